What follows belongs to an exercise in optimizing a design on an open flow for small area; a production flow would make more cautious choices.
RTL that was checked went through simulation tests only; none was proved equivalent to the original.
The runs stand in the order in which they began. Some may have run side by side, so a run need not build on the results above it, and the first need not be the original design.
The series may have gaps, and a smaller design here may also do less where the tests do not look.
Function not checked in runs 1 to 3, 5, 7 to 9 and 20: the RTL went through the layout flow alone.
Power and IR drop assume default switching activity.

[design/flow/config.mk]
export PLATFORM = sky130hd
export DESIGN_NAME = top
export DESIGN_NICKNAME = top
export VERILOG_FILES = /design/flow/design.v
export SDC_FILE = /design/flow/constraint.sdc
export NUM_CORES = 4
export LEC_CHECK = 0
export CAP_MARGIN = 20
export CORE_MARGIN = 2
export CORE_UTILIZATION = 40
export SLEW_MARGIN = 20
[design/flow/constraint.sdc]
create_clock -name core_clock -period 8.5 [get_ports {clk}]
set_input_delay 1.7000 -clock core_clock [delete_from_list [all_inputs] [get_ports {clk}]]
set_output_delay 1.7000 -clock core_clock [all_outputs]
set_load 0.01 [all_outputs]
[design/flow/design.v]
`timescale 1ns / 1ps
module alu (
    input wire [3:0] a,
    input wire [3:0] b,
    input wire [2:0] op,
    output reg [3:0] result,
    output wire zero,
    output wire negative,
    output reg carry,
    output reg overflow
);
    reg [4:0] extended_result;
    always @(*) begin
        result = 4'b0000;
        carry = 1'b0;
        overflow = 1'b0;
        extended_result = 5'b00000;
        case (op)
            3'b000: begin  
                extended_result = {1'b0, a} + {1'b0, b};
                result = extended_result[3:0];
                carry = extended_result[4];
                overflow = (a[3] == b[3]) && (result[3] != a[3]);
            end
            3'b001: begin  
                extended_result = {1'b0, a} - {1'b0, b};
                result = extended_result[3:0];
                carry = (a < b);
                overflow = (a[3] != b[3]) && (result[3] != a[3]);
            end
            3'b010: result = a & b;  
            3'b011: result = a | b;  
            3'b100: result = a ^ b;  
            3'b101: begin  
                result = a << b[1:0];
                case (b[1:0])
                    2'b01: carry = a[3];
                    2'b10: carry = a[2];
                    2'b11: carry = a[1];
                    default: carry = 1'b0;
                endcase
            end
            3'b110: begin  
                result = a >> b[1:0];
                case (b[1:0])
                    2'b01: carry = a[0];
                    2'b10: carry = a[1];
                    2'b11: carry = a[2];
                    default: carry = 1'b0;
                endcase
            end
            3'b111: result = (a < b) ? 4'b0001 : 4'b0000;  
            default: result = 4'b0000;
        endcase
    end
    assign zero = (result == 4'b0000);
    assign negative = result[3];
endmodule
`timescale 1ns / 1ps
module control_unit (
    input wire [15:0] instruction,
    output wire [2:0] alu_op,
    output wire [1:0] dest_addr,
    output wire [1:0] src_a_addr,
    output wire [1:0] src_b_addr,
    output wire use_immediate,
    output wire [3:0] immediate
);
    assign alu_op = instruction[15:13];
    assign dest_addr = instruction[12:11];
    assign src_a_addr = instruction[10:9];
    assign src_b_addr = instruction[8:7];
    assign use_immediate = instruction[6];
    assign immediate = instruction[3:0];
endmodule
`timescale 1ns / 1ps
module instruction_memory (
    input wire clk,
    input wire reset,
    input wire write_enable,
    input wire [3:0] write_addr,
    input wire [15:0] write_data,
    input wire [3:0] read_addr,
    output wire [15:0] instruction
);
    reg [15:0] memory [0:15];
    integer i;
    always @(posedge clk or posedge reset) begin
        if (reset) begin
            for (i = 0; i < 16; i = i + 1) begin
                memory[i] <= 16'b0000_0000_0000_0000;
            end
        end else if (write_enable) begin
            memory[write_addr] <= write_data;
        end
    end
    assign instruction = memory[read_addr];
endmodule
`timescale 1ns / 1ps
module register_file (
    input wire clk,
    input wire reset,
    input wire write_enable,
    input wire [1:0] write_addr,
    input wire [3:0] write_data,
    input wire [1:0] read_addr_a,
    input wire [1:0] read_addr_b,
    output wire [3:0] reg_a,
    output wire [3:0] reg_b
);
    reg [3:0] registers [0:3];
    integer i;
    always @(posedge clk or posedge reset) begin
        if (reset) begin
            for (i = 0; i < 4; i = i + 1) begin
                registers[i] <= 4'b0000;
            end
        end else if (write_enable) begin
            registers[write_addr] <= write_data;
        end
    end
    assign reg_a = registers[read_addr_a];
    assign reg_b = registers[read_addr_b];
endmodule
`timescale 1ns / 1ps
module top (
    input wire clk,
    input wire reset,
    input wire run_enable,
    input wire reg_write_enable,
    input wire [1:0] reg_write_addr,
    input wire [3:0] reg_write_data,
    input wire instr_write_enable,
    input wire [3:0] instr_write_addr,
    input wire [15:0] instr_write_data,
    output reg [3:0] pc,
    output wire [15:0] instruction,
    output wire [3:0] result,
    output wire zero,
    output wire negative,
    output wire carry,
    output wire overflow
);
    wire [1:0] dest_addr, src_a_addr, src_b_addr;
    wire [2:0] alu_op;
    wire use_immediate;
    wire [3:0] immediate;
    wire [3:0] a, b, alu_b;
    wire cpu_step;
    wire rf_write_enable;
    wire [1:0] rf_write_addr;
    wire [3:0] rf_write_data;
    instruction_memory imem (
        .clk(clk),
        .reset(reset),
        .write_enable(instr_write_enable),
        .write_addr(instr_write_addr),
        .write_data(instr_write_data),
        .read_addr(pc),
        .instruction(instruction)
    );
    control_unit cu (
        .instruction(instruction),
        .alu_op(alu_op),
        .dest_addr(dest_addr),
        .src_a_addr(src_a_addr),
        .src_b_addr(src_b_addr),
        .use_immediate(use_immediate),
        .immediate(immediate)
    );
    assign cpu_step = run_enable & ~reg_write_enable & ~instr_write_enable;
    assign rf_write_enable = reg_write_enable | cpu_step;
    assign rf_write_addr = reg_write_enable ? reg_write_addr : dest_addr;
    assign rf_write_data = reg_write_enable ? reg_write_data : result;
    register_file rf (
        .clk(clk),
        .reset(reset),
        .write_enable(rf_write_enable),
        .write_addr(rf_write_addr),
        .write_data(rf_write_data),
        .read_addr_a(src_a_addr),
        .read_addr_b(src_b_addr),
        .reg_a(a),
        .reg_b(b)
    );
    assign alu_b = use_immediate ? immediate : b;
    alu alu_inst (
        .a(a),
        .b(alu_b),
        .op(alu_op),
        .result(result),
        .zero(zero),
        .negative(negative),
        .carry(carry),
        .overflow(overflow)
    );
    always @(posedge clk or posedge reset) begin
        if (reset) begin
            pc <= 4'b0000;
        end else if (cpu_step) begin
            pc <= pc + 4'b0001;
        end
    end
endmodule
[design/flow/run.sh]
#!/bin/bash
# synth_recipe.tcl (not shown) runs the flow's synth.tcl, then flattens the netlist and writes it again
# the make line also repeats each setting of config.mk as NAME=value (left out here)
make -C /OpenROAD-flow-scripts/flow DESIGN_CONFIG=/design/flow/config.mk WORK_HOME=/design/flow/orfs CLKGATE_MAP_FILE= SYNTH_SCRIPT=/design/flow/synth_recipe.tcl finish
==> key figures, run 1 <==
Clocking
  – Clk slew on worst S/H paths: 60 ps
  – Later-pin clock latency in the skew report: 590 ps
  – Post-CTS sizing: 0
  – Root Driver: clkbuf_16
  – Htree depth: 1
  – Post-CTS Hold Fix Bufs: 0
  – Postcts setup bufs: 0
  – Clk buf depth: 3
  – Num CTS Buffers: 30
  – Clk sinks: 276
  – CTS tree: yes

Layout
  – ANT cells: 0
  – Synth-to-layout area growth: 14.6%
  – Filler cells: 3204
  – Layout cell share with drive strength beyond 1: 0.338
  – Multi-input gate area: 0.00660 mm²
  – Fin area: 0.0161 mm²
  – Register area: 0.00691 mm²
  – Nets: 1231
  – Non-Filler Instances: 1662

Timing
  – FMAX: 126 MHz
  – Period utilisation layout: 0.932
  – Clock period minus worst slack: 7920 ps
  – Setup TNS: 0 ps
  – Unrepaired setup endpoints after global routing: false
  – Fin. Hold Viols: 0
  – Fin worst setup slack: 579 ps
  – Rel. slew slack: 0.240
  – # setup viols final: 0
  – Final Slew Violations: 0
  – Worst Skew: 49.6 ps
  – Worst Tran Pin Value: 1140 ps

Placement
  – HPWL after DPL: 24500 µm
  – IO buf count: 58
  – Placed Cells incl. Taps: 1606
  – Post-Place Cell Area: 0.0150 mm²
  – Placement Setup Slack: 1240 ps
  – GPL Wtd Cong: 0.897

Setup path
  – R2R Path End: rf.registers[2][2]$_DFFE_PP0P_
  – CP peak stage delay: 810 ps
  – WP data required: 6800 ps
  – CP Max Fanout: 38
  – Critical Path End: zero
  – Critical Path Source Type: register
  – Critical path class: register to primary output
  – R2R depth: 19
  – Slowest CP cell: ha_2
  – Most frequent CP cell: nand3_1
  – Worst setup EP type: primary output
  – R2R Setup Slk: 3040 ps
  – Reg2reg start: pc[0]$_DFFE_PP0P_
  – Crit-path cells: inv_1 > ha_2 > buf_4 > a222oi_1 > nand3_1 > nand3_1 > o211ai_2 > nand2b_1 > o221a_1 > inv_4 > ha_1 > fa_1 > o21bai_1 > nand2_1 > a2bb2oi_1 > o21a_1 > o21ai_2 > a2111oi_4 > clkdlybuf4s50_1
  – Crit path arrival time: 6220 ps
  – CP startpoint: pc[0]$_DFFE_PP0P_

Die
  – Core Region: 0.0345 mm²
  – DIE AREA: 0.0367 mm²
  – Initial Utilization: 0.407
  – Die width: 191 µm
  – IO Pins: 59
  – Die Y: 191 µm
  – Num rows: 68

GRT
  – First-pass GRT wire length: 60400 µm
  – Grt total ovfl: 0
  – Pin count of the biggest net entering global routing: 89
  – GRT Total Usage: 0.216
  – Initial antenna violation count: 0
  – Number of global-route vias before repair: 9719

Synthesis
  – Synthesized flop and latch total: 276
  – Syn nets: 1201
  – Synth top cells by count: dfrtp_1 (276), mux2_2 (270), nand2_1 (52)
  – Post-synth top area cell: dfrtp_1
  – YS warnings: 6
  – Synth Flop Type: dfrtp_1
  – Async SR Flop Fraction: 1.00
  – Top post-synthesis cells by area: dfrtp_1 (49%), mux2_2 (22%), mux2i_1 (2.3%), a22oi_1 (1.8%), nand2_1 (1.4%)
  – Cell Area, Synth: 0.0141 mm²
  – Seq/Total Area, Yosys: 0.491
  – Number of synthesized flops with an enable pin: 0
  – Syn_area_per_cell: 12.2 µm²
  – Top-area cell type share of the netlist area: 0.491
  – Syn Inst Count: 1153
  – Cell with the most instances after synthesis: dfrtp_1
  – Post-synth cell types: 86

Route
  – DR DRC count: 0
  – DR WL/cell: 23.6 µm
  – Post-route ant nets: 0
  – First DRT Iteration DRCs: 626
  – Pre-antenna DRT Iters: 5
  – Vias/cell: 5.88
  – Via Count: 9780
  – Final wirelength: 39200 µm

Hold path
  – Worst hold start: imem.memory[5][13]$_DFFE_PP0P_
  – Hold Path Class: register to register

Status
  – Status: timing/DRC/antenna clean

Run
  – Max-Cap Viols: 0
==> layer usage <==
layer | vias up | wire (µm) | GRT usage
li1 | 4349 | - | -
met3 | 54 | 2110 | 0.0299
met1 | 5091 | 17600 | 0.303
met5 | - | 0 | 0
met4 | 0 | 782 | 0.0462
met2 | 286 | 18700 | 0.356
==> layout by cell type, fill, tap and decap left out, drive strengths merged, types with 7 or more instances in the layout <==
cell type and n:
mux2 277, nor3 10, o211ai 11, a22oi 34
nand3 29, nand2 52, inv 24, clkinv 11
mux2i 36, nor2 40, a211oi 12, a221oi 22
dfrtp 276, ha 15, o21ai 30, nand3b 7
clkbuf 42, clkdlybuf4s50 58, a21oi 36, a222oi 13
a31oi 17, buf 34, nand2b 12
==> worst min path at each step <==
stage / end / slack (ps) / cells after the start
global placement: imem.memory[4][7]$_DFFE_PP0P_ / 480 / 1
finish: imem.memory[5][13]$_DFFE_PP0P_ / 500 / 1
global route: imem.memory[12][14]$_DFFE_PP0P_ / 510 / 1
detailed placement: imem.memory[8][1]$_DFFE_PP0P_ / 490 / 1
CTS: imem.memory[8][1]$_DFFE_PP0P_ / 500 / 1
floorplan: rf.registers[1][2]$_DFFE_PP0P_ / 460 / 1
==> cells by family after synthesis <==
| kind of cell | Yosys count | synth area share |
|---|---|---|
| multiplexers | 314 | 0.252 |
| buffers and inverters | 121 | 0.0424 |
| AO/OA/AOI/OAI | 234 | 0.128 |
| adder cells (fa/ha/maj) | 17 | 0.0162 |
| AND/OR/NAND/NOR | 184 | 0.0660 |
| flip-flops | 276 | 0.491 |
| XOR/XNOR | 7 | 0.00436 |
==> final cells by class <==
class                      instances  share of cell area
clock buffer                      42              0.0544
clock inverter                    14              0.0123
tap                              455              0.0353
timing repair buffer              92              0.0527
multi-input combinational        756               0.410
inverter                          27             0.00668
sequential                       276               0.429
==> critical path: cells and delay by family (launching register included) <==
| kind | cells | cell delay (ps) |
|---|---|---|
| flip-flops | 1 | 430 |
| AO/OA/AOI/OAI | 8 | 1830 |
| adder cells (fa/ha/maj) | 3 | 1540 |
| buffers and inverters | 4 | 1280 |
| AND/OR/NAND/NOR | 4 | 540 |
==> sequential cells by signal, summed over array words and instances, names as in the netlist <==
name          count
imem.memory     256
pc                4
rf.registers     16
==> metrics by stage <==
stage | hold slack (ps) | utilization
finish | 500 | 0.466
global route | 510 | 0.466
detailed placement | 486 | 0.435
CTS | 499 | 0.466
floorplan | 464 | -
global placement | 479 | 0.435
Power of run 1 is not shown: the default activity estimate is doubtful for this run.
==> inputs of run 2 (changes only) <==
--- a/design/flow/design.v
+++ b/design/flow/design.v
@@ -11,3 +11,6 @@
 );
-    reg [4:0] extended_result;
+    wire sub = op[0];
+    wire [3:0] bx = b ^ {4{sub}};
+    wire [4:0] sum = {1'b0, a} + {1'b0, bx} + {4'b0, sub};
+    wire lt = ~sum[4];
     always @(*) begin
@@ -16,20 +19,12 @@
         overflow = 1'b0;
-        extended_result = 5'b00000;
         case (op)
-            3'b000: begin  
-                extended_result = {1'b0, a} + {1'b0, b};
-                result = extended_result[3:0];
-                carry = extended_result[4];
-                overflow = (a[3] == b[3]) && (result[3] != a[3]);
-            end
-            3'b001: begin  
-                extended_result = {1'b0, a} - {1'b0, b};
-                result = extended_result[3:0];
-                carry = (a < b);
-                overflow = (a[3] != b[3]) && (result[3] != a[3]);
-            end
-            3'b010: result = a & b;  
-            3'b011: result = a | b;  
-            3'b100: result = a ^ b;  
-            3'b101: begin  
+            3'b000, 3'b001: begin
+                result = sum[3:0];
+                carry = sum[4] ^ sub;
+                overflow = (a[3] == bx[3]) && (sum[3] != a[3]);
+            end
+            3'b010: result = a & b;
+            3'b011: result = a | b;
+            3'b100: result = a ^ b;
+            3'b101: begin
                 result = a << b[1:0];
@@ -42,3 +37,3 @@
             end
-            3'b110: begin  
+            3'b110: begin
                 result = a >> b[1:0];
@@ -51,4 +46,3 @@
             end
-            3'b111: result = (a < b) ? 4'b0001 : 4'b0000;  
-            default: result = 4'b0000;
+            default: result = {3'b000, lt};
         endcase
@@ -85,14 +79,31 @@
 );
-    reg [15:0] memory [0:15];
+    reg [255:0] words;
+    reg [15:0] valid;
+    wire [15:0] we;
+    wire [15:0] sel;
+    genvar w;
+    generate
+        for (w = 0; w < 16; w = w + 1) begin : g_word
+            assign we[w] = write_enable & (write_addr == w);
+            assign sel[w] = valid[w] & (read_addr == w);
+            always @(posedge clk) begin
+                words[16*w +: 16] <= words[16*w +: 16] ^
+                    ({16{we[w]}} & (write_data ^ words[16*w +: 16]));
+            end
+            always @(posedge clk or posedge reset) begin
+                if (reset)
+                    valid[w] <= 1'b0;
+                else if (we[w])
+                    valid[w] <= 1'b1;
+            end
+        end
+    endgenerate
+    reg [15:0] rd;
     integer i;
-    always @(posedge clk or posedge reset) begin
-        if (reset) begin
-            for (i = 0; i < 16; i = i + 1) begin
-                memory[i] <= 16'b0000_0000_0000_0000;
-            end
-        end else if (write_enable) begin
-            memory[write_addr] <= write_data;
-        end
-    end
-    assign instruction = memory[read_addr];
+    always @(*) begin
+        rd = 16'b0;
+        for (i = 0; i < 16; i = i + 1)
+            rd = rd | ({16{sel[i]}} & words[16*i +: 16]);
+    end
+    assign instruction = rd;
 endmodule
--- a/design/flow/config.mk
+++ b/design/flow/config.mk
@@ -7,2 +7,3 @@
 export LEC_CHECK = 0
+export ABC_AREA = 1
 export CAP_MARGIN = 20
==> run 2 against run 1 <==
Compared with the run above:
- still clean on timing, DRC and antenna
- via count down 14%
- final cell count down 3.4%
- first-iteration DRC count up 37%
- critical path type unchanged
- critical endpoint is now carry
==> key figures, run 2 <==
Setup path
  – Crit path arrival time: 5490 ps
  – Reg2reg start: pc[3]$_DFFE_PP0P_
  – Critical Path Source Type: register
  – R2R Path End: rf.registers[3][0]$_DFFE_PP0P_
  – Critical path class: register to primary output
  – CP Max Fanout: 15
  – R2R Setup Slk: 3940 ps
  – Slowest CP cell: clkdlybuf4s50_1
  – Worst setup EP type: primary output
  – Crit-path cells: nor2_2 > buf_4 > nand2_4 > inv_2 > nand2_1 > nand2_1 > nor2_1 > nand3_1 > inv_1 > o21ai_0 > nand3_1 > nand2_1 > inv_2 > nand2_2 > o21ai_0 > fa_1 > a21oi_1 > nor2_1 > nor2_1 > xnor2_1 > o22ai_1 > a31oi_1 > o21ai_0 > clkdlybuf4s50_1
  – CP peak stage delay: 580 ps
  – WP data required: 6800 ps
  – R2R depth: 24

Clocking
  – Clk sinks: 292
  – Clk buf depth: 3
  – Post-CTS Hold Fix Bufs: 0
  – Num CTS Buffers: 29
  – Post-CTS sizing: 0
  – Root Driver: clkbuf_16
  – Htree depth: 1
  – CTS tree: yes
  – Postcts setup bufs: 0
  – Clk slew on worst S/H paths: 60 ps
  – Later-pin clock latency in the skew report: 560 ps

Placement
  – Placement Setup Slack: 1940 ps
  – GPL Wtd Cong: 0.918
  – IO buf count: 58
  – HPWL after DPL: 22200 µm
  – Placed Cells incl. Taps: 1553

Die
  – Core Region: 0.0314 mm²
  – Die width: 182 µm
  – IO Pins: 59
  – Die Y: 182 µm
  – Num rows: 65
  – DIE AREA: 0.0332 mm²
  – Initial Utilization: 0.405

Timing
  – Fin worst setup slack: 1310 ps
  – Final Slew Violations: 0
  – Setup TNS: 0 ps
  – Unrepaired setup endpoints after global routing: false
  – # setup viols final: 0
  – Clock period minus worst slack: 7190 ps
  – FMAX: 139 MHz
  – Worst Skew: 14.8 ps
  – Period utilisation layout: 0.846
  – Fin. Hold Viols: 0
  – Rel. slew slack: 0.274
  – Hold WS: 473 ps
  – Worst Tran Pin Value: 1090 ps

Synthesis
  – Syn nets: 1144
  – Post-synth cell types: 49
  – Synth Flop Type: edfxtp_1
  – Synth top cells by count: nand2_1 (326), edfxtp_1 (256), nand3_1 (93)
  – Seq/Total Area, Yosys: 0.676
  – Cell Area, Synth: 0.0127 mm²
  – Syn_area_per_cell: 11.6 µm²
  – Async SR Flop Fraction: 0.123
  – Number of synthesized flops with an enable pin: 256
  – Post-synth top area cell: edfxtp_1
  – Top post-synthesis cells by area: edfxtp_1 (61%), nand2_1 (9.6%), dfrtp_1 (7.1%), nand3_1 (3.7%), nor2_1 (2.0%)
  – Syn Inst Count: 1096
  – Cell with the most instances after synthesis: nand2_1
  – Top-area cell type share of the netlist area: 0.605
  – Synthesized flop and latch total: 292
  – YS warnings: 5

Route
  – DR DRC count: 0
  – Final wirelength: 34200 µm
  – First DRT Iteration DRCs: 860
  – Post-route ant nets: 0
  – Met2 Wirelength: 16300 µm
  – DR WL/cell: 21.3 µm
  – Top Metal Used: met4
  – Via Count: 8382
  – Pre-antenna DRT Iters: 5
  – Vias/cell: 5.22
  – Routed wl met3: 2100 µm
  – M1 wire length: 15000 µm

Run
  – Max-Cap Viols: 0

Layout
  – Most frequent cells in the layout: nand2_1 (326), edfxtp_1 (256), nand3_1 (93), inv_1 (63), nor2_1 (59)
  – Synth-to-layout area growth: 16.0%
  – Layout cell share with drive strength beyond 1: 0.152
  – Filler cells: 2829
  – Most common cell after layout, fill and taps aside: nand2_1
  – Non-Filler Instances: 1605
  – Nets: 1230
  – ANT cells: 0

Hold path
  – Hold-critical path depth: 1
  – Worst hold start: imem.valid[13]$_DFFE_PP0P_
  – Hold Path Class: register to register
  – Hold Path Sink: imem.valid[13]$_DFFE_PP0P_

GRT
  – Initial antenna violation count: 0
  – Pin count of the biggest net entering global routing: 37
  – Number of global-route vias before repair: 8103
  – Grt total ovfl: 0
  – GRT Total Usage: 0.207
  – First-pass GRT wire length: 50900 µm

Status
  – Status: timing/DRC/antenna clean
[run 2: worst max path at each step]
stage                           start     to  cells after the start
global placement    pc[2]$_DFFE_PP0P_   zero                     24
floorplan           pc[0]$_DFFE_PP0P_   zero                     20
detailed placement  pc[3]$_DFFE_PP0P_   zero                     24
global route        pc[2]$_DFFE_PP0P_   zero                     24
CTS                 pc[3]$_DFFE_PP0P_   zero                     24
finish              pc[3]$_DFFE_PP0P_  carry                     24
[run 2: logic make-up after synthesis]
| group | Yosys count | synth area share |
|---|---|---|
| compound gates | 73 | 0.0446 |
| xor+xnor | 8 | 0.00552 |
| fa+ha+maj | 17 | 0.0173 |
| flops | 292 | 0.676 |
| simple gates | 602 | 0.221 |
| buf+inv | 104 | 0.0352 |
[run 2: critical path, delay by kind of cell, from the launching register on]
family	cells	cell delay (ps)
and+or+nand+nor	11	1780
buffers and inverters	5	1350
AOI/OAI and AO/OA	6	720
DFF	1	510
adders and majority gates	1	480
xor gates and xnor gates	1	100
[run 2: final cells by class]
| type | count | area (µm²) | share of cell area |
|---|---|---|---|
| sequential | 292 | 8590 | 0.583 |
| multi-input combinational | 700 | 3740 | 0.254 |
| clock buffer | 33 | 741 | 0.0503 |
| timing repair buffer | 78 | 731 | 0.0496 |
| tap | 402 | 503 | 0.0341 |
| inverter | 81 | 304 | 0.0206 |
| clock inverter | 19 | 125 | 0.00849 |
[run 2: metal layers]
metal | GRT usage | up-vias
met5 | 0 | -
met4 | 0.0461 | 0
met3 | 0.0295 | 45
met2 | 0.344 | 266
met1 | 0.290 | 4119
li1 | - | 3952
[run 2: through the flow]
step                       util  cell area, µm²
after floorplan               -           12700
after global placement    0.441           13900
after detailed placement  0.442           13900
after CTS                 0.469           14700
after global routing      0.469           14700
final                     0.469           14700
Power of run 2 is not shown: the default activity estimate is doubtful for this run.
==> inputs of run 3 (changes only) <==
--- a/design/flow/config.mk
+++ b/design/flow/config.mk
@@ -11,2 +11,3 @@
 export CORE_UTILIZATION = 40
+export CTS_BUF_LIST = sky130_fd_sc_hd__clkbuf_2 sky130_fd_sc_hd__clkbuf_4 sky130_fd_sc_hd__clkbuf_8
 export SLEW_MARGIN = 20
==> run 3 against run 2 <==
Compared with the run above:
- utilization up 0.072 points
- worst setup slack better by 21 ps
- via count up 1.5%
- final area up 0.15%
- sequential share of layout area down 0.089 points
- critical path type unchanged
- still clean on timing, DRC and antenna
- critical endpoint unchanged
==> key figures, run 3 <==
Status
  – Status: timing/DRC/antenna clean

Timing
  – Final Slew Violations: 0
  – Rel. slew slack: 0.256
  – Unrepaired setup endpoints after global routing: false
  – Fin. Hold Viols: 0
  – Period utilisation layout: 0.844
  – FMAX: 139 MHz
  – Clock period minus worst slack: 7170 ps
  – Worst Skew: 18.9 ps
  – Hold WS: 472 ps
  – Setup TNS: 0 ps
  – Worst Tran Pin Value: 1110 ps
  – # setup viols final: 0

Clocking
  – Clk buf depth: 3
  – Clk sinks: 292
  – Clk slew on worst S/H paths: 60 ps
  – Post-CTS sizing: 0
  – Later-pin clock latency in the skew report: 560 ps
  – Root Driver: clkbuf_8
  – Htree depth: 2
  – CTS tree: yes
  – Post-CTS Hold Fix Bufs: 0
  – Postcts setup bufs: 0
  – Num CTS Buffers: 48

Synthesis
  – Synth top cells by count: nand2_1 (326), edfxtp_1 (256), nand3_1 (93)
  – Syn_area_per_cell: 11.6 µm²
  – Seq/Total Area, Yosys: 0.676
  – Syn nets: 1144
  – Post-synth top area cell: edfxtp_1
  – Syn Inst Count: 1096
  – Number of synthesized flops with an enable pin: 256
  – Synthesized flop and latch total: 292
  – Cell with the most instances after synthesis: nand2_1
  – Cell Area, Synth: 0.0127 mm²
  – Top post-synthesis cells by area: edfxtp_1 (61%), nand2_1 (9.6%), dfrtp_1 (7.1%), nand3_1 (3.7%), nor2_1 (2.0%)
  – Async SR Flop Fraction: 0.123
  – Post-synth cell types: 49
  – YS warnings: 5
  – Synth Flop Type: edfxtp_1
  – Top-area cell type share of the netlist area: 0.605

Route
  – Top Metal Used: met4
  – Met2 Wirelength: 16100 µm
  – Vias/cell: 5.19
  – Via Count: 8511
  – Post-route ant nets: 0
  – DR DRC count: 0
  – DR WL/cell: 21.0 µm
  – M1 wire length: 15100 µm
  – Final wirelength: 34500 µm
  – Routed wl met3: 2440 µm
  – First DRT Iteration DRCs: 836
  – Pre-antenna DRT Iters: 5

Hold path
  – Worst hold start: imem.valid[0]$_DFFE_PP0P_
  – Hold Path Sink: imem.valid[0]$_DFFE_PP0P_
  – Hold Path Class: register to register
  – Hold-critical path depth: 1

GRT
  – First-pass GRT wire length: 51500 µm
  – Number of global-route vias before repair: 8325
  – Pin count of the biggest net entering global routing: 37
  – Grt total ovfl: 0
  – Initial antenna violation count: 0
  – GRT Total Usage: 0.210

Layout
  – ANT cells: 0
  – Most common cell after layout, fill and taps aside: nand2_1
  – Synth-to-layout area growth: 16.2%
  – Fin area: 0.0148 mm²
  – Most frequent cells in the layout: nand2_1 (326), edfxtp_1 (256), nand3_1 (93), inv_1 (63), nor2_1 (59)
  – Non-Filler Instances: 1639
  – Layout cell share with drive strength beyond 1: 0.172
  – Nets: 1249

Placement
  – HPWL after DPL: 22200 µm
  – GPL Wtd Cong: 0.918
  – Post-Place Cell Area: 0.0139 mm²
  – Placed Cells incl. Taps: 1553
  – IO buf count: 58

Setup path
  – R2R Setup Slk: 3970 ps
  – CP Max Fanout: 15
  – Crit path arrival time: 5470 ps
  – R2R depth: 24
  – WP data required: 6800 ps
  – Reg2reg start: pc[3]$_DFFE_PP0P_
  – Critical Path Source Type: register
  – Worst setup EP type: primary output
  – Critical path class: register to primary output
  – R2R Path End: rf.registers[3][0]$_DFFE_PP0P_

Die
  – DIE AREA: 0.0332 mm²
  – Num rows: 65
  – Initial Utilization: 0.405
  – Die Y: 182 µm
  – Core Region: 0.0314 mm²
  – IO Pins: 59
  – Die width: 182 µm

Run
  – Max-Cap Viols: 0
[run 3: cell types whose count changed in the layout (fill, tap and decap cells not counted), moves of 4 or more]
cell,delta
clkbuf_4,+15
clkinv_1,+8
clkbuf_16,-29
clkbuf_8,+49
clkinvlp_4,-4
clkbuf_1,-4
[run 3: how the worst max path moves through the flow]
stage	from	end	slack, ps	cells after the start
2_1_floorplan	pc[0]$_DFFE_PP0P_	zero	3440	20
4_1_cts	pc[2]$_DFFE_PP0P_	zero	1310	24
6_report	pc[3]$_DFFE_PP0P_	carry	1330	24
3_5_place_dp	pc[3]$_DFFE_PP0P_	zero	1940	24
5_1_grt	pc[2]$_DFFE_PP0P_	zero	820	24
3_3_place_gp	pc[2]$_DFFE_PP0P_	zero	2050	24
[run 3: routing by layer]
metal / track usage / vias to the layer above
li1: - / 3999
met1: 0.292 / 4116
met2: 0.341 / 334
met3: 0.0349 / 62
met4: 0.0623 / 0
met5: 0 / -
[run 3: area by class of cell]
| cell class | instances | area [µm²] |
|---|---|---|
| Clock buffer | 64 | 787 |
| Clock inverter | 22 | 101 |
| Fill cell | 2833 | 16600 |
| Inverter | 81 | 304 |
| Multi-Input combinational cell | 700 | 3740 |
| Sequential cell | 292 | 8590 |
| Tap cell | 402 | 503 |
| Timing Repair Buffer | 78 | 731 |
[run 3: critical path: stages, from the launching register on]
cell and delay, ps:
dfrtp_1 510, nor2_2 550, buf_4 260, nand2_4 60
inv_2 280, nand2_1 90, nand2_1 80, nor2_1 50
nand3_1 350, inv_1 150, o21ai_0 110, nand3_1 90
nand2_1 180, inv_2 80, nand2_2 110, o21ai_0 130
fa_1 480, a21oi_1 160, nor2_1 50, nor2_1 150
xnor2_1 90, o22ai_1 170, a31oi_1 60, o21ai_0 100
clkdlybuf4s50_1 580
[run 3: kinds of logic after synthesis]
group,after synthesis,share of synthesized area
AO/OA/AOI/OAI,73,0.0446
buffers and inverters,104,0.0352
adder cells (fa/ha/maj),17,0.0173
XOR/XNOR,8,0.00552
flip-flops,292,0.676
AND/OR/NAND/NOR,602,0.221
[run 3: stage by stage]
step	setup slack, ps	utilization
after global placement	2050	0.441
after floorplan	3440	-
after CTS	1310	0.470
after global routing	822	0.470
after detailed placement	1940	0.442
final	1330	0.470
Power of run 3 is not shown: the default activity estimate is doubtful for this run.
==> inputs of run 4 (changes only) <==
--- a/design/flow/design.v
+++ b/design/flow/design.v
@@ -81,5 +81,7 @@
     reg [15:0] valid;
+    wire [255:0] next_words;
     wire [15:0] we;
+    wire [15:0] hold;
     wire [15:0] sel;
-    genvar w;
+    genvar w, b;
     generate
@@ -87,6 +89,12 @@
             assign we[w] = write_enable & (write_addr == w);
+            assign hold[w] = ~we[w];
             assign sel[w] = valid[w] & (read_addr == w);
-            always @(posedge clk) begin
-                words[16*w +: 16] <= words[16*w +: 16] ^
-                    ({16{we[w]}} & (write_data ^ words[16*w +: 16]));
+            for (b = 0; b < 16; b = b + 1) begin : g_bit
+                imem_bit_next u_next (
+                    .load(we[w]),
+                    .hold(hold[w]),
+                    .new_bit(write_data[b]),
+                    .old_bit(words[16*w + b]),
+                    .next_bit(next_words[16*w + b])
+                );
             end
@@ -100,10 +108,40 @@
     endgenerate
-    reg [15:0] rd;
-    integer i;
-    always @(*) begin
-        rd = 16'b0;
-        for (i = 0; i < 16; i = i + 1)
-            rd = rd | ({16{sel[i]}} & words[16*i +: 16]);
-    end
-    assign instruction = rd;
+    always @(posedge clk) begin
+        words <= next_words;
+    end
+    generate
+        for (b = 0; b < 16; b = b + 1) begin : g_read
+            wire [5:0] part_n;
+            for (w = 0; w < 5; w = w + 1) begin : g_grp
+                imem_read3 u_read (
+                    .sel0(sel[3*w]),     .bit0(words[16*(3*w) + b]),
+                    .sel1(sel[3*w + 1]), .bit1(words[16*(3*w + 1) + b]),
+                    .sel2(sel[3*w + 2]), .bit2(words[16*(3*w + 2) + b]),
+                    .out_n(part_n[w])
+                );
+            end
+            assign part_n[5] = ~(sel[15] & words[16*15 + b]);
+            assign instruction[b] = ~&part_n;
+        end
+    endgenerate
+endmodule
+module imem_bit_next (
+    input wire load,
+    input wire hold,
+    input wire new_bit,
+    input wire old_bit,
+    output wire next_bit
+);
+    assign next_bit = (load & new_bit) | (hold & old_bit);
+endmodule
+module imem_read3 (
+    input wire sel0,
+    input wire bit0,
+    input wire sel1,
+    input wire bit1,
+    input wire sel2,
+    input wire bit2,
+    output wire out_n
+);
+    assign out_n = ~((sel0 & bit0) | (sel1 & bit1) | (sel2 & bit2));
 endmodule
==> design/flow/config.mk (replaced) <==
export PLATFORM = sky130hd
export DESIGN_NAME = top
export DESIGN_NICKNAME = top
export VERILOG_FILES = /design/flow/design.v
export SDC_FILE = /design/flow/constraint.sdc
export NUM_CORES = 4
export LEC_CHECK = 0
export CAP_MARGIN = 20
export CORE_MARGIN = 2
export CORE_UTILIZATION = 40
export SLEW_MARGIN = 20
export SYNTH_HIERARCHICAL = 1
==> run 4 against run 3 <==
Compared with the run above:
- worst hold slack worse by 2.2 ps
- highest routed layer unchanged
- final area decreased by 9.1%
- non-clock buffer count down 7
- worst setup slack got worse by 490 ps
- utilization grew 1.1 points
- die area down 11%
- still clean
- final cell count shrank 14%
- flip-flop and latch count unchanged
- register-to-register slack got worse by 770 ps
- critical endpoint is now zero
==> key figures, run 4 <==
Status
  – Status: timing/DRC/antenna clean

Synthesis
  – Cell Area, Synth: 0.0113 mm²
  – Number of synthesized flops with an enable pin: 0
  – Top-area cell type share of the netlist area: 0.453
  – Synthesized flop and latch total: 292
  – YS warnings: 11
  – Seq/Total Area, Yosys: 0.532
  – Mux share of post-synthesis cell area: 0.0473
  – Post-synthesis compound-gate area fraction: 0.301
  – Post-synth top area cell: dfxtp_1
  – Top post-synthesis cells by area: dfxtp_1 (45%), a22o_1 (20%), dfrtp_1 (8.0%), a222oi_1 (7.1%), mux2_2 (2.8%)
  – Syn Inst Count: 931
  – Synth top cells by count: a22o_1 (256), dfxtp_1 (256), a222oi_1 (80)
  – Synth Flop Type: dfxtp_1
  – Async SR Flop Fraction: 0.123
  – Post-synth cell types: 56
  – Syn nets: 976
  – Largest family of logic cells by synthesized area: compound AO/OA/AOI/OAI gates
  – Synth Area in Adders: 0.0161
  – Syn_area_per_cell: 12.2 µm²
  – Synth Area in Simple Gates: 0.0679
  – XOR/XNOR Fraction of Synth Area: 0.00774

Clocking
  – Post-CTS Hold Fix Bufs: 0
  – Htree depth: 1
  – Postcts setup bufs: 0
  – CTS tree: yes
  – Clk sinks: 292
  – Num CTS Buffers: 30
  – Root Driver: clkbuf_16
  – Clk buf depth: 3
  – Clk slew on worst S/H paths: 60 ps
  – Later-pin clock latency in the skew report: 560 ps
  – Post-CTS sizing: 0

Die
  – Core Region: 0.0279 mm²
  – Initial Utilization: 0.406
  – Num rows: 61
  – Die Y: 172 µm
  – Die width: 172 µm
  – DIE AREA: 0.0297 mm²
  – IO Pins: 59

Route
  – Final wirelength: 34800 µm
  – Via Count: 8723
  – DR WL/cell: 24.6 µm
  – DR DRC count: 0
  – Post-route ant nets: 0
  – Vias/cell: 6.19
  – First DRT Iteration DRCs: 1075
  – Pre-antenna DRT Iters: 7

Run
  – Max-Cap Viols: 0

Timing
  – Fin. Hold Viols: 0
  – Clock period minus worst slack: 7660 ps
  – Final Slew Violations: 0
  – Worst Tran Pin Value: 983 ps
  – Setup TNS: 0 ps
  – # setup viols final: 0
  – Unrepaired setup endpoints after global routing: false
  – Worst Skew: 12.6 ps
  – FMAX: 130 MHz
  – Period utilisation layout: 0.902
  – Rel. slew slack: 0.343

Layout
  – Nets: 1053
  – Most frequent cells in the layout: a22o_1 (256), dfxtp_1 (256), a222oi_1 (80), clkdlybuf4s50_1 (58), dfrtp_1 (36)
  – Max FFs per register: 256
  – Top Registers: imem.words x256, imem.valid x16, rf.registers x16
  – Fin area: 0.0134 mm²
  – ANT cells: 0
  – Filler cells: 2470
  – Layout cell share with drive strength beyond 1: 0.111
  – Biggest register: imem.words
  – Synth-to-layout area growth: 18.5%

Hold path
  – Worst hold start: imem.words[161]$_DFF_P_
  – Hold Path Class: register to register
  – Hold-critical path depth: 1
  – Hold Path Sink: imem.words[161]$_DFF_P_

Placement
  – GPL Wtd Cong: 0.895
  – IO buf count: 58
  – HPWL after DPL: 22300 µm
  – Post-Place Cell Area: 0.0123 mm²

Power
  – Power consumption: 0.00616 W
  – PwrDens: 459 mW/mm²
  – Leakage: 5.86 nW
  – Share of total power in the clock network: 0.238
  – Max IR drop VDD: 0.740 mV
  – Comb power frac: 0.452
  – Cell-internal power: 0.00395 W
  – Sequential cell fraction of total power: 0.310
  – Switch Pwr: 0.00221 W
  – Net Sw Frac: 0.358

GRT
  – Initial antenna violation count: 0
  – First-pass GRT wire length: 52500 µm
  – Grt total ovfl: 0
  – Pin count of the biggest net entering global routing: 21
  – Number of global-route vias before repair: 8413
  – GRT Total Usage: 0.233

Setup path
  – Reg2reg start: pc[1]$_DFFE_PP0P_
  – R2R Setup Slk: 3200 ps
  – CP startpoint: pc[1]$_DFFE_PP0P_
  – WP data required: 6800 ps
  – Worst setup EP type: primary output
  – R2R Path End: rf.registers[1][0]$_DFFE_PP0P_
  – CP Max Fanout: 16
  – R2R depth: 16
  – Critical path class: register to primary output
  – Critical Path Source Type: register
  – Crit path arrival time: 5960 ps
## run 4: final cells by class
cell class                 instances  area, µm²  share of cell area
multi-input combinational        582       4990               0.372
sequential                       292       6030               0.449
inverter                          31        116             0.00868
tap                              378        473              0.0353
clock buffer                      44        937              0.0699
clock inverter                    12        191              0.0143
timing repair buffer              71        678              0.0506
## run 4: per-stage QoR
stage,util,cells,setup slack [ps],hold WS (ps)
floorplan,-,931,1610,425
global placement,0.441,1354,1570,451
detailed placement,0.441,1354,1460,447
CTS,0.481,1410,837,468
global route,0.481,1410,406,479
finish,0.481,1410,836,470
## run 4: worst max-delay path by stage
stage	slack [ps]	cells past startpoint	endpoint
3_5_place_dp	1460	16	zero
2_1_floorplan	1610	17	carry
3_3_place_gp	1570	16	carry
4_1_cts	840	16	zero
5_1_grt	410	16	carry
6_report	840	16	zero
## run 4: cells by family (layout without fill, tap and decap cells)
group / count (synthesis) / count (layout)
fa+ha+maj: 14 / 14
mux: 40 / 40
compound gates: 383 / 383
xor+xnor: 10 / 10
flops: 292 / 292
simple gates: 135 / 135
buf+inv: 57 / 158
## run 4: routing by layer
| layer | wire (µm) | global-route usage |
|---|---|---|
| met2 | 14300 | 0.329 |
| met5 | 0 | 0 |
| met4 | 1200 | 0.0848 |
| met3 | 2950 | 0.0446 |
| met1 | 16300 | 0.350 |
## run 4: power groups by stage
stage	logic [W]	registers [W]	clock network, W
floorplan	0.00193	0.00186	0
global placement	0.00274	0.00193	0
detailed placement	0.00277	0.00192	0
CTS	0.00279	0.00190	0.00148
global route	0.00305	0.00194	0.00153
finish	0.00278	0.00191	0.00147
## run 4: Yosys stat by module (local to each module, per instance)
module,times used,cell area [µm²],flip-flops and latches
register_file,1,803,16
instruction_memory,1,6290,272
top,1,319,4
alu,1,758,0
control_unit,1,105,0
imem_read3,80,10.0,0
imem_bit_next,256,8.76,0
## run 4: critical path, cell delays in order, from the launching register on
cell and delay (ps):
dfrtp_1 510, nor2b_1 380, and3_1 640, a222oi_1 250, nand3_1 160, a211o_1 300, mux4_2 540, mux2_2 390
xor2_1 220, inv_1 90, fa_1 420, nor2b_1 160, o21ai_0 120, and2_1 180, o32a_1 230, nor4_2 250
clkdlybuf4s50_1 570
==> inputs of run 5 (changes only) <==
--- a/design/flow/design.v
+++ b/design/flow/design.v
@@ -81,7 +81,5 @@
     reg [15:0] valid;
-    wire [255:0] next_words;
     wire [15:0] we;
-    wire [15:0] hold;
     wire [15:0] sel;
-    genvar w, b;
+    genvar w;
     generate
@@ -89,12 +87,6 @@
             assign we[w] = write_enable & (write_addr == w);
-            assign hold[w] = ~we[w];
             assign sel[w] = valid[w] & (read_addr == w);
-            for (b = 0; b < 16; b = b + 1) begin : g_bit
-                imem_bit_next u_next (
-                    .load(we[w]),
-                    .hold(hold[w]),
-                    .new_bit(write_data[b]),
-                    .old_bit(words[16*w + b]),
-                    .next_bit(next_words[16*w + b])
-                );
+            always @(posedge clk) begin
+                words[16*w +: 16] <= words[16*w +: 16] ^
+                    ({16{we[w]}} & (write_data ^ words[16*w +: 16]));
             end
@@ -108,40 +100,10 @@
     endgenerate
-    always @(posedge clk) begin
-        words <= next_words;
-    end
-    generate
-        for (b = 0; b < 16; b = b + 1) begin : g_read
-            wire [5:0] part_n;
-            for (w = 0; w < 5; w = w + 1) begin : g_grp
-                imem_read3 u_read (
-                    .sel0(sel[3*w]),     .bit0(words[16*(3*w) + b]),
-                    .sel1(sel[3*w + 1]), .bit1(words[16*(3*w + 1) + b]),
-                    .sel2(sel[3*w + 2]), .bit2(words[16*(3*w + 2) + b]),
-                    .out_n(part_n[w])
-                );
-            end
-            assign part_n[5] = ~(sel[15] & words[16*15 + b]);
-            assign instruction[b] = ~&part_n;
-        end
-    endgenerate
-endmodule
-module imem_bit_next (
-    input wire load,
-    input wire hold,
-    input wire new_bit,
-    input wire old_bit,
-    output wire next_bit
-);
-    assign next_bit = (load & new_bit) | (hold & old_bit);
-endmodule
-module imem_read3 (
-    input wire sel0,
-    input wire bit0,
-    input wire sel1,
-    input wire bit1,
-    input wire sel2,
-    input wire bit2,
-    output wire out_n
-);
-    assign out_n = ~((sel0 & bit0) | (sel1 & bit1) | (sel2 & bit2));
+    reg [15:0] rd;
+    integer i;
+    always @(*) begin
+        rd = 16'b0;
+        for (i = 0; i < 16; i = i + 1)
+            rd = rd | ({16{sel[i]}} & words[16*i +: 16]);
+    end
+    assign instruction = rd;
 endmodule
--- a/design/flow/config.mk
+++ b/design/flow/config.mk
@@ -7,2 +7,3 @@
 export LEC_CHECK = 0
+export ABC_AREA = 1
 export CAP_MARGIN = 20
@@ -10,3 +11,5 @@
 export CORE_UTILIZATION = 40
+export CTS_BUF_LIST = sky130_fd_sc_hd__clkbuf_16
+export CTS_CLUSTER_DIAMETER = 80
+export CTS_CLUSTER_SIZE = 30
 export SLEW_MARGIN = 20
-export SYNTH_HIERARCHICAL = 1
==> run 5 against run 4 <==
Compared with the run above:
- worst hold slack improved by 12 ps
- utilization shrank 2.6 points
- final cell count increased by 12%
- flip-flop and latch count is the same
- synthesized cell count is 18% higher
- sequential share of layout area increased by 15 points
==> key figures, run 5 <==
Layout
  – Nets: 1216
  – Most common cell after layout, fill and taps aside: nand2_1
  – Layout cell share with drive strength beyond 1: 0.141
  – Multi-input gate area: 0.00374 mm²
  – Most frequent cells in the layout: nand2_1 (326), edfxtp_1 (256), nand3_1 (93), inv_1 (63), nor2_1 (59)
  – Non-Filler Instances: 1576
  – ANT cells: 0
  – Filler cells: 2855
  – Register area: 0.00859 mm²
  – Synth-to-layout area growth: 12.6%

Timing
  – Period utilisation layout: 0.840
  – Fin. Hold Viols: 0
  – Rel. slew slack: 0.254
  – Setup TNS: 0 ps
  – Clock period minus worst slack: 7140 ps
  – Final Slew Violations: 0
  – FMAX: 140 MHz
  – Worst Skew: 17.2 ps
  – Worst Tran Pin Value: 1120 ps
  – Unrepaired setup endpoints after global routing: false
  – # setup viols final: 0

Placement
  – IO buf count: 58
  – HPWL after DPL: 22200 µm
  – GPL Wtd Cong: 0.918
  – Placed Cells incl. Taps: 1553

Synthesis
  – Cell with the most instances after synthesis: nand2_1
  – Number of synthesized flops with an enable pin: 256
  – Synth top cells by count: nand2_1 (326), edfxtp_1 (256), nand3_1 (93)
  – Synth Area in Adders: 0.0173
  – Cell Area, Synth: 0.0127 mm²
  – Top post-synthesis cells by area: edfxtp_1 (61%), nand2_1 (9.6%), dfrtp_1 (7.1%), nand3_1 (3.7%), nor2_1 (2.0%)
  – Synthesized flop and latch total: 292
  – Seq/Total Area, Yosys: 0.676
  – Synth Flop Type: edfxtp_1
  – Mux share of post-synthesis cell area: 0
  – YS warnings: 5
  – Post-synthesis compound-gate area fraction: 0.0446
  – Top-area cell type share of the netlist area: 0.605
  – Syn nets: 1144
  – Synth Area in Simple Gates: 0.221
  – Post-synth top area cell: edfxtp_1
  – Syn Inst Count: 1096
  – Post-synth cell types: 49
  – Async SR Flop Fraction: 0.123
  – XOR/XNOR Fraction of Synth Area: 0.00552
  – Syn_area_per_cell: 11.6 µm²
  – Largest family of logic cells by synthesized area: simple AND/OR/NAND/NOR gates

Setup path
  – Worst setup EP type: primary output
  – Critical path class: register to primary output
  – CP Max Fanout: 15
  – R2R Setup Slk: 3930 ps
  – Crit path arrival time: 5440 ps
  – WP data required: 6800 ps
  – Critical Path Source Type: register

Die
  – Initial Utilization: 0.405
  – Core Region: 0.0314 mm²
  – Die Y: 182 µm
  – Num rows: 65
  – IO Pins: 59
  – Die width: 182 µm
  – DIE AREA: 0.0332 mm²

GRT
  – Grt total ovfl: 0
  – Pin count of the biggest net entering global routing: 37
  – First-pass GRT wire length: 50400 µm
  – Initial antenna violation count: 0
  – GRT Total Usage: 0.205
  – Number of global-route vias before repair: 7956

Clocking
  – Clk slew on worst S/H paths: 100 ps
  – Htree depth: 1
  – Num CTS Buffers: 15
  – Postcts setup bufs: 0
  – Root Driver: clkbuf_16
  – Post-CTS sizing: 0
  – Clk sinks: 292
  – CTS tree: yes
  – Post-CTS Hold Fix Bufs: 0
  – Clk buf depth: 3
  – Later-pin clock latency in the skew report: 500 ps

Route
  – Vias/cell: 5.28
  – Post-route ant nets: 0
  – Via Count: 8326
  – Pre-antenna DRT Iters: 5
  – Final wirelength: 33800 µm
  – DR DRC count: 0
  – DR WL/cell: 21.5 µm
  – First DRT Iteration DRCs: 839

Run
  – Max-Cap Viols: 0

Status
  – Status: timing/DRC/antenna clean

Hold path
  – Hold Path Class: register to register
run 5: changes by cell type after synthesis, moves of 71 or more:
cell,change
a222oi_1,-80
nand3_1,+71
a22o_1,-240
edfxtp_1,+256
nand2_1,+293
dfxtp_1,-256
run 5: layout make-up:
class,instances,area share
clock buffer,15,0.0262
sequential,292,0.600
inverter,81,0.0213
timing repair buffer,78,0.0511
tap,402,0.0352
multi-input combinational,700,0.262
clock inverter,8,0.00429
run 5: worst paths after layout:
check,start,end,cells after the start
worst max-delay path,pc[3]$_DFFE_PP0P_,carry,24
worst min-delay path,imem.valid[0]$_DFFE_PP0P_,imem.valid[0]$_DFFE_PP0P_,1
worst max register to register,pc[3]$_DFFE_PP0P_,rf.registers[3][0]$_DFFE_PP0P_,24
worst min register to register,imem.valid[0]$_DFFE_PP0P_,imem.valid[0]$_DFFE_PP0P_,1
max in group asynchronous,reset,rf.registers[3][0]$_DFFE_PP0P_,3
min in group asynchronous,reset,imem.valid[3]$_DFFE_PP0P_,3
run 5: metal layers:
metal,up-vias,wire length [µm],global-route usage
met5,-,0,0
met3,40,2400,0.0269
li1,3903,-,-
met4,0,786,0.0468
met2,315,15900,0.339
met1,4068,14700,0.288
run 5: logic make-up after synthesis:
family | count (synthesis)
AO/OA/AOI/OAI | 73
XOR/XNOR | 8
adder cells (fa/ha/maj) | 17
buffers and inverters | 104
flip-flops | 292
AND/OR/NAND/NOR | 602
run 5: critical path, cell delays in order (launching register included):
cell and delay, ps:
dfrtp_1 520, nor2_2 540, buf_4 260, nand2_4 60, inv_2 270, nand2_1 90, nand2_1 80, nor2_1 50
nand3_1 360, inv_1 160, o21ai_0 110, nand3_1 90, nand2_1 180, inv_2 80, nand2_2 110, o21ai_0 140
fa_1 480, a21oi_1 160, nor2_1 50, nor2_1 160, xnor2_1 100, o22ai_1 170, a31oi_1 60, o21ai_0 100
clkdlybuf4s50_1 580
run 5: metrics by stage:
stage	instance area (µm²)	hold slack (ps)	setup slack, ps	utilization
after CTS	14300	478	1380	0.455
final	14300	482	1360	0.456
after detailed placement	13900	456	1940	0.442
after floorplan	12700	439	3440	-
after global placement	13900	452	2050	0.441
after global routing	14300	491	886	0.456
Power of run 5 is not shown: the default activity estimate is doubtful for this run.
==> inputs of run 6 (changes only) <==
--- a/design/flow/design.v
+++ b/design/flow/design.v
@@ -81,5 +81,7 @@
     reg [15:0] valid;
+    wire [255:0] next_words;
     wire [15:0] we;
+    wire [15:0] hold;
     wire [15:0] sel;
-    genvar w;
+    genvar w, b;
     generate
@@ -87,6 +89,12 @@
             assign we[w] = write_enable & (write_addr == w);
+            assign hold[w] = ~we[w];
             assign sel[w] = valid[w] & (read_addr == w);
-            always @(posedge clk) begin
-                words[16*w +: 16] <= words[16*w +: 16] ^
-                    ({16{we[w]}} & (write_data ^ words[16*w +: 16]));
+            for (b = 0; b < 16; b = b + 1) begin : g_bit
+                imem_bit_next u_next (
+                    .load(we[w]),
+                    .hold(hold[w]),
+                    .new_bit(write_data[b]),
+                    .old_bit(words[16*w + b]),
+                    .next_bit(next_words[16*w + b])
+                );
             end
@@ -100,10 +108,40 @@
     endgenerate
-    reg [15:0] rd;
-    integer i;
-    always @(*) begin
-        rd = 16'b0;
-        for (i = 0; i < 16; i = i + 1)
-            rd = rd | ({16{sel[i]}} & words[16*i +: 16]);
-    end
-    assign instruction = rd;
+    always @(posedge clk) begin
+        words <= next_words;
+    end
+    generate
+        for (b = 0; b < 16; b = b + 1) begin : g_read
+            wire [5:0] part_n;
+            for (w = 0; w < 5; w = w + 1) begin : g_grp
+                imem_read3 u_read (
+                    .sel0(sel[3*w]),     .bit0(words[16*(3*w) + b]),
+                    .sel1(sel[3*w + 1]), .bit1(words[16*(3*w + 1) + b]),
+                    .sel2(sel[3*w + 2]), .bit2(words[16*(3*w + 2) + b]),
+                    .out_n(part_n[w])
+                );
+            end
+            assign part_n[5] = ~(sel[15] & words[16*15 + b]);
+            assign instruction[b] = ~&part_n;
+        end
+    endgenerate
+endmodule
+module imem_bit_next (
+    input wire load,
+    input wire hold,
+    input wire new_bit,
+    input wire old_bit,
+    output wire next_bit
+);
+    assign next_bit = (load & new_bit) | (hold & old_bit);
+endmodule
+module imem_read3 (
+    input wire sel0,
+    input wire bit0,
+    input wire sel1,
+    input wire bit1,
+    input wire sel2,
+    input wire bit2,
+    output wire out_n
+);
+    assign out_n = ~((sel0 & bit0) | (sel1 & bit1) | (sel2 & bit2));
 endmodule
==> design/flow/flow/run.sh (new file) <==
#!/bin/bash
# The standard layout (standard.sh: the standard flow's synthesis and ORFS flow) with three
# changes that only affect sizing and buffering:
#  - every port gets the smallest buffer (buf_1) rather than the default pick;
#  - after floorplan, logic cells are set to their smallest drive strength
#    (flow/downsize.tcl); the resizer upsizes where needed later on;
#  - the clock tree uses larger sink clusters of clkbuf_16 leaf buffers.
set -euo pipefail
here=$(pwd)
bash standard.sh \
  "BUFFER_PORTS_ARGS=-buffer_cell sky130_fd_sc_hd__buf_1" \
  "POST_FLOORPLAN_TCL=$here/flow/downsize.tcl" \
  "CTS_ARGS=-sink_clustering_enable -repair_clock_nets -sink_clustering_size 30 -sink_clustering_max_diameter 80 -buf_list sky130_fd_sc_hd__clkbuf_16" \
  finish > "$here/standard_sh.log" 2>&1
==> design/flow/flow/downsize.tcl (new file) <==
# Run after floorplan (POST_FLOORPLAN_TCL): give every logic cell the smallest
# drive strength of its family. Synthesis sizes cells for loads it can only
# guess; the resizer's repair_design and repair_timing steps that follow in
# placement, CTS and routing upsize or buffer wherever slew, capacitance or
# timing need it.
set n_down 0
foreach inst [get_cells *] {
  set lc [get_lib_cells -of_objects $inst]
  set name [get_name $lc]
  if {![regexp {^(sky130_fd_sc_hd__[a-z0-9]+)_([0-9]+)$} $name -> base size]} { continue }
  set best $name
  set best_area [get_property $lc area]
  foreach cand [get_lib_cells ${base}_*] {
    set cname [get_name $cand]
    if {![regexp "^${base}_\[0-9\]+\$" $cname]} { continue }
    if {[get_property $cand dont_use]} { continue }
    set a [get_property $cand area]
    if {$a < $best_area} { set best $cname; set best_area $a }
  }
  if {$best ne $name} {
    replace_cell $inst $best
    incr n_down
  }
}
puts "downsize.tcl: downsized $n_down cells"
==> design/flow/standard.sh (new file) <==
#!/bin/bash
# synth_recipe.tcl (not shown) runs the flow's synth.tcl, then flattens the netlist and writes it again
# the make line also repeats each setting of config.mk as NAME=value (left out here)
make -C /OpenROAD-flow-scripts/flow DESIGN_CONFIG=/design/flow/config.mk WORK_HOME=/design/flow/orfs CLKGATE_MAP_FILE= SYNTH_SCRIPT=/design/flow/synth_recipe.tcl "${@:-finish}"
==> design/flow/config.mk (replaced) <==
export PLATFORM = sky130hd
export DESIGN_NAME = top
export DESIGN_NICKNAME = top
export VERILOG_FILES = /design/flow/design.v
export SDC_FILE = /design/flow/constraint.sdc
export NUM_CORES = 4
export LEC_CHECK = 0
export CAP_MARGIN = 20
export CORE_MARGIN = 2
export CORE_UTILIZATION = 40
export SLEW_MARGIN = 20
export SYNTH_HIERARCHICAL = 1
removed: design/flow/run.sh
==> run 6 against run 5 <==
Compared with the run above:
- still clean on timing, DRC and antenna
- area after synthesis down 11%
- count of clock-buffer cells in the layout unchanged
- worst hold slack worse by 6.6 ps
- synthesized cell count is 15% lower
- flip-flop and latch count is the same
- via count is 4.2% higher
- critical endpoint is now zero
==> key figures, run 6 <==
Setup path
  – Reg2reg start: pc[1]$_DFFE_PP0P_
  – Critical Path End: zero
  – R2R depth: 15
  – Critical Path Source Type: register
  – WP data required: 6800 ps
  – Crit path arrival time: 5580 ps
  – CP Max Fanout: 16
  – R2R Setup Slk: 3070 ps
  – Critical path class: register to primary output
  – Worst setup EP type: primary output
  – CP startpoint: pc[1]$_DFFE_PP0P_
  – R2R Path End: rf.registers[2][3]$_DFFE_PP0P_

GRT
  – Pin count of the biggest net entering global routing: 32
  – GRT Total Usage: 0.227
  – Initial antenna violation count: 0
  – Number of global-route vias before repair: 8233
  – First-pass GRT wire length: 51400 µm
  – Grt total ovfl: 0

Die
  – Core Region: 0.0279 mm²
  – Initial Utilization: 0.406
  – IO Pins: 59
  – DIE AREA: 0.0297 mm²
  – Num rows: 61
  – Die width: 172 µm
  – Die Y: 172 µm

Placement
  – Placement Setup Slack: 1820 ps
  – GPL Wtd Cong: 0.904
  – HPWL after DPL: 22300 µm
  – IO buf count: 58
  – Post-Place Cell Area: 0.0119 mm²

Layout
  – Top Registers: imem.words x256, imem.valid x16, rf.registers x16
  – Most frequent cells in the layout: a22o_1 (256), dfxtp_1 (256), a222oi_1 (80), buf_1 (56), dfrtp_1 (36)
  – Layout cell share with drive strength beyond 1: 0.0769
  – Nets: 1039
  – ANT cells: 0
  – Biggest register: imem.words
  – Synth-to-layout area growth: 9.22%
  – Fin area: 0.0124 mm²
  – Post-layout util: 0.444
  – Max FFs per register: 256

Power
  – Cell-internal power: 0.00308 W
  – Switch Pwr: 0.00204 W
  – Share of total power in the clock network: 0.159
  – Comb power frac: 0.468
  – Sequential cell fraction of total power: 0.373
  – Net Sw Frac: 0.398
  – Max IR drop VDD: 0.677 mV
  – PwrDens: 414 mW/mm²
  – Leakage: 5.39 nW

Synthesis
  – Seq/Total Area, Yosys: 0.532
  – Number of synthesized flops with an enable pin: 0
  – Top post-synthesis cells by area: dfxtp_1 (45%), a22o_1 (20%), dfrtp_1 (8.0%), a222oi_1 (7.1%), mux2_2 (2.8%)
  – Post-synth cell types: 56
  – Synth Flop Type: dfxtp_1
  – Synth top cells by count: a22o_1 (256), dfxtp_1 (256), a222oi_1 (80)
  – Syn Inst Count: 931
  – Synthesized flop and latch total: 292
  – YS warnings: 11
  – Post-synth top area cell: dfxtp_1
  – Top-area cell type share of the netlist area: 0.453
  – Async SR Flop Fraction: 0.123
  – Cell Area, Synth: 0.0113 mm²
  – Syn_area_per_cell: 12.2 µm²
  – Syn nets: 976

Route
  – Via Count: 8674
  – Pre-antenna DRT Iters: 7
  – DR WL/cell: 24.6 µm
  – Post-route ant nets: 0
  – DR DRC count: 0
  – First DRT Iteration DRCs: 1002
  – Final wirelength: 33900 µm
  – Vias/cell: 6.29

Clocking
  – Num CTS Buffers: 14
  – Post-CTS Hold Fix Bufs: 0
  – Post-CTS sizing: 0
  – Clk buf depth: 3
  – Root Driver: clkbuf_16
  – CTS tree: yes
  – Clk slew on worst S/H paths: 120 ps
  – Postcts setup bufs: 0
  – Clk sinks: 292
  – Later-pin clock latency in the skew report: 500 ps
  – Htree depth: 1

Timing
  – Worst Tran Pin Value: 1270 ps
  – Fin worst setup slack: 1220 ps
  – Final Slew Violations: 0
  – Worst Skew: 28.4 ps
  – Unrepaired setup endpoints after global routing: false
  – # setup viols final: 0
  – Fin. Hold Viols: 0
  – FMAX: 137 MHz
  – Period utilisation layout: 0.856
  – Rel. slew slack: 0.156
  – Clock period minus worst slack: 7280 ps
  – Setup TNS: 0 ps

Run
  – Max-Cap Viols: 0

Hold path
  – Hold-critical path depth: 1
  – Hold Path Class: register to register

Status
  – Status: timing/DRC/antenna clean
==> run 6: stage by stage <==
step                hold WS (ps)  total power [W]  std cells
global route                 492          0.00543       1379
detailed placement           446          0.00430       1356
CTS                          477          0.00512       1379
floorplan                    425          0.00379        931
finish                       475          0.00511       1379
global placement             447          0.00427       1355
==> run 6: cells by family after synthesis <==
logic type               Yosys count  synth area share
buffers and inverters             57            0.0276
adder cells (fa/ha/maj)           14            0.0161
flip-flops                       292             0.532
AO/OA/AOI/OAI                    383             0.301
multiplexers                      40            0.0473
AND/OR/NAND/NOR                  135            0.0679
XOR/XNOR                          10           0.00774
==> run 6: layout make-up <==
type                       instances  area, µm²
clock buffer                      15        375
clock inverter                     8       90.1
sequential                       292       6030
inverter                          31        116
timing repair buffer              73        337
multi-input combinational        582       4940
fill                            2618      15500
tap                              378        473
==> run 6: worst max-delay path: stages (launching register included) <==
cell and delay (ps):
dfrtp_1 540, nor2b_1 320, and3_1 640, a222oi_1 260, nand3_1 160, a211o_1 320
mux4_2 540, mux2_2 400, xor2_1 200, ha_1 320, nand2_1 50, o21ai_0 310
xnor2_1 100, o311ai_0 660, nor4_1 90, buf_1 160
==> run 6: worst min-delay path by stage <==
stage	start	end	slack (ps)
after floorplan	imem.valid[0]$_DFFE_PP0P_	imem.valid[0]$_DFFE_PP0P_	430
after global placement	imem.valid[8]$_DFFE_PP0P_	imem.valid[8]$_DFFE_PP0P_	450
after detailed placement	imem.valid[10]$_DFFE_PP0P_	imem.valid[10]$_DFFE_PP0P_	450
after CTS	imem.valid[10]$_DFFE_PP0P_	imem.valid[10]$_DFFE_PP0P_	480
after global routing	imem.words[192]$_DFF_P_	imem.words[192]$_DFF_P_	490
final	imem.valid[10]$_DFFE_PP0P_	imem.valid[10]$_DFFE_PP0P_	470
==> run 6: modules after synthesis, one instance, submodules excluded <==
| module | flip-flops and latches | cells inside | area (µm²) |
|---|---|---|---|
| imem_read3 | 0 | 1 | 10.0 |
| instruction_memory | 272 | 408 | 6290 |
| control_unit | 0 | 14 | 105 |
| alu | 0 | 102 | 758 |
| register_file | 16 | 45 | 803 |
| imem_bit_next | 0 | 1 | 8.76 |
| top | 4 | 26 | 319 |
==> run 6: power by group through the flow <==
stage | logic (W) | registers (W) | clock network, W
floorplan | 0.00193 | 0.00186 | 0
global placement | 0.00234 | 0.00193 | 0
detailed placement | 0.00237 | 0.00192 | 0
CTS | 0.00239 | 0.00190 | 0.000829
global route | 0.00261 | 0.00194 | 0.000877
finish | 0.00239 | 0.00190 | 0.000813
==> run 6: metal layers <==
metal | vias to the layer above | share of wire | GRT usage
met5 | - | 0 | 0
met4 | 0 | 0.034 | 0.0826
met3 | 52 | 0.076 | 0.0346
met2 | 335 | 0.43 | 0.334
met1 | 4347 | 0.46 | 0.337
li1 | 3940 | - | -
==> inputs of run 7 (changes only) <==
--- a/design/flow/design.v
+++ b/design/flow/design.v
@@ -13,4 +13,11 @@
     wire [3:0] bx = b ^ {4{sub}};
-    wire [4:0] sum = {1'b0, a} + {1'b0, bx} + {4'b0, sub};
-    wire lt = ~sum[4];
+    wire [4:0] c;
+    wire [3:0] sum;
+    assign c[0] = sub;
+    genvar i;
+    generate for (i = 0; i < 4; i = i + 1) begin : g_add
+        assign sum[i] = a[i] ^ bx[i] ^ c[i];
+        assign c[i+1] = (a[i] & bx[i]) | (c[i] & (a[i] ^ bx[i]));
+    end endgenerate
+    wire lt = ~c[4];
     always @(*) begin
@@ -21,4 +28,4 @@
             3'b000, 3'b001: begin
-                result = sum[3:0];
-                carry = sum[4] ^ sub;
+                result = sum;
+                carry = c[4] ^ sub;
                 overflow = (a[3] == bx[3]) && (sum[3] != a[3]);
@@ -159,15 +166,27 @@
 );
-    reg [3:0] registers [0:3];
-    integer i;
+    reg [15:0] registers;
+    wire [15:0] next_registers;
+    genvar r, b;
+    generate
+        for (r = 0; r < 4; r = r + 1) begin : g_reg
+            wire load = write_enable & (write_addr == r);
+            for (b = 0; b < 4; b = b + 1) begin : g_bit
+                imem_bit_next u_next (
+                    .load(load),
+                    .hold(~load),
+                    .new_bit(write_data[b]),
+                    .old_bit(registers[4*r + b]),
+                    .next_bit(next_registers[4*r + b])
+                );
+            end
+        end
+    endgenerate
     always @(posedge clk or posedge reset) begin
-        if (reset) begin
-            for (i = 0; i < 4; i = i + 1) begin
-                registers[i] <= 4'b0000;
-            end
-        end else if (write_enable) begin
-            registers[write_addr] <= write_data;
-        end
-    end
-    assign reg_a = registers[read_addr_a];
-    assign reg_b = registers[read_addr_b];
+        if (reset)
+            registers <= 16'b0;
+        else
+            registers <= next_registers;
+    end
+    assign reg_a = registers[4*read_addr_a +: 4];
+    assign reg_b = registers[4*read_addr_b +: 4];
 endmodule
==> design/flow/flow/run.sh (replaced) <==
#!/bin/bash
# The standard layout (standard.sh: the standard flow's synthesis and ORFS flow) with
# changes that only affect sizing and buffering:
#  - every port gets the smallest buffer (buf_1) rather than the default pick;
#  - after floorplan, synthesis buffers are removed and logic cells are set to
#    their smallest drive strength (flow/downsize.tcl); the resizer buffers and
#    upsizes where needed later on;
#  - the clock tree uses larger sink clusters of clkbuf_16 leaf buffers and no
#    dummy loads.
set -euo pipefail
here=$(pwd)
bash standard.sh \
  "BUFFER_PORTS_ARGS=-buffer_cell sky130_fd_sc_hd__buf_1" \
  "POST_FLOORPLAN_TCL=$here/flow/downsize.tcl" \
  "CTS_ARGS=-sink_clustering_enable -repair_clock_nets -sink_clustering_size 28 -sink_clustering_max_diameter 60 -buf_list sky130_fd_sc_hd__clkbuf_16 -dont_use_dummy_load" \
  finish > "$here/standard_sh.log" 2>&1
--- a/design/flow/flow/downsize.tcl
+++ b/design/flow/flow/downsize.tcl
@@ -1 +1,3 @@
+# Remove the buffers synthesis inserted; repair_design re-buffers where needed.
+remove_buffers
 # Run after floorplan (POST_FLOORPLAN_TCL): give every logic cell the smallest
==> run 7 against run 6 <==
Compared with the run above:
- fmax down 6.0%
- via count rose by 0.56%
- combinational power fell by 4%
- clock skew barely moved
- area after synthesis barely moved
- worst hold slack lost 14 ps
- largest cell class unchanged
- still clean
- non-clock buffer count is 3 higher
- clock power increased by 9.0%
- worst setup slack worse by 460 ps
==> key figures, run 7 <==
Status
  – Status: timing/DRC/antenna clean

Hold path
  – Hold Path Class: register to register
  – Worst hold start: imem.valid[2]$_DFFE_PP0P_

Synthesis
  – Post-synth cell types: 56
  – Synth top cells by count: a22o_1 (272), dfxtp_1 (256), a222oi_1 (80)
  – Syn nets: 979
  – Syn_area_per_cell: 12.1 µm²
  – Cell with the most instances after synthesis: a22o_1
  – Cell Area, Synth: 0.0113 mm²
  – Seq/Total Area, Yosys: 0.532
  – Number of synthesized flops with an enable pin: 0
  – Post-synth top area cell: dfxtp_1
  – Top post-synthesis cells by area: dfxtp_1 (45%), a22o_1 (21%), dfrtp_1 (8.0%), a222oi_1 (7.1%), mux4_1 (1.9%)
  – YS warnings: 10
  – Synth Flop Type: dfxtp_1
  – Async SR Flop Fraction: 0.123
  – Synthesized flop and latch total: 292
  – Syn Inst Count: 934
  – Top-area cell type share of the netlist area: 0.453

Power
  – Switch Pwr: 0.00201 W
  – Net Sw Frac: 0.394
  – Comb power frac: 0.452
  – Max IR drop VDD: 0.585 mV
  – Sequential cell fraction of total power: 0.374
  – Cell-internal power: 0.00309 W
  – PwrDens: 410 mW/mm²
  – Leakage: 5.48 nW
  – Share of total power in the clock network: 0.174

GRT
  – Number of global-route vias before repair: 8237
  – Initial antenna violation count: 0
  – First-pass GRT wire length: 52400 µm
  – GRT Total Usage: 0.233
  – Pin count of the biggest net entering global routing: 24
  – Grt total ovfl: 0

Setup path
  – CP peak stage delay: 630 ps
  – WP data required: 6800 ps
  – Most frequent CP cell: fa_1
  – Crit path arrival time: 6040 ps
  – CP Max Fanout: 17
  – Slowest CP cell: and3_1
  – CP startpoint: pc[1]$_DFFE_PP0P_
  – Crit-path cells: nor2b_1 > and3_1 > a222oi_1 > nand3_1 > a211o_1 > mux4_2 > mux2_2 > mux2_2 > fa_1 > fa_1 > inv_1 > fa_1 > nor2_1 > a21oi_1 > nor2_1 > a2111o_1 > nor4_1 > buf_1
  – Buf/Inv on CP: 2
  – Critical Path Source Type: register
  – Worst setup EP type: primary output
  – Critical path class: register to primary output
  – Family with the most delay on the worst path: simple AND/OR/NAND/NOR gates
  – Reg2reg start: pc[1]$_DFFE_PP0P_

Clocking
  – Later-pin clock latency in the skew report: 510 ps
  – Post-CTS Hold Fix Bufs: 0
  – Postcts setup bufs: 0
  – Clk sinks: 292
  – Clk slew on worst S/H paths: 90 ps
  – CTS tree: yes
  – Root Driver: clkbuf_16
  – Post-CTS sizing: 0
  – Num CTS Buffers: 21
  – Htree depth: 1
  – Clk buf depth: 3

Route
  – Final wirelength: 34500 µm
  – Via Count: 8723
  – Post-route ant nets: 0
  – First DRT Iteration DRCs: 1144
  – DR DRC count: 0
  – Vias/cell: 6.31
  – Pre-antenna DRT Iters: 8
  – DR WL/cell: 24.9 µm

Layout
  – Non-Filler Instances: 1383
  – ANT cells: 0
  – Most frequent cells in the layout: a22o_1 (272), dfxtp_1 (256), a222oi_1 (80), buf_1 (57), dfrtp_1 (36)
  – Most common cell after layout, fill and taps aside: a22o_1
  – Synth-to-layout area growth: 9.82%
  – Top Registers: imem.words x256, imem.valid x16, rf.registers x16
  – Nets: 1052
  – Max FFs per register: 256
  – Biggest register: imem.words
  – Post-layout util: 0.446
  – Layout cell share with drive strength beyond 1: 0.0677

Run
  – Max-Cap Viols: 0

Timing
  – # setup viols final: 0
  – Final Slew Violations: 0
  – Setup TNS: 0 ps
  – Hold WS: 461 ps
  – Period utilisation layout: 0.911
  – Fin. Hold Viols: 0
  – Rel. slew slack: 0.228
  – Clock period minus worst slack: 7740 ps
  – Unrepaired setup endpoints after global routing: false
  – Worst Tran Pin Value: 1160 ps
  – Worst Skew: 28.3 ps
  – FMAX: 129 MHz

Die
  – Die width: 172 µm
  – IO Pins: 59
  – DIE AREA: 0.0297 mm²
  – Core Region: 0.0279 mm²
  – Die Y: 172 µm
  – Num rows: 61
  – Initial Utilization: 0.406

Placement
  – Placed Cells incl. Taps: 1362
  – GPL Wtd Cong: 0.916
  – IO buf count: 58
  – HPWL after DPL: 23000 µm
run 7: cell count changes in the layout (fill, tap and decap cells not counted), moves of 3 or more:
| cell | before | now |
|---|---|---|
| a221oi_1 | 4 | 1 |
| inv_1 | 34 | 31 |
| o21ai_0 | 5 | 1 |
| nor3_1 | 3 | 0 |
| nor2_1 | 8 | 14 |
| clkbuf_16 | 15 | 21 |
| o22ai_1 | 0 | 3 |
| a21oi_1 | 8 | 12 |
| a22o_1 | 256 | 272 |
| nand2b_1 | 23 | 17 |
| mux2_2 | 28 | 12 |
| and3b_1 | 1 | 4 |
run 7: per-layer routing:
| layer | global-route usage | vias up | part of all wire |
|---|---|---|---|
| li1 | - | 3975 | - |
| met1 | 0.347 | 4322 | 0.47 |
| met2 | 0.341 | 385 | 0.42 |
| met3 | 0.0435 | 41 | 0.084 |
| met4 | 0.0665 | 0 | 0.025 |
| met5 | 0 | - | 0 |
run 7: worst paths after layout:
path	end	slack, ps	depth (start not counted)
worst max-delay path	zero	760	18
worst min-delay path	imem.valid[2]$_DFFE_PP0P_	460	1
worst max register to register	rf.registers[6]$_DFF_PP0_	2680	15
worst min register to register	imem.valid[2]$_DFFE_PP0P_	460	1
max in group asynchronous	imem.valid[2]$_DFFE_PP0P_	6730	2
min in group asynchronous	pc[0]$_DFFE_PP0P_	1120	2
run 7: layout make-up:
type / instances / area, µm²
inverter: 33 / 124
tap: 378 / 473
multi-input combinational: 583 / 4920
fill: 2580 / 15400
timing repair buffer: 76 / 369
clock buffer: 21 / 526
sequential: 292 / 6030
run 7: modules after synthesis (local to each module, per instance):
module | cells | flops+latches
imem_read3 | 1 | 0
register_file | 33 | 16
instruction_memory | 408 | 272
top | 26 | 4
control_unit | 14 | 0
imem_bit_next | 1 | 0
alu | 101 | 0
run 7: cells by family (layout without fill, tap and decap cells):
logic type      Yosys count  after routing  share of synthesized area
compound gates          397            397                      0.311
xor+xnor                 10             10                    0.00774
fa+ha+maj                14             14                     0.0175
buf+inv                  59            130                     0.0281
flops                   292            292                      0.532
mux                      23             23                     0.0333
simple gates            139            139                     0.0704
run 7: power by group through the flow:
stage	logic, W	registers, W	clock network, W
floorplan	0.00181	0.00186	0
global placement	0.00228	0.00193	0
detailed placement	0.00229	0.00192	0
CTS	0.00230	0.00190	0.000902
global route	0.00256	0.00194	0.000957
finish	0.00230	0.00191	0.000886
run 7: stage by stage:
stage / instance area (µm²) / setup slack [ps] / total power [W]
floorplan: 11300 / 988 / 0.00367
global placement: 11900 / 1390 / 0.00421
detailed placement: 11900 / 1310 / 0.00422
CTS: 12400 / 742 / 0.00511
global route: 12400 / 347 / 0.00546
finish: 12400 / 755 / 0.00509
==> inputs of run 8 (changes only) <==
--- a/design/flow/flow/run.sh
+++ b/design/flow/flow/run.sh
@@ -14,3 +14,3 @@
   "POST_FLOORPLAN_TCL=$here/flow/downsize.tcl" \
-  "CTS_ARGS=-sink_clustering_enable -repair_clock_nets -sink_clustering_size 28 -sink_clustering_max_diameter 60 -buf_list sky130_fd_sc_hd__clkbuf_16 -dont_use_dummy_load" \
+  "CTS_ARGS=-sink_clustering_enable -repair_clock_nets -sink_clustering_size 30 -sink_clustering_max_diameter 80 -buf_list sky130_fd_sc_hd__clkbuf_16 -dont_use_dummy_load" \
   finish > "$here/standard_sh.log" 2>&1
--- a/design/flow/config.mk
+++ b/design/flow/config.mk
@@ -9,3 +9,3 @@
 export CORE_MARGIN = 2
-export CORE_UTILIZATION = 40
+export CORE_UTILIZATION = 65
 export SLEW_MARGIN = 20
==> run 8 against run 7 <==
Compared with the run above:
- final cell count fell by 12%
- fmax fell by 1.9%
- still clean
- critical path type unchanged
- register-to-register slack got worse by 160 ps
- largest power group unchanged
- utilization rose by 25 points
- die area fell by 38%
- sequential power barely moved
- worst hold slack improved by 15 ps
==> key figures, run 8 <==
Die
  – Initial Utilization: 0.659
  – Die width: 136 µm
  – Core Region: 0.0172 mm²
  – IO Pins: 59
  – Num rows: 48
  – DIE AREA: 0.0185 mm²
  – Die Y: 136 µm

Run
  – Max-Cap Viols: 0

Synthesis
  – Syn Inst Count: 934
  – Seq/Total Area, Yosys: 0.532
  – Mux share of post-synthesis cell area: 0.0333
  – Synth Area in Simple Gates: 0.0704
  – Cell with the most instances after synthesis: a22o_1
  – Largest family of logic cells by synthesized area: compound AO/OA/AOI/OAI gates
  – Top post-synthesis cells by area: dfxtp_1 (45%), a22o_1 (21%), dfrtp_1 (8.0%), a222oi_1 (7.1%), mux4_1 (1.9%)
  – Synth Area in Adders: 0.0175
  – Post-synth cell types: 56
  – Post-synth top area cell: dfxtp_1
  – Async SR Flop Fraction: 0.123
  – Syn nets: 979
  – Synth Flop Type: dfxtp_1
  – Top-area cell type share of the netlist area: 0.453
  – YS warnings: 10
  – Number of synthesized flops with an enable pin: 0
  – Synth top cells by count: a22o_1 (272), dfxtp_1 (256), a222oi_1 (80)
  – Syn_area_per_cell: 12.1 µm²
  – Synthesized flop and latch total: 292
  – Cell Area, Synth: 0.0113 mm²
  – XOR/XNOR Fraction of Synth Area: 0.00774
  – Post-synthesis compound-gate area fraction: 0.311

Timing
  – Fin worst setup slack: 608 ps
  – FMAX: 127 MHz
  – Unrepaired setup endpoints after global routing: false
  – Hold WS: 476 ps
  – Worst Skew: 52.4 ps
  – # setup viols final: 0
  – Final Slew Violations: 0
  – Fin. Hold Viols: 0
  – Worst Tran Pin Value: 1230 ps
  – Period utilisation layout: 0.928
  – Rel. slew slack: 0.178
  – Clock period minus worst slack: 7890 ps
  – Setup TNS: 0 ps

Layout
  – Max FFs per register: 256
  – Synth-to-layout area growth: 5.79%
  – Post-layout util: 0.697
  – ANT cells: 0
  – Biggest register: imem.words
  – Top Registers: imem.words x256, imem.valid x16, rf.registers x16
  – Most frequent cells in the layout: a22o_1 (272), dfxtp_1 (256), a222oi_1 (80), buf_1 (57), dfrtp_1 (36)
  – Most common cell after layout, fill and taps aside: a22o_1
  – Nets: 1034
  – Layout cell share with drive strength beyond 1: 0.0507

Power
  – Cell-internal power: 0.00295 W
  – PwrDens: 413 mW/mm²
  – Share of total power in the clock network: 0.143
  – Power consumption: 0.00495 W
  – Leakage: 5.34 nW
  – Sequential cell fraction of total power: 0.386
  – Net Sw Frac: 0.404
  – Max IR drop VDD: 0.587 mV
  – Comb power frac: 0.471
  – Switch Pwr: 0.00200 W

GRT
  – Grt total ovfl: 0
  – Number of global-route vias before repair: 8584
  – Pin count of the biggest net entering global routing: 31
  – GRT Total Usage: 0.355
  – Initial antenna violation count: 0
  – First-pass GRT wire length: 50700 µm

Status
  – Status: timing/DRC/antenna clean

Clocking
  – Clk sinks: 292
  – Htree depth: 1
  – Postcts setup bufs: 0
  – Post-CTS Hold Fix Bufs: 0
  – Later-pin clock latency in the skew report: 500 ps
  – Root Driver: clkbuf_16
  – Clk slew on worst S/H paths: 110 ps
  – Post-CTS sizing: 0
  – CTS tree: yes
  – Num CTS Buffers: 14
  – Clk buf depth: 3

Placement
  – GPL Wtd Cong: 0.953
  – IO buf count: 58
  – HPWL after DPL: 21900 µm
  – Placement Setup Slack: 1260 ps

Route
  – Final wirelength: 33200 µm
  – First DRT Iteration DRCs: 1211
  – DR DRC count: 0
  – Post-route ant nets: 0
  – DR WL/cell: 27.4 µm
  – Pre-antenna DRT Iters: 6
  – Via Count: 9162
  – Vias/cell: 7.56

Setup path
  – Critical path class: register to primary output
  – R2R Setup Slk: 2520 ps
  – WP data required: 6800 ps
  – Critical Path Source Type: register
  – CP Max Fanout: 17
  – Crit path arrival time: 6190 ps
  – Worst setup EP type: primary output

Hold path
  – Hold Path Class: register to register
-- run 8: worst paths after layout --
check | from | end | depth (start not counted)
min in group asynchronous | reset | pc[3]$_DFFE_PP0P_ | 2
worst min-delay path | imem.words[124]$_DFF_P_ | imem.words[124]$_DFF_P_ | 1
worst min register to register | imem.words[124]$_DFF_P_ | imem.words[124]$_DFF_P_ | 1
worst max register to register | pc[1]$_DFFE_PP0P_ | rf.registers[10]$_DFF_PP0_ | 15
max in group asynchronous | reset | imem.valid[3]$_DFFE_PP0P_ | 2
worst max-delay path | pc[1]$_DFFE_PP0P_ | zero | 18
-- run 8: power by group through the flow --
stage	Combinational, W	Clock [W]	Sequential, W
5_1_grt	0.00254	0.000757	0.00194
2_1_floorplan	0.00181	0	0.00186
3_3_place_gp	0.00224	0	0.00191
6_report	0.00233	0.000708	0.00191
3_5_place_dp	0.00229	0	0.00192
4_1_cts	0.00230	0.000713	0.00190
-- run 8: stage by stage --
step	std cells	instance area, µm²
6_report	1212	12000
3_5_place_dp	1197	11600
4_1_cts	1211	12000
2_1_floorplan	934	11300
5_1_grt	1212	12000
3_3_place_gp	1197	11600
-- run 8: area by class of cell --
type                    count  area [µm²]
flip-flops and latches    292        6030
repair buffers             65         279
fillers                  1301        5200
inverters                  33         124
multi-input cells         583        4920
clock buffers              14         350
well taps                 225         282
-- run 8: metal layers --
| metal | global-route usage | vias to the layer above | part of all wire | routed length [µm] |
|---|---|---|---|---|
| li1 | - | 3936 | - | - |
| met1 | 0.548 | 4586 | 0.44 | 14500 |
| met2 | 0.510 | 592 | 0.43 | 14200 |
| met3 | 0.0656 | 48 | 0.11 | 3680 |
| met4 | 0.0990 | 0 | 0.027 | 882 |
| met5 | 0 | - | 0 | 0 |
-- run 8: worst max-delay path, cell delays in order (launching register included) --
cell	delay, ps
dfrtp_1	510
nor2b_1	240
and3_1	430
a222oi_1	610
nand3_1	190
a211o_1	380
mux4_2	450
mux2_2	420
mux2_2	320
fa_1	380
fa_1	360
inv_1	80
fa_1	200
nor2_1	50
a21oi_1	140
nor2_1	50
a2111o_1	430
nor4_1	260
buf_1	180
-- run 8: logic make-up after synthesis --
family	count (synthesis)
multiplexers	23
AND/OR/NAND/NOR	139
XOR/XNOR	10
buffers and inverters	59
adder cells (fa/ha/maj)	14
flip-flops	292
AO/OA/AOI/OAI	397
-- run 8: modules after synthesis, one instance, submodules excluded --
| module | copies in the design | flops+latches | cells | cell area, µm² |
|---|---|---|---|---|
| control_unit | 1 | 0 | 14 | 105 |
| imem_bit_next | 272 | 0 | 1 | 8.76 |
| imem_read3 | 80 | 0 | 1 | 10.0 |
| top | 1 | 4 | 26 | 319 |
| alu | 1 | 0 | 101 | 752 |
| instruction_memory | 1 | 272 | 408 | 6290 |
| register_file | 1 | 16 | 33 | 674 |
==> inputs of run 9 (changes only) <==
--- a/design/flow/flow/run.sh
+++ b/design/flow/flow/run.sh
@@ -14,3 +14,3 @@
   "POST_FLOORPLAN_TCL=$here/flow/downsize.tcl" \
-  "CTS_ARGS=-sink_clustering_enable -repair_clock_nets -sink_clustering_size 30 -sink_clustering_max_diameter 80 -buf_list sky130_fd_sc_hd__clkbuf_16 -dont_use_dummy_load" \
+  "CTS_ARGS=-sink_clustering_enable -repair_clock_nets -sink_clustering_size 30 -sink_clustering_max_diameter 60 -buf_list sky130_fd_sc_hd__clkbuf_16 -dont_use_dummy_load" \
   finish > "$here/standard_sh.log" 2>&1
--- a/design/flow/config.mk
+++ b/design/flow/config.mk
@@ -10,2 +10,3 @@
 export CORE_UTILIZATION = 65
+export PLACE_DENSITY = 0.75
 export SLEW_MARGIN = 20
==> run 9 against run 8 <==
Compared with the run above:
- flip-flop and latch count did not move
- combinational power barely moved
- non-clock buffer count fell by 1
- sequential power barely moved
- clock skew rose by 7.6 ps
- fmax rose by 1.4%
- critical path type unchanged
- critical endpoint unchanged
- largest cell class unchanged
==> key figures, run 9 <==
Setup path
  – Reg2reg start: pc[0]$_DFFE_PP0P_
  – CP startpoint: pc[0]$_DFFE_PP0P_
  – Critical path class: register to primary output
  – CP peak stage delay: 650 ps
  – CP Max Fanout: 17
  – WP data required: 6800 ps
  – Crit path arrival time: 6090 ps
  – Crit-path cells: nor2_1 > and3_1 > a222oi_1 > nand3_1 > a211o_1 > mux4_2 > mux2_2 > mux2_2 > fa_1 > fa_1 > inv_1 > fa_1 > nor2_1 > a21oi_1 > nor2_1 > a2111o_1 > nor4_1 > buf_1
  – Worst setup EP type: primary output
  – Critical Path Source Type: register
  – Slowest CP cell: a222oi_1

Timing
  – Fin worst setup slack: 713 ps
  – FMAX: 128 MHz
  – Hold WS: 458 ps
  – # setup viols final: 0
  – Rel. slew slack: 0.235
  – Fin. Hold Viols: 0
  – Worst Tran Pin Value: 1150 ps
  – Setup TNS: 0 ps
  – Clock period minus worst slack: 7790 ps
  – Unrepaired setup endpoints after global routing: false
  – Worst Skew: 60.0 ps
  – Period utilisation layout: 0.916
  – Final Slew Violations: 0

Route
  – Final wirelength: 33000 µm
  – First DRT Iteration DRCs: 1336
  – Vias/cell: 7.46
  – Pre-antenna DRT Iters: 6
  – DR WL/cell: 27.1 µm
  – DR DRC count: 0
  – Post-route ant nets: 0
  – Via Count: 9064

Clocking
  – Num CTS Buffers: 18
  – Postcts setup bufs: 0
  – Htree depth: 1
  – Clk slew on worst S/H paths: 80 ps
  – Post-CTS Hold Fix Bufs: 0
  – Root Driver: clkbuf_16
  – CTS tree: yes
  – Post-CTS sizing: 0
  – Later-pin clock latency in the skew report: 520 ps
  – Clk buf depth: 3
  – Clk sinks: 292

Layout
  – Biggest register: imem.words
  – Most common cell after layout, fill and taps aside: a22o_1
  – Most frequent cells in the layout: a22o_1 (272), dfxtp_1 (256), a222oi_1 (80), buf_1 (57), dfrtp_1 (36)
  – Synth-to-layout area growth: 6.54%
  – Layout cell share with drive strength beyond 1: 0.0535
  – ANT cells: 0
  – Filler cells: 1239
  – Max FFs per register: 256
  – Nets: 1037
  – Register area: 0.00603 mm²
  – Multi-input gate area: 0.00492 mm²
  – Top Registers: imem.words x256, imem.valid x16, rf.registers x16

Power
  – PwrDens: 415 mW/mm²
  – Leakage: 5.39 nW
  – Power consumption: 0.00501 W
  – Max IR drop VDD: 1.07 mV

GRT
  – Grt total ovfl: 0
  – First-pass GRT wire length: 49500 µm
  – Pin count of the biggest net entering global routing: 30
  – Initial antenna violation count: 0
  – GRT Total Usage: 0.349
  – Number of global-route vias before repair: 8473

Synthesis
  – Number of synthesized flops with an enable pin: 0
  – YS warnings: 10
  – Seq/Total Area, Yosys: 0.532
  – Async SR Flop Fraction: 0.123
  – Post-synth cell types: 56
  – Syn Inst Count: 934
  – Syn_area_per_cell: 12.1 µm²
  – Synth Flop Type: dfxtp_1
  – Cell with the most instances after synthesis: a22o_1
  – Top-area cell type share of the netlist area: 0.453
  – Post-synth top area cell: dfxtp_1
  – Top post-synthesis cells by area: dfxtp_1 (45%), a22o_1 (21%), dfrtp_1 (8.0%), a222oi_1 (7.1%), mux4_1 (1.9%)
  – Syn nets: 979
  – Synth top cells by count: a22o_1 (272), dfxtp_1 (256), a222oi_1 (80)
  – Synthesized flop and latch total: 292
  – Cell Area, Synth: 0.0113 mm²

Placement
  – HPWL after DPL: 21800 µm
  – Placement Setup Slack: 1300 ps
  – IO buf count: 58
  – GPL Wtd Cong: 0.943

Die
  – DIE AREA: 0.0185 mm²
  – Initial Utilization: 0.659
  – Die width: 136 µm
  – Core Region: 0.0172 mm²
  – Num rows: 48
  – IO Pins: 59
  – Die Y: 136 µm

Status
  – Status: timing/DRC/antenna clean

Run
  – Max-Cap Viols: 0

Hold path
  – Worst hold start: imem.valid[2]$_DFFE_PP0P_
  – Hold Path Class: register to register
[run 9: per-module statistics from Yosys, one instance, submodules excluded]
module              times used  flip-flops and latches  cells  cell area, µm²
control_unit                 1                       0     14             105
instruction_memory           1                     272    408            6290
imem_read3                  80                       0      1            10.0
alu                          1                       0    101             752
top                          1                       4     26             319
imem_bit_next              272                       0      1            8.76
register_file                1                      16     33             674
[run 9: cell type report]
cell class                      count  area share
Multi-Input combinational cell    583       0.408
Inverter                           33      0.0103
Timing Repair Buffer               64      0.0219
Tap cell                          225      0.0233
Clock buffer                       18      0.0373
Sequential cell                   292       0.500
[run 9: per-stage QoR]
stage                     std cells  utilization  instance area (µm²)
after global routing           1215        0.702                12100
final                          1215        0.702                12100
after global placement         1197        0.676                11600
after detailed placement       1197        0.676                11600
after CTS                      1215        0.702                12100
after floorplan                 934            -                11300
[run 9: logic make-up (layout without fill, tap and decap cells)]
group | after synthesis | in the layout | share of synthesized area
and+or+nand+nor | 139 | 139 | 0.0704
DFF | 292 | 292 | 0.532
muxes | 23 | 23 | 0.0333
xor gates and xnor gates | 10 | 10 | 0.00774
buffers and inverters | 59 | 115 | 0.0281
AOI/OAI and AO/OA | 397 | 397 | 0.311
adders and majority gates | 14 | 14 | 0.0175
[run 9: final timing paths]
kind	cells past startpoint	slack, ps	end
min	1	460	imem.valid[2]$_DFFE_PP0P_
max reg2reg	18	2620	rf.registers[11]$_DFF_PP0_
min in group asynchronous	2	1140	pc[0]$_DFFE_PP0P_
min reg2reg	1	460	imem.valid[2]$_DFFE_PP0P_
max in group asynchronous	2	6700	imem.valid[2]$_DFFE_PP0P_
max	18	710	zero
[run 9: power by group]
group / switching (W) / internal [W]
logic: 0.00134 / 0.000958
registers: 0.000213 / 0.00169
clock network: 0.000427 / 0.000378
total: 0.00198 / 0.00303
[run 9: per-layer routing]
metal	vias up	track usage	share of wire
li1	3949	-	-
met1	4459	0.522	0.42
met2	593	0.500	0.42
met3	63	0.0839	0.13
met4	0	0.109	0.030
met5	-	0	0
[run 9: worst max-delay path, delay by kind of cell, from the launching register on]
kind                       cells  cell delay [ps]
AOI/OAI and AO/OA              4             1580
adders and majority gates      3              950
buffers and inverters          2              260
DFF                            1              540
muxes                          3             1180
and+or+nand+nor                6             1090
==> inputs of run 10 (changes only) <==
--- a/design/flow/design.v
+++ b/design/flow/design.v
@@ -5,7 +5,7 @@
     input wire [2:0] op,
-    output reg [3:0] result,
+    output wire [3:0] result,
     output wire zero,
     output wire negative,
-    output reg carry,
-    output reg overflow
+    output wire carry,
+    output wire overflow
 );
@@ -17,41 +17,29 @@
     genvar i;
-    generate for (i = 0; i < 4; i = i + 1) begin : g_add
-        assign sum[i] = a[i] ^ bx[i] ^ c[i];
-        assign c[i+1] = (a[i] & bx[i]) | (c[i] & (a[i] ^ bx[i]));
-    end endgenerate
-    wire lt = ~c[4];
-    always @(*) begin
-        result = 4'b0000;
-        carry = 1'b0;
-        overflow = 1'b0;
-        case (op)
-            3'b000, 3'b001: begin
-                result = sum;
-                carry = c[4] ^ sub;
-                overflow = (a[3] == bx[3]) && (sum[3] != a[3]);
-            end
-            3'b010: result = a & b;
-            3'b011: result = a | b;
-            3'b100: result = a ^ b;
-            3'b101: begin
-                result = a << b[1:0];
-                case (b[1:0])
-                    2'b01: carry = a[3];
-                    2'b10: carry = a[2];
-                    2'b11: carry = a[1];
-                    default: carry = 1'b0;
-                endcase
-            end
-            3'b110: begin
-                result = a >> b[1:0];
-                case (b[1:0])
-                    2'b01: carry = a[0];
-                    2'b10: carry = a[1];
-                    2'b11: carry = a[2];
-                    default: carry = 1'b0;
-                endcase
-            end
-            default: result = {3'b000, lt};
-        endcase
-    end
+    generate
+        for (i = 0; i < 4; i = i + 1) begin : g_add
+            assign sum[i] = a[i] ^ bx[i] ^ c[i];
+            assign c[i+1] = (a[i] & bx[i]) | (c[i] & (a[i] ^ bx[i]));
+        end
+    endgenerate
+    wire [1:0] s = b[1:0];
+    wire s0 = (s == 2'd0), s1 = (s == 2'd1), s2 = (s == 2'd2), s3 = (s == 2'd3);
+    wire [3:0] shl = {(s0 & a[3]) | (s1 & a[2]) | (s2 & a[1]) | (s3 & a[0]),
+                      (s0 & a[2]) | (s1 & a[1]) | (s2 & a[0]),
+                      (s0 & a[1]) | (s1 & a[0]),
+                      (s0 & a[0])};
+    wire [3:0] shr = {(s0 & a[3]),
+                      (s0 & a[2]) | (s1 & a[3]),
+                      (s0 & a[1]) | (s1 & a[2]) | (s2 & a[3]),
+                      (s0 & a[0]) | (s1 & a[1]) | (s2 & a[2]) | (s3 & a[3])};
+    wire shl_out = (s1 & a[3]) | (s2 & a[2]) | (s3 & a[1]);
+    wire shr_out = (s1 & a[0]) | (s2 & a[1]) | (s3 & a[2]);
+    wire o_arith = ~op[2] & ~op[1];
+    wire o_and = (op == 3'b010), o_or = (op == 3'b011), o_xor = (op == 3'b100);
+    wire o_sll = (op == 3'b101), o_srl = (op == 3'b110), o_slt = (op == 3'b111);
+    assign result = ({4{o_arith}} & sum) | ({4{o_and}} & (a & b)) |
+                    ({4{o_or}} & (a | b)) | ({4{o_xor}} & (a ^ b)) |
+                    ({4{o_sll}} & shl) | ({4{o_srl}} & shr) |
+                    {3'b000, o_slt & ~c[4]};
+    assign carry = (o_arith & (c[4] ^ sub)) | (o_sll & shl_out) | (o_srl & shr_out);
+    assign overflow = o_arith & (c[3] ^ c[4]);
     assign zero = (result == 4'b0000);
--- a/design/flow/flow/run.sh
+++ b/design/flow/flow/run.sh
@@ -14,3 +14,3 @@
   "POST_FLOORPLAN_TCL=$here/flow/downsize.tcl" \
-  "CTS_ARGS=-sink_clustering_enable -repair_clock_nets -sink_clustering_size 30 -sink_clustering_max_diameter 60 -buf_list sky130_fd_sc_hd__clkbuf_16 -dont_use_dummy_load" \
+  "CTS_ARGS=-sink_clustering_enable -repair_clock_nets -sink_clustering_size 30 -sink_clustering_max_diameter 80 -buf_list sky130_fd_sc_hd__clkbuf_16 -dont_use_dummy_load" \
   finish > "$here/standard_sh.log" 2>&1
--- a/design/flow/config.mk
+++ b/design/flow/config.mk
@@ -7,7 +7,6 @@
 export LEC_CHECK = 0
-export CAP_MARGIN = 20
+export CAP_MARGIN = 5
 export CORE_MARGIN = 2
 export CORE_UTILIZATION = 65
-export PLACE_DENSITY = 0.75
-export SLEW_MARGIN = 20
+export SLEW_MARGIN = 5
 export SYNTH_HIERARCHICAL = 1
==> run 10 against run 9 <==
Compared with the run above:
- final area fell by 1.5%
- non-clock buffer count unchanged
- worst setup slack got worse by 140 ps
- total power decreased by 3.9%
- critical path depth stayed put
- critical path type unchanged
- via count increased by 0.44%
- clock skew fell by 19 ps
- synthesized cell count fell by 0.75%
- first-iteration DRC count up 4.3%
- die area fell by 0.62%
- highest routed layer unchanged
==> key figures, run 10 <==
Clocking
  – Postcts setup bufs: 0
  – Clk slew on worst S/H paths: 110 ps
  – Post-CTS sizing: 0
  – CTS tree: yes
  – Clk buf depth: 3
  – Later-pin clock latency in the skew report: 500 ps
  – Root Driver: clkbuf_16
  – Num CTS Buffers: 14
  – Post-CTS Hold Fix Bufs: 0
  – Clk sinks: 292
  – Htree depth: 1

Layout
  – Max FFs per register: 256
  – Top Registers: imem.words x256, imem.valid x16, rf.registers x16
  – Biggest register: imem.words
  – Most common cell after layout, fill and taps aside: a22o_1
  – Layout cell share with drive strength beyond 1: 0.0470
  – Nets: 1023
  – Most frequent cells in the layout: a22o_1 (272), dfxtp_1 (256), a222oi_1 (80), buf_1 (58)
  – Fin area: 0.0119 mm²
  – ANT cells: 0
  – Synth-to-layout area growth: 5.66%

Power
  – Sequential cell fraction of total power: 0.396
  – PwrDens: 405 mW/mm²
  – Switch Pwr: 0.00194 W
  – Comb power frac: 0.457
  – Max IR drop VDD: 0.573 mV
  – Leakage: 5.28 nW
  – Share of total power in the clock network: 0.147
  – Cell-internal power: 0.00288 W
  – Net Sw Frac: 0.403

Setup path
  – R2R depth: 18
  – Crit path arrival time: 6230 ps
  – CP Max Fanout: 16
  – Critical Path Source Type: register
  – WP data required: 6800 ps
  – Critical path class: register to primary output
  – Worst setup EP type: primary output

Synthesis
  – XOR/XNOR Fraction of Synth Area: 0.00545
  – Synthesized flop and latch total: 292
  – Syn_area_per_cell: 12.1 µm²
  – Seq/Total Area, Yosys: 0.536
  – Cell with the most instances after synthesis: a22o_1
  – Syn Inst Count: 927
  – Cell Area, Synth: 0.0112 mm²
  – Synth Area in Adders: 0.0153
  – Mux share of post-synthesis cell area: 0.0338
  – Async SR Flop Fraction: 0.123
  – Synth top cells by count: a22o_1 (272), dfxtp_1 (256), a222oi_1 (80)
  – Synth Area in Simple Gates: 0.0722
  – Top post-synthesis cells by area: dfxtp_1 (46%), a22o_1 (21%), dfrtp_1 (8.0%), a222oi_1 (7.1%), mux4_1 (1.9%)
  – Number of synthesized flops with an enable pin: 0
  – Largest family of logic cells by synthesized area: compound AO/OA/AOI/OAI gates
  – YS warnings: 9
  – Post-synth cell types: 54
  – Synth Flop Type: dfxtp_1
  – Post-synthesis compound-gate area fraction: 0.310
  – Syn nets: 970
  – Post-synth top area cell: dfxtp_1
  – Top-area cell type share of the netlist area: 0.456

Run
  – Max-Cap Viols: 0

Route
  – Post-route ant nets: 0
  – DR WL/cell: 28.0 µm
  – Via Count: 9104
  – DR DRC count: 0
  – Pre-antenna DRT Iters: 6
  – Final wirelength: 33700 µm
  – First DRT Iteration DRCs: 1394
  – Vias/cell: 7.57

GRT
  – Grt total ovfl: 0
  – Initial antenna violation count: 0
  – GRT Total Usage: 0.361
  – First-pass GRT wire length: 51000 µm
  – Pin count of the biggest net entering global routing: 31
  – Number of global-route vias before repair: 8498

Die
  – IO Pins: 59
  – Core Region: 0.0171 mm²
  – Die Y: 136 µm
  – Initial Utilization: 0.657
  – DIE AREA: 0.0184 mm²
  – Num rows: 48
  – Die width: 136 µm

Placement
  – IO buf count: 58
  – GPL Wtd Cong: 0.966
  – Post-Place Cell Area: 0.0115 mm²
  – HPWL after DPL: 22200 µm

Hold path
  – Hold Path Class: register to register
  – Hold-critical path depth: 1

Timing
  – # setup viols final: 0
  – Period utilisation layout: 0.933
  – Setup TNS: 0 ps
  – Fin. Hold Viols: 0
  – Worst Tran Pin Value: 1250 ps
  – Final Slew Violations: 0
  – Clock period minus worst slack: 7930 ps
  – FMAX: 126 MHz
  – Rel. slew slack: 0.166
  – Worst Skew: 41.1 ps
  – Unrepaired setup endpoints after global routing: false

Status
  – Status: timing/DRC/antenna clean
## run 10: cell count changes after synthesis, moves of 3 or more
cell	delta
buf_4	-4
xor2_1	-3
a31oi_1	+3
nor3_1	+3
nand3_1	+3
o22ai_1	-3
a21oi_1	-6
## run 10: final cells by class
cell class / instances / area, µm²
sequential: 292 / 6030
fill: 1263 / 5230
multi-input combinational: 578 / 4850
clock buffer: 14 / 350
tap: 225 / 282
timing repair buffer: 64 / 263
inverter: 30 / 113
## run 10: Yosys stat by module, one instance, submodules excluded
module	copies in the design	flops+latches	cells inside	area [µm²]
control_unit	1	0	14	105
register_file	1	16	33	674
top	1	4	26	319
alu	1	0	94	679
imem_bit_next	272	0	1	8.76
instruction_memory	1	272	408	6290
imem_read3	80	0	1	10.0
## run 10: cell families (layout without fill, tap and decap cells)
group | Yosys count | in the layout
muxes | 23 | 23
buffers and inverters | 57 | 108
AOI/OAI and AO/OA | 391 | 391
DFF | 292 | 292
and+or+nand+nor | 145 | 145
xor gates and xnor gates | 7 | 7
adders and majority gates | 12 | 12
## run 10: layer usage
layer / wire, µm / GRT usage / share of wire
met3: 4520 / 0.112 / 0.13
met1: 13900 / 0.529 / 0.41
met4: 955 / 0.0995 / 0.028
met2: 14300 / 0.518 / 0.42
met5: 0 / 0 / 0
## run 10: final timing paths
path | from | end | slack, ps
min in group asynchronous | reset | pc[0]$_DFFE_PP0P_ | 1130
min | imem.words[241]$_DFF_P_ | imem.words[241]$_DFF_P_ | 470
max in group asynchronous | reset | imem.valid[0]$_DFFE_PP0P_ | 6670
max | pc[1]$_DFFE_PP0P_ | zero | 570
max reg2reg | pc[1]$_DFFE_PP0P_ | rf.registers[7]$_DFF_PP0_ | 2530
min reg2reg | imem.words[241]$_DFF_P_ | imem.words[241]$_DFF_P_ | 470
## run 10: power groups by stage
stage,Sequential (W),Clock (W),Combinational (W)
2_1_floorplan,0.00186,0,0.00168
3_3_place_gp,0.00191,0,0.00209
3_5_place_dp,0.00192,0,0.00215
4_1_cts,0.00190,0.000714,0.00216
5_1_grt,0.00194,0.000759,0.00238
6_report,0.00191,0.000708,0.00220
## run 10: through the flow
step	cells	hold WS [ps]	utilization	worst slack, ps	total power (W)
global placement	1189	445	0.674	1390	0.00400
finish	1203	473	0.694	572	0.00481
global route	1203	488	0.694	163	0.00508
floorplan	927	425	-	1080	0.00354
detailed placement	1189	444	0.674	1240	0.00407
CTS	1203	473	0.694	668	0.00477
## run 10: worst max-delay path, cell delays in order (launching register included)
cell,delay [ps]
dfrtp_1,550
nor2b_1,360
and3_1,650
a222oi_1,250
nand3_1,170
a211o_1,290
mux4_2,550
mux2_2,380
nand2_1,170
a21boi_0,250
fa_1,210
inv_1,50
fa_1,410
fa_1,420
nor2b_1,140
a21oi_1,120
o221ai_1,220
nor4_1,350
buf_1,180
==> inputs of run 11 (changes only) <==
--- a/design/flow/config.mk
+++ b/design/flow/config.mk
@@ -9,3 +9,4 @@
 export CORE_MARGIN = 2
-export CORE_UTILIZATION = 65
+export CORE_UTILIZATION = 80
+export PLACE_DENSITY = 0.85
 export SLEW_MARGIN = 5
==> run 11 against run 10 <==
Compared with the run above:
- still clean on timing, DRC and antenna
- register-to-register slack about the same
- count of clock-buffer cells in the layout is 1 lower
- synthesized cell count stayed put
- utilization rose by 16 points
- worst setup slack worse by 46 ps
- area after synthesis did not move
- die area is 18% lower
- combinational power decreased by 2%
- fmax decreased by 0.57%
- first-iteration DRC count is 34% higher
- sequential share of layout area grew 0.35 points
==> key figures, run 11 <==
Status
  – Status: timing/DRC/antenna clean

Synthesis
  – Top-area cell type share of the netlist area: 0.456
  – Cell with the most instances after synthesis: a22o_1
  – Synthesized flop and latch total: 292
  – Seq/Total Area, Yosys: 0.536
  – Number of synthesized flops with an enable pin: 0
  – YS warnings: 9
  – Syn Inst Count: 927
  – Post-synth top area cell: dfxtp_1
  – Synth top cells by count: a22o_1 (272), dfxtp_1 (256), a222oi_1 (80)
  – Post-synth cell types: 54
  – Top post-synthesis cells by area: dfxtp_1 (46%), a22o_1 (21%), dfrtp_1 (8.0%), a222oi_1 (7.1%), mux4_1 (1.9%)
  – Syn nets: 970
  – Syn_area_per_cell: 12.1 µm²
  – Synth Flop Type: dfxtp_1
  – Async SR Flop Fraction: 0.123
  – Cell Area, Synth: 0.0112 mm²

Layout
  – Multi-input gate area: 0.00485 mm²
  – Most frequent cells in the layout: a22o_1 (272), dfxtp_1 (256), a222oi_1 (80), buf_1 (58)
  – Biggest register: imem.words
  – Register area: 0.00603 mm²
  – Filler cells: 723
  – ANT cells: 0
  – Max FFs per register: 256
  – Layout cell share with drive strength beyond 1: 0.0461
  – Most common cell after layout, fill and taps aside: a22o_1
  – Synth-to-layout area growth: 4.94%
  – Top Registers: imem.words x256, imem.valid x16, rf.registers x16
  – Nets: 1022

Hold path
  – Hold-critical path depth: 1
  – Hold Path Sink: imem.valid[12]$_DFFE_PP0P_
  – Worst hold start: imem.valid[12]$_DFFE_PP0P_
  – Hold Path Class: register to register

Setup path
  – Crit-path cells: nor2b_1 > and3_1 > a222oi_1 > nand3_1 > a211o_1 > mux4_2 > mux2_2 > nand2_1 > a21boi_0 > fa_1 > inv_1 > fa_1 > fa_1 > nor2b_1 > a21oi_1 > o221ai_1 > nor4_1 > buf_1
  – Critical Path Source Type: register
  – CP peak stage delay: 680 ps
  – Reg2reg start: pc[1]$_DFFE_PP0P_
  – R2R Path End: rf.registers[3]$_DFF_PP0_
  – WP data required: 6800 ps
  – Worst setup EP type: primary output
  – CP startpoint: pc[1]$_DFFE_PP0P_
  – Buf/Inv on CP: 2
  – CP Max Fanout: 16
  – Family with the most delay on the worst path: simple AND/OR/NAND/NOR gates
  – Slowest CP cell: and3_1
  – R2R depth: 18
  – Crit path arrival time: 6270 ps
  – R2R Setup Slk: 2520 ps
  – Most frequent CP cell: fa_1
  – Critical path class: register to primary output

Clocking
  – Htree depth: 1
  – Later-pin clock latency in the skew report: 480 ps
  – Clk buf depth: 3
  – Clk slew on worst S/H paths: 110 ps
  – Post-CTS Hold Fix Bufs: 0
  – Clk sinks: 292
  – CTS tree: yes
  – Post-CTS sizing: 0
  – Root Driver: clkbuf_16
  – Num CTS Buffers: 13
  – Postcts setup bufs: 0

Route
  – Final wirelength: 32300 µm
  – Via Count: 9171
  – DR WL/cell: 27.9 µm
  – First DRT Iteration DRCs: 1863
  – Pre-antenna DRT Iters: 12
  – Vias/cell: 7.93
  – Post-route ant nets: 0
  – DR DRC count: 0

Timing
  – Final Slew Violations: 0
  – Setup TNS: 0 ps
  – Clock period minus worst slack: 7970 ps
  – Fin worst setup slack: 526 ps
  – FMAX: 125 MHz
  – Fin. Hold Viols: 0
  – # setup viols final: 0
  – Unrepaired setup endpoints after global routing: false
  – Rel. slew slack: 0.192
  – Worst Tran Pin Value: 1210 ps
  – Worst Skew: 21.7 ps
  – Hold WS: 479 ps
  – Period utilisation layout: 0.938

GRT
  – Pin count of the biggest net entering global routing: 31
  – GRT Total Usage: 0.426
  – Initial antenna violation count: 0
  – Number of global-route vias before repair: 8502
  – First-pass GRT wire length: 48800 µm
  – Grt total ovfl: 0

Die
  – Die width: 123 µm
  – Die Y: 123 µm
  – Initial Utilization: 0.814
  – Num rows: 43
  – IO Pins: 59
  – Core Region: 0.0138 mm²
  – DIE AREA: 0.0150 mm²

Placement
  – GPL Wtd Cong: 0.999
  – IO buf count: 58
  – HPWL after DPL: 21200 µm
  – Placement Setup Slack: 1190 ps

Run
  – Max-Cap Viols: 0

Power
  – Power consumption: 0.00476 W
  – Max IR drop VDD: 0.643 mV
  – Leakage: 5.26 nW
  – PwrDens: 403 mW/mm²
==> run 11: changes by cell type in the layout (fill, tap and decap cells not counted), sizes merged <==
| cell | change |
|---|---|
| clkbuf | -1 |
==> run 11: worst register-to-register path, delay by kind of cell, from the launching register on <==
family                   cells  cell delay (ps)
AND/OR/NAND/NOR              5             1570
flip-flops                   1              560
multiplexers                 3             1290
AO/OA/AOI/OAI                6             1370
adder cells (fa/ha/maj)      3             1050
buffers and inverters        1               50
==> run 11: worst max-delay path by stage <==
stage | end | slack [ps] | depth (start not counted)
2_1_floorplan | zero | 1080 | 19
6_report | zero | 530 | 18
3_3_place_gp | zero | 1520 | 18
3_5_place_dp | zero | 1190 | 18
5_1_grt | zero | 290 | 18
4_1_cts | zero | 640 | 18
==> run 11: layout make-up <==
| cell class | instances | share of cell area |
|---|---|---|
| Timing Repair Buffer | 64 | 0.0223 |
| Tap cell | 180 | 0.0191 |
| Clock buffer | 13 | 0.0276 |
| Inverter | 30 | 0.00954 |
| Multi-Input combinational cell | 578 | 0.411 |
| Sequential cell | 292 | 0.510 |
==> run 11: report_power, final <==
part           switching, W  internal (W)
logic               0.00127      0.000884
registers          0.000232       0.00169
clock network      0.000401      0.000278
==> run 11: per-layer routing <==
metal	part of all wire	up-vias	track usage
met5	0	-	0
met4	0.048	0	0.178
met3	0.15	109	0.102
met2	0.42	748	0.592
met1	0.39	4410	0.637
li1	-	3904	-
==> run 11: cell families (layout without fill, tap and decap cells) <==
logic type,Yosys count,after routing,synth area share
muxes,23,23,0.0338
AOI/OAI and AO/OA,391,391,0.310
DFF,292,292,0.536
and+or+nand+nor,145,145,0.0722
xor gates and xnor gates,7,7,0.00545
adders and majority gates,12,12,0.0153
buffers and inverters,57,107,0.0272
==> run 11: through the flow <==
| stage | area, µm² | cells | utilization |
|---|---|---|---|
| after detailed placement | 11500 | 1144 | 0.830 |
| after global placement | 11500 | 1144 | 0.830 |
| final | 11800 | 1157 | 0.854 |
| after floorplan | 11200 | 927 | - |
| after CTS | 11800 | 1157 | 0.854 |
| after global routing | 11800 | 1157 | 0.854 |
==> run 11: Yosys stat by module (local to each module, per instance) <==
module	cells inside	times used	area [µm²]	flip-flops and latches
alu	94	1	679	0
top	26	1	319	4
imem_bit_next	1	272	8.76	0
imem_read3	1	80	10.0	0
instruction_memory	408	1	6290	272
control_unit	14	1	105	0
register_file	33	1	674	16
==> inputs of run 12 (changes only) <==
--- a/design/flow/design.v
+++ b/design/flow/design.v
@@ -23,22 +23,31 @@
     endgenerate
-    wire [1:0] s = b[1:0];
-    wire s0 = (s == 2'd0), s1 = (s == 2'd1), s2 = (s == 2'd2), s3 = (s == 2'd3);
-    wire [3:0] shl = {(s0 & a[3]) | (s1 & a[2]) | (s2 & a[1]) | (s3 & a[0]),
-                      (s0 & a[2]) | (s1 & a[1]) | (s2 & a[0]),
-                      (s0 & a[1]) | (s1 & a[0]),
-                      (s0 & a[0])};
-    wire [3:0] shr = {(s0 & a[3]),
-                      (s0 & a[2]) | (s1 & a[3]),
-                      (s0 & a[1]) | (s1 & a[2]) | (s2 & a[3]),
-                      (s0 & a[0]) | (s1 & a[1]) | (s2 & a[2]) | (s3 & a[3])};
-    wire shl_out = (s1 & a[3]) | (s2 & a[2]) | (s3 & a[1]);
-    wire shr_out = (s1 & a[0]) | (s2 & a[1]) | (s3 & a[2]);
     wire o_arith = ~op[2] & ~op[1];
-    wire o_and = (op == 3'b010), o_or = (op == 3'b011), o_xor = (op == 3'b100);
-    wire o_sll = (op == 3'b101), o_srl = (op == 3'b110), o_slt = (op == 3'b111);
-    assign result = ({4{o_arith}} & sum) | ({4{o_and}} & (a & b)) |
-                    ({4{o_or}} & (a | b)) | ({4{o_xor}} & (a ^ b)) |
-                    ({4{o_sll}} & shl) | ({4{o_srl}} & shr) |
-                    {3'b000, o_slt & ~c[4]};
-    assign carry = (o_arith & (c[4] ^ sub)) | (o_sll & shl_out) | (o_srl & shr_out);
+    wire o_and = ~op[2] & op[1] & ~op[0];
+    wire o_or = ~op[2] & op[1] & op[0];
+    wire o_xor = op[2] & ~op[1] & ~op[0];
+    wire o_sll = op[2] & ~op[1] & op[0];
+    wire o_srl = op[2] & op[1] & ~op[0];
+    wire o_slt = op[2] & op[1] & op[0];
+    wire [3:0] x = a ^ b;
+    wire [3:0] n = a & b;
+    wire sel_n = o_and | o_or;
+    wire sel_x = o_or | o_xor;
+    wire [3:0] s;
+    assign s[0] = ~b[1] & ~b[0];
+    assign s[1] = ~b[1] & b[0];
+    assign s[2] = b[1] & ~b[0];
+    assign s[3] = b[1] & b[0];
+    wire [3:0] l = {4{o_sll}} & s;
+    wire [3:0] r = {4{o_srl}} & s;
+    wire z = (o_sll | o_srl) & s[0];
+    wire [3:0] shift;
+    assign shift[0] = (z & a[0]) | (r[1] & a[1]) | (r[2] & a[2]) | (r[3] & a[3]);
+    assign shift[1] = (z & a[1]) | (l[1] & a[0]) | (r[1] & a[2]) | (r[2] & a[3]);
+    assign shift[2] = (z & a[2]) | (l[1] & a[1]) | (l[2] & a[0]) | (r[1] & a[3]);
+    assign shift[3] = (z & a[3]) | (l[1] & a[2]) | (l[2] & a[1]) | (l[3] & a[0]);
+    assign result = ({4{o_arith}} & sum) | ({4{sel_n}} & n) | ({4{sel_x}} & x) |
+                    shift | {3'b000, o_slt & ~c[4]};
+    assign carry = (o_arith & (c[4] ^ sub)) |
+                   (l[1] & a[3]) | (l[2] & a[2]) | (l[3] & a[1]) |
+                   (r[1] & a[0]) | (r[2] & a[1]) | (r[3] & a[2]);
     assign overflow = o_arith & (c[3] ^ c[4]);
--- a/design/flow/config.mk
+++ b/design/flow/config.mk
@@ -9,4 +9,3 @@
 export CORE_MARGIN = 2
-export CORE_UTILIZATION = 80
-export PLACE_DENSITY = 0.85
+export CORE_UTILIZATION = 65
 export SLEW_MARGIN = 5
==> run 12 against run 11 <==
Compared with the run above:
- area after synthesis decreased by 0.60%
- utilization decreased by 15 points
- worst setup slack improved by 460 ps
- fmax increased by 6.1%
- routed wire length increased by 3.1%
- via count decreased by 2.0%
- flip-flop and latch count unchanged
- first-iteration DRC count decreased by 20%
- worst hold slack got worse by 2.9 ps
- final area about the same
==> key figures, run 12 <==
Status
  – Status: timing/DRC/antenna clean

Hold path
  – Hold Path Class: register to register
  – Hold-critical path depth: 1

Route
  – First DRT Iteration DRCs: 1483
  – DR WL/cell: 28.2 µm
  – DR DRC count: 0
  – Pre-antenna DRT Iters: 9
  – Final wirelength: 33300 µm
  – Post-route ant nets: 0
  – Via Count: 8991
  – Vias/cell: 7.61

Synthesis
  – Post-synth top area cell: dfxtp_1
  – Async SR Flop Fraction: 0.123
  – Synthesized flop and latch total: 292
  – YS warnings: 9
  – Syn nets: 946
  – Post-synth cell types: 50
  – Number of synthesized flops with an enable pin: 0
  – Top post-synthesis cells by area: dfxtp_1 (46%), a22o_1 (21%), dfrtp_1 (8.1%), a222oi_1 (7.2%), mux4_1 (1.9%)
  – Seq/Total Area, Yosys: 0.539
  – Syn Inst Count: 907
  – Top-area cell type share of the netlist area: 0.458
  – Synth top cells by count: a22o_1 (273), dfxtp_1 (256), a222oi_1 (80)
  – Cell Area, Synth: 0.0112 mm²
  – Syn_area_per_cell: 12.3 µm²
  – Synth Flop Type: dfxtp_1
  – Cell with the most instances after synthesis: a22o_1

Timing
  – FMAX: 133 MHz
  – Clock period minus worst slack: 7510 ps
  – Fin. Hold Viols: 0
  – Setup TNS: 0 ps
  – Worst Skew: 18.7 ps
  – # setup viols final: 0
  – Unrepaired setup endpoints after global routing: false
  – Rel. slew slack: 0.129
  – Period utilisation layout: 0.884
  – Worst Tran Pin Value: 1310 ps
  – Final Slew Violations: 0

Layout
  – Max FFs per register: 256
  – ANT cells: 0
  – Filler cells: 1251
  – Synth-to-layout area growth: 5.54%
  – Post-layout util: 0.707
  – Biggest register: imem.words
  – Layout cell share with drive strength beyond 1: 0.0499
  – Nets: 1002
  – Most common cell after layout, fill and taps aside: a22o_1
  – Most frequent cells in the layout: a22o_1 (273), dfxtp_1 (256), a222oi_1 (80), buf_1 (58), dfrtp_1 (36)
  – Top Registers: imem.words x256, imem.valid x16, rf.registers x16

Clocking
  – Root Driver: clkbuf_16
  – Post-CTS sizing: 0
  – Later-pin clock latency in the skew report: 490 ps
  – Htree depth: 1
  – Clk slew on worst S/H paths: 110 ps
  – Postcts setup bufs: 0
  – Clk buf depth: 3
  – Post-CTS Hold Fix Bufs: 0
  – Clk sinks: 292
  – CTS tree: yes
  – Num CTS Buffers: 13

GRT
  – Number of global-route vias before repair: 8399
  – GRT Total Usage: 0.355
  – First-pass GRT wire length: 50000 µm
  – Grt total ovfl: 0
  – Pin count of the biggest net entering global routing: 31
  – Initial antenna violation count: 0

Setup path
  – CP Max Fanout: 16
  – R2R depth: 18
  – Crit path arrival time: 5810 ps
  – Critical Path Source Type: register
  – WP data required: 6800 ps
  – Worst setup EP type: primary output
  – Critical path class: register to primary output

Power
  – PwrDens: 400 mW/mm²
  – Max IR drop VDD: 0.599 mV
  – Leakage: 5.25 nW

Die
  – Core Region: 0.0167 mm²
  – Die Y: 135 µm
  – Num rows: 47
  – Die width: 135 µm
  – DIE AREA: 0.0183 mm²
  – Initial Utilization: 0.670
  – IO Pins: 59

Placement
  – IO buf count: 58
  – HPWL after DPL: 21700 µm
  – GPL Wtd Cong: 0.935

Run
  – Max-Cap Viols: 0
-- run 12: cell types whose count changed after synthesis, sizes merged, moves of 6 or more --
cell / before / now
o21ai: 2 / 8
and3b: 3 / 11
nand2: 36 / 29
nor2: 13 / 6
-- run 12: cell type report --
| cell class | count | area (µm²) | share of cell area |
|---|---|---|---|
| multi-input combinational | 564 | 4800 | 0.407 |
| inverter | 27 | 101 | 0.00859 |
| timing repair buffer | 65 | 270 | 0.0229 |
| clock buffer | 13 | 325 | 0.0276 |
| sequential | 292 | 6030 | 0.511 |
| tap | 220 | 275 | 0.0233 |
-- run 12: cells by family (layout without fill, tap and decap cells) --
family	Yosys count	after routing	share of synthesized area
buf+inv	51	105	0.0257
flops	292	292	0.539
fa+ha+maj	8	8	0.0110
simple gates	133	133	0.0704
compound gates	392	392	0.314
xor+xnor	7	7	0.00548
mux	24	24	0.0347
-- run 12: modules after synthesis, one instance, submodules excluded --
module              cell area, µm²  flops+latches  copies in the design  cells
top                            319              4                     1     26
imem_read3                    10.0              0                    80      1
register_file                  674             16                     1     33
imem_bit_next                 8.76              0                   272      1
instruction_memory            6290            272                     1    408
alu                            612              0                     1     74
control_unit                   105              0                     1     14
-- run 12: path summary, 6_finish.rpt --
kind	startpoint	endpoint	slack (ps)
worst min register to register	imem.valid[8]$_DFFE_PP0P_	imem.valid[8]$_DFFE_PP0P_	480
worst max-delay path	pc[1]$_DFFE_PP0P_	zero	990
max in group asynchronous	reset	rf.registers[2]$_DFF_PP0_	6760
worst max register to register	pc[1]$_DFFE_PP0P_	rf.registers[15]$_DFF_PP0_	2860
worst min-delay path	imem.valid[8]$_DFFE_PP0P_	imem.valid[8]$_DFFE_PP0P_	480
min in group asynchronous	reset	pc[2]$_DFFE_PP0P_	1120
-- run 12: stage by stage --
stage,setup slack [ps],cells,hold slack (ps),cell area [µm²],total power [W]
2_1_floorplan,1220,907,425,11200,0.00346
3_3_place_gp,1720,1168,445,11500,0.00394
3_5_place_dp,1600,1168,445,11500,0.00399
4_1_cts,1080,1181,473,11800,0.00467
5_1_grt,566,1181,493,11800,0.00494
6_report,987,1181,476,11800,0.00472
-- run 12: routing by layer --
metal | track usage | share of wire
met3 | 0.106 | 0.13
met5 | 0 | 0
met2 | 0.509 | 0.42
met4 | 0.0828 | 0.023
met1 | 0.532 | 0.42
-- run 12: critical path: stages, from the launching register on --
cell       delay (ps)
dfrtp_1           510
nor2b_1           230
and3_1            430
a222oi_1          590
nand3_1           190
a211o_1           380
mux4_2            460
mux2_2            350
o21ai_0           220
fa_1              230
fa_1              200
inv_1              60
fa_1              430
and3_1            200
o21ai_0           150
o2111ai_1         190
nor4_1            310
buf_1             180
-- run 12: report_power, final --
part	internal (W)	leakage (nW)	switching (W)	total [W]
logic	0.000890	2.54	0.00123	0.00212
clock network	0.000278	0.160	0.000409	0.000687
registers	0.00169	2.55	0.000219	0.00191
==> inputs of run 13 (changes only) <==
--- a/design/flow/flow/run.sh
+++ b/design/flow/flow/run.sh
@@ -14,3 +14,3 @@
   "POST_FLOORPLAN_TCL=$here/flow/downsize.tcl" \
-  "CTS_ARGS=-sink_clustering_enable -repair_clock_nets -sink_clustering_size 30 -sink_clustering_max_diameter 80 -buf_list sky130_fd_sc_hd__clkbuf_16 -dont_use_dummy_load" \
+  "CTS_ARGS=-sink_clustering_enable -repair_clock_nets -sink_clustering_size 28 -sink_clustering_max_diameter 80 -buf_list sky130_fd_sc_hd__clkbuf_16 -dont_use_dummy_load" \
   finish > "$here/standard_sh.log" 2>&1
--- a/design/flow/config.mk
+++ b/design/flow/config.mk
@@ -9,3 +9,5 @@
 export CORE_MARGIN = 2
-export CORE_UTILIZATION = 65
+export CORE_UTILIZATION = 70
+export GPL_ROUTABILITY_DRIVEN = 0
+export GPL_TIMING_DRIVEN = 0
 export SLEW_MARGIN = 5
==> run 13 against run 12 <==
Compared with the run above:
- critical endpoint unchanged
- non-clock buffer count shrank 4
- via count grew 2.5%
- area after synthesis is the same
- routed wire length is 2.6% lower
- sequential power hardly changed
- combinational power is essentially flat
- die area decreased by 6.9%
- clock skew grew 15 ps
- worst setup slack worse by 330 ps
- clock power grew 3%
- largest power group unchanged
- total power down 0.52%
- fmax shrank 4.2%
==> key figures, run 13 <==
Setup path
  – WP data required: 6800 ps
  – CP Max Fanout: 16
  – CP startpoint: pc[1]$_DFFE_PP0P_
  – Worst setup EP type: primary output
  – Reg2reg start: pc[1]$_DFFE_PP0P_
  – Crit path arrival time: 6140 ps
  – Critical Path Source Type: register
  – Critical path class: register to primary output

Power
  – Power consumption: 0.00469 W
  – Leakage: 5.25 nW
  – PwrDens: 398 mW/mm²
  – Max IR drop VDD: 0.564 mV

Layout
  – Synth-to-layout area growth: 5.58%
  – Non-Filler Instances: 1174
  – Most common cell after layout, fill and taps aside: a22o_1
  – Biggest register: imem.words
  – ANT cells: 0
  – Post-layout util: 0.749
  – Nets: 999
  – Fin area: 0.0118 mm²
  – Top Registers: imem.words x256, imem.valid x16, rf.registers x16
  – Most frequent cells in the layout: a22o_1 (273), dfxtp_1 (256), a222oi_1 (80), buf_1 (58), dfrtp_1 (36)
  – Layout cell share with drive strength beyond 1: 0.0501
  – Max FFs per register: 256

Timing
  – Hold WS: 468 ps
  – Clock period minus worst slack: 7840 ps
  – # setup viols final: 0
  – Unrepaired setup endpoints after global routing: false
  – Final Slew Violations: 0
  – FMAX: 128 MHz
  – Worst Skew: 34.1 ps
  – Fin. Hold Viols: 0
  – Period utilisation layout: 0.922
  – Worst Tran Pin Value: 1080 ps
  – Rel. slew slack: 0.283

Synthesis
  – Number of synthesized flops with an enable pin: 0
  – Syn nets: 946
  – Top-area cell type share of the netlist area: 0.458
  – Syn Inst Count: 907
  – Async SR Flop Fraction: 0.123
  – Cell Area, Synth: 0.0112 mm²
  – Synthesized flop and latch total: 292
  – Syn_area_per_cell: 12.3 µm²
  – Post-synth cell types: 50
  – Post-synth top area cell: dfxtp_1
  – Seq/Total Area, Yosys: 0.539
  – YS warnings: 9
  – Top post-synthesis cells by area: dfxtp_1 (46%), a22o_1 (21%), dfrtp_1 (8.1%), a222oi_1 (7.2%), mux4_1 (1.9%)
  – Synth Flop Type: dfxtp_1
  – Cell with the most instances after synthesis: a22o_1
  – Synth top cells by count: a22o_1 (273), dfxtp_1 (256), a222oi_1 (80)

Placement
  – Placed Cells incl. Taps: 1160
  – HPWL after DPL: 20200 µm
  – Post-Place Cell Area: 0.0115 mm²
  – IO buf count: 58

Route
  – Final wirelength: 32400 µm
  – Post-route ant nets: 0
  – Pre-antenna DRT Iters: 6
  – DR DRC count: 0
  – Vias/cell: 7.85
  – First DRT Iteration DRCs: 1552
  – Via Count: 9214
  – DR WL/cell: 27.6 µm

Clocking
  – CTS tree: yes
  – Num CTS Buffers: 14
  – Htree depth: 1
  – Clk slew on worst S/H paths: 100 ps
  – Later-pin clock latency in the skew report: 490 ps
  – Post-CTS sizing: 0
  – Clk buf depth: 3
  – Postcts setup bufs: 0
  – Clk sinks: 292
  – Post-CTS Hold Fix Bufs: 0
  – Root Driver: clkbuf_16

Die
  – IO Pins: 59
  – Die width: 130 µm
  – DIE AREA: 0.0170 mm²
  – Num rows: 46
  – Core Region: 0.0158 mm²
  – Initial Utilization: 0.709
  – Die Y: 130 µm

GRT
  – Initial antenna violation count: 0
  – Number of global-route vias before repair: 8662
  – GRT Total Usage: 0.372
  – Grt total ovfl: 0
  – First-pass GRT wire length: 48900 µm
  – Pin count of the biggest net entering global routing: 29

Hold path
  – Worst hold start: imem.valid[15]$_DFFE_PP0P_
  – Hold Path Class: register to register

Status
  – Status: timing/DRC/antenna clean

Run
  – Max-Cap Viols: 0
==> run 13: cell counts after synthesis <==
Identical to the previous run, type by type.
==> run 13: area by class of cell <==
class,count,area [µm²]
clock buffers,14,350
flip-flops and latches,292,6030
fillers,1056,3960
inverters,27,101
well taps,216,270
multi-input cells,564,4810
repair buffers,61,248
==> run 13: kinds of logic after synthesis <==
| logic type | synth area share |
|---|---|
| flip-flops | 0.539 |
| multiplexers | 0.0347 |
| AND/OR/NAND/NOR | 0.0704 |
| XOR/XNOR | 0.00548 |
| adder cells (fa/ha/maj) | 0.0110 |
| buffers and inverters | 0.0257 |
| AO/OA/AOI/OAI | 0.314 |
==> run 13: per-stage QoR <==
step	setup slack, ps	setup TNS, ps
6_report	661	0
5_1_grt	397	0
4_1_cts	746	0
3_5_place_dp	1290	0
3_3_place_gp	-262	-689
2_1_floorplan	1220	0
==> run 13: metal layers <==
layer  global-route usage  routed length [µm]
met1                0.531               13200
met2                0.571               14600
met3               0.0806                3720
met4                0.121                 908
met5                    0                   0
==> run 13: worst paths after layout <==
check	endpoint	slack [ps]	cells past startpoint
worst max-delay path	zero	660	17
worst min-delay path	imem.valid[15]$_DFFE_PP0P_	470	1
worst max register to register	rf.registers[7]$_DFF_PP0_	2540	18
worst min register to register	imem.valid[15]$_DFFE_PP0P_	470	1
max in group asynchronous	imem.valid[15]$_DFFE_PP0P_	6800	2
min in group asynchronous	pc[1]$_DFFE_PP0P_	1090	2
==> run 13: power breakdown <==
group          switching [W]  internal (W)
combinational        0.00120      0.000888
sequential          0.000210       0.00169
clock               0.000409      0.000298
total                0.00182       0.00288
==> run 13: per-module statistics from Yosys, one instance, submodules excluded <==
module | flip-flops and latches | cells
register_file | 16 | 33
imem_bit_next | 0 | 1
control_unit | 0 | 14
imem_read3 | 0 | 1
top | 4 | 26
alu | 0 | 74
instruction_memory | 272 | 408
==> run 13: worst max-delay path: stages (launching register included) <==
cell       delay (ps)
dfrtp_1           580
nor2b_1           330
and3_1            750
a222oi_1          270
nand3_1           230
a211o_1           300
mux4_2            570
mux2_2            370
o21ai_0           220
fa_1              250
fa_1              220
inv_1              70
fa_1              450
and3_1            220
o21ai_0           140
o2111ai_1         190
nor4_1            330
buf_1             180
==> inputs of run 14 (changes only) <==
--- a/design/flow/config.mk
+++ b/design/flow/config.mk
@@ -10,4 +10,2 @@
 export CORE_UTILIZATION = 70
-export GPL_ROUTABILITY_DRIVEN = 0
-export GPL_TIMING_DRIVEN = 0
 export SLEW_MARGIN = 5
==> run 14 against run 13 <==
Compared with the run above:
- largest power group unchanged
- non-clock buffer count up 2
- global-route usage up 0.18 points
- highest routed layer unchanged
- clock skew decreased by 1.3 ps
- worst hold slack gained 7.2 ps
- critical path type unchanged
- first-iteration DRC count shrank 2.1%
- die area did not move
- final area stayed put
==> key figures, run 14 <==
Die
  – Core Region: 0.0158 mm²
  – IO Pins: 59
  – Num rows: 46
  – DIE AREA: 0.0170 mm²
  – Die Y: 130 µm
  – Initial Utilization: 0.709
  – Die width: 130 µm

Route
  – Via Count: 8988
  – Final wirelength: 32200 µm
  – Pre-antenna DRT Iters: 8
  – DR WL/cell: 27.4 µm
  – Post-route ant nets: 0
  – First DRT Iteration DRCs: 1519
  – Vias/cell: 7.64
  – DR DRC count: 0

Power
  – Comb power frac: 0.446
  – Share of total power in the clock network: 0.148
  – Max IR drop VDD: 0.622 mV
  – Power consumption: 0.00471 W
  – Cell-internal power: 0.00288 W
  – Leakage: 5.26 nW
  – Sequential cell fraction of total power: 0.406
  – PwrDens: 399 mW/mm²
  – Switch Pwr: 0.00183 W
  – Net Sw Frac: 0.389

Clocking
  – Post-CTS Hold Fix Bufs: 0
  – Clk slew on worst S/H paths: 100 ps
  – Clk sinks: 292
  – Root Driver: clkbuf_16
  – Postcts setup bufs: 0
  – Clk buf depth: 3
  – CTS tree: yes
  – Htree depth: 1
  – Later-pin clock latency in the skew report: 490 ps
  – Post-CTS sizing: 0
  – Num CTS Buffers: 14

Setup path
  – CP peak stage delay: 610 ps
  – Slowest CP cell: a222oi_1
  – Buf/Inv on CP: 2
  – Crit-path cells: nor2_1 > and3_1 > a222oi_1 > nand3_1 > a211o_1 > mux4_2 > mux2_2 > xor2_1 > fa_1 > fa_1 > inv_1 > fa_1 > nand2b_1 > a32oi_1 > o2111ai_1 > nor4_1 > buf_1
  – Most frequent CP cell: fa_1
  – Critical path class: register to primary output
  – Crit path arrival time: 5820 ps
  – Family with the most delay on the worst path: compound AO/OA/AOI/OAI gates
  – WP data required: 6800 ps
  – CP Max Fanout: 16
  – Critical Path Source Type: register
  – Worst setup EP type: primary output

Synthesis
  – Post-synth cell types: 50
  – Syn Inst Count: 907
  – Synthesized flop and latch total: 292
  – Synth top cells by count: a22o_1 (273), dfxtp_1 (256), a222oi_1 (80)
  – Number of synthesized flops with an enable pin: 0
  – Synth Flop Type: dfxtp_1
  – Post-synth top area cell: dfxtp_1
  – Cell with the most instances after synthesis: a22o_1
  – Async SR Flop Fraction: 0.123
  – Syn_area_per_cell: 12.3 µm²
  – Seq/Total Area, Yosys: 0.539
  – Syn nets: 946
  – Top post-synthesis cells by area: dfxtp_1 (46%), a22o_1 (21%), dfrtp_1 (8.1%), a222oi_1 (7.2%), mux4_1 (1.9%)
  – Cell Area, Synth: 0.0112 mm²
  – YS warnings: 9
  – Top-area cell type share of the netlist area: 0.458

GRT
  – First-pass GRT wire length: 48700 µm
  – Initial antenna violation count: 0
  – Number of global-route vias before repair: 8461
  – GRT Total Usage: 0.374
  – Pin count of the biggest net entering global routing: 29
  – Grt total ovfl: 0

Timing
  – FMAX: 133 MHz
  – Worst Skew: 32.8 ps
  – Hold WS: 476 ps
  – Period utilisation layout: 0.884
  – Rel. slew slack: 0.192
  – Setup TNS: 0 ps
  – # setup viols final: 0
  – Fin. Hold Viols: 0
  – Clock period minus worst slack: 7520 ps
  – Fin worst setup slack: 982 ps
  – Final Slew Violations: 0
  – Worst Tran Pin Value: 1210 ps
  – Unrepaired setup endpoints after global routing: false

Layout
  – Layout cell share with drive strength beyond 1: 0.0490
  – Max FFs per register: 256
  – Biggest register: imem.words
  – Filler cells: 1116
  – Most frequent cells in the layout: a22o_1 (273), dfxtp_1 (256), a222oi_1 (80), buf_1 (58), dfrtp_1 (36)
  – Nets: 1001
  – ANT cells: 0
  – Synth-to-layout area growth: 5.58%
  – Most common cell after layout, fill and taps aside: a22o_1
  – Top Registers: imem.words x256, imem.valid x16, rf.registers x16

Status
  – Status: timing/DRC/antenna clean

Placement
  – HPWL after DPL: 21000 µm
  – GPL Wtd Cong: 0.930
  – IO buf count: 58
  – Placement Setup Slack: 1590 ps

Run
  – Max-Cap Viols: 0

Hold path
  – Hold Path Class: register to register
## run 14: cell counts after synthesis
Identical to the previous run, type by type.
## run 14: cell families (layout without fill, tap and decap cells)
group	after synthesis	after routing	synth area share
xor+xnor	7	7	0.00548
compound gates	392	392	0.314
fa+ha+maj	8	8	0.0110
simple gates	133	133	0.0704
buf+inv	51	104	0.0257
flops	292	292	0.539
mux	24	24	0.0347
## run 14: routing by layer
metal,GRT usage,share of wire,routed length [µm],up-vias
met2,0.528,0.42,13500,615
met1,0.573,0.42,13400,4448
met4,0.107,0.028,913,0
met3,0.0928,0.14,4390,62
met5,0,0,0,-
li1,-,-,-,3863
## run 14: stage by stage
step                      instances  instance area [µm²]   util
after detailed placement       1162                11500  0.726
after CTS                      1176                11800  0.749
final                          1176                11800  0.749
after floorplan                 907                11200      -
after global routing           1176                11800  0.749
after global placement         1162                11500  0.726
## run 14: final timing paths
| check | start | to | slack (ps) | depth (start not counted) |
|---|---|---|---|---|
| worst max-delay path | pc[0]$_DFFE_PP0P_ | zero | 980 | 17 |
| worst min-delay path | imem.words[52]$_DFF_P_ | imem.words[52]$_DFF_P_ | 480 | 1 |
| worst max register to register | pc[0]$_DFFE_PP0P_ | rf.registers[3]$_DFF_PP0_ | 2830 | 17 |
| worst min register to register | imem.words[52]$_DFF_P_ | imem.words[52]$_DFF_P_ | 480 | 1 |
| max in group asynchronous | reset | imem.valid[14]$_DFFE_PP0P_ | 6690 | 2 |
| min in group asynchronous | reset | pc[2]$_DFFE_PP0P_ | 1150 | 2 |
## run 14: area by class of cell
cell class                      count  area [µm²]  share of cell area
Multi-Input combinational cell    564        4800               0.407
Inverter                           27         101             0.00858
Sequential cell                   292        6030               0.510
Clock buffer                       14         350              0.0297
Timing Repair Buffer               63         255              0.0216
Tap cell                          216         270              0.0229
## run 14: worst reg2reg max path: cells and delay by family (launching register included)
kind	cells	cell delay, ps
compound gates	5	1670
xor+xnor	1	180
fa+ha+maj	3	1010
buf+inv	1	90
flops	1	580
mux	3	1180
simple gates	4	820
## run 14: power groups by stage
stage	Clock [W]	Sequential [W]	Combinational, W
after global placement	0	0.00191	0.00199
after global routing	0.000746	0.00194	0.00226
after detailed placement	0	0.00192	0.00206
after floorplan	0	0.00186	0.00160
final	0.000698	0.00191	0.00210
after CTS	0.000700	0.00190	0.00207
## run 14: per-module statistics from Yosys, one instance, submodules excluded
module / copies in the design / cells inside / cell area (µm²) / flops+latches
top: 1 / 26 / 319 / 4
alu: 1 / 74 / 612 / 0
instruction_memory: 1 / 408 / 6290 / 272
control_unit: 1 / 14 / 105 / 0
imem_read3: 80 / 1 / 10.0 / 0
register_file: 1 / 33 / 674 / 16
imem_bit_next: 272 / 1 / 8.76 / 0
==> inputs of run 15 (changes only) <==
--- a/design/flow/flow/run.sh
+++ b/design/flow/flow/run.sh
@@ -14,3 +14,3 @@
   "POST_FLOORPLAN_TCL=$here/flow/downsize.tcl" \
-  "CTS_ARGS=-sink_clustering_enable -repair_clock_nets -sink_clustering_size 28 -sink_clustering_max_diameter 80 -buf_list sky130_fd_sc_hd__clkbuf_16 -dont_use_dummy_load" \
+  "CTS_ARGS=-sink_clustering_enable -repair_clock_nets -sink_clustering_size 32 -sink_clustering_max_diameter 100 -buf_list sky130_fd_sc_hd__clkbuf_16 -dont_use_dummy_load" \
   finish > "$here/standard_sh.log" 2>&1
==> run 15 against run 14 <==
Compared with the run above:
- still clean on timing, DRC and antenna
- count of clock-buffer cells in the layout shrank 1
- total power shrank 0.50%
- flip-flop and latch count is the same
- final area shrank 0.21%
- worst setup slack gained 14 ps
- critical path depth is the same
- highest routed layer unchanged
==> key figures, run 15 <==
Status
  – Status: timing/DRC/antenna clean

Timing
  – # setup viols final: 0
  – Final Slew Violations: 0
  – Setup TNS: 0 ps
  – Rel. slew slack: 0.229
  – FMAX: 133 MHz
  – Hold WS: 475 ps
  – Fin. Hold Viols: 0
  – Unrepaired setup endpoints after global routing: false
  – Period utilisation layout: 0.883
  – Clock period minus worst slack: 7500 ps
  – Worst Tran Pin Value: 1160 ps
  – Worst Skew: 70.0 ps

Layout
  – ANT cells: 0
  – Filler cells: 1107
  – Biggest register: imem.words
  – Nets: 1000
  – Most frequent cells in the layout: a22o_1 (273), dfxtp_1 (256), a222oi_1 (80), buf_1 (58), dfrtp_1 (36)
  – Top Registers: imem.words x256, imem.valid x16, rf.registers x16
  – Layout cell share with drive strength beyond 1: 0.0480
  – Max FFs per register: 256
  – Post-layout util: 0.747
  – Synth-to-layout area growth: 5.36%
  – Most common cell after layout, fill and taps aside: a22o_1

Synthesis
  – Synth top cells by count: a22o_1 (273), dfxtp_1 (256), a222oi_1 (80)
  – Post-synth top area cell: dfxtp_1
  – Post-synth cell types: 50
  – Syn_area_per_cell: 12.3 µm²
  – Top post-synthesis cells by area: dfxtp_1 (46%), a22o_1 (21%), dfrtp_1 (8.1%), a222oi_1 (7.2%), mux4_1 (1.9%)
  – Seq/Total Area, Yosys: 0.539
  – YS warnings: 9
  – Top-area cell type share of the netlist area: 0.458
  – Number of synthesized flops with an enable pin: 0
  – Syn nets: 946
  – Synth Flop Type: dfxtp_1
  – Async SR Flop Fraction: 0.123
  – Syn Inst Count: 907
  – Synthesized flop and latch total: 292
  – Cell Area, Synth: 0.0112 mm²
  – Cell with the most instances after synthesis: a22o_1

Route
  – Pre-antenna DRT Iters: 7
  – Vias/cell: 7.62
  – Post-route ant nets: 0
  – Final wirelength: 31900 µm
  – Via Count: 8953
  – DR DRC count: 0
  – DR WL/cell: 27.1 µm
  – First DRT Iteration DRCs: 1486

Power
  – Leakage: 5.24 nW
  – PwrDens: 398 mW/mm²
  – Max IR drop VDD: 0.621 mV

Die
  – Initial Utilization: 0.709
  – Die Y: 130 µm
  – Die width: 130 µm
  – DIE AREA: 0.0170 mm²
  – Core Region: 0.0158 mm²
  – IO Pins: 59
  – Num rows: 46

Placement
  – IO buf count: 58
  – GPL Wtd Cong: 0.930
  – HPWL after DPL: 21000 µm

Clocking
  – Clk buf depth: 3
  – Htree depth: 1
  – Num CTS Buffers: 13
  – Root Driver: clkbuf_16
  – Post-CTS sizing: 0
  – Clk sinks: 292
  – Postcts setup bufs: 0
  – Post-CTS Hold Fix Bufs: 0
  – Later-pin clock latency in the skew report: 490 ps
  – CTS tree: yes
  – Clk slew on worst S/H paths: 110 ps

Setup path
  – CP peak stage delay: 670 ps
  – Critical Path Source Type: register
  – Crit-path cells: nor2b_1 > and3_1 > a222oi_1 > nand3_1 > a211o_1 > mux4_2 > mux2_2 > xor2_1 > fa_1 > fa_1 > inv_1 > fa_1 > nand2b_1 > a32oi_1 > o2111ai_1 > nor4_1 > buf_1
  – Family with the most delay on the worst path: simple AND/OR/NAND/NOR gates
  – Most frequent CP cell: fa_1
  – WP data required: 6800 ps
  – CP Max Fanout: 16
  – Buf/Inv on CP: 2
  – Critical path class: register to primary output
  – Crit path arrival time: 5800 ps
  – Worst setup EP type: primary output
  – Slowest CP cell: and3_1

GRT
  – Number of global-route vias before repair: 8349
  – Initial antenna violation count: 0
  – GRT Total Usage: 0.371
  – Pin count of the biggest net entering global routing: 33
  – First-pass GRT wire length: 48400 µm
  – Grt total ovfl: 0

Hold path
  – Hold Path Class: register to register

Run
  – Max-Cap Viols: 0
-- run 15: cell types whose count changed in the layout (fill, tap and decap cells not counted) --
cell       delta
clkbuf_16     -1
-- run 15: final timing paths --
kind                            cells after the start  slack (ps)                    start                   endpoint
max in group asynchronous                           2        6730                    reset  imem.valid[5]$_DFFE_PP0P_
min in group asynchronous                           2        1160                    reset          pc[2]$_DFFE_PP0P_
worst max register to register                     17        2880        pc[1]$_DFFE_PP0P_  rf.registers[7]$_DFF_PP0_
worst max-delay path                               17        1000        pc[1]$_DFFE_PP0P_                       zero
worst min-delay path                                1         470  imem.words[128]$_DFF_P_    imem.words[128]$_DFF_P_
worst min register to register                      1         470  imem.words[128]$_DFF_P_    imem.words[128]$_DFF_P_
-- run 15: Yosys stat by module (local to each module, per instance), a selection --
module | cells | flip-flops and latches
top | 26 | 4
instruction_memory | 408 | 272
imem_read3 | 1 | 0
control_unit | 14 | 0
alu | 74 | 0
imem_bit_next | 1 | 0
-- run 15: power breakdown --
group | internal [W] | switching, W
combinational | 0.000885 | 0.00121
clock | 0.000278 | 0.000402
sequential | 0.00169 | 0.000218
total | 0.00285 | 0.00183
-- run 15: area by class of cell --
| cell class | instances | area, µm² | area share |
|---|---|---|---|
| multi-input cells | 564 | 4800 | 0.408 |
| well taps | 216 | 270 | 0.0229 |
| repair buffers | 63 | 255 | 0.0217 |
| flip-flops and latches | 292 | 6030 | 0.511 |
| clock buffers | 13 | 325 | 0.0276 |
| inverters | 27 | 101 | 0.00860 |
-- run 15: cells by family (layout without fill, tap and decap cells) --
family                   count (synthesis)  after routing  share of synthesized area
buffers and inverters                   51            103                     0.0257
multiplexers                            24             24                     0.0347
AND/OR/NAND/NOR                        133            133                     0.0704
adder cells (fa/ha/maj)                  8              8                     0.0110
XOR/XNOR                                 7              7                    0.00548
flip-flops                             292            292                      0.539
AO/OA/AOI/OAI                          392            392                      0.314
-- run 15: per-stage QoR --
stage	worst slack (ps)	instance area, µm²	std cells	power, W
floorplan	1220	11200	907	0.00346
global placement	1760	11500	1162	0.00389
detailed placement	1590	11500	1162	0.00398
CTS	1040	11800	1175	0.00465
global route	694	11800	1175	0.00492
finish	996	11800	1175	0.00469
-- run 15: per-layer routing --
layer	GRT usage	up-vias	part of all wire
met1	0.571	4408	0.42
met3	0.0912	58	0.13
met4	0.114	0	0.033
met2	0.518	622	0.42
li1	-	3865	-
met5	0	-	0
==> inputs of run 16 (changes only) <==
--- a/design/flow/flow/run.sh
+++ b/design/flow/flow/run.sh
@@ -14,3 +14,3 @@
   "POST_FLOORPLAN_TCL=$here/flow/downsize.tcl" \
-  "CTS_ARGS=-sink_clustering_enable -repair_clock_nets -sink_clustering_size 32 -sink_clustering_max_diameter 100 -buf_list sky130_fd_sc_hd__clkbuf_16 -dont_use_dummy_load" \
+  "CTS_ARGS=-sink_clustering_enable -repair_clock_nets -sink_clustering_size 30 -sink_clustering_max_diameter 90 -buf_list sky130_fd_sc_hd__clkbuf_16 -dont_use_dummy_load" \
   finish > "$here/standard_sh.log" 2>&1
==> run 16 against run 15 <==
Compared with the run above:
- sequential power barely moved
- critical path depth stayed put
- area after synthesis unchanged
- count of clock-buffer cells in the layout stayed put
- global-route usage up 0.075 points
- via count shrank 0.23%
- register-to-register slack hardly changed
- clock skew shrank 46 ps
- fmax grew 0.26%
- flip-flop and latch count unchanged
- critical path type unchanged
- critical endpoint unchanged
- highest routed layer unchanged
==> key figures, run 16 <==
Status
  – Status: timing/DRC/antenna clean

Layout
  – Fin area: 0.0118 mm²
  – Most common cell after layout, fill and taps aside: a22o_1
  – Nets: 1000
  – Layout cell share with drive strength beyond 1: 0.0480
  – Max FFs per register: 256
  – Synth-to-layout area growth: 5.36%
  – Top Registers: imem.words x256, imem.valid x16, rf.registers x16
  – ANT cells: 0
  – Most frequent cells in the layout: a22o_1 (273), dfxtp_1 (256), a222oi_1 (80), buf_1 (58), dfrtp_1 (36)
  – Biggest register: imem.words

GRT
  – First-pass GRT wire length: 48200 µm
  – Pin count of the biggest net entering global routing: 31
  – GRT Total Usage: 0.372
  – Initial antenna violation count: 0
  – Grt total ovfl: 0
  – Number of global-route vias before repair: 8291

Clocking
  – Htree depth: 1
  – CTS tree: yes
  – Num CTS Buffers: 13
  – Root Driver: clkbuf_16
  – Post-CTS Hold Fix Bufs: 0
  – Clk slew on worst S/H paths: 110 ps
  – Clk buf depth: 3
  – Postcts setup bufs: 0
  – Clk sinks: 292
  – Later-pin clock latency in the skew report: 490 ps
  – Post-CTS sizing: 0

Placement
  – IO buf count: 58
  – HPWL after DPL: 21000 µm
  – GPL Wtd Cong: 0.930
  – Post-Place Cell Area: 0.0115 mm²

Setup path
  – Critical Path Source Type: register
  – Critical path class: register to primary output
  – Crit path arrival time: 5780 ps
  – Slowest CP cell: and3_1
  – WP data required: 6800 ps
  – Crit-path cells: nor2b_1 > and3_1 > a222oi_1 > nand3_1 > a211o_1 > mux4_2 > mux2_2 > xor2_1 > fa_1 > fa_1 > inv_1 > fa_1 > nand2b_1 > a32oi_1 > o2111ai_1 > nor4_1 > buf_1
  – Worst setup EP type: primary output
  – Buf/Inv on CP: 2
  – Most frequent CP cell: fa_1
  – CP Max Fanout: 16
  – CP peak stage delay: 670 ps
  – Family with the most delay on the worst path: simple AND/OR/NAND/NOR gates

Synthesis
  – Number of synthesized flops with an enable pin: 0
  – Post-synth top area cell: dfxtp_1
  – Seq/Total Area, Yosys: 0.539
  – Cell Area, Synth: 0.0112 mm²
  – Synth Flop Type: dfxtp_1
  – Top post-synthesis cells by area: dfxtp_1 (46%), a22o_1 (21%), dfrtp_1 (8.1%), a222oi_1 (7.2%), mux4_1 (1.9%)
  – Syn Inst Count: 907
  – Cell with the most instances after synthesis: a22o_1
  – Syn nets: 946
  – Post-synth cell types: 50
  – Syn_area_per_cell: 12.3 µm²
  – Top-area cell type share of the netlist area: 0.458
  – Synthesized flop and latch total: 292
  – YS warnings: 9
  – Synth top cells by count: a22o_1 (273), dfxtp_1 (256), a222oi_1 (80)
  – Async SR Flop Fraction: 0.123

Timing
  – Clock period minus worst slack: 7480 ps
  – FMAX: 134 MHz
  – Hold WS: 481 ps
  – Final Slew Violations: 0
  – # setup viols final: 0
  – Worst Tran Pin Value: 1190 ps
  – Setup TNS: 0 ps
  – Unrepaired setup endpoints after global routing: false
  – Rel. slew slack: 0.206
  – Worst Skew: 23.8 ps
  – Period utilisation layout: 0.881
  – Fin. Hold Viols: 0

Die
  – Core Region: 0.0158 mm²
  – Die Y: 130 µm
  – IO Pins: 59
  – Initial Utilization: 0.709
  – Die width: 130 µm
  – Num rows: 46
  – DIE AREA: 0.0170 mm²

Route
  – Pre-antenna DRT Iters: 9
  – Vias/cell: 7.60
  – DR DRC count: 0
  – First DRT Iteration DRCs: 1476
  – Met2 Wirelength: 13600 µm
  – Top Metal Used: met4
  – DR WL/cell: 27.2 µm
  – Final wirelength: 32000 µm
  – M1 wire length: 13100 µm
  – Post-route ant nets: 0
  – Via Count: 8932
  – Routed wl met3: 4450 µm

Power
  – Leakage: 5.24 nW
  – PwrDens: 397 mW/mm²
  – Max IR drop VDD: 0.610 mV

Run
  – Max-Cap Viols: 0

Hold path
  – Hold Path Class: register to register
==> run 16: worst paths after layout <==
check | from | end | depth (start not counted) | slack, ps
max | pc[1]$_DFFE_PP0P_ | zero | 17 | 1020
min | imem.words[124]$_DFF_P_ | imem.words[124]$_DFF_P_ | 1 | 480
max reg2reg | pc[1]$_DFFE_PP0P_ | rf.registers[7]$_DFF_PP0_ | 17 | 2890
min reg2reg | imem.words[124]$_DFF_P_ | imem.words[124]$_DFF_P_ | 1 | 480
max in group asynchronous | reset | imem.valid[5]$_DFFE_PP0P_ | 2 | 6710
min in group asynchronous | reset | pc[2]$_DFFE_PP0P_ | 2 | 1170
==> run 16: Yosys stat by module, one instance, submodules excluded <==
| module | area [µm²] | cells | flops+latches | times used |
|---|---|---|---|---|
| alu | 612 | 74 | 0 | 1 |
| control_unit | 105 | 14 | 0 | 1 |
| imem_bit_next | 8.76 | 1 | 0 | 272 |
| imem_read3 | 10.0 | 1 | 0 | 80 |
| instruction_memory | 6290 | 408 | 272 | 1 |
| register_file | 674 | 33 | 16 | 1 |
| top | 319 | 26 | 4 | 1 |
==> run 16: per-stage QoR <==
step	util	setup slack, ps	instances	total power [W]
after global placement	0.726	1760	1162	0.00389
after CTS	0.747	1060	1175	0.00465
final	0.747	1020	1175	0.00468
after detailed placement	0.726	1590	1162	0.00398
after floorplan	-	1220	907	0.00346
after global routing	0.747	706	1175	0.00492
==> run 16: cell type report <==
cell class	count	area (µm²)
Tap cell	216	270
Fill cell	1108	3990
Sequential cell	292	6030
Clock buffer	13	325
Timing Repair Buffer	63	255
Multi-Input combinational cell	564	4800
Inverter	27	101
==> run 16: layer usage <==
metal  vias up  track usage
li1       3863            -
met1      4381        0.571
met2       637        0.526
met3        51       0.0957
met4         0       0.0970
met5         -            0
==> run 16: cell families after synthesis <==
kind of cell | share of synthesized area
buffers and inverters | 0.0257
adders and majority gates | 0.0110
DFF | 0.539
and+or+nand+nor | 0.0704
xor gates and xnor gates | 0.00548
muxes | 0.0347
AOI/OAI and AO/OA | 0.314
==> run 16: power by group <==
group,internal [W],total (W),switching (W)
clock,0.000278,0.000675,0.000397
sequential,0.00169,0.00191,0.000218
combinational,0.000885,0.00210,0.00121
==> run 16: worst register-to-register path, delay by kind of cell, from the launching register on <==
kind / cells / cell delay (ps)
and+or+nand+nor: 4 / 1210
AOI/OAI and AO/OA: 5 / 1210
buffers and inverters: 1 / 90
xor gates and xnor gates: 1 / 180
muxes: 3 / 1260
adders and majority gates: 3 / 1010
DFF: 1 / 540
==> inputs of run 17 (changes only) <==
--- a/design/flow/design.v
+++ b/design/flow/design.v
@@ -264,4 +264,4 @@
             pc <= 4'b0000;
-        end else if (cpu_step) begin
-            pc <= pc + 4'b0001;
+        end else begin
+            pc <= pc + {3'b000, cpu_step};
         end
==> run 17 against run 16 <==
Compared with the run above:
- utilization shrank 0.079 points
- synthesized cell count shrank 0.22%
- critical path type unchanged
- worst setup slack lost 190 ps
- count of clock-buffer cells in the layout is the same
- global-route usage is essentially flat
- worst hold slack lost 5.2 ps
- final area shrank 0.11%
- sequential share of layout area grew 0.054 points
- area after synthesis is essentially flat
- via count grew 0.88%
- final cell count shrank 0.17%
- largest cell class unchanged
==> key figures, run 17 <==
Placement
  – IO buf count: 58
  – GPL Wtd Cong: 0.945
  – HPWL after DPL: 21100 µm

Setup path
  – Slowest CP cell: a222oi_1
  – Reg2reg start: pc[1]$_DFF_PP0_
  – Crit path arrival time: 5970 ps
  – R2R Setup Slk: 2650 ps
  – Crit-path cells: nor2b_1 > and3_1 > a222oi_1 > nand3_1 > a211o_1 > mux4_2 > mux2_1 > o21ai_0 > fa_1 > fa_1 > inv_1 > fa_1 > and3_1 > o21ai_0 > o2111ai_1 > nor4_1 > buf_1
  – Critical Path Source Type: register
  – R2R Path End: rf.registers[3]$_DFF_PP0_
  – R2R depth: 18
  – Family with the most delay on the worst path: compound AO/OA/AOI/OAI gates
  – WP data required: 6800 ps
  – CP peak stage delay: 610 ps
  – Most frequent CP cell: fa_1
  – CP Max Fanout: 16
  – Buf/Inv on CP: 2
  – Worst setup EP type: primary output
  – Critical path class: register to primary output

GRT
  – First-pass GRT wire length: 48600 µm
  – GRT Total Usage: 0.371
  – Grt total ovfl: 0
  – Number of global-route vias before repair: 8450
  – Initial antenna violation count: 0
  – Pin count of the biggest net entering global routing: 31

Clocking
  – CTS tree: yes
  – Num CTS Buffers: 13
  – Post-CTS sizing: 0
  – Later-pin clock latency in the skew report: 480 ps
  – Clk slew on worst S/H paths: 110 ps
  – Clk sinks: 292
  – Post-CTS Hold Fix Bufs: 0
  – Postcts setup bufs: 0
  – Clk buf depth: 3
  – Htree depth: 1
  – Root Driver: clkbuf_16

Synthesis
  – Top post-synthesis cells by area: dfxtp_1 (46%), a22o_1 (21%), dfrtp_1 (8.1%), a222oi_1 (7.2%), mux4_1 (1.9%)
  – Async SR Flop Fraction: 0.123
  – Syn nets: 945
  – Synth Flop Type: dfxtp_1
  – YS warnings: 9
  – Synth top cells by count: a22o_1 (273), dfxtp_1 (256), a222oi_1 (80)
  – Synthesized flop and latch total: 292
  – Syn Inst Count: 905
  – Post-synth top area cell: dfxtp_1
  – Number of synthesized flops with an enable pin: 0
  – Syn_area_per_cell: 12.4 µm²
  – Seq/Total Area, Yosys: 0.539
  – Top-area cell type share of the netlist area: 0.459
  – Post-synth cell types: 49
  – Cell Area, Synth: 0.0112 mm²
  – Cell with the most instances after synthesis: a22o_1

Die
  – DIE AREA: 0.0170 mm²
  – Num rows: 46
  – Core Region: 0.0158 mm²
  – Die width: 130 µm
  – IO Pins: 59
  – Initial Utilization: 0.709
  – Die Y: 130 µm

Timing
  – Clock period minus worst slack: 7670 ps
  – Fin. Hold Viols: 0
  – Worst Tran Pin Value: 1310 ps
  – Rel. slew slack: 0.128
  – Unrepaired setup endpoints after global routing: false
  – # setup viols final: 0
  – Period utilisation layout: 0.902
  – FMAX: 130 MHz
  – Worst Skew: 23.8 ps
  – Setup TNS: 0 ps
  – Final Slew Violations: 0

Hold path
  – Hold Path Class: register to register
  – Worst hold start: imem.valid[14]$_DFFE_PP0P_
  – Hold Path Sink: imem.valid[14]$_DFFE_PP0P_
  – Hold-critical path depth: 1

Route
  – Pre-antenna DRT Iters: 9
  – Vias/cell: 7.68
  – Via Count: 9011
  – DR DRC count: 0
  – First DRT Iteration DRCs: 1432
  – DR WL/cell: 27.3 µm
  – Final wirelength: 32100 µm
  – Post-route ant nets: 0

Layout
  – Layout cell share with drive strength beyond 1: 0.0376
  – Top Registers: imem.words x256, imem.valid x16, rf.registers x16
  – Filler cells: 1093
  – Most common cell after layout, fill and taps aside: a22o_1
  – Post-layout util: 0.746
  – Max FFs per register: 256
  – Synth-to-layout area growth: 5.30%
  – Biggest register: imem.words
  – Most frequent cells in the layout: a22o_1 (273), dfxtp_1 (256), a222oi_1 (80), buf_1 (58), dfrtp_1 (36)
  – ANT cells: 0
  – Nets: 999

Power
  – Leakage: 5.25 nW
  – PwrDens: 395 mW/mm²
  – Max IR drop VDD: 0.488 mV

Run
  – Max-Cap Viols: 0

Status
  – Status: timing/DRC/antenna clean
## run 17: routing by layer
metal | global-route usage | vias up | wire length, µm
met2 | 0.532 | 620 | 13700
met5 | 0 | - | 0
li1 | - | 3851 | -
met4 | 0.0876 | 0 | 763
met3 | 0.0955 | 59 | 4330
met1 | 0.566 | 4481 | 13200
## run 17: power by group
group	internal [W]	switching, W	leakage, nW	total (W)
Combinational	0.000860	0.00121	2.53	0.00207
Clock	0.000278	0.000392	0.160	0.000670
Sequential	0.00169	0.000215	2.55	0.00191
Total	0.00283	0.00182	5.25	0.00465
## run 17: layout make-up
cell class | instances | area, µm² | area share
flip-flops and latches | 292 | 6030 | 0.512
multi-input cells | 563 | 4790 | 0.407
clock buffers | 13 | 325 | 0.0276
well taps | 216 | 270 | 0.0230
repair buffers | 63 | 255 | 0.0217
inverters | 26 | 97.6 | 0.00829
## run 17: worst reg2reg max path: cells and delay by family, from the launching register on
family | cells | cell delay [ps]
mux | 3 | 1360
compound gates | 6 | 1800
buf+inv | 1 | 90
simple gates | 5 | 1040
fa+ha+maj | 3 | 970
flops | 1 | 500
## run 17: cell families after synthesis
group	share of synthesized area
buffers and inverters	0.0254
adders and majority gates	0.0121
DFF	0.539
and+or+nand+nor	0.0697
AOI/OAI and AO/OA	0.313
muxes	0.0357
xor gates and xnor gates	0.00470
## run 17: per-module statistics from Yosys, one instance, submodules excluded
module,cells,cell area (µm²),copies in the design,flip-flops and latches
alu,74,612,1,0
register_file,33,674,1,16
top,24,314,1,4
instruction_memory,408,6290,1,272
control_unit,14,105,1,0
imem_bit_next,1,8.76,272,0
imem_read3,1,10.0,80,0
## run 17: worst max path at each step
stage	cells past startpoint	slack [ps]	from	end
after floorplan	18	1190	pc[2]$_DFF_PP0_	zero
after global placement	17	1670	pc[1]$_DFF_PP0_	zero
after detailed placement	17	1400	pc[1]$_DFF_PP0_	zero
after CTS	17	880	pc[1]$_DFF_PP0_	zero
after global routing	17	440	pc[1]$_DFF_PP0_	zero
final	17	830	pc[1]$_DFF_PP0_	zero
## run 17: metrics by stage
stage | setup WS (ps) | std cells | instance area [µm²] | hold slack [ps] | power, W
global route | 437 | 1173 | 11800 | 493 | 0.00488
global placement | 1670 | 1160 | 11400 | 443 | 0.00387
CTS | 876 | 1173 | 11800 | 475 | 0.00460
detailed placement | 1400 | 1160 | 11400 | 445 | 0.00394
finish | 830 | 1173 | 11800 | 476 | 0.00465
floorplan | 1190 | 905 | 11200 | 425 | 0.00348
==> inputs of run 18 (changes only) <==
--- a/design/flow/design.v
+++ b/design/flow/design.v
@@ -24,5 +24,2 @@
     wire o_arith = ~op[2] & ~op[1];
-    wire o_and = ~op[2] & op[1] & ~op[0];
-    wire o_or = ~op[2] & op[1] & op[0];
-    wire o_xor = op[2] & ~op[1] & ~op[0];
     wire o_sll = op[2] & ~op[1] & op[0];
@@ -30,6 +27,6 @@
     wire o_slt = op[2] & op[1] & op[0];
+    wire sel_n = ~op[2] & op[1];
+    wire sel_x = (~op[2] & op[1] & op[0]) | (op[2] & ~op[1] & ~op[0]);
     wire [3:0] x = a ^ b;
     wire [3:0] n = a & b;
-    wire sel_n = o_and | o_or;
-    wire sel_x = o_or | o_xor;
     wire [3:0] s;
@@ -39,17 +36,43 @@
     assign s[3] = b[1] & b[0];
-    wire [3:0] l = {4{o_sll}} & s;
-    wire [3:0] r = {4{o_srl}} & s;
+    wire [3:1] l = {3{o_sll}} & s[3:1];
+    wire [3:1] r = {3{o_srl}} & s[3:1];
     wire z = (o_sll | o_srl) & s[0];
-    wire [3:0] shift;
-    assign shift[0] = (z & a[0]) | (r[1] & a[1]) | (r[2] & a[2]) | (r[3] & a[3]);
-    assign shift[1] = (z & a[1]) | (l[1] & a[0]) | (r[1] & a[2]) | (r[2] & a[3]);
-    assign shift[2] = (z & a[2]) | (l[1] & a[1]) | (l[2] & a[0]) | (r[1] & a[3]);
-    assign shift[3] = (z & a[3]) | (l[1] & a[2]) | (l[2] & a[1]) | (l[3] & a[0]);
-    assign result = ({4{o_arith}} & sum) | ({4{sel_n}} & n) | ({4{sel_x}} & x) |
-                    shift | {3'b000, o_slt & ~c[4]};
-    assign carry = (o_arith & (c[4] ^ sub)) |
-                   (l[1] & a[3]) | (l[2] & a[2]) | (l[3] & a[1]) |
-                   (r[1] & a[0]) | (r[2] & a[1]) | (r[3] & a[2]);
+    wire arith_carry = c[4] ^ sub;
+    wire [2:0] r0_n;
+    imem_read3 u_r0_0 (.sel0(o_arith), .bit0(sum[0]), .sel1(sel_n), .bit1(n[0]),
+                          .sel2(sel_x), .bit2(x[0]), .out_n(r0_n[0]));
+    imem_read3 u_r0_1 (.sel0(z), .bit0(a[0]), .sel1(r[1]), .bit1(a[1]),
+                          .sel2(r[2]), .bit2(a[2]), .out_n(r0_n[1]));
+    assign r0_n[2] = ~((r[3] & a[3]) | (o_slt & ~c[4]));
+    assign result[0] = ~&r0_n;
+    wire [2:0] r1_n;
+    imem_read3 u_r1_0 (.sel0(o_arith), .bit0(sum[1]), .sel1(sel_n), .bit1(n[1]),
+                          .sel2(sel_x), .bit2(x[1]), .out_n(r1_n[0]));
+    imem_read3 u_r1_1 (.sel0(z), .bit0(a[1]), .sel1(l[1]), .bit1(a[0]),
+                          .sel2(r[1]), .bit2(a[2]), .out_n(r1_n[1]));
+    assign r1_n[2] = ~((r[2] & a[3]));
+    assign result[1] = ~&r1_n;
+    wire [2:0] r2_n;
+    imem_read3 u_r2_0 (.sel0(o_arith), .bit0(sum[2]), .sel1(sel_n), .bit1(n[2]),
+                          .sel2(sel_x), .bit2(x[2]), .out_n(r2_n[0]));
+    imem_read3 u_r2_1 (.sel0(z), .bit0(a[2]), .sel1(l[1]), .bit1(a[1]),
+                          .sel2(l[2]), .bit2(a[0]), .out_n(r2_n[1]));
+    assign r2_n[2] = ~((r[1] & a[3]));
+    assign result[2] = ~&r2_n;
+    wire [2:0] r3_n;
+    imem_read3 u_r3_0 (.sel0(o_arith), .bit0(sum[3]), .sel1(sel_n), .bit1(n[3]),
+                          .sel2(sel_x), .bit2(x[3]), .out_n(r3_n[0]));
+    imem_read3 u_r3_1 (.sel0(z), .bit0(a[3]), .sel1(l[1]), .bit1(a[2]),
+                          .sel2(l[2]), .bit2(a[1]), .out_n(r3_n[1]));
+    assign r3_n[2] = ~((l[3] & a[0]));
+    assign result[3] = ~&r3_n;
+    wire [2:0] cy_n;
+    imem_read3 u_cy_0 (.sel0(o_arith), .bit0(arith_carry), .sel1(l[1]), .bit1(a[3]),
+                          .sel2(l[2]), .bit2(a[2]), .out_n(cy_n[0]));
+    imem_read3 u_cy_1 (.sel0(l[3]), .bit0(a[1]), .sel1(r[1]), .bit1(a[0]),
+                          .sel2(r[2]), .bit2(a[1]), .out_n(cy_n[1]));
+    assign cy_n[2] = ~((r[3] & a[2]));
+    assign carry = ~&cy_n;
     assign overflow = o_arith & (c[3] ^ c[4]);
-    assign zero = (result == 4'b0000);
+    assign zero = ~|result;
     assign negative = result[3];
==> run 18 against run 17 <==
Compared with the run above:
- final area shrank 0.88%
- total power fell by 0.31%
- largest cell class unchanged
- flip-flop and latch count did not move
- synthesized cell count down 1.8%
- fmax shrank 5.2%
- routed wire length decreased by 0.86%
- critical path depth decreased by 1
- via count fell by 1.1%
- critical path type unchanged
- sequential share of layout area is 0.46 points higher
- utilization is 1.5 points higher
- combinational power about the same
- largest power group unchanged
- count of clock-buffer cells in the layout unchanged
==> key figures, run 18 <==
Hold path
  – Hold Path Class: register to register
  – Hold Path Sink: imem.valid[11]$_DFFE_PP0P_
  – Worst hold start: imem.valid[11]$_DFFE_PP0P_
  – Hold-critical path depth: 1

Synthesis
  – Syn nets: 929
  – Number of synthesized flops with an enable pin: 0
  – Post-synth cell types: 46
  – Top-area cell type share of the netlist area: 0.464
  – Top post-synthesis cells by area: dfxtp_1 (46%), a22o_1 (22%), a222oi_1 (8.2%), dfrtp_1 (8.2%), mux4_1 (1.9%)
  – Synthesized flop and latch total: 292
  – Post-synth top area cell: dfxtp_1
  – Cell Area, Synth: 0.0111 mm²
  – Async SR Flop Fraction: 0.123
  – Syn_area_per_cell: 12.4 µm²
  – Synth top cells by count: a22o_1 (273), dfxtp_1 (256), a222oi_1 (90)
  – Cell with the most instances after synthesis: a22o_1
  – Seq/Total Area, Yosys: 0.545
  – Syn Inst Count: 889
  – Synth Flop Type: dfxtp_1
  – YS warnings: 9

Setup path
  – Worst setup EP type: primary output
  – Most frequent CP cell: fa_1
  – Critical path class: register to primary output
  – Family with the most delay on the worst path: compound AO/OA/AOI/OAI gates
  – Crit-path cells: and2b_1 > and3_1 > a222oi_1 > nand3_1 > a211o_1 > mux4_2 > mux2_1 > xnor2_1 > fa_1 > fa_1 > inv_1 > fa_1 > a222oi_1 > o211ai_1 > nor4_1 > buf_1
  – CP Max Fanout: 16
  – Crit path arrival time: 6390 ps
  – R2R Setup Slk: 2320 ps
  – R2R depth: 16
  – R2R Path End: rf.registers[11]$_DFF_PP0_
  – Critical Path Source Type: register
  – CP peak stage delay: 530 ps
  – Reg2reg start: pc[1]$_DFF_PP0_
  – Slowest CP cell: dfrtp_1
  – WP data required: 6800 ps
  – Buf/Inv on CP: 2

GRT
  – Grt total ovfl: 0
  – Number of global-route vias before repair: 8027
  – Pin count of the biggest net entering global routing: 31
  – First-pass GRT wire length: 47700 µm
  – GRT Total Usage: 0.372
  – Initial antenna violation count: 0

Die
  – Die width: 130 µm
  – Core Region: 0.0153 mm²
  – Num rows: 45
  – Die Y: 130 µm
  – IO Pins: 59
  – Initial Utilization: 0.722
  – DIE AREA: 0.0168 mm²

Run
  – Max-Cap Viols: 0

Clocking
  – Clk sinks: 292
  – Clk buf depth: 3
  – Post-CTS Hold Fix Bufs: 0
  – Htree depth: 1
  – Later-pin clock latency in the skew report: 480 ps
  – Postcts setup bufs: 0
  – Num CTS Buffers: 13
  – Clk slew on worst S/H paths: 110 ps
  – Root Driver: clkbuf_16
  – Post-CTS sizing: 0
  – CTS tree: yes

Placement
  – Placed Cells incl. Taps: 1141
  – HPWL after DPL: 20800 µm
  – IO buf count: 58
  – GPL Wtd Cong: 0.995
  – Post-Place Cell Area: 0.0113 mm²

Timing
  – Worst Tran Pin Value: 1230 ps
  – Fin. Hold Viols: 0
  – Final Slew Violations: 0
  – # setup viols final: 0
  – Unrepaired setup endpoints after global routing: false
  – Clock period minus worst slack: 8090 ps
  – Setup TNS: 0 ps
  – Rel. slew slack: 0.183
  – Worst Skew: 24.4 ps
  – FMAX: 124 MHz
  – Period utilisation layout: 0.952

Power
  – Max IR drop VDD: 0.827 mV
  – Leakage: 5.16 nW
  – PwrDens: 397 mW/mm²

Route
  – DR DRC count: 0
  – DR WL/cell: 27.6 µm
  – Vias/cell: 7.72
  – First DRT Iteration DRCs: 1569
  – Final wirelength: 31800 µm
  – Pre-antenna DRT Iters: 7
  – Post-route ant nets: 0
  – Via Count: 8911

Layout
  – Fin area: 0.0117 mm²
  – ANT cells: 0
  – Layout cell share with drive strength beyond 1: 0.0339
  – Most common cell after layout, fill and taps aside: a22o_1
  – Max FFs per register: 256
  – Nets: 985
  – Non-Filler Instances: 1154
  – Most frequent cells in the layout: a22o_1 (273), dfxtp_1 (256), a222oi_1 (90), buf_1 (58), dfrtp_1 (36)
  – Top Registers: imem.words x256, imem.valid x16, rf.registers x16
  – Synth-to-layout area growth: 5.55%
  – Biggest register: imem.words

Status
  – Status: timing/DRC/antenna clean
run 18: changes by cell type in the layout (fill, tap and decap cells not counted), moves of 3 or more:
cell / change
a222oi_1: +10
and3b_1: -8
nor2_1: +8
o21ai_0: -8
a22oi_1: -4
mux2_2: -3
o2111ai_1: -3
o211ai_1: +3
run 18: layout make-up:
| class | count | area (µm²) |
|---|---|---|
| multi-input cells | 551 | 4700 |
| inverters | 24 | 90.1 |
| repair buffers | 63 | 255 |
| flip-flops and latches | 292 | 6030 |
| well taps | 211 | 264 |
| fillers | 1041 | 3650 |
| clock buffers | 13 | 325 |
run 18: power breakdown:
group	switching (W)	total, W	internal [W]	leakage, nW
Sequential	0.000216	0.00191	0.00169	2.55
Clock	0.000394	0.000671	0.000278	0.160
Combinational	0.00121	0.00205	0.000845	2.45
run 18: metrics by stage:
stage | hold WS [ps] | power [W] | utilization | setup WS (ps)
floorplan | 425 | 0.00344 | - | 923
global placement | 445 | 0.00380 | 0.740 | 1380
detailed placement | 444 | 0.00390 | 0.740 | 1120
CTS | 473 | 0.00457 | 0.762 | 585
global route | 488 | 0.00486 | 0.762 | 103
finish | 474 | 0.00463 | 0.762 | 408
run 18: how the worst max path moves through the flow:
stage,start,endpoint,slack [ps],cells after the start
2_1_floorplan,pc[2]$_DFF_PP0_,zero,920,16
3_3_place_gp,pc[1]$_DFF_PP0_,zero,1380,16
3_5_place_dp,pc[1]$_DFF_PP0_,zero,1120,16
4_1_cts,pc[1]$_DFF_PP0_,zero,580,16
5_1_grt,pc[2]$_DFF_PP0_,zero,100,16
6_report,pc[1]$_DFF_PP0_,zero,410,16
run 18: cells by family after synthesis:
group | Yosys count | synth area share
compound gates | 386 | 0.316
xor+xnor | 7 | 0.00555
fa+ha+maj | 9 | 0.0122
buf+inv | 46 | 0.0230
flops | 292 | 0.545
mux | 19 | 0.0322
simple gates | 130 | 0.0657
run 18: per-module statistics from Yosys, one instance, submodules excluded:
module | flip-flops and latches | area, µm² | cells | copies in the design
alu | 0 | 387 | 48 | 1
register_file | 16 | 674 | 33 | 1
control_unit | 0 | 105 | 14 | 1
imem_bit_next | 0 | 8.76 | 1 | 272
instruction_memory | 272 | 6290 | 408 | 1
top | 4 | 314 | 24 | 1
imem_read3 | 0 | 10.0 | 1 | 90
run 18: worst reg2reg max path: stages (launching register included):
cell and delay, ps:
dfrtp_1 530, and2b_1 270, and3_1 390, a222oi_1 490
nand3_1 210, a211o_1 390, mux4_2 470, mux2_1 420
xnor2_1 210, fa_1 450, fa_1 420, inv_1 90
fa_1 410, a222oi_1 400, o211ai_1 250, mux2_1 430
a22o_1 240
run 18: routing by layer:
metal  wire (µm)  global-route usage  up-vias
li1            -                   -     3815
met1       12800               0.572     4363
met2       13200               0.511      667
met3        4710              0.0991       66
met4        1100               0.116        0
met5           0                   0        -
==> inputs of run 19 (changes only) <==
--- a/design/flow/flow/run.sh
+++ b/design/flow/flow/run.sh
@@ -14,3 +14,3 @@
   "POST_FLOORPLAN_TCL=$here/flow/downsize.tcl" \
-  "CTS_ARGS=-sink_clustering_enable -repair_clock_nets -sink_clustering_size 30 -sink_clustering_max_diameter 90 -buf_list sky130_fd_sc_hd__clkbuf_16 -dont_use_dummy_load" \
+  "CTS_ARGS=-sink_clustering_enable -repair_clock_nets -sink_clustering_size 30 -sink_clustering_max_diameter 90 -buf_list sky130_fd_sc_hd__clkbuf_16 -root_buf sky130_fd_sc_hd__clkbuf_4 -tree_buf sky130_fd_sc_hd__clkbuf_4 -dont_use_dummy_load" \
   finish > "$here/standard_sh.log" 2>&1
==> run 19 against run 18 <==
Compared with the run above:
- critical endpoint unchanged
- non-clock buffer count is the same
- worst setup slack lost 26 ps
- still clean on timing, DRC and antenna
- final cell count is essentially flat
- register-to-register slack gained 120 ps
- fmax shrank 0.32%
- final area shrank 0.38%
- sequential power is essentially flat
- critical path depth is the same
- area after synthesis is the same
- total power shrank 1.4%
==> key figures, run 19 <==
Layout
  – Top Registers: imem.words x256, imem.valid x16, rf.registers x16
  – Fin area: 0.0116 mm²
  – Multi-input gate area: 0.00471 mm²
  – Max FFs per register: 256
  – Most frequent cells in the layout: a22o_1 (273), dfxtp_1 (256), a222oi_1 (90), buf_1 (58), dfrtp_1 (36)
  – Biggest register: imem.words
  – Synth-to-layout area growth: 5.15%
  – Most common cell after layout, fill and taps aside: a22o_1
  – Layout cell share with drive strength beyond 1: 0.0392
  – Nets: 985
  – Register area: 0.00603 mm²
  – Filler cells: 1054

Clocking
  – Clk sinks: 292
  – Root Driver: clkbuf_4
  – Htree depth: 1
  – Clk slew on worst S/H paths: 110 ps
  – Post-CTS sizing: 0
  – Postcts setup bufs: 0
  – Num CTS Buffers: 13
  – Later-pin clock latency in the skew report: 620 ps
  – Clk buf depth: 3
  – CTS tree: yes
  – Post-CTS Hold Fix Bufs: 0

Route
  – Post-route ant nets: 0
  – DR WL/cell: 27.3 µm
  – Final wirelength: 31600 µm
  – Via Count: 8895
  – DR DRC count: 0
  – First DRT Iteration DRCs: 1756
  – Vias/cell: 7.70
  – Pre-antenna DRT Iters: 8

GRT
  – Initial antenna violation count: 1
  – First-pass GRT wire length: 47500 µm
  – Number of global-route vias before repair: 7992
  – Pin count of the biggest net entering global routing: 31
  – Grt total ovfl: 0
  – GRT Total Usage: 0.370

Timing
  – Hold WS: 477 ps
  – Fin. Hold Viols: 0
  – Period utilisation layout: 0.955
  – Final Slew Violations: 0
  – Rel. slew slack: 0.178
  – Unrepaired setup endpoints after global routing: false
  – Clock period minus worst slack: 8120 ps
  – Worst Tran Pin Value: 1230 ps
  – Worst Skew: 24.3 ps
  – FMAX: 123 MHz
  – Setup TNS: 0 ps
  – # setup viols final: 0

Power
  – Power consumption: 0.00457 W
  – Max IR drop VDD: 0.818 mV
  – Leakage: 5.14 nW
  – PwrDens: 393 mW/mm²

Synthesis
  – Top post-synthesis cells by area: dfxtp_1 (46%), a22o_1 (22%), a222oi_1 (8.2%), dfrtp_1 (8.2%), mux4_1 (1.9%)
  – Synth Flop Type: dfxtp_1
  – Post-synthesis compound-gate area fraction: 0.316
  – Async SR Flop Fraction: 0.123
  – Synth top cells by count: a22o_1 (273), dfxtp_1 (256), a222oi_1 (90)
  – Syn nets: 929
  – Cell with the most instances after synthesis: a22o_1
  – Syn Inst Count: 889
  – Cell Area, Synth: 0.0111 mm²
  – Largest family of logic cells by synthesized area: compound AO/OA/AOI/OAI gates
  – XOR/XNOR Fraction of Synth Area: 0.00555
  – YS warnings: 9
  – Number of synthesized flops with an enable pin: 0
  – Synthesized flop and latch total: 292
  – Synth Area in Simple Gates: 0.0657
  – Post-synth top area cell: dfxtp_1
  – Synth Area in Adders: 0.0122
  – Post-synth cell types: 46
  – Seq/Total Area, Yosys: 0.545
  – Mux share of post-synthesis cell area: 0.0322
  – Syn_area_per_cell: 12.4 µm²
  – Top-area cell type share of the netlist area: 0.464

Setup path
  – Slowest CP cell: a222oi_1
  – Crit path arrival time: 6420 ps
  – CP Max Fanout: 16
  – Worst setup EP type: primary output
  – CP peak stage delay: 520 ps
  – Critical Path Source Type: register
  – Critical path class: register to primary output
  – WP data required: 6800 ps
  – Crit-path cells: and2_0 > and3_1 > a222oi_1 > nand2_1 > a211o_1 > mux4_2 > mux2_1 > xnor2_1 > fa_1 > fa_1 > inv_1 > fa_1 > a222oi_1 > o211ai_1 > nor4_1 > buf_1
  – Most frequent CP cell: fa_1

Status
  – Status: timing/DRC/antenna clean

Die
  – DIE AREA: 0.0168 mm²
  – Initial Utilization: 0.722
  – Num rows: 45
  – Die width: 130 µm
  – IO Pins: 59
  – Core Region: 0.0153 mm²
  – Die Y: 130 µm

Placement
  – GPL Wtd Cong: 0.995
  – Post-Place Cell Area: 0.0113 mm²
  – IO buf count: 58
  – HPWL after DPL: 20800 µm

Run
  – Max-Cap Viols: 0

Hold path
  – Hold Path Class: register to register
-- run 19: cell count changes in the layout (fill, tap and decap cells not counted), sizes merged --
cell   before  now
diode       0    1
-- run 19: worst max-delay path, delay by kind of cell (launching register included) --
kind                     cells  cell delay, ps
AO/OA/AOI/OAI                4            1520
XOR/XNOR                     1             210
adder cells (fa/ha/maj)      3            1280
buffers and inverters        2             270
flip-flops                   1             500
multiplexers                 2             890
AND/OR/NAND/NOR              4            1120
-- run 19: cell families after synthesis --
family | count (synthesis)
AOI/OAI and AO/OA | 386
xor gates and xnor gates | 7
adders and majority gates | 9
buffers and inverters | 46
DFF | 292
muxes | 19
and+or+nand+nor | 130
-- run 19: area by class of cell --
class / instances / area share
antenna: 1 / 0.000215
clock buffer: 13 / 0.0235
inverter: 24 / 0.00775
multi-input combinational: 551 / 0.405
sequential: 292 / 0.519
tap: 211 / 0.0227
timing repair buffer: 63 / 0.0220
-- run 19: Yosys stat by module, one instance, submodules excluded --
module / area (µm²) / cells inside / copies in the design / flip-flops and latches
imem_read3: 10.0 / 1 / 90 / 0
top: 314 / 24 / 1 / 4
alu: 387 / 48 / 1 / 0
register_file: 674 / 33 / 1 / 16
instruction_memory: 6290 / 408 / 1 / 272
control_unit: 105 / 14 / 1 / 0
imem_bit_next: 8.76 / 1 / 272 / 0
-- run 19: per-layer routing --
layer | GRT usage | vias up | share of wire
li1 | - | 3823 | -
met1 | 0.574 | 4350 | 0.42
met2 | 0.512 | 666 | 0.41
met3 | 0.0945 | 56 | 0.14
met4 | 0.102 | 0 | 0.030
met5 | 0 | - | 0
-- run 19: worst paths after layout --
kind                                       startpoint  depth (start not counted)  slack, ps                          to
setup / recovery                      pc[1]$_DFF_PP0_                         16        380                        zero
hold / removal             imem.valid[11]$_DFFE_PP0P_                          1        480  imem.valid[11]$_DFFE_PP0P_
setup reg to reg                      pc[1]$_DFF_PP0_                         16       2440  rf.registers[11]$_DFF_PP0_
hold reg to reg            imem.valid[11]$_DFFE_PP0P_                          1        480  imem.valid[11]$_DFFE_PP0P_
max in group asynchronous                       reset                          2       6880  imem.valid[13]$_DFFE_PP0P_
min in group asynchronous                       reset                          2       1000             pc[2]$_DFF_PP0_
-- run 19: metrics by stage --
stage / util / cells / setup slack (ps)
floorplan: - / 889 / 923
CTS: 0.758 / 1154 / 433
global route: 0.759 / 1155 / 8.55
detailed placement: 0.740 / 1141 / 1120
global placement: 0.740 / 1141 / 1380
finish: 0.759 / 1155 / 382
-- run 19: report_power, final --
group | total [W] | internal, W | switching, W
combinational | 0.00204 | 0.000845 | 0.00120
sequential | 0.00191 | 0.00169 | 0.000214
clock | 0.000618 | 0.000228 | 0.000390
total | 0.00457 | 0.00276 | 0.00180
==> inputs of run 20 (changes only) <==
--- a/design/flow/design.v
+++ b/design/flow/design.v
@@ -182,5 +182,4 @@
     input wire [1:0] read_addr_a,
-    input wire [1:0] read_addr_b,
     output wire [3:0] reg_a,
-    output wire [3:0] reg_b
+    output wire [15:0] regs
 );
@@ -210,3 +209,3 @@
     assign reg_a = registers[4*read_addr_a +: 4];
-    assign reg_b = registers[4*read_addr_b +: 4];
+    assign regs = registers;
 endmodule
@@ -235,3 +234,4 @@
     wire [3:0] immediate;
-    wire [3:0] a, b, alu_b;
+    wire [3:0] a, alu_b;
+    wire [15:0] regs;
     wire cpu_step;
@@ -269,7 +269,23 @@
         .read_addr_a(src_a_addr),
-        .read_addr_b(src_b_addr),
         .reg_a(a),
-        .reg_b(b)
+        .regs(regs)
     );
-    assign alu_b = use_immediate ? immediate : b;
+    wire [3:0] b_sel;
+    genvar k;
+    generate
+        for (k = 0; k < 4; k = k + 1) begin : g_bsel
+            assign b_sel[k] = ~use_immediate & (src_b_addr == k);
+        end
+        for (k = 0; k < 4; k = k + 1) begin : g_b
+            wire [1:0] part_n;
+            imem_read3 u_b (
+                .sel0(b_sel[0]), .bit0(regs[k]),
+                .sel1(b_sel[1]), .bit1(regs[4 + k]),
+                .sel2(b_sel[2]), .bit2(regs[8 + k]),
+                .out_n(part_n[0])
+            );
+            assign part_n[1] = ~((b_sel[3] & regs[12 + k]) | (use_immediate & immediate[k]));
+            assign alu_b[k] = ~&part_n;
+        end
+    endgenerate
     alu alu_inst (
==> run 20 against run 19 <==
Compared with the run above:
- total power increased by 1.2%
- combinational power grew 2%
- synthesized cell count rose by 1.3%
- final area is 0.13% higher
- clock power barely moved
- flip-flop and latch count did not move
- global-route usage up 1.3 points
- count of clock-buffer cells in the layout stayed put
- critical path type unchanged
- highest routed layer unchanged
==> key figures, run 20 <==
Status
  – Status: timing/DRC/antenna clean

GRT
  – Grt total ovfl: 0
  – Number of global-route vias before repair: 8391
  – First-pass GRT wire length: 49400 µm
  – Initial antenna violation count: 1
  – GRT Total Usage: 0.383
  – Pin count of the biggest net entering global routing: 31

Route
  – Via Count: 9095
  – First DRT Iteration DRCs: 1580
  – DR WL/cell: 27.7 µm
  – DR DRC count: 0
  – Pre-antenna DRT Iters: 9
  – Vias/cell: 7.79
  – Post-route ant nets: 0
  – Final wirelength: 32400 µm

Timing
  – Worst Tran Pin Value: 1300 ps
  – Setup TNS: 0 ps
  – Period utilisation layout: 0.960
  – Fin. Hold Viols: 0
  – FMAX: 123 MHz
  – Final Slew Violations: 0
  – # setup viols final: 0
  – Hold WS: 478 ps
  – Unrepaired setup endpoints after global routing: false
  – Worst Skew: 19.0 ps
  – Clock period minus worst slack: 8160 ps
  – Rel. slew slack: 0.133

Synthesis
  – Syn nets: 941
  – Synthesized flop and latch total: 292
  – Async SR Flop Fraction: 0.123
  – Syn_area_per_cell: 12.2 µm²
  – Syn Inst Count: 901
  – Top post-synthesis cells by area: dfxtp_1 (46%), a22o_1 (22%), a222oi_1 (8.5%), dfrtp_1 (8.2%), a211o_1 (1.2%)
  – Synth Flop Type: dfxtp_1
  – YS warnings: 9
  – Seq/Total Area, Yosys: 0.546
  – Cell Area, Synth: 0.0110 mm²
  – Number of synthesized flops with an enable pin: 0
  – Post-synth top area cell: dfxtp_1
  – Post-synth cell types: 45
  – Cell with the most instances after synthesis: a22o_1
  – Synth top cells by count: a22o_1 (273), dfxtp_1 (256), a222oi_1 (94)
  – Top-area cell type share of the netlist area: 0.465

Run
  – Max-Cap Viols: 0

Setup path
  – Reg2reg start: pc[1]$_DFF_PP0_
  – Critical path class: register to primary output
  – Critical Path Source Type: register
  – WP data required: 6800 ps
  – Slowest CP cell: a222oi_1
  – CP peak stage delay: 580 ps
  – Crit-path cells: and2_0 > and3_1 > a222oi_1 > nand2_1 > a211o_1 > nor3b_2 > a222oi_1 > o211ai_1 > mux2i_1 > fa_1 > fa_1 > inv_1 > fa_1 > a222oi_1 > o211ai_1 > nor4_1 > buf_1
  – Crit path arrival time: 6460 ps
  – CP Max Fanout: 16
  – Worst setup EP type: primary output
  – R2R depth: 17
  – R2R Setup Slk: 2420 ps
  – R2R Path End: rf.registers[15]$_DFF_PP0_

Hold path
  – Hold Path Sink: imem.valid[11]$_DFFE_PP0P_
  – Worst hold start: imem.valid[11]$_DFFE_PP0P_
  – Hold Path Class: register to register
  – Hold-critical path depth: 1

Clocking
  – Clk sinks: 292
  – Num CTS Buffers: 13
  – Htree depth: 1
  – CTS tree: yes
  – Root Driver: clkbuf_4
  – Later-pin clock latency in the skew report: 630 ps
  – Clk slew on worst S/H paths: 110 ps
  – Clk buf depth: 3

Layout
  – Biggest register: imem.words
  – Max FFs per register: 256
  – Synth-to-layout area growth: 5.48%
  – Most frequent cells in the layout: a22o_1 (273), dfxtp_1 (256), a222oi_1 (94), buf_1 (58), dfrtp_1 (36)
  – Multi-input gate area: 0.00471 mm²
  – Layout cell share with drive strength beyond 1: 0.0356
  – Filler cells: 1061
  – Nets: 998
  – Most common cell after layout, fill and taps aside: a22o_1
  – Top Registers: imem.words x256, imem.valid x16, rf.registers x16
  – Register area: 0.00603 mm²

Placement
  – GPL Wtd Cong: 1.03
  – IO buf count: 58
  – HPWL after DPL: 21400 µm

Power
  – Cell-internal power: 0.00276 W
  – Share of total power in the clock network: 0.134
  – Switch Pwr: 0.00186 W
  – PwrDens: 397 mW/mm²
  – Max IR drop VDD: 0.899 mV
  – Comb power frac: 0.451
  – Sequential cell fraction of total power: 0.416
  – Net Sw Frac: 0.403
  – Leakage: 5.13 nW

Die
  – Num rows: 45
  – DIE AREA: 0.0168 mm²
  – Die Y: 130 µm
  – Initial Utilization: 0.720
  – Core Region: 0.0153 mm²
  – Die width: 130 µm
  – IO Pins: 59
## run 20: Yosys stat by module (local to each module, per instance)
module              area (µm²)  times used  cells  flops+latches
imem_bit_next             8.76         272      1              0
control_unit               105           1     14              0
register_file              569           1     29             16
top                        359           1     36              4
alu                        387           1     48              0
imem_read3                10.0          94      1              0
instruction_memory        6290           1    408            272
## run 20: metal layers
metal,track usage,vias to the layer above,wire length (µm)
li1,-,3869,-
met1,0.586,4518,13600
met2,0.549,654,13700
met3,0.0846,54,4150
met4,0.104,0,948
met5,0,-,0
## run 20: logic make-up after synthesis
group                    synth area share
XOR/XNOR                          0.00556
AO/OA/AOI/OAI                       0.323
multiplexers                       0.0186
flip-flops                          0.546
AND/OR/NAND/NOR                    0.0708
adder cells (fa/ha/maj)            0.0122
buffers and inverters              0.0235
## run 20: power by group through the flow
stage / logic (W) / clock network, W / registers (W)
floorplan: 0.00160 / 0 / 0.00186
global placement: 0.00191 / 0 / 0.00192
detailed placement: 0.00199 / 0 / 0.00193
CTS: 0.00201 / 0.000621 / 0.00191
global route: 0.00220 / 0.000673 / 0.00195
finish: 0.00208 / 0.000618 / 0.00192
## run 20: what timing repair did
| action | 4_1_cts | 5_1_grt |
|---|---|---|
| hold endpoints to repair | 0 | 0 |
| hold buffers | 0 | 0 |
| resized for setup | 0 | 4 |
| setup buffers | 0 | 0 |
| setup endpoints to repair | 0 | 1 |
## run 20: area by class of cell
cell class,count,share of cell area
Multi-Input combinational cell,562,0.405
Tap cell,211,0.0227
Timing Repair Buffer,65,0.0232
Antenna cell,1,0.000215
Sequential cell,292,0.518
Clock buffer,13,0.0234
Inverter,24,0.00774
## run 20: worst max-delay path by stage
stage | to | depth (start not counted) | slack [ps] | start
after floorplan | zero | 18 | 970 | pc[2]$_DFF_PP0_
after global placement | zero | 17 | 1400 | pc[1]$_DFF_PP0_
after detailed placement | zero | 17 | 1200 | pc[1]$_DFF_PP0_
after CTS | zero | 17 | 410 | pc[1]$_DFF_PP0_
after global routing | zero | 17 | 10 | pc[1]$_DFF_PP0_
final | zero | 17 | 340 | pc[1]$_DFF_PP0_
## run 20: critical path, delay by kind of cell (launching register included)
family	cells	cell delay, ps
compound gates	6	2180
buf+inv	2	270
flops	1	500
fa+ha+maj	3	1280
simple gates	5	1390
mux	1	210
## run 20: stage by stage
step                       util  power (W)  setup WS [ps]  std cells  instance area [µm²]
final                     0.760    0.00462            343       1168                11600
after global routing      0.760    0.00482           13.6       1168                11600
after CTS                 0.759    0.00453            407       1167                11600
after detailed placement  0.741    0.00392           1200       1154                11300
after global placement    0.741    0.00383           1400       1154                11300
after floorplan               -    0.00346            972        901                11000
==> inputs of run 21 (changes only) <==
--- a/design/flow/design.v
+++ b/design/flow/design.v
@@ -182,4 +182,5 @@
     input wire [1:0] read_addr_a,
+    input wire [1:0] read_addr_b,
     output wire [3:0] reg_a,
-    output wire [15:0] regs
+    output wire [3:0] reg_b
 );
@@ -209,3 +210,3 @@
     assign reg_a = registers[4*read_addr_a +: 4];
-    assign regs = registers;
+    assign reg_b = registers[4*read_addr_b +: 4];
 endmodule
@@ -234,4 +235,3 @@
     wire [3:0] immediate;
-    wire [3:0] a, alu_b;
-    wire [15:0] regs;
+    wire [3:0] a, b, alu_b;
     wire cpu_step;
@@ -269,23 +269,7 @@
         .read_addr_a(src_a_addr),
+        .read_addr_b(src_b_addr),
         .reg_a(a),
-        .regs(regs)
+        .reg_b(b)
     );
-    wire [3:0] b_sel;
-    genvar k;
-    generate
-        for (k = 0; k < 4; k = k + 1) begin : g_bsel
-            assign b_sel[k] = ~use_immediate & (src_b_addr == k);
-        end
-        for (k = 0; k < 4; k = k + 1) begin : g_b
-            wire [1:0] part_n;
-            imem_read3 u_b (
-                .sel0(b_sel[0]), .bit0(regs[k]),
-                .sel1(b_sel[1]), .bit1(regs[4 + k]),
-                .sel2(b_sel[2]), .bit2(regs[8 + k]),
-                .out_n(part_n[0])
-            );
-            assign part_n[1] = ~((b_sel[3] & regs[12 + k]) | (use_immediate & immediate[k]));
-            assign alu_b[k] = ~&part_n;
-        end
-    endgenerate
+    assign alu_b = use_immediate ? immediate : b;
     alu alu_inst (
--- a/design/flow/flow/run.sh
+++ b/design/flow/flow/run.sh
@@ -7,4 +7,5 @@
 #    upsizes where needed later on;
-#  - the clock tree uses larger sink clusters of clkbuf_16 leaf buffers and no
-#    dummy loads.
+#  - the clock tree uses larger sink clusters of clkbuf_16 leaf buffers, small
+#    clkbuf_4 buffers above the leaves (they drive only a few leaf buffers),
+#    and no dummy loads.
 set -euo pipefail
==> run 21 against run 20 <==
Compared with the run above:
- largest power group unchanged
- routed wire length is 2.5% lower
- utilization is 0.098 points lower
- final cell count fell by 1.1%
- largest cell class unchanged
- critical path type unchanged
- global-route usage fell by 1.3 points
- final area fell by 0.13%
- combinational power fell by 2%
- still clean on timing, DRC and antenna
- first-iteration DRC count up 11%
==> key figures, run 21 <==
Status
  – Status: timing/DRC/antenna clean

Layout
  – Fin area: 0.0116 mm²
  – Non-Filler Instances: 1155
  – Filler cells: 1054
  – Register area: 0.00603 mm²
  – Nets: 985
  – Layout cell share with drive strength beyond 1: 0.0392
  – Top Registers: imem.words x256, imem.valid x16, rf.registers x16
  – Multi-input gate area: 0.00471 mm²
  – Synth-to-layout area growth: 5.15%
  – Most common cell after layout, fill and taps aside: a22o_1
  – Most frequent cells in the layout: a22o_1 (273), dfxtp_1 (256), a222oi_1 (90), buf_1 (58), dfrtp_1 (36)
  – Biggest register: imem.words
  – Max FFs per register: 256

Synthesis
  – Number of synthesized flops with an enable pin: 0
  – Top-area cell type share of the netlist area: 0.464
  – Syn Inst Count: 889
  – Post-synth top area cell: dfxtp_1
  – Cell with the most instances after synthesis: a22o_1
  – Synthesized flop and latch total: 292
  – Syn nets: 929
  – YS warnings: 9
  – Seq/Total Area, Yosys: 0.545
  – Synth top cells by count: a22o_1 (273), dfxtp_1 (256), a222oi_1 (90)
  – Synth Flop Type: dfxtp_1
  – Async SR Flop Fraction: 0.123
  – Syn_area_per_cell: 12.4 µm²
  – Cell Area, Synth: 0.0111 mm²
  – Post-synth cell types: 46
  – Top post-synthesis cells by area: dfxtp_1 (46%), a22o_1 (22%), a222oi_1 (8.2%), dfrtp_1 (8.2%), mux4_1 (1.9%)

Setup path
  – Crit-path cells: and2_0 > and3_1 > a222oi_1 > nand2_1 > a211o_1 > mux4_2 > mux2_1 > xnor2_1 > fa_1 > fa_1 > inv_1 > fa_1 > a222oi_1 > o211ai_1 > nor4_1 > buf_1
  – Buf/Inv on CP: 2
  – CP startpoint: pc[1]$_DFF_PP0_
  – R2R depth: 16
  – WP data required: 6800 ps
  – Worst setup EP type: primary output
  – Most frequent CP cell: fa_1
  – CP peak stage delay: 520 ps
  – CP Max Fanout: 16
  – Critical Path Source Type: register
  – Slowest CP cell: a222oi_1
  – Reg2reg start: pc[1]$_DFF_PP0_
  – Crit path arrival time: 6420 ps
  – Critical path class: register to primary output
  – R2R Path End: rf.registers[11]$_DFF_PP0_
  – R2R Setup Slk: 2440 ps
  – Family with the most delay on the worst path: compound AO/OA/AOI/OAI gates

Placement
  – Placed Cells incl. Taps: 1141
  – IO buf count: 58
  – GPL Wtd Cong: 0.995
  – HPWL after DPL: 20800 µm
  – Post-Place Cell Area: 0.0113 mm²
  – Placement Setup Slack: 1120 ps

Clocking
  – Post-CTS Hold Fix Bufs: 0
  – Postcts setup bufs: 0
  – Num CTS Buffers: 13
  – Clk sinks: 292
  – Clk buf depth: 3
  – Root Driver: clkbuf_4
  – Post-CTS sizing: 0
  – Htree depth: 1
  – CTS tree: yes
  – Clk slew on worst S/H paths: 110 ps
  – Later-pin clock latency in the skew report: 620 ps

Power
  – Switch Pwr: 0.00180 W
  – Share of total power in the clock network: 0.135
  – Net Sw Frac: 0.395
  – Comb power frac: 0.447
  – Cell-internal power: 0.00276 W
  – Sequential cell fraction of total power: 0.417
  – Leakage: 5.14 nW
  – PwrDens: 393 mW/mm²
  – Max IR drop VDD: 0.818 mV

Route
  – Vias/cell: 7.70
  – DR DRC count: 0
  – Via Count: 8895
  – Pre-antenna DRT Iters: 8
  – Final wirelength: 31600 µm
  – First DRT Iteration DRCs: 1756
  – Post-route ant nets: 0
  – DR WL/cell: 27.3 µm

Timing
  – Fin worst setup slack: 382 ps
  – Hold WS: 477 ps
  – Fin. Hold Viols: 0
  – Rel. slew slack: 0.178
  – Unrepaired setup endpoints after global routing: false
  – FMAX: 123 MHz
  – Period utilisation layout: 0.955
  – Clock period minus worst slack: 8120 ps
  – # setup viols final: 0
  – Worst Tran Pin Value: 1230 ps
  – Worst Skew: 24.3 ps
  – Final Slew Violations: 0
  – Setup TNS: 0 ps

GRT
  – Pin count of the biggest net entering global routing: 31
  – GRT Total Usage: 0.370
  – Grt total ovfl: 0
  – Number of global-route vias before repair: 7992
  – Initial antenna violation count: 1
  – First-pass GRT wire length: 47500 µm

Die
  – Core Region: 0.0153 mm²
  – Die Y: 130 µm
  – Die width: 130 µm
  – Initial Utilization: 0.722
  – Num rows: 45
  – IO Pins: 59
  – DIE AREA: 0.0168 mm²

Hold path
  – Hold Path Class: register to register
  – Hold Path Sink: imem.valid[11]$_DFFE_PP0P_
  – Worst hold start: imem.valid[11]$_DFFE_PP0P_
  – Hold-critical path depth: 1

Run
  – Max-Cap Viols: 0
## run 21: changes by cell type after synthesis, sizes merged
cell / before / now
a222oi: 94 / 90
mux2: 6 / 10
mux4: 4 / 8
nand2: 32 / 28
nand3: 26 / 22
o211ai: 7 / 3
nor3b: 4 / 2
buf: 21 / 20
nor3: 3 / 2
## run 21: worst max path at each step
stage,depth (start not counted),to
finish,16,zero
CTS,16,zero
detailed placement,16,zero
global route,16,zero
global placement,16,zero
floorplan,16,zero
## run 21: power groups by stage
| stage | Clock [W] | Sequential, W | Combinational [W] |
|---|---|---|---|
| floorplan | 0 | 0.00186 | 0.00158 |
| global placement | 0 | 0.00191 | 0.00190 |
| detailed placement | 0 | 0.00192 | 0.00198 |
| CTS | 0.000620 | 0.00190 | 0.00200 |
| global route | 0.000667 | 0.00194 | 0.00220 |
| finish | 0.000618 | 0.00191 | 0.00204 |
## run 21: modules after synthesis (local to each module, per instance)
module              times used  area, µm²  cells  flops+latches
instruction_memory           1       6290    408            272
register_file                1        674     33             16
alu                          1        387     48              0
top                          1        314     24              4
control_unit                 1        105     14              0
imem_read3                  90       10.0      1              0
imem_bit_next              272       8.76      1              0
## run 21: metrics by stage
stage	power (W)	util
6_report	0.00457	0.759
5_1_grt	0.00481	0.759
4_1_cts	0.00451	0.758
3_5_place_dp	0.00390	0.740
3_3_place_gp	0.00380	0.740
2_1_floorplan	0.00344	-
## run 21: cells by family after synthesis
logic type,share of synthesized area
AO/OA/AOI/OAI,0.316
XOR/XNOR,0.00555
adder cells (fa/ha/maj),0.0122
buffers and inverters,0.0230
flip-flops,0.545
multiplexers,0.0322
AND/OR/NAND/NOR,0.0657
## run 21: layout make-up
class | count | share of cell area
inverters | 24 | 0.00775
clock buffers | 13 | 0.0235
multi-input cells | 551 | 0.405
flip-flops and latches | 292 | 0.519
diodes | 1 | 0.000215
well taps | 211 | 0.0227
repair buffers | 63 | 0.0220
## run 21: per-layer routing
layer  wire length, µm  GRT usage  up-vias
met5                 0          0        -
met4               933      0.102        0
met3              4430     0.0945       56
met2             13000      0.512      666
met1             13200      0.574     4350
li1                  -          -     3823
==> inputs of run 22 (changes only) <==
--- a/design/flow/config.mk
+++ b/design/flow/config.mk
@@ -9,3 +9,3 @@
 export CORE_MARGIN = 2
-export CORE_UTILIZATION = 70
+export CORE_UTILIZATION = 75
 export SLEW_MARGIN = 5
==> run 22 against run 21 <==
Compared with the run above:
- largest cell class unchanged
- clock power grew 0.6%
- still clean
- area after synthesis is the same
- final area shrank 0.30%
- worst setup slack gained 60 ps
- critical path depth is the same
- highest routed layer unchanged
- global-route usage grew 2.8 points
- fmax grew 0.75%
- largest power group unchanged
- worst hold slack lost 3.9 ps
- synthesized cell count is the same
- flip-flop and latch count is the same
- utilization grew 4.1 points
- count of clock-buffer cells in the layout is the same
==> key figures, run 22 <==
Synthesis
  – Cell Area, Synth: 0.0111 mm²
  – Syn Inst Count: 889
  – Post-synth cell types: 46
  – Top post-synthesis cells by area: dfxtp_1 (46%), a22o_1 (22%), a222oi_1 (8.2%), dfrtp_1 (8.2%), mux4_1 (1.9%)
  – Synthesized flop and latch total: 292
  – Synth Flop Type: dfxtp_1
  – Number of synthesized flops with an enable pin: 0
  – YS warnings: 9
  – Post-synth top area cell: dfxtp_1
  – Synth top cells by count: a22o_1 (273), dfxtp_1 (256), a222oi_1 (90)
  – Top-area cell type share of the netlist area: 0.464
  – Syn_area_per_cell: 12.4 µm²
  – Cell with the most instances after synthesis: a22o_1
  – Syn nets: 929
  – Seq/Total Area, Yosys: 0.545
  – Async SR Flop Fraction: 0.123

Route
  – Pre-antenna DRT Iters: 6
  – DR DRC count: 0
  – Via Count: 9110
  – Post-route ant nets: 0
  – First DRT Iteration DRCs: 1851
  – Final wirelength: 32200 µm
  – Vias/cell: 8.08
  – DR WL/cell: 28.6 µm

Layout
  – ANT cells: 0
  – Max FFs per register: 256
  – Synth-to-layout area growth: 4.83%
  – Most common cell after layout, fill and taps aside: a22o_1
  – Non-Filler Instances: 1128
  – Fin area: 0.0116 mm²
  – Most frequent cells in the layout: a22o_1 (273), dfxtp_1 (256), a222oi_1 (90), buf_1 (58), dfrtp_1 (36)
  – Top Registers: imem.words x256, imem.valid x16, rf.registers x16
  – Layout cell share with drive strength beyond 1: 0.0350
  – Filler cells: 849
  – Nets: 986
  – Biggest register: imem.words

Setup path
  – Crit path arrival time: 6360 ps
  – Critical Path Source Type: register
  – Most frequent CP cell: fa_1
  – CP Max Fanout: 16
  – Buf/Inv on CP: 2
  – Slowest CP cell: a222oi_1
  – Family with the most delay on the worst path: compound AO/OA/AOI/OAI gates
  – Critical path class: register to primary output
  – CP peak stage delay: 570 ps
  – Crit-path cells: and2_0 > and3_1 > a222oi_1 > nand2_1 > a211o_1 > mux4_2 > mux2_1 > xnor2_1 > fa_1 > fa_1 > inv_1 > fa_1 > a222oi_1 > o211ai_1 > nor4_1 > buf_1
  – WP data required: 6800 ps
  – Worst setup EP type: primary output

Placement
  – Post-Place Cell Area: 0.0113 mm²
  – GPL Wtd Cong: 0.943
  – IO buf count: 58
  – Placed Cells incl. Taps: 1115
  – HPWL after DPL: 21200 µm

Die
  – Die Y: 125 µm
  – Num rows: 44
  – Die width: 125 µm
  – Core Region: 0.0145 mm²
  – IO Pins: 59
  – DIE AREA: 0.0157 mm²
  – Initial Utilization: 0.763

Clocking
  – Clk buf depth: 3
  – Later-pin clock latency in the skew report: 640 ps
  – CTS tree: yes
  – Post-CTS sizing: 0
  – Htree depth: 1
  – Post-CTS Hold Fix Bufs: 0
  – Clk slew on worst S/H paths: 110 ps
  – Root Driver: clkbuf_4
  – Postcts setup bufs: 0
  – Num CTS Buffers: 13
  – Clk sinks: 292

GRT
  – GRT Total Usage: 0.398
  – First-pass GRT wire length: 49600 µm
  – Number of global-route vias before repair: 8434
  – Initial antenna violation count: 0
  – Grt total ovfl: 0
  – Pin count of the biggest net entering global routing: 31

Power
  – Share of total power in the clock network: 0.136
  – Comb power frac: 0.444
  – Sequential cell fraction of total power: 0.420
  – Switch Pwr: 0.00180 W
  – Cell-internal power: 0.00276 W
  – Net Sw Frac: 0.395
  – Leakage: 5.14 nW
  – Max IR drop VDD: 0.879 mV
  – PwrDens: 393 mW/mm²

Timing
  – Period utilisation layout: 0.948
  – Clock period minus worst slack: 8060 ps
  – Unrepaired setup endpoints after global routing: false
  – Worst Tran Pin Value: 1240 ps
  – Rel. slew slack: 0.171
  – FMAX: 124 MHz
  – Fin. Hold Viols: 0
  – Final Slew Violations: 0
  – Worst Skew: 27.7 ps
  – # setup viols final: 0
  – Setup TNS: 0 ps

Run
  – Max-Cap Viols: 0

Status
  – Status: timing/DRC/antenna clean

Hold path
  – Hold Path Class: register to register
[run 22: Yosys stat by module (local to each module, per instance), a selection]
module | area, µm² | cells | flops+latches | copies in the design
alu | 387 | 48 | 0 | 1
control_unit | 105 | 14 | 0 | 1
imem_read3 | 10.0 | 1 | 0 | 90
instruction_memory | 6290 | 408 | 272 | 1
register_file | 674 | 33 | 16 | 1
top | 314 | 24 | 4 | 1
[run 22: kinds of logic after synthesis]
kind of cell | synth area share
compound gates | 0.316
xor+xnor | 0.00555
fa+ha+maj | 0.0122
buf+inv | 0.0230
flops | 0.545
mux | 0.0322
simple gates | 0.0657
[run 22: power groups by stage]
stage	Combinational, W	Clock (W)	Sequential (W)
after global placement	0.00193	0	0.00191
after global routing	0.00218	0.000666	0.00194
after floorplan	0.00158	0	0.00186
after CTS	0.00198	0.000616	0.00190
final	0.00202	0.000622	0.00191
after detailed placement	0.00197	0	0.00192
[run 22: path summary, 6_finish.rpt]
check	from	endpoint	slack, ps	depth (start not counted)
max	pc[1]$_DFF_PP0_	zero	440	16
min	imem.valid[12]$_DFFE_PP0P_	imem.valid[12]$_DFFE_PP0P_	470	1
max reg2reg	pc[1]$_DFF_PP0_	rf.registers[3]$_DFF_PP0_	2500	16
min reg2reg	imem.valid[12]$_DFFE_PP0P_	imem.valid[12]$_DFFE_PP0P_	470	1
max in group asynchronous	reset	imem.valid[8]$_DFFE_PP0P_	6920	2
min in group asynchronous	reset	pc[3]$_DFF_PP0_	980	2
[run 22: metal layers]
layer | vias up | track usage | share of wire
li1 | 3818 | - | -
met1 | 4418 | 0.588 | 0.38
met2 | 789 | 0.578 | 0.42
met3 | 85 | 0.121 | 0.16
met4 | 0 | 0.101 | 0.035
met5 | - | 0 | 0
[run 22: layout make-up]
class / instances / area, µm² / area share
sequential: 292 / 6030 / 0.520
multi-input combinational: 551 / 4700 / 0.406
clock buffer: 13 / 273 / 0.0235
timing repair buffer: 64 / 263 / 0.0227
tap: 184 / 230 / 0.0199
inverter: 24 / 90.1 / 0.00778
[run 22: through the flow]
step / power [W] / utilization / hold slack, ps / setup slack (ps)
3_3_place_gp: 0.00384 / 0.781 / 444 / 1370
2_1_floorplan: 0.00344 / - / 425 / 923
3_5_place_dp: 0.00389 / 0.781 / 445 / 1180
6_report: 0.00456 / 0.800 / 473 / 442
4_1_cts: 0.00450 / 0.800 / 472 / 484
5_1_grt: 0.00479 / 0.800 / 481 / 126
==> inputs of run 23 (changes only) <==
--- a/design/flow/config.mk
+++ b/design/flow/config.mk
@@ -9,3 +9,4 @@
 export CORE_MARGIN = 2
-export CORE_UTILIZATION = 75
+export CORE_UTILIZATION = 70
+export PLACE_DENSITY = 0.72
 export SLEW_MARGIN = 5
==> run 23 against run 22 <==
Compared with the run above:
- fmax decreased by 0.74%
- final area increased by 0.30%
- synthesized cell count stayed put
- via count down 2.4%
- global-route usage shrank 2.8 points
- total power is 0.19% higher
- final cell count is 2.4% higher
- worst setup slack worse by 60 ps
- clock power is 0.6% lower
- worst hold slack better by 3.9 ps
- critical endpoint unchanged
==> key figures, run 23 <==
Synthesis
  – Top-area cell type share of the netlist area: 0.464
  – Synth Flop Type: dfxtp_1
  – Syn Inst Count: 889
  – Cell with the most instances after synthesis: a22o_1
  – Post-synth cell types: 46
  – Post-synth top area cell: dfxtp_1
  – Syn_area_per_cell: 12.4 µm²
  – Top post-synthesis cells by area: dfxtp_1 (46%), a22o_1 (22%), a222oi_1 (8.2%), dfrtp_1 (8.2%), mux4_1 (1.9%)
  – Seq/Total Area, Yosys: 0.545
  – Number of synthesized flops with an enable pin: 0
  – Synth top cells by count: a22o_1 (273), dfxtp_1 (256), a222oi_1 (90)
  – YS warnings: 9
  – Synthesized flop and latch total: 292
  – Syn nets: 929
  – Cell Area, Synth: 0.0111 mm²
  – Async SR Flop Fraction: 0.123

Power
  – Leakage: 5.14 nW
  – PwrDens: 393 mW/mm²
  – Max IR drop VDD: 0.818 mV

Die
  – Core Region: 0.0153 mm²
  – Initial Utilization: 0.722
  – Num rows: 45
  – IO Pins: 59
  – DIE AREA: 0.0168 mm²
  – Die Y: 130 µm
  – Die width: 130 µm

Route
  – DR WL/cell: 27.3 µm
  – Pre-antenna DRT Iters: 8
  – Post-route ant nets: 0
  – Vias/cell: 7.70
  – First DRT Iteration DRCs: 1756
  – DR DRC count: 0
  – Final wirelength: 31600 µm
  – Via Count: 8895

Hold path
  – Hold Path Class: register to register
  – Hold-critical path depth: 1

Clocking
  – Later-pin clock latency in the skew report: 620 ps
  – CTS tree: yes
  – Root Driver: clkbuf_4
  – Num CTS Buffers: 13
  – Postcts setup bufs: 0
  – Clk buf depth: 3
  – Htree depth: 1
  – Clk slew on worst S/H paths: 110 ps
  – Clk sinks: 292

Timing
  – Unrepaired setup endpoints after global routing: false
  – Period utilisation layout: 0.955
  – Final Slew Violations: 0
  – Fin. Hold Viols: 0
  – # setup viols final: 0
  – Rel. slew slack: 0.178
  – Hold WS: 477 ps
  – Clock period minus worst slack: 8120 ps
  – Worst Skew: 24.3 ps
  – Setup TNS: 0 ps
  – Worst Tran Pin Value: 1230 ps
  – FMAX: 123 MHz
  – Fin worst setup slack: 382 ps

GRT
  – Pin count of the biggest net entering global routing: 31
  – Initial antenna violation count: 1
  – GRT Total Usage: 0.370
  – Grt total ovfl: 0
  – Number of global-route vias before repair: 7992
  – First-pass GRT wire length: 47500 µm

Setup path
  – Worst setup EP type: primary output
  – Crit path arrival time: 6420 ps
  – Most frequent CP cell: fa_1
  – CP Max Fanout: 16
  – R2R depth: 16
  – CP peak stage delay: 520 ps
  – Critical Path Source Type: register
  – Crit-path cells: and2_0 > and3_1 > a222oi_1 > nand2_1 > a211o_1 > mux4_2 > mux2_1 > xnor2_1 > fa_1 > fa_1 > inv_1 > fa_1 > a222oi_1 > o211ai_1 > nor4_1 > buf_1
  – Slowest CP cell: a222oi_1
  – Critical path class: register to primary output
  – WP data required: 6800 ps

Status
  – Status: timing/DRC/antenna clean

Layout
  – Synth-to-layout area growth: 5.15%
  – Most common cell after layout, fill and taps aside: a22o_1
  – Max FFs per register: 256
  – Multi-input gate area: 0.00471 mm²
  – Post-layout util: 0.759
  – Most frequent cells in the layout: a22o_1 (273), dfxtp_1 (256), a222oi_1 (90), buf_1 (58), dfrtp_1 (36)
  – Filler cells: 1054
  – Biggest register: imem.words
  – Top Registers: imem.words x256, imem.valid x16, rf.registers x16
  – Nets: 985
  – Register area: 0.00603 mm²
  – Layout cell share with drive strength beyond 1: 0.0392

Run
  – Max-Cap Viols: 0

Placement
  – IO buf count: 58
  – HPWL after DPL: 20800 µm
  – Placement Setup Slack: 1120 ps
  – GPL Wtd Cong: 0.995
[run 23: changes by cell type in the layout (fill, tap and decap cells not counted), sizes merged]
cell / change
diode: +1
buf: -1
[run 23: metrics by stage]
stage | instance area [µm²] | std cells | power [W]
2_1_floorplan | 11100 | 889 | 0.00344
3_3_place_gp | 11300 | 1141 | 0.00380
3_5_place_dp | 11300 | 1141 | 0.00390
4_1_cts | 11600 | 1154 | 0.00451
5_1_grt | 11600 | 1155 | 0.00481
6_report | 11600 | 1155 | 0.00457
[run 23: area by class of cell]
type | count | area share
clock buffer | 13 | 0.0235
tap | 211 | 0.0227
multi-input combinational | 551 | 0.405
antenna | 1 | 0.000215
timing repair buffer | 63 | 0.0220
inverter | 24 | 0.00775
sequential | 292 | 0.519
[run 23: critical path, delay by kind of cell (launching register included)]
kind	cells	cell delay (ps)
simple gates	4	1120
compound gates	4	1520
buf+inv	2	270
xor+xnor	1	210
flops	1	500
fa+ha+maj	3	1280
mux	2	890
[run 23: cell families (layout without fill, tap and decap cells)]
family	Yosys count	in the layout	share of synthesized area
compound gates	386	386	0.316
flops	292	292	0.545
simple gates	130	130	0.0657
buf+inv	46	100	0.0230
mux	19	19	0.0322
fa+ha+maj	9	9	0.0122
xor+xnor	7	7	0.00555
other cells	0	1	0
[run 23: per-module statistics from Yosys (local to each module, per instance)]
module | cell area [µm²] | cells
instruction_memory | 6290 | 408
imem_bit_next | 8.76 | 1
register_file | 674 | 33
top | 314 | 24
alu | 387 | 48
imem_read3 | 10.0 | 1
control_unit | 105 | 14
[run 23: power by group]
group          total (W)  switching, W  internal [W]
clock network   0.000618      0.000390      0.000228
registers        0.00191      0.000214       0.00169
logic            0.00204       0.00120      0.000845
[run 23: path summary, 6_finish.rpt]
check | start | endpoint | slack, ps
setup reg to reg | pc[1]$_DFF_PP0_ | rf.registers[11]$_DFF_PP0_ | 2440
setup / recovery | pc[1]$_DFF_PP0_ | zero | 380
max in group asynchronous | reset | imem.valid[13]$_DFFE_PP0P_ | 6880
min in group asynchronous | reset | pc[2]$_DFF_PP0_ | 1000
hold / removal | imem.valid[11]$_DFFE_PP0P_ | imem.valid[11]$_DFFE_PP0P_ | 480
hold reg to reg | imem.valid[11]$_DFFE_PP0P_ | imem.valid[11]$_DFFE_PP0P_ | 480
[run 23: metal layers]
layer | part of all wire | vias up | GRT usage
li1 | - | 3823 | -
met1 | 0.42 | 4350 | 0.574
met2 | 0.41 | 666 | 0.512
met3 | 0.14 | 56 | 0.0945
met4 | 0.030 | 0 | 0.102
met5 | 0 | - | 0
[run 23: what timing repair did]
| action | 4_1_cts | 5_1_grt |
|---|---|---|
| setup endpoints to repair | 0 | 1 |
| hold buffers | 0 | 0 |
| endpoints found under the hold margin | 0 | 0 |
| gates resized for setup | 0 | 5 |

[port drivers added, routing unchanged]
How much do the figures lean on ideal ports? The routed layouts below were timed once more, with nothing changed but the port constraints. Step 1 (the two cells are an assumption about what drives the block):
set clk [get_ports {clk}]
set_driving_cell -lib_cell sky130_fd_sc_hd__clkbuf_16 $clk
set_driving_cell -lib_cell sky130_fd_sc_hd__buf_2 [delete_from_list [all_inputs] $clk]
Step 2, shift: input delay + t, output delay - t, t = (earliest + latest rising clock arrival at the registers) / 2. This alone moves slack from input paths to output paths. Three values: ideal, step 1, step 2; two values: the first two.
run | t (ns) | slack for setup (ns) | worst hold slack (ns) | slew at the worst register clock pin (ns) | worst slew at a driven data input, ns
run 1 | 0.618 | 0.579 / 0.530 / 1.148 | 0.500 / 0.500 / 0.500 | 0.06 / 0.06 | 0.07
run 2 | 0.596 | 1.309 / 1.262 / 1.858 | 0.473 / 0.473 / 0.473 | 0.06 / 0.06 | 0.06
run 3 | 0.591 | 1.330 / 1.290 / 1.881 | 0.472 / 0.472 / 0.472 | 0.07 / 0.07 | 0.05
run 4 | 0.603 | 0.836 / 0.784 / 1.387 | 0.470 / 0.470 / 0.470 | 0.07 / 0.07 | 0.04
run 5 | 0.535 | 1.359 / 1.312 / 1.847 | 0.482 / 0.482 / 0.482 | 0.11 / 0.11 | 0.06
run 6 | 0.540 | 1.220 / 1.169 / 1.709 | 0.475 / 0.475 / 0.475 | 0.12 / 0.12 | 0.07
run 7 | 0.548 | 0.755 / 0.706 / 1.255 | 0.461 / 0.461 / 0.461 | 0.09 / 0.09 | 0.08
run 8 | 0.524 | 0.608 / 0.559 / 1.083 | 0.476 / 0.476 / 0.476 | 0.11 / 0.11 | 0.04
run 9 | 0.533 | 0.713 / 0.667 / 1.200 | 0.458 / 0.458 / 0.458 | 0.10 / 0.10 | 0.05
run 10 | 0.530 | 0.572 / 0.524 / 1.054 | 0.473 / 0.473 / 0.473 | 0.11 / 0.11 | 0.04
run 11 | 0.520 | 0.526 / 0.480 / 1.000 | 0.479 / 0.479 / 0.479 | 0.11 / 0.11 | 0.04
run 12 | 0.524 | 0.987 / 0.944 / 1.468 | 0.476 / 0.476 / 0.476 | 0.12 / 0.12 | 0.03
run 13 | 0.525 | 0.661 / 0.614 / 1.139 | 0.468 / 0.468 / 0.468 | 0.11 / 0.11 | 0.04
run 14 | 0.522 | 0.982 / 0.934 / 1.457 | 0.476 / 0.476 / 0.476 | 0.11 / 0.11 | 0.04
run 15 | 0.502 | 0.996 / 0.950 / 1.452 | 0.475 / 0.475 / 0.475 | 0.12 / 0.12 | 0.04
run 16 | 0.523 | 1.016 / 0.968 / 1.491 | 0.481 / 0.481 / 0.481 | 0.11 / 0.11 | 0.04
run 17 | 0.519 | 0.830 / 0.781 / 1.300 | 0.476 / 0.476 / 0.476 | 0.11 / 0.11 | 0.03
run 18 | 0.517 | 0.408 / 0.362 / 0.879 | 0.474 / 0.474 / 0.474 | 0.11 / 0.11 | 0.03
run 19 | 0.660 | 0.382 / 0.340 / 1.000 | 0.477 / 0.477 / 0.477 | 0.11 / 0.11 | 0.03
run 20 | 0.667 | 0.343 / 0.301 / 0.968 | 0.478 / 0.478 / 0.478 | 0.11 / 0.11 | 0.07
run 21 | 0.660 | 0.382 / 0.340 / 1.000 | 0.477 / 0.477 / 0.477 | 0.11 / 0.11 | 0.03
run 22 | 0.664 | 0.442 / 0.407 / 1.071 | 0.473 / 0.473 / 0.473 | 0.11 / 0.11 | 0.05
run 23 | 0.660 | 0.382 / 0.340 / 1.000 | 0.477 / 0.477 / 0.477 | 0.11 / 0.11 | 0.03
After both steps setup and hold are still met in every run listed.
